What follows belongs to an exercise in optimizing a design on an open flow for small area; a production flow would make more cautious choices.
RTL that was checked went through simulation tests only; none was proved equivalent to the original.
The runs stand in the order in which they began. Some may have run side by side, so a run need not build on the results above it, and the first need not be the original design.
Some runs may be left out. An edit can pass the tests and still lose a function that they never use.
No functional check of the RTL was part of runs 5 and 6.

==> flow/design.v <==
`timescale 1ns / 1ps
module vga(clk,
			  rst,
			  h_sync,
			  v_sync,
			  r_pixel,
			  c_pixel,
			  video_on);
	input  clk,rst;
	output h_sync,  
			 v_sync,  
			 video_on; 
	output [9:0] r_pixel, 
			 c_pixel; 
	wire		 h_sync,
				 v_sync,
				 video_on;
	reg [9:0] r_pixel,c_pixel;
	parameter H_PIXEL = 640;
	parameter HSYNC_START = 659;
	parameter HSYNC_END = 755;
	parameter H_MAX = 799;
	parameter V_PIXEL = 480;
	parameter VSYNC_START = 493;
	parameter VSYNC_END = 494;
	parameter V_MAX = 524;
	always @(posedge clk) begin
		if (rst) begin
			r_pixel 	<= 0;
			c_pixel  <= 0;
		end
		else begin
			if(c_pixel == H_MAX) begin
				c_pixel <= 10'b0;
			end
			else begin
				c_pixel <= c_pixel+1;
			end
			if(r_pixel >= V_MAX && c_pixel >= H_MAX) begin
				r_pixel <= 10'b0;
			end
			else if(c_pixel == H_MAX) begin
				r_pixel <= r_pixel +1;
			end
		end
	end
	assign h_sync   = ~((c_pixel >= HSYNC_START)&&(c_pixel <= HSYNC_END));
	assign v_sync   = ~((r_pixel >= VSYNC_START)&&(r_pixel <= VSYNC_END));
	assign video_on = ((c_pixel < H_PIXEL)&&(r_pixel < V_PIXEL));
endmodule
`timescale 1ns / 1ps
module LevelDebounce(clk,
							rst,
							button,
							debounce);
	input  	  clk,
				  rst,
				  button;
	output 	  debounce;
	parameter DEBOUNCE_COUNT = 20'd7;
	reg [19:0] cntr;
	reg 		  debounce;
	reg 		  button_1;
	reg 		  button_sync;
	always @(posedge clk)
	begin
		button_1 <= button;
		button_sync <= button_1;
	end
	always @(posedge clk)
	begin
		if(rst)
		begin
			cntr <= 0;
			debounce <= 0;
		end
		else if (button_sync)
		begin
			if(cntr + 20'd1 == DEBOUNCE_COUNT)
			begin
				cntr <= 0 ;
				debounce <= 1;
			end
			else
			begin
				cntr <= cntr + 20'd1;
			end
		end
		else
		begin
			cntr <= 0;
			debounce <= 0;
		end
	end
endmodule
`timescale 1ns / 1ps
module movement(clk,
					 rst,
					 game_over,
					 btn_right,
					 btn_left,
					 btn_up,
					 btn_down,
					 Head_X,
					 Head_Y,
					 post_ticket);
	input  clk,
			 rst,
			 game_over,
			 btn_right,
			 btn_left,
			 btn_up,
			 btn_down;
	output [7:0] Head_X,
			 Head_Y;
	output post_ticket;
	parameter snake_speed = 25'd511;
	parameter move_right  = 4'b0001,
				 move_left 	 = 4'b0010,
				 move_up 	 = 4'b0100,
				 move_down 	 = 4'b1000;
	reg 		  post_ticket; 
	reg [3:0]  move,Head_position; 
	reg [7:0]  Head_X,Head_Y; 
	reg [24:0] speed_cnt; 
	always @(posedge clk) begin
		if(rst) begin
			post_ticket <= 0;
			speed_cnt 	<= 0;
		end
		else if(speed_cnt == snake_speed ) begin
			speed_cnt 	<= 0;
			post_ticket <= 1;
		end
		else begin
			post_ticket <= 0;
			speed_cnt 	<= speed_cnt + 1;
		end
	end
	always @(posedge clk) begin
		if(rst) begin
			move <= 0;
		end
		else if(btn_left  == 1 && !game_over) begin
			move <= move_left;
		end
		else if(btn_right == 1 && !game_over) begin
			move <= move_right;
		end
		else if(btn_up    == 1 && !game_over) begin
			move <= move_up;
		end
		else if(btn_down  == 1 && !game_over) begin
			move <= move_down;
		end
	end
	always @(posedge clk) begin
		if(rst)begin
			Head_position <= move_right;
		end
		else if(post_ticket) begin
			if(move == move_left  && Head_position != move_left  && Head_position != move_right)begin
				Head_position <= move_left;
			end
			else if(move == move_right && Head_position != move_right && Head_position != move_left) begin
				Head_position <= move_right;
			end
			else if(move == move_up    && Head_position != move_up    && Head_position != move_down) begin
				Head_position <= move_up;
			end
			else if(move == move_down  && Head_position != move_down  && Head_position != move_up)   begin
				Head_position <= move_down;
			end
		end
	end
	always @(posedge clk) begin
		if(rst) begin
			Head_X <= 8'h40;
			Head_Y <= 8'h40;
		end
		else if(post_ticket) begin
			case(Head_position)
				move_left  : Head_X <= Head_X - 1;
				move_right : Head_X <= Head_X + 1;
				move_up 	  : Head_Y <= Head_Y - 1;
				move_down  : Head_Y <= Head_Y + 1;
				default    : ;
			endcase
		end
	end
endmodule
`timescale 1ns / 1ps
module food_gen(clk,
					 rst,
					 c_pixel,
					 r_pixel,
					 gen_food,
					 game_over,
					 food_X,
					 food_Y,
					 food_prnt,
					 bound_prnt );
	input [7:0] c_pixel,
					r_pixel;
	input 		clk,
					rst,
					gen_food,
					game_over;
	output 		food_prnt,
					bound_prnt;
	output [7:0]	food_X,
					food_Y;
	reg			food_prnt,
					bound_prnt;
	reg 	[7:0]	new_food_X,
					new_food_Y;
	reg 	[7:0] food_X,
					food_Y;
	always @(*)
	begin
		if(!game_over && !gen_food && c_pixel == food_X && r_pixel == food_Y) begin
			food_prnt = 1'b1;
		end
		else begin
			food_prnt = 1'b0;
		end
		if (c_pixel < 8'h10 || c_pixel >8'h90) begin
			 bound_prnt = 1'b1;
		end
		else if (r_pixel < 8'h0A || r_pixel >8'h6E) begin
			bound_prnt = 1'b1;
		end
		else begin
			bound_prnt = 1'b0;
		end
	end
	always @(posedge clk)
	begin
	  if (rst) begin
		new_food_X <= 8'h11;
		new_food_Y <= 8'hB;
	  end
	  else begin
		if(new_food_X >= 8'h89 )begin
			new_food_X <= 8'h11;
		end
		else begin
			new_food_X <= new_food_X + 1;
		end
		if(new_food_Y >= 8'h6d) begin
			new_food_Y <= 8'hB;
		end
		else begin
			new_food_Y <= new_food_Y + 1;
		end
	  end
	end
	always @(posedge clk)
	begin
	  if(rst) begin
			food_X <= 8'h50;
		   food_Y <= 8'h47;
	  end
	  else if(gen_food)begin
			food_X <= new_food_X;
		   food_Y <= new_food_Y;
	  end
	end
endmodule
`timescale 1ns / 1ps
module print_snake(clk,
						 rst,
						 post_ticket,
						 r_pixel,
						 c_pixel,
						 pos_X,
						 pos_Y,
						 food_X,
						 food_Y,
						 prnt,
						 make_food,
						 game_over);
	input 		 clk,
					 rst,
					 post_ticket;
	input [7:0]  r_pixel,
					 c_pixel,
					 pos_X,
					 pos_Y,
					 food_X,
					 food_Y;
	output 		 prnt;
	output 		 make_food,
					 game_over;
	reg [7:0]    snake_len;
	reg [15:0] 	 snake_body[0:100];
	reg 		 	 prnt,
					 make_food,
					 game_over;
	reg 			 go_keep,
					 hit;
	reg [7:0]    len_next;
	integer k;
	always @(*) begin
		prnt = 1'b0;
		for (k = 1; k <= 100; k = k + 1) begin
			if ({c_pixel,r_pixel} == snake_body[k]) begin
				prnt = 1'b1;
			end
		end
	end
	always @(*) begin
		go_keep = (snake_len >= 8'd100) ? game_over : 1'b0;
		if(!go_keep && snake_body[0] == {food_X,food_Y}) begin
			len_next = (snake_len >= 8'd100) ? 8'd100 : snake_len + 8'd1;
		end
		else begin
			len_next = snake_len;
		end
		hit = 1'b0;
		for (k = 2; k <= 100; k = k + 1) begin
			if ((snake_body[0] == snake_body[k]) && (len_next >= k)) begin
				hit = 1'b1;
			end
		end
		if ( ( snake_body[0][15:8] == 8'h91 )|| ( snake_body[0][15:8] == 8'h10 )|| ( snake_body[0][7:0] == 8'h6F )||( snake_body[0][7:0] == 8'h0A ) ) begin
			hit = 1'b1;
		end
	end
	always @(posedge clk)
	begin
		if(rst)begin
			game_over <= 0;
			make_food <= 0;
			snake_len <= 8'd10;
			snake_body[0]  <= {8'h40,8'h40};
			for (k = 1; k <= 18; k = k + 1) begin
				snake_body[k] <= {8'h40 - k[7:0], 8'h40};
			end
			for (k = 19; k <= 100; k = k + 1) begin
				snake_body[k] <= 16'd0;
			end
		end
		else if(post_ticket) begin
			for (k = 1; k <= 100; k = k + 1) begin
				if(snake_len >= k) begin
					snake_body[k] <= snake_body[k-1];
				end
				else begin
					snake_body[k] <= 16'h0;
				end
			end
			if(!go_keep) begin
				snake_body[0] <= {pos_X,pos_Y};
			end
			else begin
				snake_body[0] <= 0;
			end
			make_food <= !go_keep && (snake_body[0] == {food_X,food_Y});
			snake_len <= len_next;
			game_over <= go_keep | hit;
		end
	end
endmodule
`timescale 1ns / 1ps
module set_color(clk,
					  rst,
					  video_on,
					  food_prnt,
					  bound_prnt,
					  prnt,
					  game_over,
					  vgaRed,
					  vgaGreen,
					  vgaBlue);
	input		 	 clk,
					 rst,
					 video_on;
	input  	    food_prnt,
					 game_over,
					 bound_prnt,
					 prnt;
	output [2:0] vgaRed;
	output [2:0] vgaGreen;
	output [1:0] vgaBlue;
	reg 			 flag;
	reg    [2:0] vgaRed,
					 vgaGreen;
	reg	 [1:0] vgaBlue;
	always @(posedge clk)
	begin
	    if(rst) begin
			flag 		<= 0;
			vgaRed   <= 3'h7;
			vgaGreen <= 3'h0;
			vgaBlue  <= 2'h0;
	    end
	    else if(video_on)begin
			 if(flag) begin
				 vgaRed   <= 3'h0;
				 vgaGreen <= 3'h0;
				 vgaBlue  <= 2'h0;
			 end
			 else if(game_over)begin
				 flag <= 1;
			 end
			 else if(bound_prnt == 1'b1) begin
				 vgaRed   <= 3'h0;
				 vgaGreen <= 3'h0;
				 vgaBlue  <= 2'h3;
			 end
			 else if(prnt == 1'b1 )begin
				 vgaRed   <= 3'h7;
				 vgaGreen <= 3'h0;
				 vgaBlue  <= 2'h0;
			 end
			 else if(food_prnt == 1'b1)begin
				 vgaRed   <= 3'h0;
				 vgaGreen <= 3'h7;
				 vgaBlue  <= 2'h0;
			 end
			 else begin
				 vgaRed   <= 3'h0;
				 vgaGreen <= 3'h0;
				 vgaBlue  <= 2'h0;
			 end
		end
		else begin
			vgaRed   <= 3'h0;
			vgaGreen <= 3'h0;
			vgaBlue  <= 2'h0;
		end
	end
endmodule
`timescale 1ns / 1ps
module snake_game(clk,
						rst,
						btn_right,
						btn_left,
						btn_up,
						btn_down,
						h_sync,
						v_sync,
						vgaRed,
						vgaGreen,
						vgaBlue);
	input 		 clk,
					 rst,
					 btn_right,
					 btn_left,
					 btn_up,
					 btn_down;
	output 		 h_sync,
					 v_sync;
	output [2:0] vgaRed,
					 vgaGreen;
	output [1:0] vgaBlue;
	wire 		  	 post_ticket,
					 btn_right_db,
					 btn_left_db,
					 btn_up_db,
					 btn_down_db,
					 prnt,
					 video_on,
					 game_over,
					 gen_food,
					 food_prnt,
					 bound_prnt;
	wire 	 [9:0] r_pixel,c_pixel;
	wire 	 [7:0] food_X,
					 food_Y,
					 Head_loc_X,
					 Head_loc_Y;
	 vga	 SV( .clk(clk),
				  .rst(rst),
				  .h_sync(h_sync),
				  .v_sync(v_sync),
				  .r_pixel(r_pixel),
				  .c_pixel(c_pixel),
				  .video_on(video_on));
	 movement SM(.clk(clk),
					 .rst(rst),
					 .game_over(game_over),
					 .btn_right(btn_right_db),
					 .btn_left(btn_left_db),
					 .btn_up(btn_up_db),
					 .btn_down(btn_down_db),
					 .Head_X(Head_loc_X),
					 .Head_Y(Head_loc_Y),
				 	 .post_ticket(post_ticket));
	 print_snake PS(.clk(clk),
						 .rst(rst),
						 .post_ticket(post_ticket),
						 .r_pixel(r_pixel[9:2]),
						 .c_pixel(c_pixel[9:2]),
						 .pos_X(Head_loc_X),
						 .pos_Y(Head_loc_Y),
						 .food_X(food_X),
						 .food_Y(food_Y),
						 .prnt(prnt),
						 .make_food(gen_food),
						 .game_over(game_over));
	 food_gen FG(.clk(clk),
					 .rst(rst),
					 .c_pixel(c_pixel[9:2]),
					 .r_pixel(r_pixel[9:2]),
					 .gen_food(gen_food),
					 .game_over(game_over),
					 .food_X(food_X),
					 .food_Y(food_Y),
					 .food_prnt(food_prnt),
					 .bound_prnt(bound_prnt) );
	 set_color SC(.clk(clk),
					  .rst(rst),
					  .video_on(video_on),
					  .food_prnt(food_prnt),
					  .bound_prnt(bound_prnt),
					  .prnt(prnt),
					  .game_over(game_over),
					  .vgaRed(vgaRed),
					  .vgaGreen(vgaGreen),
					  .vgaBlue(vgaBlue));
	 LevelDebounce BTN_Right(.clk(clk),
									 .rst(rst),
									 .button(btn_right),
									 .debounce(btn_right_db));
	 LevelDebounce BTN_Left( .clk(clk),
									 .rst(rst),
									 .button(btn_left),
									 .debounce(btn_left_db));
	 LevelDebounce BTN_Up(	 .clk(clk),
									 .rst(rst),
									 .button(btn_up),
									 .debounce(btn_up_db));
	 LevelDebounce BTN_Down( .clk(clk),
									 .rst(rst),
									 .button(btn_down),
									 .debounce(btn_down_db));
endmodule
==> flow/run.sh <==
#!/bin/bash
# synth_recipe.tcl (not shown) runs the flow's synth.tcl, then flattens the netlist and writes it again
# the make line also repeats each setting of config.mk as NAME=value (left out here)
make -C /OpenROAD-flow-scripts/flow DESIGN_CONFIG=/design/flow/config.mk WORK_HOME=/design/flow/orfs CLKGATE_MAP_FILE= SYNTH_SCRIPT=/design/flow/synth_recipe.tcl finish
==> flow/config.mk <==
export PLATFORM = sky130hd
export DESIGN_NAME = snake_game
export DESIGN_NICKNAME = snake_game
export VERILOG_FILES = /design/flow/design.v
export SDC_FILE = /design/flow/constraint.sdc
export NUM_CORES = 4
export LEC_CHECK = 0
export CAP_MARGIN = 20
export CORE_MARGIN = 2
export CORE_UTILIZATION = 40
export SLEW_MARGIN = 20
==> flow/constraint.sdc <==
create_clock -name core_clock -period 8.0 [get_ports {clk}]
set_input_delay 1.6000 -clock core_clock [delete_from_list [all_inputs] [get_ports {clk}]]
set_output_delay 1.6000 -clock core_clock [all_outputs]
set_load 0.01 [all_outputs]
==> results of run 1 <==
[final timing paths]
check                                   startpoint                         end  slack, ns
setup / recovery        SV.r_pixel[8]$_SDFFE_PP0P_                      v_sync       2.85
hold / removal             BTN_Up.button_1$_DFF_P_  BTN_Up.button_sync$_DFF_P_       0.33
setup reg to reg  PS.snake_body[0][6]$_SDFFE_PP1P_   PS.game_over$_SDFFE_PP0P_       3.09
hold reg to reg            BTN_Up.button_1$_DFF_P_  BTN_Up.button_sync$_DFF_P_       0.33
[area by class of cell]
cell class              count  share of cell area (%)
multi-input cells        8904                    55.1
inverters                  39                   0.138
diodes                      7                  0.0157
clock inverters            76                   0.798
clock buffers             288                    5.19
repair buffers            256                    2.16
flip-flops and latches   1824                    32.8
well taps                3366                    3.77
[cell usage in the layout, fill, tap and decap left out, types with 14 or more instances in the layout]
master,n
a21oi_2,14
a31oi_1,18
nand3_1,219
xor2_1,1885
ha_1,37
and3_1,40
nor3_1,45
xnor2_1,1473
nor2_1,1740
buf_12,35
a21oi_1,269
nor4_1,541
buf_4,203
clkbuf_16,201
nor4_2,31
or3_1,14
clkinv_2,37
clkbuf_1,43
clkdlybuf4s50_1,14
clkbuf_8,44
mux2i_1,14
nand4_1,508
nand2_1,237
a22oi_1,1387
o21ai_0,67
dfxtp_4,33
dfxtp_1,1791
nor2b_1,16
nand2b_1,18
inv_1,38
nor2_2,24
a221o_1,89
[routing by layer]
layer  vias to the layer above  GRT usage [%]  part of all wire (%)  wire [um]
met5                         -              0                 0.057        232
met4                        36           16.8                   6.3      25900
met3                      1373           6.78                    10      42100
met2                      5253           46.0                    43     177000
met1                     44337           39.8                    40     166000
li1                      39998              -                     -          -
[kinds of logic (layout without fill, tap and decap cells)]
kind of cell | count (synthesis) | in the layout | synth area share [%]
buffers and inverters | 1003 | 659 | 4.11
AO/OA/AOI/OAI | 1984 | 1984 | 14.0
adder cells (fa/ha/maj) | 39 | 39 | 0.494
multiplexers | 16 | 16 | 0.174
AND/OR/NAND/NOR | 3506 | 3506 | 16.5
flip-flops | 1824 | 1824 | 35.8
XOR/XNOR | 3358 | 3358 | 28.9
other | 1 | 8 | 0.00368
[per-stage QoR]
step | utilization [%] | setup slack, ns | hold WS, ns
2_1_floorplan | - | 4.59 | 0.310
3_3_place_gp | 41.3 | 3.09 | 0.312
3_5_place_dp | 41.3 | 3.20 | 0.316
4_1_cts | 43.9 | 2.82 | 0.336
5_1_grt | 44.0 | 2.70 | 0.351
6_report | 44.0 | 2.85 | 0.334
[registers in the layout, indices dropped and copies added (netlist names), 4 cells and up]
| name | count |
|---|---|
| BTN_Right.cntr | 20 |
| SM.speed_cnt | 25 |
| FG.new_food_X | 8 |
| PS.snake_len | 8 |
| SM.Head_Y | 8 |
| BTN_Left.cntr | 20 |
| BTN_Down.cntr | 20 |
| FG.new_food_Y | 8 |
| BTN_Up.cntr | 20 |
| FG.food_Y | 8 |
| SM.Head_X | 8 |
| SV.r_pixel | 10 |
| PS.snake_body | 1616 |
| SV.c_pixel | 10 |
| SM.move | 4 |
| SM.Head_position | 4 |
| FG.food_X | 8 |
[critical path, cell delays in order (launching register included)]
cell	delay [ns]
dfxtp_4	0.80
buf_12	0.58
nand2_1	0.18
nor2_1	0.23
nand3_1	0.23
clkdlybuf4s50_1	0.54
==> results.yml, run 1 <==
route:
  remaining_drc_errors: 0
  first_iter_violations: 12027
  postRouteAntennaNets: 0
  detail_route.vias_per_cell: 6.17
  avgRoutedWirePerCell_um: 27.8
  num_vias: 90997
  drt_pre_antenna_iters: 7
  totalWireLength_mm: 410
synthesis:
  avgSynthCellArea_sq_um: 8.68
  synth_edf_count: 0
  seq_area_frac_synth_pct: 35.8
  postSynth.asyncResetShare_pct: 0
  synthTopCellsByCount: "xor2_1, dfxtp_1, nor2_1"
  syn_inst: 11731
  synthMostInstantiatedCell: "xor2_1"
  synth_cell_types: 85
  yosysWarnings: 7
  yosys.area.top_type_share_pct: 35.8
  synthTopCellsByArea: "dfxtp_1, xor2_1, xnor2_1"
  synth_area_leader_cell: "dfxtp_1"
  synth-seq-cells: 1824
  syn-cell-area_sq_um: 102000
  synth_nets: 11776
  ys.flop_type: "dfxtp_1"
placed_design:
  placed_cells: 14385
  portBuffers: 15
  hpwl_mm: 265
  placed_cell_area_sq_um: 105000
  place_congestion: 0.969
clock_network:
  clockBufferDepth: 3
  cts_setup_buffers: 0
  ctsHoldBuffers: 0
  cts_tree: "done"
  cts_root_buf: "clkbuf_16"
  cts.sinks: 1824
  cts_inserted_buffers: 200
  clk_pin_slew_ns: 0.06
  clkLatencyLatePin_ns: 0.91
  h-tree-depth: 4
  cts_resized: 0
worst_setup_path:
  cp.arrival_ns: 3.55
  worstPathMaxFanout: 58
  start_kind: "register"
  cp.required_ns: 6.40
  setup.worst_path.end_class: "output port"
  r2r_cells: 11
  critPathKind: "register to output port"
job:
  cap_violations: 0
sta:
  rsz0062_at_grt: "no"
  hold_viol: 0
  tns_ns: 0
  finalCritPeriodShare_pct: 64.3
  fmax_ghz: 0.194
  layout_min_cycle_time_ns: 5.15
  relSlewSlack_pct: 14.5
  drv_slew: 0
  skew_ns: 0.0527
  worst_slew_pin_slew_ns: 1.27
  finalSetupViolCount: 0
min_path:
  hold_class: "register to register"
  holdPathStages: 0
layout:
  num-nets-final: 11270
  multi_input_area_sq_um: 61500
  register_area_sq_um: 36600
  drive_above_1_share_pct: 6.21
  final_cell_area_sq_um: 112000
  synthToLayoutAreaGrowth_pct: 9.54
  fin_cells: 14760
  fill_cells: 24662
global_route:
  overflow: 0
  grt_pass1_vias: 86366
  track_usage_pct: 30.4
  grt_start_max_net_pins: 206
  antenna_found_initial: 22
  grt_pass1_wl_mm: 597
floorplan:
  die_area_sq_um: 259000
  start_util_pct: 40.2
  io_pins: 16
  die_x_um: 509
  fp.dieH_um: 509
  core_area_sq_um: 254000
  core.rowCount: 185
outcome:
  status: "complete, no violations"
Power of run 1 is not shown: the default activity estimate is doubtful for this run.
==> run 2, diff against run 1 <==
--- a/flow/design.v
+++ b/flow/design.v
@@ -58,6 +58,5 @@
 				  button;
 	output 	  debounce;
-	parameter DEBOUNCE_COUNT = 20'd7;
-	reg [19:0] cntr;
+	reg [2:0]  cntr;
 	reg 		  debounce;
 	reg 		  button_1;
@@ -77,5 +76,5 @@
 		else if (button_sync)
 		begin
-			if(cntr + 20'd1 == DEBOUNCE_COUNT)
+			if(cntr == 3'd6)
 			begin
 				cntr <= 0 ;
@@ -84,5 +83,5 @@
 			else
 			begin
-				cntr <= cntr + 20'd1;
+				cntr <= cntr + 3'd1;
 			end
 		end
@@ -95,100 +94,4 @@
 endmodule
 `timescale 1ns / 1ps
-module movement(clk,
-					 rst,
-					 game_over,
-					 btn_right,
-					 btn_left,
-					 btn_up,
-					 btn_down,
-					 Head_X,
-					 Head_Y,
-					 post_ticket);
-	input  clk,
-			 rst,
-			 game_over,
-			 btn_right,
-			 btn_left,
-			 btn_up,
-			 btn_down;
-	output [7:0] Head_X,
-			 Head_Y;
-	output post_ticket;
-	parameter snake_speed = 25'd511;
-	parameter move_right  = 4'b0001,
-				 move_left 	 = 4'b0010,
-				 move_up 	 = 4'b0100,
-				 move_down 	 = 4'b1000;
-	reg 		  post_ticket; 
-	reg [3:0]  move,Head_position; 
-	reg [7:0]  Head_X,Head_Y; 
-	reg [24:0] speed_cnt; 
-	always @(posedge clk) begin
-		if(rst) begin
-			post_ticket <= 0;
-			speed_cnt 	<= 0;
-		end
-		else if(speed_cnt == snake_speed ) begin
-			speed_cnt 	<= 0;
-			post_ticket <= 1;
-		end
-		else begin
-			post_ticket <= 0;
-			speed_cnt 	<= speed_cnt + 1;
-		end
-	end
-	always @(posedge clk) begin
-		if(rst) begin
-			move <= 0;
-		end
-		else if(btn_left  == 1 && !game_over) begin
-			move <= move_left;
-		end
-		else if(btn_right == 1 && !game_over) begin
-			move <= move_right;
-		end
-		else if(btn_up    == 1 && !game_over) begin
-			move <= move_up;
-		end
-		else if(btn_down  == 1 && !game_over) begin
-			move <= move_down;
-		end
-	end
-	always @(posedge clk) begin
-		if(rst)begin
-			Head_position <= move_right;
-		end
-		else if(post_ticket) begin
-			if(move == move_left  && Head_position != move_left  && Head_position != move_right)begin
-				Head_position <= move_left;
-			end
-			else if(move == move_right && Head_position != move_right && Head_position != move_left) begin
-				Head_position <= move_right;
-			end
-			else if(move == move_up    && Head_position != move_up    && Head_position != move_down) begin
-				Head_position <= move_up;
-			end
-			else if(move == move_down  && Head_position != move_down  && Head_position != move_up)   begin
-				Head_position <= move_down;
-			end
-		end
-	end
-	always @(posedge clk) begin
-		if(rst) begin
-			Head_X <= 8'h40;
-			Head_Y <= 8'h40;
-		end
-		else if(post_ticket) begin
-			case(Head_position)
-				move_left  : Head_X <= Head_X - 1;
-				move_right : Head_X <= Head_X + 1;
-				move_up 	  : Head_Y <= Head_Y - 1;
-				move_down  : Head_Y <= Head_Y + 1;
-				default    : ;
-			endcase
-		end
-	end
-endmodule
-`timescale 1ns / 1ps
 module food_gen(clk,
 					 rst,
@@ -271,9 +174,10 @@
 module print_snake(clk,
 						 rst,
-						 post_ticket,
+						 btn_right,
+						 btn_left,
+						 btn_up,
+						 btn_down,
 						 r_pixel,
 						 c_pixel,
-						 pos_X,
-						 pos_Y,
 						 food_X,
 						 food_Y,
@@ -283,83 +187,190 @@
 	input 		 clk,
 					 rst,
-					 post_ticket;
-	input [7:0]  r_pixel,
-					 c_pixel,
-					 pos_X,
-					 pos_Y,
-					 food_X,
+					 btn_right,
+					 btn_left,
+					 btn_up,
+					 btn_down;
+	input [9:0]  r_pixel,
+					 c_pixel;
+	input [7:0]  food_X,
 					 food_Y;
 	output 		 prnt;
-	output 		 make_food,
+	output reg	 make_food,
 					 game_over;
-	reg [7:0]    snake_len;
-	reg [15:0] 	 snake_body[0:100];
-	reg 		 	 prnt,
-					 make_food,
-					 game_over;
-	reg 			 go_keep,
-					 hit;
-	reg [7:0]    len_next;
-	integer k;
-	always @(*) begin
-		prnt = 1'b0;
-		for (k = 1; k <= 100; k = k + 1) begin
-			if ({c_pixel,r_pixel} == snake_body[k]) begin
-				prnt = 1'b1;
-			end
+	localparam [1:0] DR = 2'd0, DL = 2'd1, DU = 2'd2, DD = 2'd3;
+	integer i;
+	reg [8:0] spd;
+	reg       post_ticket;
+	always @(posedge clk) begin
+		if (rst) begin
+			spd <= 0;
+			post_ticket <= 0;
+		end
+		else begin
+			spd <= spd + 9'd1;
+			post_ticket <= (spd == 9'd511);
 		end
 	end
+	reg       mv_v;
+	reg [1:0] mv_d;
+	always @(posedge clk) begin
+		if (rst)
+			mv_v <= 0;
+		else if (!game_over) begin
+			if (btn_left)       begin mv_v <= 1; mv_d <= DL; end
+			else if (btn_right) begin mv_v <= 1; mv_d <= DR; end
+			else if (btn_up)    begin mv_v <= 1; mv_d <= DU; end
+			else if (btn_down)  begin mv_v <= 1; mv_d <= DD; end
+		end
+	end
+	reg [1:0]  HP;       
+	reg [1:0]  LD;       
+	reg [6:0]  z;        
+	reg [15:0] body0;    
+	reg [6:0]  len;      
+	reg [6:0]  E;        
+	reg        hit_r, dup_r;
+	reg [15:0] tail;     
+	wire [7:0] b0x = body0[15:8];
+	wire [7:0] b0y = body0[7:0];
+	wire       zf  = |z;
+	reg [7:0] hx, hy;
 	always @(*) begin
-		go_keep = (snake_len >= 8'd100) ? game_over : 1'b0;
-		if(!go_keep && snake_body[0] == {food_X,food_Y}) begin
-			len_next = (snake_len >= 8'd100) ? 8'd100 : snake_len + 8'd1;
+		hx = b0x;
+		hy = b0y;
+		if (zf)
+			case (LD)
+				DR: hx = b0x + 8'd1;
+				DL: hx = b0x - 8'd1;
+				DU: hy = b0y - 8'd1;
+				DD: hy = b0y + 8'd1;
+			endcase
+	end
+	wire go_keep = (len == 7'd100) & game_over;
+	wire eat     = !go_keep && (body0 == {food_X, food_Y});
+	wire wall    = (b0x == 8'h91) || (b0x == 8'h10) || (b0y == 8'h6F) || (b0y == 8'h0A);
+	always @(posedge clk) begin
+		if (rst) begin
+			game_over <= 0;
+			make_food <= 0;
+			len       <= 7'd10;
+			E         <= 7'd10;
+			body0     <= 16'h4040;
+			HP        <= DR;
+			LD        <= DR;
+			z         <= 0;
+		end
+		else if (post_ticket) begin
+			make_food <= eat;
+			len       <= (eat && len != 7'd100) ? len + 7'd1 : len;
+			E         <= len;
+			game_over <= go_keep | hit_r | wall;
+			body0     <= go_keep ? 16'h0 : {hx, hy};
+			LD        <= HP;
+			if (mv_v && (mv_d[1] != HP[1]))
+				HP <= mv_d;
+			if (z != 7'd127)
+				z <= z + 7'd1;
+		end
+	end
+	reg [1:0] ring [0:99];
+	reg [6:0] c100;
+	reg       pending, fill, dirty;
+	reg [1:0] ins_dir;
+	wire       c99     = (c100 == 7'd99);
+	wire       ins_now = c99 && (pending || post_ticket);
+	wire       start   = ins_now || (c100 == 7'd0);
+	wire [1:0] cur_dir = ins_now ? (pending ? ins_dir : LD) : (fill ? DR : ring[0]);
+	always @(posedge clk) begin
+		for (i = 0; i < 99; i = i + 1)
+			ring[i] <= ring[i+1];
+		ring[99] <= cur_dir;
+	end
+	always @(posedge clk) begin
+		if (rst) begin
+			c100    <= 0;
+			pending <= 0;
+			fill    <= 1;
+			dirty   <= 0;
 		end
 		else begin
-			len_next = snake_len;
-		end
-		hit = 1'b0;
-		for (k = 2; k <= 100; k = k + 1) begin
-			if ((snake_body[0] == snake_body[k]) && (len_next >= k)) begin
-				hit = 1'b1;
-			end
-		end
-		if ( ( snake_body[0][15:8] == 8'h91 )|| ( snake_body[0][15:8] == 8'h10 )|| ( snake_body[0][7:0] == 8'h6F )||( snake_body[0][7:0] == 8'h0A ) ) begin
-			hit = 1'b1;
+			c100    <= ins_now ? 7'd1 : (c99 ? 7'd0 : c100 + 7'd1);
+			if (c99)
+				fill <= 0;
+			pending <= post_ticket ? !ins_now : (ins_now ? 1'b0 : pending);
+			dirty   <= start ? (post_ticket && !ins_now) : (dirty | post_ticket);
 		end
 	end
 	always @(posedge clk)
-	begin
-		if(rst)begin
-			game_over <= 0;
-			make_food <= 0;
-			snake_len <= 8'd10;
-			snake_body[0]  <= {8'h40,8'h40};
-			for (k = 1; k <= 18; k = k + 1) begin
-				snake_body[k] <= {8'h40 - k[7:0], 8'h40};
-			end
-			for (k = 19; k <= 100; k = k + 1) begin
-				snake_body[k] <= 16'd0;
-			end
+		if (post_ticket)
+			ins_dir <= LD;
+	reg [15:0] wpos;
+	wire [6:0] zk     = (dirty && !start) ? z - 7'd1 : z;
+	wire [6:0] kcur   = ins_now ? 7'd1 : c100 + 7'd1;
+	wire       nostep = (kcur == zk) || (ins_now && !pending);
+	wire [15:0] base  = start ? body0 : wpos;
+	reg  [15:0] wnext;
+	always @(*) begin
+		wnext = base;
+		if (!nostep)
+			case (cur_dir)
+				DR: wnext[15:8] = base[15:8] - 8'd1;
+				DL: wnext[15:8] = base[15:8] + 8'd1;
+				DU: wnext[7:0]  = base[7:0]  + 8'd1;
+				DD: wnext[7:0]  = base[7:0]  - 8'd1;
+			endcase
+	end
+	always @(posedge clk)
+		wpos <= wnext;
+	wire [6:0] wk  = (c100 == 7'd0) ? 7'd100 : c100;
+	wire       eq0 = (wpos == body0);
+	wire       eqt = (wpos == tail);
+	reg        hacc, dacc;
+	always @(posedge clk) begin
+		if (wk == 7'd1) begin
+			hacc <= 0;
+			dacc <= eqt;
 		end
-		else if(post_ticket) begin
-			for (k = 1; k <= 100; k = k + 1) begin
-				if(snake_len >= k) begin
-					snake_body[k] <= snake_body[k-1];
-				end
-				else begin
-					snake_body[k] <= 16'h0;
-				end
-			end
-			if(!go_keep) begin
-				snake_body[0] <= {pos_X,pos_Y};
-			end
-			else begin
-				snake_body[0] <= 0;
-			end
-			make_food <= !go_keep && (snake_body[0] == {food_X,food_Y});
-			snake_len <= len_next;
-			game_over <= go_keep | hit;
+		else begin
+			hacc <= hacc | eq0;
+			dacc <= dacc | eqt;
+		end
+		if (wk == E) begin
+			hit_r <= hacc | eq0;
+			dup_r <= dacc | eq0;
+			tail  <= wpos;
+		end
+	end
+	wire       lastline = (r_pixel[1:0] == 2'b11);
+	wire       clr_all  = lastline && (c_pixel == 10'd579);
+	wire [7:0] rowB     = r_pixel[9:2] + {7'd0, lastline && (c_pixel >= 10'd580)};
+	reg  breq, bact, bext;
+	wire bstart = start && breq;
+	wire [6:0] limit = post_ticket ? len - 7'd1 : (dirty ? E - 7'd1 : E);
+	wire       wset = ((bact && (wk <= limit)) || bext) && (wpos[7:0] == rowB);
+	wire       tadd = post_ticket && (b0y == rowB);
+	wire       sen  = wset | tadd;
+	wire [7:0] sx   = wset ? wpos[15:8] : b0x;
+	wire       trem = post_ticket && (len == E) && !dup_r && (tail[7:0] == rowB);
+	always @(posedge clk) begin
+		if (rst) begin
+			breq <= 0;
+			bact <= 0;
+			bext <= 0;
+		end
+		else begin
+			if (clr_all)
+				breq <= 1;
+			else if (bstart)
+				breq <= 0;
+			bact <= bstart ? 1'b1 : (start ? 1'b0 : bact);
+			bext <= start && bact && (dirty || (post_ticket && ins_now));
 		end
 	end
+	reg [144:16] bm;
+	always @(posedge clk)
+		for (i = 16; i <= 144; i = i + 1)
+			bm[i] <= !clr_all && ((bm[i] && !(trem && tail[15:8] == i)) || (sen && sx == i));
+	assign prnt = bm[c_pixel[9:2]];
 endmodule
 `timescale 1ns / 1ps
@@ -456,6 +467,5 @@
 					 vgaGreen;
 	output [1:0] vgaBlue;
-	wire 		  	 post_ticket,
-					 btn_right_db,
+	wire 		  	 btn_right_db,
 					 btn_left_db,
 					 btn_up_db,
@@ -469,7 +479,5 @@
 	wire 	 [9:0] r_pixel,c_pixel;
 	wire 	 [7:0] food_X,
-					 food_Y,
-					 Head_loc_X,
-					 Head_loc_Y;
+					 food_Y;
 	 vga	 SV( .clk(clk),
 				  .rst(rst),
@@ -479,21 +487,12 @@
 				  .c_pixel(c_pixel),
 				  .video_on(video_on));
-	 movement SM(.clk(clk),
-					 .rst(rst),
-					 .game_over(game_over),
-					 .btn_right(btn_right_db),
-					 .btn_left(btn_left_db),
-					 .btn_up(btn_up_db),
-					 .btn_down(btn_down_db),
-					 .Head_X(Head_loc_X),
-					 .Head_Y(Head_loc_Y),
-				 	 .post_ticket(post_ticket));
 	 print_snake PS(.clk(clk),
 						 .rst(rst),
-						 .post_ticket(post_ticket),
-						 .r_pixel(r_pixel[9:2]),
-						 .c_pixel(c_pixel[9:2]),
-						 .pos_X(Head_loc_X),
-						 .pos_Y(Head_loc_Y),
+						 .btn_right(btn_right_db),
+						 .btn_left(btn_left_db),
+						 .btn_up(btn_up_db),
+						 .btn_down(btn_down_db),
+						 .r_pixel(r_pixel),
+						 .c_pixel(c_pixel),
 						 .food_X(food_X),
 						 .food_Y(food_Y),
==> run 2 against run 1 <==
Compared with the run above: non-clock buffer count shrank 226; sequential cell count shrank 1308; register-to-register slack worse by 0.71 ns; die area decreased by 79%; sequential share of layout area rose by 12 points; cell count fell by 81%; area after synthesis down 79%; synthesized cell count is 82% lower; critical path depth increased by 12; wire length fell by 88%; count of clock-buffer cells in the layout down 213.
==> results.yml, run 2 <==
route:
  detail_route.vias_per_cell: 5.54
  drt_pre_antenna_iters: 9
  num_vias: 15329
  first_iter_violations: 1068
  avgRoutedWirePerCell_um: 18.4
  postRouteAntennaNets: 0
  totalWireLength_mm: 50.9
  remaining_drc_errors: 0
placed_design:
  placed_cells: 2671
  place_congestion: 0.827
  portBuffers: 15
  dp_slack_ns: 2.49
  hpwl_mm: 33.7
floorplan:
  die_x_um: 235
  core_area_sq_um: 52800
  fp.dieH_um: 235
  io_pins: 16
  start_util_pct: 40.6
  die_area_sq_um: 55400
  core.rowCount: 84
global_route:
  grt_start_max_net_pins: 106
  grt_pass1_wl_mm: 82.8
  met3_usage_pct: 2.99
  gr-usage-met2_pct: 29.3
  top_usage_layer: "met2"
  antenna_found_initial: 1
  overflow: 0
  track_usage_pct: 18.3
  grt_pass1_vias: 14861
  use_met1_pct: 25.4
clock_network:
  cts_inserted_buffers: 53
  cts_resized: 0
  clk_pin_slew_ns: 0.06
  cts_root_buf: "clkbuf_16"
  h-tree-depth: 2
  ctsHoldBuffers: 0
  clkLatencyLatePin_ns: 0.62
  cts.sinks: 516
  cts_setup_buffers: 0
  cts_tree: "done"
  clockBufferDepth: 3
synthesis:
  syn_inst: 2103
  synth-seq-cells: 516
  avgSynthCellArea_sq_um: 10.2
  synthMostInstantiatedCell: "dfxtp_1"
  ys.flop_type: "dfxtp_1"
  seq_area_frac_synth_pct: 49.3
  synth_area_leader_cell: "dfxtp_1"
  synthTopCellsByCount: "dfxtp_1, nand2_1, nor2_1"
  syn-cell-area_sq_um: 21400
  synth_nets: 2181
  yosysWarnings: 6
  synth_edf_count: 22
  postSynth.asyncResetShare_pct: 0
  synth_cell_types: 70
  yosys.area.top_type_share_pct: 46.2
  synthTopCellsByArea: "dfxtp_1, mux4_2, xor2_1"
sta:
  rsz0062_at_grt: "no"
  hold_viol: 0
  tns_ns: 0
  worst_slew_pin_slew_ns: 1.11
  finalSetupViolCount: 0
  relSlewSlack_pct: 25.7
  skew_ns: 0.0415
  layout_min_cycle_time_ns: 5.62
  worst_slack_ns: 2.38
  finalCritPeriodShare_pct: 70.2
  fmax_ghz: 0.178
  drv_slew: 0
layout:
  fill_cells: 4976
  drive_above_1_share_pct: 8.38
  largest_reg_flops: 200
  num-nets-final: 2116
  fin_cells: 2765
  top_regs: "PS.ring x200, PS.bm x129"
  antenna_cells_inserted: 0
  mostFrequentLayoutCells: "dfxtp_1, nand2_1, nor2_1"
  regMostFlops: "PS.ring"
  synthToLayoutAreaGrowth_pct: 10.9
  final_common_cell: "dfxtp_1"
min_path:
  hold_class: "register to register"
worst_setup_path:
  r2r_slack_ns: 2.38
  worstPathMaxFanout: 39
  cp_slowest_cell: "nor4_1"
  crit_chain: "buf_4 -> nor4_1 -> nor2b_1 -> o311a_1 -> ha_1 -> ha_1 -> nand3_2 -> xor2_1 -> xnor2_1 -> nor4_1 -> nand4_1 -> a21oi_2 -> buf_4 -> mux2i_2 -> buf_4 -> nand2b_1 -> o21ai_0"
  cp.required_ns: 8.44
  max_stage_delay_ns: 0.78
  cp.arrival_ns: 6.06
  start_kind: "register"
  critPathKind: "register to register"
  critPathMostFrequentCell: "buf_4"
  setup.worst_path.end_class: "register"
job:
  cap_violations: 0
outcome:
  status: "complete, no violations"
[run 2: changes by cell type after synthesis, sizes merged, moves of 204 or more]
cell    change
xor2     -1780
buf       -325
a21oi     -204
xnor2    -1386
a22oi    -1385
nand4     -487
dfxtp    -1330
nor4      -550
clkbuf    -489
nor2     -1611
[run 2: cells by family after synthesis]
logic type / synth area share, %
mux: 7.13
compound gates: 13.5
fa+ha+maj: 4.35
flops: 49.3
simple gates: 13.3
other cells: 0.0175
buf+inv: 3.73
xor+xnor: 8.69
[run 2: critical path: cells and delay by family (launching register included)]
kind	cells	cell delay (ns)
xor gates and xnor gates	2	0.35
AOI/OAI and AO/OA	3	0.91
DFF	1	0.29
adders and majority gates	2	0.49
buffers and inverters	3	1.04
muxes	1	0.49
and+or+nand+nor	6	1.85
[run 2: layout make-up]
| type | count | area [sq um] | area share (%) |
|---|---|---|---|
| Clock inverter | 19 | 249 | 1.05 |
| Inverter | 45 | 169 | 0.711 |
| Timing Repair Buffer | 30 | 258 | 1.09 |
| Multi-Input combinational cell | 1392 | 10100 | 42.6 |
| Clock buffer | 75 | 1550 | 6.53 |
| Sequential cell | 516 | 10600 | 44.4 |
| Tap cell | 688 | 861 | 3.62 |
[run 2: stage by stage]
stage	hold WS, ns	utilization [%]	instance area [sq um]
2_1_floorplan	0.310	-	21400
3_3_place_gp	0.310	41.6	21900
3_5_place_dp	0.312	41.6	21900
4_1_cts	0.312	45.0	23700
5_1_grt	0.320	45.0	23700
6_report	0.318	45.0	23700
[run 2: worst paths after layout]
| kind | start | endpoint | depth (start not counted) |
|---|---|---|---|
| worst min register to register | PS.ring[86][0]$_DFF_P_ | PS.ring[85][0]$_DFF_P_ | 0 |
| worst max register to register | SV.c_pixel[3]$_SDFF_PP0_ | PS.bm[80]$_DFF_P_ | 17 |
| worst max-delay path | SV.c_pixel[3]$_SDFF_PP0_ | PS.bm[80]$_DFF_P_ | 17 |
| worst min-delay path | PS.ring[86][0]$_DFF_P_ | PS.ring[85][0]$_DFF_P_ | 0 |
[run 2: metal layers]
| layer | part of all wire (%) | up-vias |
|---|---|---|
| li1 | - | 7343 |
| met5 | 0.022 | - |
| met3 | 6.4 | 77 |
| met4 | 2.0 | 2 |
| met1 | 46 | 7429 |
| met2 | 46 | 478 |
Power of run 2 is not shown: the default activity estimate is doubtful for this run.
==> run 3, diff against run 2 <==
--- a/flow/config.mk
+++ b/flow/config.mk
@@ -8,4 +8,6 @@
 export CAP_MARGIN = 20
 export CORE_MARGIN = 2
-export CORE_UTILIZATION = 40
+export CORE_UTILIZATION = 60
+export CTS_BUF_LIST = sky130_fd_sc_hd__clkbuf_8
+export CTS_CLUSTER_SIZE = 20
 export SLEW_MARGIN = 20
==> run 3 against run 2 <==
Compared with the run above: still clean on timing, DRC and antenna; register-to-register slack better by 0.43 ns; sequential cell count unchanged; utilization rose by 21 points; wire length down 2.3%; non-clock buffer count is 1 higher; critical path depth shrank 2; die area down 33%; clock skew down 0.0018 ns; synthesized cell count unchanged; area after synthesis is the same; final area down 1.5%; critical path type unchanged; critical endpoint is now PS.bm[122]$_DFF_P_; highest routed layer is now met4.
==> results.yml, run 3 <==
job:
  cap_violations: 0
floorplan:
  start_util_pct: 60.5
  core.rowCount: 69
  fp.dieH_um: 193
  io_pins: 16
  die_area_sq_um: 37200
  die_x_um: 193
  core_area_sq_um: 35400
route:
  remaining_drc_errors: 0
  first_iter_violations: 1158
  detail_route.vias_per_cell: 5.94
  route.met3.wl_mm: 2.63
  met1Wirelength_mm: 22.9
  postRouteAntennaNets: 0
  totalWireLength_mm: 49.8
  num_vias: 15401
  avgRoutedWirePerCell_um: 19.2
  drt_pre_antenna_iters: 5
  wl_met2_mm: 23.1
  topRoutingLayerUsed: "met4"
min_path:
  hold_class: "register to register"
  holdPathStages: 0
  worstHoldStart: "PS.ring[76][1]$_DFF_P_"
  hold-path-endpoint: "PS.ring[75][1]$_DFF_P_"
clock_network:
  ctsHoldBuffers: 0
  cts_root_buf: "clkbuf_8"
  clkLatencyLatePin_ns: 0.67
  cts.sinks: 516
  cts_tree: "done"
  cts_resized: 0
  clk_pin_slew_ns: 0.06
  cts_inserted_buffers: 80
  h-tree-depth: 3
  cts_setup_buffers: 0
  clockBufferDepth: 3
sta:
  worst_slew_pin_slew_ns: 0.971
  skew_ns: 0.0397
  layout_min_cycle_time_ns: 5.19
  fmax_ghz: 0.193
  hold_viol: 0
  finalCritPeriodShare_pct: 64.8
  finalSetupViolCount: 0
  drv_slew: 0
  worst_slack_ns: 2.81
  relSlewSlack_pct: 34.8
  rsz0062_at_grt: "no"
  tns_ns: 0
outcome:
  status: "complete, no violations"
placed_design:
  place_congestion: 0.847
  dp_slack_ns: 2.95
  hpwl_mm: 32.7
  portBuffers: 15
layout:
  num-nets-final: 2144
  register_area_sq_um: 10600
  regMostFlops: "PS.ring"
  synthToLayoutAreaGrowth_pct: 9.19
  drive_above_1_share_pct: 9.76
  top_regs: "PS.ring x200, PS.bm x129"
  final_common_cell: "dfxtp_1"
  fill_cells: 2916
  antenna_cells_inserted: 0
  multi_input_area_sq_um: 10100
  mostFrequentLayoutCells: "dfxtp_1, nand2_1, nor2_1"
  largest_reg_flops: 200
synthesis:
  yosysWarnings: 6
  synthMostInstantiatedCell: "dfxtp_1"
  syn_inst: 2103
  synth_edf_count: 22
  synth_area_leader_cell: "dfxtp_1"
  synth_cell_types: 70
  postSynth.asyncResetShare_pct: 0
  ys.flop_type: "dfxtp_1"
  seq_area_frac_synth_pct: 49.3
  syn-cell-area_sq_um: 21400
  yosys.area.top_type_share_pct: 46.2
  synthTopCellsByArea: "dfxtp_1, mux4_2, xor2_1"
  synth_nets: 2181
  synth-seq-cells: 516
  avgSynthCellArea_sq_um: 10.2
  synthTopCellsByCount: "dfxtp_1, nand2_1, nor2_1"
worst_setup_path:
  worstPathMaxFanout: 31
  r2r_slack_ns: 2.81
  setup.worst_path.end_class: "register"
  r2r_end: "PS.bm[122]$_DFF_P_"
  start_kind: "register"
  cp.arrival_ns: 5.69
  crit-reg2reg-launch: "SV.c_pixel[4]$_SDFF_PP0_"
  r2r_cells: 15
  critPathKind: "register to register"
  cp.required_ns: 8.51
global_route:
  overflow: 0
  grt_pass1_wl_mm: 79.8
  grt_pass1_vias: 14871
  antenna_found_initial: 0
  grt_start_max_net_pins: 116
  track_usage_pct: 27.1
==> run 3: cell types whose count changed in the layout (fill, tap and decap cells not counted), sizes merged <==
cell / before / now
inv: 49 / 81
clkbuf: 75 / 103
clkinv: 9 / 6
clkinvlp: 3 / 1
buf: 16 / 17
bufinv: 3 / 2
==> run 3: layer usage <==
metal / vias up / track usage (%)
met3: 92 / 4.71
met5: - / 0
li1: 7416 / -
met2: 458 / 44.5
met4: 0 / 8.86
met1: 7435 / 36.6
==> run 3: cell type report <==
cell class	count	share of cell area (%)
Clock buffer	103	6.06
Tap cell	461	2.47
Multi-Input combinational cell	1392	43.2
Inverter	45	0.722
Timing Repair Buffer	31	1.15
Clock inverter	45	1.26
Sequential cell	516	45.1
==> run 3: cell families after synthesis <==
kind of cell    count (synthesis)  synth area share (%)
other cells                     1                0.0175
compound gates                432                  13.5
buf+inv                       195                  3.73
flops                         516                  49.3
simple gates                  587                  13.3
xor+xnor                      200                  8.69
fa+ha+maj                      72                  4.35
mux                           100                  7.13
==> run 3: how the worst max path moves through the flow <==
stage,startpoint,to,cells after the start
finish,SV.c_pixel[4]$_SDFF_PP0_,PS.bm[122]$_DFF_P_,15
global route,SV.c_pixel[4]$_SDFF_PP0_,PS.bm[40]$_DFF_P_,15
CTS,SV.c_pixel[4]$_SDFF_PP0_,PS.bm[122]$_DFF_P_,15
detailed placement,SV.c_pixel[4]$_SDFF_PP0_,PS.bm[122]$_DFF_P_,15
global placement,SV.c_pixel[3]$_SDFF_PP0_,PS.bm[78]$_DFF_P_,16
floorplan,SV.c_pixel[3]$_SDFF_PP0_,PS.bm[32]$_DFF_P_,18
==> run 3: critical path, cell delays in order, from the launching register on <==
cell	delay [ns]
dfxtp_1	0.58
nor4_1	0.88
nor2b_1	0.11
o311a_1	0.34
ha_1	0.24
ha_1	0.25
nand3_2	0.12
xor2_1	0.26
xnor2_1	0.09
nor4_1	0.33
nand4_1	0.17
a21oi_2	0.13
buf_4	0.40
nor4b_1	0.16
a21oi_4	0.79
o31ai_1	0.17
==> run 3: metrics by stage <==
stage	cells	util [%]	cell area [sq um]	hold WS, ns
floorplan	2103	-	21400	0.310
global placement	2445	61.2	21700	0.311
detailed placement	2445	61.2	21700	0.312
CTS	2593	66.0	23400	0.319
global route	2593	66.1	23400	0.323
finish	2593	66.1	23400	0.314
Power of run 3 is not shown: the default activity estimate is doubtful for this run.
==> run 4, diff against run 3 <==
--- a/flow/config.mk
+++ b/flow/config.mk
@@ -9,5 +9,5 @@
 export CORE_MARGIN = 2
 export CORE_UTILIZATION = 60
-export CTS_BUF_LIST = sky130_fd_sc_hd__clkbuf_8
-export CTS_CLUSTER_SIZE = 20
+export CTS_BUF_LIST = sky130_fd_sc_hd__clkbuf_4
+export CTS_CLUSTER_SIZE = 30
 export SLEW_MARGIN = 20
==> run 4 against run 3 <==
Compared with the run above: via count up 2.6%; die area unchanged; largest cell class unchanged; critical path depth unchanged.
==> results.yml, run 4 <==
placed_design:
  hpwl_mm: 32.7
  portBuffers: 15
  place_congestion: 0.847
floorplan:
  core_area_sq_um: 35400
  io_pins: 16
  core.rowCount: 69
  start_util_pct: 60.5
  die_x_um: 193
  fp.dieH_um: 193
  die_area_sq_um: 37200
clock_network:
  clkLatencyLatePin_ns: 0.86
  h-tree-depth: 4
  cts.sinks: 516
  cts_inserted_buffers: 133
  cts_resized: 0
  clockBufferDepth: 3
  cts_setup_buffers: 0
  ctsHoldBuffers: 0
  clk_pin_slew_ns: 0.06
  cts_root_buf: "clkbuf_4"
  cts_tree: "done"
sta:
  relSlewSlack_pct: 34.9
  skew_ns: 0.0751
  finalSetupViolCount: 0
  tns_ns: 0
  worst_slew_pin_slew_ns: 0.974
  fmax_ghz: 0.193
  drv_slew: 0
  finalCritPeriodShare_pct: 64.7
  rsz0062_at_grt: "no"
  holdWs_ns: 0.296
  hold_viol: 0
  layout_min_cycle_time_ns: 5.18
synthesis:
  postSynth.asyncResetShare_pct: 0
  syn_inst: 2103
  avgSynthCellArea_sq_um: 10.2
  synth_area_leader_cell: "dfxtp_1"
  synth-seq-cells: 516
  yosysWarnings: 6
  syn-cell-area_sq_um: 21400
  yosys.area.top_type_share_pct: 46.2
  seq_area_frac_synth_pct: 49.3
  synth_edf_count: 22
  ys.flop_type: "dfxtp_1"
  synthTopCellsByArea: "dfxtp_1, mux4_2, xor2_1"
  synthTopCellsByCount: "dfxtp_1, nand2_1, nor2_1"
  synth_nets: 2181
  synth_cell_types: 70
  synthMostInstantiatedCell: "dfxtp_1"
route:
  remaining_drc_errors: 0
  postRouteAntennaNets: 0
  drt_pre_antenna_iters: 7
  num_vias: 15797
  detail_route.vias_per_cell: 5.91
  avgRoutedWirePerCell_um: 18.8
  totalWireLength_mm: 50.3
  first_iter_violations: 1130
global_route:
  grt_start_max_net_pins: 116
  grt_pass1_wl_mm: 80.7
  antenna_found_initial: 2
  overflow: 0
  track_usage_pct: 27.5
  grt_pass1_vias: 15420
job:
  cap_violations: 0
outcome:
  status: "complete, no violations"
worst_setup_path:
  worstPathMaxFanout: 31
  path_delay_family: "simple AND/OR/NAND/NOR gates"
  path_buf_inv: 1
  critPathKind: "register to register"
  max_stage_delay_ns: 0.88
  setup.worst_path.end_class: "register"
  cp.arrival_ns: 5.82
  crit_chain: "nor4_1 -> nor2b_1 -> o311a_1 -> ha_1 -> ha_1 -> nand3_2 -> xor2_1 -> xnor2_1 -> nor4_1 -> nand4_1 -> a21oi_2 -> buf_4 -> nor4b_1 -> a21oi_4 -> o31ai_1"
  cp.required_ns: 8.65
  start_kind: "register"
  cp_slowest_cell: "nor4_1"
layout:
  num-nets-final: 2197
  final_common_cell: "dfxtp_1"
  mostFrequentLayoutCells: "dfxtp_1, clkbuf_4, nand2_1"
  top_regs: "PS.ring x200, PS.bm x129"
  largest_reg_flops: 200
  fill_cells: 2988
  drive_above_1_share_pct: 13.2
  multi_input_area_sq_um: 10100
  register_area_sq_um: 10600
  synthToLayoutAreaGrowth_pct: 9.03
  regMostFlops: "PS.ring"
min_path:
  hold_class: "register to register"
-- run 4: cell types whose count changed in the layout (fill, tap and decap cells not counted), sizes merged --
cell,before,now
clkbuf,103,182
clkinv,6,34
inv,81,54
diode,0,2
bufinv,2,3
clkinvlp,1,0
-- run 4: final timing paths --
kind | to | start | cells after the start | slack [ns]
setup / recovery | PS.bm[114]$_DFF_P_ | SV.c_pixel[4]$_SDFF_PP0_ | 15 | 2.82
hold / removal | PS.ring[4][1]$_DFF_P_ | PS.ring[5][1]$_DFF_P_ | 0 | 0.30
setup reg to reg | PS.bm[114]$_DFF_P_ | SV.c_pixel[4]$_SDFF_PP0_ | 15 | 2.82
hold reg to reg | PS.ring[4][1]$_DFF_P_ | PS.ring[5][1]$_DFF_P_ | 0 | 0.30
-- run 4: cell families (layout without fill, tap and decap cells) --
family / Yosys count / after routing / share of synthesized area, %
compound gates: 432 / 432 / 13.5
flops: 516 / 516 / 49.3
other cells: 1 / 3 / 0.0175
buf+inv: 195 / 304 / 3.73
xor+xnor: 200 / 200 / 8.69
mux: 100 / 100 / 7.13
simple gates: 587 / 587 / 13.3
fa+ha+maj: 72 / 72 / 4.35
-- run 4: area by class of cell --
cell class,count,area share [%]
well taps,461,2.47
flip-flops and latches,516,45.2
diodes,2,0.0214
repair buffers,31,1.15
inverters,45,0.723
clock inverters,46,1.32
clock buffers,182,5.85
multi-input cells,1392,43.3
-- run 4: per-layer routing --
layer	share of wire [%]	vias up	track usage [%]	wire, um
li1	-	7600	-	-
met1	45	7577	35.9	22500
met2	47	525	45.1	23700
met3	5.9	95	5.78	2990
met4	2.3	0	10.0	1170
met5	0	-	0	0
-- run 4: through the flow --
step / area, sq um / util, % / instances / setup WS [ns]
after floorplan: 21400 / - / 2103 / 3.78
after global placement: 21700 / 61.2 / 2445 / 3.13
after detailed placement: 21700 / 61.2 / 2445 / 2.95
after CTS: 23300 / 65.9 / 2673 / 2.93
after global routing: 23300 / 66.0 / 2675 / 2.49
final: 23300 / 66.0 / 2675 / 2.82
Power of run 4 is not shown: the default activity estimate is doubtful for this run.
==> run 5, diff against run 4 <==
--- a/flow/design.v
+++ b/flow/design.v
@@ -59,5 +59,5 @@
 	output 	  debounce;
 	reg [2:0]  cntr;
-	reg 		  debounce;
+	wire 		  debounce = (cntr == 3'd7);
 	reg 		  button_1;
 	reg 		  button_sync;
@@ -69,26 +69,8 @@
 	always @(posedge clk)
 	begin
-		if(rst)
-		begin
+		if (rst || !button_sync)
 			cntr <= 0;
-			debounce <= 0;
-		end
-		else if (button_sync)
-		begin
-			if(cntr == 3'd6)
-			begin
-				cntr <= 0 ;
-				debounce <= 1;
-			end
-			else
-			begin
-				cntr <= cntr + 3'd1;
-			end
-		end
-		else
-		begin
-			cntr <= 0;
-			debounce <= 0;
-		end
+		else if (cntr != 3'd7)
+			cntr <= cntr + 3'd1;
 	end
 endmodule
@@ -226,13 +208,13 @@
 	reg [1:0]  HP;       
 	reg [1:0]  LD;       
-	reg [6:0]  z;        
+	reg        zf;       
 	reg [15:0] body0;    
 	reg [6:0]  len;      
-	reg [6:0]  E;        
+	reg        grew;     
+	wire [6:0] E = len - {6'd0, grew};   
 	reg        hit_r, dup_r;
 	reg [15:0] tail;     
 	wire [7:0] b0x = body0[15:8];
 	wire [7:0] b0y = body0[7:0];
-	wire       zf  = |z;
 	reg [7:0] hx, hy;
 	always @(*) begin
@@ -255,14 +237,14 @@
 			make_food <= 0;
 			len       <= 7'd10;
-			E         <= 7'd10;
+			grew      <= 0;
 			body0     <= 16'h4040;
 			HP        <= DR;
 			LD        <= DR;
-			z         <= 0;
+			zf        <= 0;
 		end
 		else if (post_ticket) begin
 			make_food <= eat;
 			len       <= (eat && len != 7'd100) ? len + 7'd1 : len;
-			E         <= len;
+			grew      <= eat && len != 7'd100;
 			game_over <= go_keep | hit_r | wall;
 			body0     <= go_keep ? 16'h0 : {hx, hy};
@@ -270,6 +252,5 @@
 			if (mv_v && (mv_d[1] != HP[1]))
 				HP <= mv_d;
-			if (z != 7'd127)
-				z <= z + 7'd1;
+			zf        <= 1;
 		end
 	end
@@ -281,5 +262,6 @@
 	wire       ins_now = c99 && (pending || post_ticket);
 	wire       start   = ins_now || (c100 == 7'd0);
-	wire [1:0] cur_dir = ins_now ? (pending ? ins_dir : LD) : (fill ? DR : ring[0]);
+	wire [1:0] new_dir = zf ? LD : DL;    
+	wire [1:0] cur_dir = ins_now ? (pending ? ins_dir : new_dir) : (fill ? DR : ring[0]);
 	always @(posedge clk) begin
 		for (i = 0; i < 99; i = i + 1)
@@ -304,9 +286,11 @@
 	always @(posedge clk)
 		if (post_ticket)
-			ins_dir <= LD;
+			ins_dir <= new_dir;
 	reg [15:0] wpos;
-	wire [6:0] zk     = (dirty && !start) ? z - 7'd1 : z;
-	wire [6:0] kcur   = ins_now ? 7'd1 : c100 + 7'd1;
-	wire       nostep = (kcur == zk) || (ins_now && !pending);
+	reg [1:0]  wprev;    
+	wire [1:0] prev   = start ? LD : wprev;
+	wire       nostep = (cur_dir == DL && prev == DR) || (ins_now && !pending);
+	always @(posedge clk)
+		wprev <= cur_dir;
 	wire [15:0] base  = start ? body0 : wpos;
 	reg  [15:0] wnext;
@@ -342,10 +326,9 @@
 		end
 	end
-	wire       lastline = (r_pixel[1:0] == 2'b11);
-	wire       clr_all  = lastline && (c_pixel == 10'd579);
-	wire [7:0] rowB     = r_pixel[9:2] + {7'd0, lastline && (c_pixel >= 10'd580)};
+	wire       clr_all = (c_pixel == 10'd579);
+	wire [7:0] rowB    = r_pixel[9:2] + {7'd0, (r_pixel[1:0] == 2'b11) && (c_pixel >= 10'd580)};
 	reg  breq, bact, bext;
 	wire bstart = start && breq;
-	wire [6:0] limit = post_ticket ? len - 7'd1 : (dirty ? E - 7'd1 : E);
+	wire [6:0] limit = dirty ? E - 7'd1 : E;
 	wire       wset = ((bact && (wk <= limit)) || bext) && (wpos[7:0] == rowB);
 	wire       tadd = post_ticket && (b0y == rowB);
@@ -368,9 +351,48 @@
 		end
 	end
-	reg [144:16] bm;
+	reg [15:0] dlo;
+	reg [9:1]  dhi;
+	always @(*) begin
+		dlo = 16'd0;
+		dlo[sx[3:0]] = 1'b1;
+		dhi = 9'd0;
+		for (i = 1; i <= 9; i = i + 1)
+			dhi[i] = sen && (sx[7:4] == i);
+	end
+	wire [144:16] bmn;
+	genvar g;
+	generate
+		for (g = 16; g <= 144; g = g + 1) begin : map
+			rowmap_bit mb(.clk(clk), .clr(clr_all), .h(dhi[g/16]), .l(dlo[g%16]), .qn(bmn[g]));
+		end
+	endgenerate
+	reg       m1v, m2v, tk1;
+	reg [7:0] m1x, m2x;
+	always @(posedge clk) begin
+		if (rst || clr_all) begin
+			m1v <= 0;
+			m2v <= 0;
+			tk1 <= 0;
+		end
+		else if (post_ticket) begin
+			tk1 <= 1;
+			if (!tk1) begin
+				m1v <= trem;
+				m1x <= tail[15:8];
+			end
+			else begin
+				m2v <= trem;
+				m2x <= tail[15:8];
+			end
+		end
+	end
+	wire [7:0] cx = c_pixel[9:2];
+	assign prnt = !bmn[cx] && !(m1v && m1x == cx) && !(m2v && m2x == cx);
+endmodule
+module rowmap_bit(clk, clr, h, l, qn);
+	input clk, clr, h, l;
+	output reg qn;
 	always @(posedge clk)
-		for (i = 16; i <= 144; i = i + 1)
-			bm[i] <= !clr_all && ((bm[i] && !(trem && tail[15:8] == i)) || (sen && sx == i));
-	assign prnt = bm[c_pixel[9:2]];
+		qn <= clr | (qn & ~(h & l));
 endmodule
 `timescale 1ns / 1ps
--- a/flow/config.mk
+++ b/flow/config.mk
@@ -9,5 +9,5 @@
 export CORE_MARGIN = 2
 export CORE_UTILIZATION = 60
-export CTS_BUF_LIST = sky130_fd_sc_hd__clkbuf_4
+export CTS_CLUSTER_DIAMETER = 60
 export CTS_CLUSTER_SIZE = 30
 export SLEW_MARGIN = 20
==> run 5 against run 4 <==
Compared with the run above: sequential share of layout area increased by 3.1 points; largest cell class unchanged; register-to-register slack got worse by 1.6 ns; count of clock-buffer cells in the layout decreased by 145; critical path type unchanged; cell count decreased by 7.4%; final area decreased by 4.4%; worst setup slack got worse by 1.6 ns; hold slack improved by 0.029 ns; die area decreased by 2.1%; synthesized cell count decreased by 1.8%; non-clock buffer count decreased by 2; first-iteration DRC count increased by 9.6%; clock skew decreased by 0.048 ns.
==> results.yml, run 5 <==
synthesis:
  synth-seq-cells: 519
  yosysWarnings: 7
  synth_edf_count: 38
  synthTopCellsByCount: "dfxtp_1, nor2_1, a21oi_1"
  postSynth.asyncResetShare_pct: 0
  synthMostInstantiatedCell: "dfxtp_1"
  syn_inst: 2065
  ys.flop_type: "dfxtp_1"
  yosys.area.top_type_share_pct: 46.0
  synth_cell_types: 89
  seq_area_frac_synth_pct: 51.4
  synth_area_leader_cell: "dfxtp_1"
  synthTopCellsByArea: "dfxtp_1, edfxtp_1, nor2_1"
  synth_nets: 2144
  syn-cell-area_sq_um: 20900
  avgSynthCellArea_sq_um: 10.1
route:
  remaining_drc_errors: 0
  num_vias: 14445
  drt_pre_antenna_iters: 5
  postRouteAntennaNets: 0
  detail_route.vias_per_cell: 5.83
  avgRoutedWirePerCell_um: 18.9
  first_iter_violations: 1238
  totalWireLength_mm: 46.7
clock_network:
  h-tree-depth: 1
  clkLatencyLatePin_ns: 0.60
  clk_pin_slew_ns: 0.10
  cts.sinks: 519
  ctsHoldBuffers: 0
  clockBufferDepth: 3
  cts_resized: 0
  cts_setup_buffers: 0
  cts_inserted_buffers: 31
  cts_root_buf: "clkbuf_16"
  cts_tree: "done"
worst_setup_path:
  critPathKind: "register to register"
  max_stage_delay_ns: 0.75
  cp.arrival_ns: 7.20
  setup.worst_path.end_class: "register"
  start_kind: "register"
  path_delay_family: "simple AND/OR/NAND/NOR gates"
  worstPathMaxFanout: 24
  path_buf_inv: 0
  cp.required_ns: 8.43
  critPathMostFrequentCell: "ha_1"
  crit_chain: "or2_2 -> nor3_1 -> nor2b_1 -> o311a_1 -> ha_1 -> ha_1 -> nand3b_1 -> a21oi_1 -> nor4_1 -> or2_0 -> nor2_1 -> mux2i_1 -> ha_1 -> nand2_1 -> a2bb2oi_1 -> o21ai_2 -> nor2b_1 -> a21oi_1"
  cp_slowest_cell: "or2_0"
outcome:
  status: "complete, no violations"
job:
  cap_violations: 0
layout:
  antenna_cells_inserted: 0
  largest_reg_flops: 198
  num-nets-final: 2079
  final_util_pct: 64.8
  fill_cells: 2817
  final_common_cell: "dfxtp_1"
  top_regs: "PS.ring x198, PS.map.mb.qn x129"
  drive_above_1_share_pct: 8.36
  regMostFlops: "PS.ring"
  mostFrequentLayoutCells: "dfxtp_1, nor2_1, a21oi_1"
  synthToLayoutAreaGrowth_pct: 6.54
global_route:
  overflow: 0
  grt_pass1_vias: 13603
  top_usage_layer: "met2"
  use_met1_pct: 38.2
  grt_start_max_net_pins: 66
  track_usage_pct: 25.9
  met3_usage_pct: 3.39
  gr-usage-met2_pct: 39.7
  grt_pass1_wl_mm: 74.4
  antenna_found_initial: 1
floorplan:
  core_area_sq_um: 34500
  fp.dieH_um: 191
  die_x_um: 191
  io_pins: 16
  core.rowCount: 68
  die_area_sq_um: 36400
  start_util_pct: 60.8
placed_design:
  portBuffers: 15
  place_congestion: 0.920
  hpwl_mm: 32.3
sta:
  fmax_ghz: 0.148
  finalCritPeriodShare_pct: 84.6
  worst_slew_pin_slew_ns: 1.13
  layout_min_cycle_time_ns: 6.77
  finalSetupViolCount: 0
  relSlewSlack_pct: 23.4
  skew_ns: 0.0269
  rsz0062_at_grt: "no"
  holdWs_ns: 0.325
  hold_viol: 0
  drv_slew: 0
  tns_ns: 0
min_path:
  hold_class: "register to register"
## run 5: worst register-to-register path: cells and delay by family (launching register included)
family	cells	cell delay, ns
AO/OA/AOI/OAI	5	1.44
adder cells (fa/ha/maj)	3	0.93
flip-flops	1	0.60
multiplexers	1	0.22
AND/OR/NAND/NOR	9	3.43
## run 5: area by class of cell
cell class | count | area, sq um | area share (%)
sequential | 519 | 10800 | 48.3
multi-input combinational | 1374 | 9440 | 42.3
clock buffer | 37 | 838 | 3.76
tap | 455 | 569 | 2.55
clock inverter | 17 | 273 | 1.22
timing repair buffer | 29 | 250 | 1.12
inverter | 45 | 169 | 0.757
## run 5: logic make-up (layout without fill, tap and decap cells)
kind of cell    Yosys count  count (layout)  synth area share [%]
xor+xnor                200             200                  8.43
flops                   519             519                  51.4
fa+ha+maj                73              73                  4.50
mux                      90              90                  6.02
simple gates            686             686                  16.5
other cells               1               1                0.0179
compound gates          324             324                  9.48
buf+inv                 172             128                  3.61
## run 5: metal layers
| metal | part of all wire (%) | vias to the layer above |
|---|---|---|
| met1 | 48 | 6977 |
| met5 | 0 | - |
| met4 | 2.8 | 0 |
| li1 | - | 7007 |
| met3 | 5.3 | 89 |
| met2 | 44 | 372 |
## run 5: final timing paths
kind / slack [ns] / from / end / depth (start not counted)
max: 1.23 / SV.c_pixel[4]$_SDFF_PP0_ / PS.map[108].mb.qn$_DFF_P_ / 18
min: 0.33 / PS.ring[13][1]$_DFF_P_ / PS.ring[12][1]$_DFF_P_ / 0
max reg2reg: 1.23 / SV.c_pixel[4]$_SDFF_PP0_ / PS.map[108].mb.qn$_DFF_P_ / 18
min reg2reg: 0.33 / PS.ring[13][1]$_DFF_P_ / PS.ring[12][1]$_DFF_P_ / 0
## run 5: stage by stage
step,worst slack [ns],std cells,cell area [sq um]
floorplan,2.88,2065,20900
global placement,1.52,2422,21200
detailed placement,1.35,2422,21200
CTS,1.32,2476,22300
global route,0.832,2476,22300
finish,1.23,2476,22300
Power of run 5 is not shown: the default activity estimate is doubtful for this run.
==> run 6, diff against run 5 <==
--- a/flow/config.mk
+++ b/flow/config.mk
@@ -9,5 +9,5 @@
 export CORE_MARGIN = 2
 export CORE_UTILIZATION = 60
-export CTS_CLUSTER_DIAMETER = 60
-export CTS_CLUSTER_SIZE = 30
+export CTS_CLUSTER_DIAMETER = 100
+export CTS_CLUSTER_SIZE = 25
 export SLEW_MARGIN = 20
==> run 6 against run 5 <==
Compared with the run above: fmax barely moved; final area fell by 2.0%; register-to-register slack barely moved; hold slack got worse by 0.0013 ns; global-route usage fell by 0.21 points; critical path depth did not move; critical path type unchanged.
==> results.yml, run 6 <==
synthesis:
  avgSynthCellArea_sq_um: 10.1
  synthTopCellsByCount: "dfxtp_1, nor2_1, a21oi_1"
  synth-seq-cells: 519
  yosysWarnings: 7
  postSynth.asyncResetShare_pct: 0
  synth_nets: 2144
  synth_area_leader_cell: "dfxtp_1"
  syn-cell-area_sq_um: 20900
  synthMostInstantiatedCell: "dfxtp_1"
  syn_inst: 2065
  synth_edf_count: 38
  synth_cell_types: 89
  ys.flop_type: "dfxtp_1"
  yosys.area.top_type_share_pct: 46.0
  seq_area_frac_synth_pct: 51.4
  synthTopCellsByArea: "dfxtp_1, edfxtp_1, nor2_1"
route:
  first_iter_violations: 1158
  detail_route.vias_per_cell: 5.82
  avgRoutedWirePerCell_um: 18.9
  postRouteAntennaNets: 0
  drt_pre_antenna_iters: 5
  totalWireLength_mm: 46.4
  num_vias: 14302
  remaining_drc_errors: 0
sta:
  layout_min_cycle_time_ns: 6.76
  tns_ns: 0
  drv_slew: 0
  rsz0062_at_grt: "no"
  fmax_ghz: 0.148
  hold_viol: 0
  skew_ns: 0.0261
  relSlewSlack_pct: 22.7
  worst_slew_pin_slew_ns: 1.14
  finalSetupViolCount: 0
  finalCritPeriodShare_pct: 84.5
global_route:
  track_usage_pct: 25.7
  grt_pass1_vias: 13502
  overflow: 0
  grt_start_max_net_pins: 66
  antenna_found_initial: 1
  grt_pass1_wl_mm: 73.9
worst_setup_path:
  setup.worst_path.end_class: "register"
  r2r_cells: 18
  crit_start: "SV.c_pixel[4]$_SDFF_PP0_"
  max_stage_delay_ns: 0.75
  r2r_slack_ns: 1.24
  path_buf_inv: 0
  worstPathMaxFanout: 24
  r2r_end: "PS.map[108].mb.qn$_DFF_P_"
  cp.required_ns: 8.42
  start_kind: "register"
  crit-reg2reg-launch: "SV.c_pixel[4]$_SDFF_PP0_"
  critPathMostFrequentCell: "ha_1"
  cp.arrival_ns: 7.18
  cp_slowest_cell: "o21ai_2"
  crit_chain: "or2_2 -> nor3_1 -> nor2b_1 -> o311a_1 -> ha_1 -> ha_1 -> nand3b_1 -> a21oi_1 -> nor4_1 -> or2_0 -> nor2_1 -> mux2i_1 -> ha_1 -> nand2_1 -> a2bb2oi_1 -> o21ai_2 -> nor2b_1 -> a21oi_1"
  critPathKind: "register to register"
  path_delay_family: "simple AND/OR/NAND/NOR gates"
clock_network:
  clkLatencyLatePin_ns: 0.58
  cts.sinks: 519
  clk_pin_slew_ns: 0.10
  ctsHoldBuffers: 0
  cts_resized: 0
  clockBufferDepth: 3
  h-tree-depth: 1
  cts_tree: "done"
  cts_root_buf: "clkbuf_16"
  cts_setup_buffers: 0
  cts_inserted_buffers: 24
layout:
  num-nets-final: 2072
  final_common_cell: "dfxtp_1"
  fill_cells: 2872
  synthToLayoutAreaGrowth_pct: 4.38
  drive_above_1_share_pct: 7.20
  antenna_cells_inserted: 0
  largest_reg_flops: 198
  regMostFlops: "PS.ring"
  mostFrequentLayoutCells: "dfxtp_1, nor2_1, a21oi_1"
  top_regs: "PS.ring x198, PS.map.mb.qn x129"
floorplan:
  start_util_pct: 60.8
  core.rowCount: 68
  fp.dieH_um: 191
  core_area_sq_um: 34500
  die_x_um: 191
  io_pins: 16
  die_area_sq_um: 36400
min_path:
  worstHoldStart: "PS.ring[9][1]$_DFF_P_"
  holdPathStages: 0
  hold-path-endpoint: "PS.ring[8][1]$_DFF_P_"
  hold_class: "register to register"
placed_design:
  hpwl_mm: 32.3
  place_congestion: 0.920
  portBuffers: 15
outcome:
  status: "complete, no violations"
job:
  cap_violations: 0
==> run 6: changes by cell type in the layout (fill, tap and decap cells not counted), moves of 2 or more <==
cell	before	now
clkbuf_1	2	7
clkinv_2	0	2
clkbuf_16	31	24
clkbuf_8	4	0
clkinv_8	3	0
inv_6	4	0
inv_16	2	0
inv_8	3	0
==> run 6: final cells by class <==
type / instances / area [sq um] / share of cell area, %
flip-flops and latches: 519 / 10800 / 49.3
repair buffers: 29 / 250 / 1.14
well taps: 455 / 569 / 2.60
inverters: 45 / 169 / 0.773
clock inverters: 3 / 40.0 / 0.183
clock buffers: 31 / 627 / 2.87
multi-input cells: 1374 / 9440 / 43.2
==> run 6: per-layer routing <==
layer	global-route usage [%]	vias up	part of all wire (%)	wire, um
met1	37.9	6917	48	22300
met4	7.90	2	3.0	1390
met5	0	-	0.015	7
met2	39.4	313	44	20400
met3	3.04	83	4.7	2170
li1	-	6987	-	-
==> run 6: per-stage QoR <==
step           setup WS (ns)  cell area [sq um]  cells  util (%)  hold WS [ns]
2_1_floorplan           2.88              20900   2065         -         0.310
3_3_place_gp            1.52              21200   2422      61.5         0.309
3_5_place_dp            1.35              21200   2422      61.5         0.312
4_1_cts                 1.33              21900   2456      63.4         0.329
5_1_grt                0.844              21900   2456      63.4         0.329
6_report                1.24              21900   2456      63.4         0.324
==> run 6: worst max path at each step <==
stage / to / slack [ns] / depth (start not counted)
global route: PS.map[108].mb.qn$_DFF_P_ / 0.84 / 18
global placement: PS.map[108].mb.qn$_DFF_P_ / 1.52 / 18
floorplan: PS.map[83].mb.qn$_DFF_P_ / 2.88 / 22
CTS: PS.map[60].mb.qn$_DFF_P_ / 1.33 / 18
finish: PS.map[108].mb.qn$_DFF_P_ / 1.24 / 18
detailed placement: PS.map[108].mb.qn$_DFF_P_ / 1.35 / 18
==> run 6: kinds of logic (layout without fill, tap and decap cells) <==
family | count (synthesis) | after routing | synth area share [%]
AOI/OAI and AO/OA | 324 | 324 | 9.48
xor gates and xnor gates | 200 | 200 | 8.43
adders and majority gates | 73 | 73 | 4.50
buffers and inverters | 172 | 108 | 3.61
DFF | 519 | 519 | 51.4
muxes | 90 | 90 | 6.02
other | 1 | 1 | 0.0179
and+or+nand+nor | 686 | 686 | 16.5
Power of run 6 is not shown: the default activity estimate is doubtful for this run.
==> run 7, diff against run 6 <==
--- a/flow/design.v
+++ b/flow/design.v
@@ -360,9 +360,9 @@
 			dhi[i] = sen && (sx[7:4] == i);
 	end
-	wire [144:16] bmn;
+	wire [144:16] bm;
 	genvar g;
 	generate
 		for (g = 16; g <= 144; g = g + 1) begin : map
-			rowmap_bit mb(.clk(clk), .clr(clr_all), .h(dhi[g/16]), .l(dlo[g%16]), .qn(bmn[g]));
+			rowmap_bit mb(.clk(clk), .clr(clr_all), .h(dhi[g/16]), .l(dlo[g%16]), .q(bm[g]));
 		end
 	endgenerate
@@ -388,11 +388,40 @@
 	end
 	wire [7:0] cx = c_pixel[9:2];
-	assign prnt = !bmn[cx] && !(m1v && m1x == cx) && !(m2v && m2x == cx);
+	wire bsel;
+	rowmap_read rr(.bm(bm), .cx(cx), .q(bsel));
+	assign prnt = bsel && !(m1v && m1x == cx) && !(m2v && m2x == cx);
 endmodule
-module rowmap_bit(clk, clr, h, l, qn);
+module rowmap_bit(clk, clr, h, l, q);
 	input clk, clr, h, l;
-	output reg qn;
+	output reg q;
 	always @(posedge clk)
-		qn <= clr | (qn & ~(h & l));
+		q <= ~clr & (q | (h & l));
+endmodule
+module rowmap_read(bm, cx, q);
+	input [144:16] bm;
+	input [7:0] cx;
+	output q;
+	wire [15:0] lo;
+	wire [9:1]  hi;
+	wire [9:1]  g;
+	genvar j;
+	generate
+		for (j = 0; j < 16; j = j + 1) begin : dl
+			assign lo[j] = (cx[3:0] == j);
+		end
+		for (j = 1; j <= 9; j = j + 1) begin : dh
+			assign hi[j] = (cx[7:4] == j);
+		end
+		for (j = 1; j <= 8; j = j + 1) begin : gr
+			rm_group16 gg(.b(bm[16*j+15:16*j]), .lo(lo), .y(g[j]));
+		end
+	endgenerate
+	assign g[9] = bm[144];
+	assign q = |(g & hi);
+endmodule
+module rm_group16(b, lo, y);
+	input [15:0] b, lo;
+	output y;
+	assign y = |(b & lo);
 endmodule
 `timescale 1ns / 1ps
--- a/flow/config.mk
+++ b/flow/config.mk
@@ -12,2 +12,4 @@
 export CTS_CLUSTER_SIZE = 25
 export SLEW_MARGIN = 20
+export SYNTH_HIERARCHICAL = 1
+export SYNTH_MINIMUM_KEEP_SIZE = 0
==> run 7 against run 6 <==
Compared with the run above: die area down 3.5%; non-clock buffer count grew 12; clock skew fell by 0.00051 ns; wire length down 7.8%; still clean on timing, DRC and antenna; area after synthesis down 3.5%; first-iteration DRC count shrank 5.5%; sequential share of layout area rose by 0.95 points; count of clock-buffer cells in the layout shrank 3.
==> results.yml, run 7 <==
sta:
  skew_ns: 0.0256
  holdWs_ns: 0.326
  fmax_ghz: 0.156
  finalCritPeriodShare_pct: 80.0
  layout_min_cycle_time_ns: 6.40
  relSlewSlack_pct: 28.3
  finalSetupViolCount: 0
  drv_slew: 0
  tns_ns: 0
  hold_viol: 0
  rsz0062_at_grt: "no"
  worst_slew_pin_slew_ns: 1.08
layout:
  largest_reg_flops: 200
  num-nets-final: 1996
  multi_input_area_sq_um: 9010
  final_cell_area_sq_um: 21400
  top_regs: "PS.ring x200, PS.map.mb.q x129"
  synthToLayoutAreaGrowth_pct: 6.13
  mostFrequentLayoutCells: "dfxtp_1, nor2_1, a21oi_1"
  antenna_cells_inserted: 0
  regMostFlops: "PS.ring"
  drive_above_1_share_pct: 7.17
  fill_cells: 2803
  final_common_cell: "dfxtp_1"
  register_area_sq_um: 10800
floorplan:
  die_x_um: 188
  start_util_pct: 60.6
  die_area_sq_um: 35200
  core_area_sq_um: 33400
  fp.dieH_um: 188
  core.rowCount: 67
  io_pins: 16
synthesis:
  synth_edf_count: 38
  syn-cell-area_sq_um: 20200
  yosysWarnings: 13
  synthTopCellsByCount: "dfxtp_1, nor2_1, a21oi_1"
  postSynth.asyncResetShare_pct: 0
  avgSynthCellArea_sq_um: 10.5
  ys.flop_type: "dfxtp_1"
  syn_inst: 1928
  seq_area_frac_synth_pct: 53.3
  synth_area_leader_cell: "dfxtp_1"
  yosys.area.top_type_share_pct: 47.7
  synth_cell_types: 86
  synthTopCellsByArea: "dfxtp_1, edfxtp_1, nor2_1"
  synth-seq-cells: 519
  synthMostInstantiatedCell: "dfxtp_1"
  synth_nets: 2004
placed_design:
  portBuffers: 15
  place_congestion: 0.843
  placed_cell_area_sq_um: 20800
  hpwl_mm: 29.1
worst_setup_path:
  crit_chain: "or4_1 -> a211oi_1 -> nor2_1 -> ha_1 -> ha_1 -> xnor2_2 -> xnor2_1 -> nor3_1 -> nand4_1 -> or3_1 -> nor2_1 -> mux2i_1 -> ha_1 -> nand2_1 -> nor2_1 -> a211oi_1 -> a21oi_1 -> nor3_1 -> a21oi_1 -> nor2_1"
  max_stage_delay_ns: 0.90
  cp.arrival_ns: 6.92
  critPathMostFrequentCell: "nor2_1"
  start_kind: "register"
  setup.worst_path.end_class: "register"
  worstPathMaxFanout: 20
  cp_slowest_cell: "nor3_1"
  cp.required_ns: 8.52
  critPathKind: "register to register"
  path_delay_family: "simple AND/OR/NAND/NOR gates"
  path_buf_inv: 0
global_route:
  grt_pass1_vias: 13067
  track_usage_pct: 24.2
  use_met1_pct: 35.4
  gr-usage-met2_pct: 38.9
  top_usage_layer: "met2"
  antenna_found_initial: 0
  met3_usage_pct: 2.34
  grt_pass1_wl_mm: 69.8
  overflow: 0
  grt_start_max_net_pins: 81
clock_network:
  cts.sinks: 519
  ctsHoldBuffers: 0
  cts_root_buf: "clkbuf_16"
  clockBufferDepth: 3
  clk_pin_slew_ns: 0.10
  cts_inserted_buffers: 24
  cts_tree: "done"
  h-tree-depth: 1
  cts_setup_buffers: 0
  clkLatencyLatePin_ns: 0.59
  cts_resized: 0
route:
  remaining_drc_errors: 0
  drt_pre_antenna_iters: 5
  num_vias: 13759
  postRouteAntennaNets: 0
  detail_route.vias_per_cell: 5.80
  first_iter_violations: 1094
  avgRoutedWirePerCell_um: 18.0
  totalWireLength_mm: 42.7
job:
  cap_violations: 0
min_path:
  hold_class: "register to register"
outcome:
  status: "complete, no violations"
-- run 7: changes by cell type in the layout (fill, tap and decap cells not counted), sizes merged, moves of 12 or more --
cell / before / now
mux4: 26 / 0
nor2: 295 / 265
nand2b: 17 / 29
nand2: 87 / 63
a22o: 1 / 33
nand3: 56 / 41
a31oi: 23 / 10
buf: 15 / 27
inv: 44 / 28
a221oi: 4 / 32
-- run 7: final cells by class --
class	count	area share [%]
tap	448	2.61
clock inverter	2	0.181
multi-input combinational	1306	42.0
clock buffer	28	2.87
inverter	28	0.490
timing repair buffer	41	1.59
sequential	519	50.2
-- run 7: cell families (layout without fill, tap and decap cells) --
group	count (synthesis)	after routing	synth area share (%)
simple gates	610	610	14.9
flops	519	519	53.3
compound gates	359	359	12.4
xor+xnor	201	201	9.16
buf+inv	103	99	2.38
fa+ha+maj	70	70	4.48
mux	65	65	3.36
other cells	1	1	0.0186
-- run 7: worst register-to-register path, cell delays in order (launching register included) --
cell and delay [ns]:
dfxtp_1 0.55, or4_1 0.66, a211oi_1 0.27, nor2_1 0.09
ha_1 0.23, ha_1 0.26, xnor2_2 0.28, xnor2_1 0.10
nor3_1 0.22, nand4_1 0.15, or3_1 0.44, nor2_1 0.69
mux2i_1 0.17, ha_1 0.37, nand2_1 0.18, nor2_1 0.06
a211oi_1 0.26, a21oi_1 0.19, nor3_1 0.90, a21oi_1 0.15
nor2_1 0.13
-- run 7: layer usage --
metal / vias to the layer above / wire [um]
met5: - / 0
met4: 0 / 956
met3: 60 / 1880
met2: 329 / 19500
met1: 6628 / 20400
li1: 6742 / -
-- run 7: stage by stage --
step / setup slack (ns) / instances / util (%)
3_3_place_gp: 1.83 / 2342 / 62.2
5_1_grt: 1.06 / 2372 / 64.3
4_1_cts: 1.51 / 2372 / 64.2
2_1_floorplan: 2.78 / 1928 / -
6_report: 1.60 / 2372 / 64.3
3_5_place_dp: 1.58 / 2342 / 62.2
-- run 7: path summary, 6_finish.rpt --
path	start	to	slack (ns)	cells after the start
max	SV.c_pixel[2]$_SDFF_PP0_	PS.map[30].mb.q$_DFF_P_	1.60	20
max reg2reg	SV.c_pixel[2]$_SDFF_PP0_	PS.map[30].mb.q$_DFF_P_	1.60	20
min reg2reg	PS.ring[96][0]$_DFF_P_	PS.ring[95][0]$_DFF_P_	0.33	0
min	PS.ring[96][0]$_DFF_P_	PS.ring[95][0]$_DFF_P_	0.33	0
-- run 7: Yosys stat by module, one instance, submodules excluded, excerpt --
| module | cells inside | flops+latches | area [sq um] |
|---|---|---|---|
| food_gen | 157 | 32 | 1510 |
| rm_group16 | 9 | 0 | 101 |
| set_color | 20 | 4 | 203 |
| LevelDebounce | 15 | 5 | 184 |
| vga | 124 | 20 | 1080 |
| print_snake | 1074 | 314 | 11900 |
| rowmap_bit | 3 | 1 | 28.8 |
| rowmap_read | 34 | 0 | 210 |
Power of run 7 is not shown: the default activity estimate is doubtful for this run.
==> run 8, diff against run 7 <==
--- a/flow/design.v
+++ b/flow/design.v
@@ -6,4 +6,5 @@
 			  r_pixel,
 			  c_pixel,
+			  r_next,
 			  video_on);
 	input  clk,rst;
@@ -12,9 +13,11 @@
 			 video_on; 
 	output [9:0] r_pixel, 
-			 c_pixel; 
+			 c_pixel, 
+			 r_next; 
 	wire		 h_sync,
 				 v_sync,
 				 video_on;
 	reg [9:0] r_pixel,c_pixel;
+	assign r_next = r_pixel + 10'd1;
 	parameter H_PIXEL = 640;
 	parameter HSYNC_START = 659;
@@ -41,5 +44,5 @@
 			end
 			else if(c_pixel == H_MAX) begin
-				r_pixel <= r_pixel +1;
+				r_pixel <= r_next;
 			end
 		end
@@ -161,4 +164,5 @@
 						 btn_down,
 						 r_pixel,
+						 r_next,
 						 c_pixel,
 						 food_X,
@@ -174,4 +178,5 @@
 					 btn_down;
 	input [9:0]  r_pixel,
+					 r_next,
 					 c_pixel;
 	input [7:0]  food_X,
@@ -230,5 +235,5 @@
 	end
 	wire go_keep = (len == 7'd100) & game_over;
-	wire eat     = !go_keep && (body0 == {food_X, food_Y});
+	wire eat     = (body0 == {food_X, food_Y});
 	wire wall    = (b0x == 8'h91) || (b0x == 8'h10) || (b0y == 8'h6F) || (b0y == 8'h0A);
 	always @(posedge clk) begin
@@ -248,5 +253,5 @@
 			grew      <= eat && len != 7'd100;
 			game_over <= go_keep | hit_r | wall;
-			body0     <= go_keep ? 16'h0 : {hx, hy};
+			body0     <= {hx, hy};    
 			LD        <= HP;
 			if (mv_v && (mv_d[1] != HP[1]))
@@ -327,5 +332,5 @@
 	end
 	wire       clr_all = (c_pixel == 10'd579);
-	wire [7:0] rowB    = r_pixel[9:2] + {7'd0, (r_pixel[1:0] == 2'b11) && (c_pixel >= 10'd580)};
+	wire [7:0] rowB    = (c_pixel >= 10'd580) ? r_next[9:2] : r_pixel[9:2];
 	reg  breq, bact, bext;
 	wire bstart = start && breq;
@@ -528,5 +533,5 @@
 					 food_prnt,
 					 bound_prnt;
-	wire 	 [9:0] r_pixel,c_pixel;
+	wire 	 [9:0] r_pixel,c_pixel,r_next;
 	wire 	 [7:0] food_X,
 					 food_Y;
@@ -537,4 +542,5 @@
 				  .r_pixel(r_pixel),
 				  .c_pixel(c_pixel),
+				  .r_next(r_next),
 				  .video_on(video_on));
 	 print_snake PS(.clk(clk),
@@ -545,4 +551,5 @@
 						 .btn_down(btn_down_db),
 						 .r_pixel(r_pixel),
+						 .r_next(r_next),
 						 .c_pixel(c_pixel),
 						 .food_X(food_X),
==> run 8 against run 7 <==
Compared with the run above: still clean; count of clock-buffer cells in the layout grew 1; utilization grew 0.84 points; cell count shrank 0.97%; sequential cell count is the same; final area shrank 0.95%; first-iteration DRC count shrank 11%; worst setup slack gained 0.66 ns; critical path type unchanged.
==> results.yml, run 8 <==
floorplan:
  core_area_sq_um: 32600
  die_area_sq_um: 34700
  fp.dieH_um: 186
  io_pins: 16
  core.rowCount: 66
  start_util_pct: 61.1
  die_x_um: 186
worst_setup_path:
  critPathKind: "register to register"
  crit-reg2reg-launch: "PS.len[0]$_SDFFE_PP0P_"
  crit_chain: "inv_1 -> ha_1 -> nand2_1 -> xor2_1 -> nand4_1 -> a211oi_1 -> xnor2_1 -> ha_1 -> nand3_1 -> nor2_1 -> a21oi_1 -> a21boi_0 -> o211ai_1 -> buf_4 -> mux2i_1 -> ha_1 -> mux4_1 -> nor3_1 -> a21oi_1 -> nor2_1"
  setup.worst_path.end_class: "register"
  path_delay_family: "simple AND/OR/NAND/NOR gates"
  cp_slowest_cell: "nor3_1"
  cp.required_ns: 8.50
  critPathMostFrequentCell: "ha_1"
  cp.arrival_ns: 6.24
  r2r_end: "PS.map[86].mb.q$_DFF_P_"
  path_buf_inv: 2
  r2r_slack_ns: 2.26
  worstPathMaxFanout: 20
  start_kind: "register"
  max_stage_delay_ns: 0.91
  r2r_cells: 20
min_path:
  hold-path-endpoint: "PS.ring[2][0]$_DFF_P_"
  worstHoldStart: "PS.ring[3][0]$_DFF_P_"
  hold_class: "register to register"
  holdPathStages: 0
synthesis:
  avgSynthCellArea_sq_um: 10.4
  postSynth.asyncResetShare_pct: 0
  synth_nets: 1984
  syn_inst: 1909
  syn-cell-area_sq_um: 19900
  ys.flop_type: "dfxtp_1"
  synthTopCellsByCount: "dfxtp_1, nor2_1, a21oi_1"
  yosys.area.top_type_share_pct: 48.3
  synth_edf_count: 38
  synth_area_leader_cell: "dfxtp_1"
  seq_area_frac_synth_pct: 54.0
  synthMostInstantiatedCell: "dfxtp_1"
  yosysWarnings: 13
  synth_cell_types: 76
  synthTopCellsByArea: "dfxtp_1, edfxtp_1, xor2_1"
  synth-seq-cells: 519
clock_network:
  clkLatencyLatePin_ns: 0.58
  clk_pin_slew_ns: 0.10
  clockBufferDepth: 3
  cts.sinks: 519
  cts_setup_buffers: 0
  cts_tree: "done"
  h-tree-depth: 1
  cts_inserted_buffers: 24
  cts_root_buf: "clkbuf_16"
  ctsHoldBuffers: 0
  cts_resized: 0
sta:
  drv_slew: 0
  skew_ns: 0.0171
  relSlewSlack_pct: 23.1
  fmax_ghz: 0.174
  worst_slew_pin_slew_ns: 1.14
  rsz0062_at_grt: "no"
  tns_ns: 0
  finalCritPeriodShare_pct: 71.7
  layout_min_cycle_time_ns: 5.74
  hold_viol: 0
  finalSetupViolCount: 0
  holdWs_ns: 0.322
placed_design:
  portBuffers: 15
  placed_cell_area_sq_um: 20600
  place_congestion: 0.880
  hpwl_mm: 28.5
route:
  first_iter_violations: 975
  avgRoutedWirePerCell_um: 18.1
  drt_pre_antenna_iters: 5
  totalWireLength_mm: 42.5
  remaining_drc_errors: 0
  num_vias: 13437
  postRouteAntennaNets: 0
  detail_route.vias_per_cell: 5.72
global_route:
  track_usage_pct: 24.2
  grt_pass1_wl_mm: 69.0
  grt_start_max_net_pins: 108
  overflow: 0
  antenna_found_initial: 0
  grt_pass1_vias: 12886
layout:
  mostFrequentLayoutCells: "dfxtp_1, nor2_1, a21oi_1"
  synthToLayoutAreaGrowth_pct: 6.50
  antenna_cells_inserted: 0
  regMostFlops: "PS.ring"
  final_cell_area_sq_um: 21200
  top_regs: "PS.ring x200, PS.map.mb.q x129"
  num-nets-final: 1977
  drive_above_1_share_pct: 7.03
  final_common_cell: "dfxtp_1"
  largest_reg_flops: 200
job:
  cap_violations: 0
outcome:
  status: "complete, no violations"
==> run 8: changes by cell type after synthesis, sizes merged, moves of 6 or more <==
cell	before	now
a21oi	190	182
xnor3	6	0
nand4	31	25
nand2	63	78
mux2	22	13
nor3	55	47
o21ai	22	34
a31oi	10	3
mux2i	43	64
==> run 8: cells by family after synthesis <==
kind of cell | synth area share, %
buf+inv | 2.20
mux | 4.21
flops | 54.0
other cells | 0.0188
fa+ha+maj | 4.48
simple gates | 14.1
xor+xnor | 8.83
compound gates | 12.2
==> run 8: worst max path at each step <==
stage | from | slack (ns) | end | depth (start not counted)
2_1_floorplan | SV.c_pixel[3]$_SDFF_PP0_ | 0.63 | PS.m1x[0]$_DFFE_PP_ | 4
5_1_grt | PS.len[0]$_SDFFE_PP0P_ | 1.79 | PS.map[120].mb.q$_DFF_P_ | 20
3_3_place_gp | PS.len[0]$_SDFFE_PP0P_ | 2.34 | PS.map[61].mb.q$_DFF_P_ | 20
6_report | PS.len[0]$_SDFFE_PP0P_ | 2.26 | PS.map[86].mb.q$_DFF_P_ | 20
3_5_place_dp | PS.len[0]$_SDFFE_PP0P_ | 2.38 | PS.map[86].mb.q$_DFF_P_ | 20
4_1_cts | PS.len[0]$_SDFFE_PP0P_ | 2.33 | PS.map[86].mb.q$_DFF_P_ | 20
==> run 8: Yosys stat by module, one instance, submodules excluded, a selection <==
module         copies in the design  cell area [sq um]  flops+latches
food_gen                          1               1510             32
print_snake                       1              11600            314
LevelDebounce                     4                184              5
rm_group16                        8                101              0
rowmap_bit                      129               28.8              1
vga                               1               1150             20
==> run 8: per-layer routing <==
layer  global-route usage (%)  wire length (um)  part of all wire [%]  vias up
met2                     38.3             18700                    44      337
met1                     35.7             20600                    49     6423
met3                     2.33              1940                   4.6       76
li1                         -                 -                     -     6601
met4                     6.65              1180                   2.8        0
met5                        0                 0                     0        -
==> run 8: final cells by class <==
| type | instances | area, sq um |
|---|---|---|
| timing repair buffer | 36 | 303 |
| inverter | 31 | 116 |
| tap | 442 | 553 |
| multi-input combinational | 1290 | 8840 |
| clock buffer | 29 | 619 |
| fill | 2656 | 11400 |
| clock inverter | 2 | 36.3 |
| sequential | 519 | 10800 |
==> run 8: metrics by stage <==
| stage | instances | worst slack [ns] | util [%] |
|---|---|---|---|
| 3_5_place_dp | 2318 | 2.38 | 63.1 |
| 2_1_floorplan | 1909 | 0.634 | - |
| 4_1_cts | 2349 | 2.33 | 65.1 |
| 5_1_grt | 2349 | 1.79 | 65.1 |
| 3_3_place_gp | 2318 | 2.34 | 63.0 |
| 6_report | 2349 | 2.26 | 65.1 |
Power of run 8 is not shown: the default activity estimate is doubtful for this run.
==> run 9, diff against run 8 <==
--- a/flow/design.v
+++ b/flow/design.v
@@ -389,4 +389,6 @@
 				m2v <= trem;
 				m2x <= tail[15:8];
+				if (tadd && m1x == b0x)
+					m1v <= 0;
 			end
 		end
==> run 9 against run 8 <==
Compared with the run above: area after synthesis grew 0.98%; critical path depth grew 3; cell count grew 0.85%; sequential share of layout area shrank 0.35 points; global-route usage shrank 0.37 points; fmax shrank 12%; count of clock-buffer cells in the layout grew 2; sequential cell count is the same; non-clock buffer count shrank 1; utilization shrank 0.86 points; first-iteration DRC count shrank 6.9%.
==> results.yml, run 9 <==
worst_setup_path:
  r2r_cells: 23
  setup.worst_path.end_class: "register"
  critPathKind: "register to register"
  r2r_slack_ns: 1.48
  worstPathMaxFanout: 14
  start_kind: "register"
  cp.arrival_ns: 7.03
  cp.required_ns: 8.51
  r2r_end: "PS.map[142].mb.q$_DFF_P_"
  crit-reg2reg-launch: "PS.len[0]$_SDFFE_PP0P_"
floorplan:
  fp.dieH_um: 187
  core_area_sq_um: 33300
  core.rowCount: 67
  io_pins: 16
  die_x_um: 187
  die_area_sq_um: 35100
  start_util_pct: 60.5
clock_network:
  h-tree-depth: 1
  cts_inserted_buffers: 24
  clkLatencyLatePin_ns: 0.58
  cts.sinks: 519
  ctsHoldBuffers: 0
  cts_setup_buffers: 0
  cts_tree: "done"
  clk_pin_slew_ns: 0.10
  clockBufferDepth: 3
  cts_root_buf: "clkbuf_16"
  cts_resized: 0
synthesis:
  postSynth.asyncResetShare_pct: 0
  synth_nets: 1993
  seq_area_frac_synth_pct: 53.5
  synthTopCellsByCount: "dfxtp_1, nor2_1, a21oi_1"
  yosys.area.top_type_share_pct: 47.8
  synth-seq-cells: 519
  syn-cell-area_sq_um: 20100
  ys.flop_type: "dfxtp_1"
  avgSynthCellArea_sq_um: 10.5
  synthMostInstantiatedCell: "dfxtp_1"
  synthTopCellsByArea: "dfxtp_1, edfxtp_1, xor2_1"
  yosysWarnings: 13
  synth_area_leader_cell: "dfxtp_1"
  syn_inst: 1918
  synth_cell_types: 81
  synth_edf_count: 38
layout:
  antenna_cells_inserted: 0
  drive_above_1_share_pct: 7.08
  regMostFlops: "PS.ring"
  top_regs: "PS.ring x200, PS.map.mb.q x129"
  final_common_cell: "dfxtp_1"
  mostFrequentLayoutCells: "dfxtp_1, nor2_1, a21oi_1"
  num-nets-final: 1988
  synthToLayoutAreaGrowth_pct: 6.19
  fin_cells: 2369
  largest_reg_flops: 200
sta:
  layout_min_cycle_time_ns: 6.52
  worst_slew_pin_slew_ns: 1.10
  finalSetupViolCount: 0
  finalCritPeriodShare_pct: 81.5
  relSlewSlack_pct: 25.9
  worst_slack_ns: 1.48
  tns_ns: 0
  fmax_ghz: 0.153
  holdWs_ns: 0.324
  rsz0062_at_grt: "no"
  hold_viol: 0
  drv_slew: 0
  skew_ns: 0.0146
route:
  avgRoutedWirePerCell_um: 17.7
  detail_route.vias_per_cell: 5.74
  postRouteAntennaNets: 0
  first_iter_violations: 908
  totalWireLength_mm: 42.0
  num_vias: 13595
  remaining_drc_errors: 0
  drt_pre_antenna_iters: 5
global_route:
  grt_start_max_net_pins: 82
  gr-usage-met2_pct: 38.0
  track_usage_pct: 23.9
  grt_pass1_vias: 12879
  met3_usage_pct: 2.14
  overflow: 0
  antenna_found_initial: 0
  top_usage_layer: "met2"
  use_met1_pct: 34.9
  grt_pass1_wl_mm: 68.4
min_path:
  worstHoldStart: "PS.ring[92][0]$_DFF_P_"
  holdPathStages: 0
  hold-path-endpoint: "PS.ring[91][0]$_DFF_P_"
  hold_class: "register to register"
placed_design:
  dp_slack_ns: 1.67
  placed_cells: 2334
  portBuffers: 15
  hpwl_mm: 28.4
  place_congestion: 0.882
outcome:
  status: "complete, no violations"
job:
  cap_violations: 0
[run 9: worst max-delay path by stage]
| stage | startpoint | slack (ns) | end |
|---|---|---|---|
| 6_report | PS.len[0]$_SDFFE_PP0P_ | 1.48 | PS.map[142].mb.q$_DFF_P_ |
| 5_1_grt | PS.len[0]$_SDFFE_PP0P_ | 0.92 | PS.map[78].mb.q$_DFF_P_ |
| 4_1_cts | PS.len[0]$_SDFFE_PP0P_ | 1.64 | PS.map[94].mb.q$_DFF_P_ |
| 3_5_place_dp | PS.len[0]$_SDFFE_PP0P_ | 1.67 | PS.map[94].mb.q$_DFF_P_ |
| 3_3_place_gp | PS.len[0]$_SDFFE_PP0P_ | 2.04 | PS.map[46].mb.q$_DFF_P_ |
| 2_1_floorplan | SV.c_pixel[3]$_SDFF_PP0_ | 0.45 | PS.m1x[0]$_DFFE_PP_ |
[run 9: cells by family after synthesis]
logic type | after synthesis | share of synthesized area (%)
AOI/OAI and AO/OA | 350 | 12.3
DFF | 519 | 53.5
and+or+nand+nor | 603 | 14.7
muxes | 68 | 3.50
other | 1 | 0.0186
adders and majority gates | 69 | 4.44
buffers and inverters | 94 | 2.22
xor gates and xnor gates | 214 | 9.31
[run 9: worst max-delay path: stages, from the launching register on]
cell	delay (ns)
dfxtp_1	0.46
inv_1	0.12
ha_1	0.22
nor2b_1	0.15
xnor2_1	0.45
nand4_1	0.21
a211oi_1	0.33
xnor2_1	0.17
ha_1	0.28
nand4_1	0.13
a21oi_1	0.05
nor4b_1	0.30
o31a_1	0.36
and3_4	0.39
mux2_4	0.38
inv_4	0.12
ha_1	0.43
inv_1	0.21
nor3_1	0.28
o21ai_0	0.11
mux2_2	0.30
nor3_1	0.69
a21oi_1	0.15
nor2_1	0.13
[run 9: area by class of cell]
class                           count  area, sq um
Clock buffer                       31          627
Clock inverter                      3         40.0
Fill cell                        2749        11900
Inverter                           28          108
Multi-Input combinational cell   1305         8990
Sequential cell                   519        10800
Tap cell                          448          561
Timing Repair Buffer               35          293
[run 9: layer usage]
metal,up-vias,routed length [um]
met3,57,1960
met1,6510,20300
li1,6684,-
met5,-,0
met2,344,18600
met4,0,1090
[run 9: modules after synthesis, one instance, submodules excluded, a selection]
module         flip-flops and latches  cells inside  cell area [sq um]  copies in the design
print_snake                       314          1052              11800                     1
food_gen                           32           157               1510                     1
vga                                20           136               1150                     1
rowmap_read                         0            34                210                     1
set_color                           4            20                203                     1
LevelDebounce                       5            15                184                     4
rm_group16                          0             9                101                     8
rowmap_bit                          1             3               28.8                   129
[run 9: per-stage QoR]
stage                     utilization (%)  area (sq um)
after CTS                            64.2         21400
final                                64.3         21400
after global routing                 64.3         21400
after detailed placement             62.2         20700
after global placement               62.2         20700
after floorplan                         -         20100
Power of run 9 is not shown: the default activity estimate is doubtful for this run.
==> run 10, diff against run 9 <==
--- a/flow/design.v
+++ b/flow/design.v
@@ -331,43 +331,35 @@
 		end
 	end
-	wire       clr_all = (c_pixel == 10'd579);
-	wire [7:0] rowB    = (c_pixel >= 10'd580) ? r_next[9:2] : r_pixel[9:2];
-	reg  breq, bact, bext;
-	wire bstart = start && breq;
+	wire [9:0] c       = c_pixel;
+	wire       clr_all = (c == 10'd579);
+	wire       clrA    = clr_all || (c == 10'd127) || (c == 10'd383);
+	wire       clrB    = (c == 10'd255) || (c == 10'd511);
+	wire       blank   = (c >= 10'd580);
+	wire [7:0] rowB    = blank ? r_next[9:2] : r_pixel[9:2];
+	wire [2:0] tgt     = blank ? 3'd0 : {1'b0, c[8:7]} + 3'd1;
+	wire       tgt_ok  = blank || !c[9];
 	wire [6:0] limit = dirty ? E - 7'd1 : E;
-	wire       wset = ((bact && (wk <= limit)) || bext) && (wpos[7:0] == rowB);
-	wire       tadd = post_ticket && (b0y == rowB);
-	wire       sen  = wset | tadd;
-	wire [7:0] sx   = wset ? wpos[15:8] : b0x;
-	wire       trem = post_ticket && (len == E) && !dup_r && (tail[7:0] == rowB);
-	always @(posedge clk) begin
-		if (rst) begin
-			breq <= 0;
-			bact <= 0;
-			bext <= 0;
-		end
-		else begin
-			if (clr_all)
-				breq <= 1;
-			else if (bstart)
-				breq <= 0;
-			bact <= bstart ? 1'b1 : (start ? 1'b0 : bact);
-			bext <= start && bact && (dirty || (post_ticket && ins_now));
-		end
-	end
-	reg [15:0] dlo;
-	reg [9:1]  dhi;
-	always @(*) begin
-		dlo = 16'd0;
-		dlo[sx[3:0]] = 1'b1;
-		dhi = 9'd0;
-		for (i = 1; i <= 9; i = i + 1)
-			dhi[i] = sen && (sx[7:4] == i);
-	end
-	wire [144:16] bm;
+	wire       wset  = (wk <= limit) && (wpos[7:0] == rowB) && tgt_ok && (wpos[15:13] == tgt);
+	wire       trow  = post_ticket && (b0y == rowB);
+	wire       tadd  = trow && ((tgt_ok && b0x[7:5] == tgt) || (!blank && b0x[7:5] == c[9:7]));
+	wire       trem  = post_ticket && (len == E) && !dup_r && (tail[7:0] == rowB);
+	wire [15:0] lo1, lo2;
+	wire [3:0]  hi1, hi2;
 	genvar g;
 	generate
-		for (g = 16; g <= 144; g = g + 1) begin : map
-			rowmap_bit mb(.clk(clk), .clr(clr_all), .h(dhi[g/16]), .l(dlo[g%16]), .q(bm[g]));
+		for (g = 0; g < 16; g = g + 1) begin : dl
+			assign lo1[g] = (wpos[11:8] == g);
+			assign lo2[g] = (b0x[3:0] == g);
+		end
+		for (g = 0; g < 4; g = g + 1) begin : dh
+			assign hi1[g] = wset && (wpos[13:12] == g);
+			assign hi2[g] = tadd && (b0x[5:4] == g);
+		end
+	endgenerate
+	wire [63:0] bm;
+	generate
+		for (g = 0; g < 64; g = g + 1) begin : map
+			rowmap_bit mb(.clk(clk), .clr(g < 32 ? clrA : clrB),
+							  .h1(hi1[g/16]), .l1(lo1[g%16]), .h2(hi2[g/16]), .l2(lo2[g%16]), .q(bm[g]));
 		end
 	endgenerate
@@ -389,5 +381,5 @@
 				m2v <= trem;
 				m2x <= tail[15:8];
-				if (tadd && m1x == b0x)
+				if (trow && m1x == b0x)
 					m1v <= 0;
 			end
@@ -396,20 +388,19 @@
 	wire [7:0] cx = c_pixel[9:2];
 	wire bsel;
-	rowmap_read rr(.bm(bm), .cx(cx), .q(bsel));
+	rowmap_read rr(.bm(bm), .cx(cx[5:0]), .q(bsel));
 	assign prnt = bsel && !(m1v && m1x == cx) && !(m2v && m2x == cx);
 endmodule
-module rowmap_bit(clk, clr, h, l, q);
-	input clk, clr, h, l;
+module rowmap_bit(clk, clr, h1, l1, h2, l2, q);
+	input clk, clr, h1, l1, h2, l2;
 	output reg q;
 	always @(posedge clk)
-		q <= ~clr & (q | (h & l));
+		q <= ~clr & (q | (h1 & l1) | (h2 & l2));
 endmodule
 module rowmap_read(bm, cx, q);
-	input [144:16] bm;
-	input [7:0] cx;
+	input [63:0] bm;
+	input [5:0] cx;
 	output q;
 	wire [15:0] lo;
-	wire [9:1]  hi;
-	wire [9:1]  g;
+	wire [3:0]  g;
 	genvar j;
 	generate
@@ -417,13 +408,9 @@
 			assign lo[j] = (cx[3:0] == j);
 		end
-		for (j = 1; j <= 9; j = j + 1) begin : dh
-			assign hi[j] = (cx[7:4] == j);
-		end
-		for (j = 1; j <= 8; j = j + 1) begin : gr
+		for (j = 0; j < 4; j = j + 1) begin : gr
 			rm_group16 gg(.b(bm[16*j+15:16*j]), .lo(lo), .y(g[j]));
 		end
 	endgenerate
-	assign g[9] = bm[144];
-	assign q = |(g & hi);
+	assign q = g[cx[5:4]];
 endmodule
 module rm_group16(b, lo, y);
==> run 10 against run 9 <==
Compared with the run above: non-clock buffer count is 1 lower; area after synthesis is 8.2% lower; global-route usage is essentially flat; count of clock-buffer cells in the layout shrank 4; critical path type unchanged.
==> results.yml, run 10 <==
synthesis:
  synth_area_leader_cell: "dfxtp_1"
  syn_inst: 1689
  synthTopCellsByArea: "dfxtp_1, a221oi_2, edfxtp_1"
  synthMostInstantiatedCell: "dfxtp_1"
  ys.flop_type: "dfxtp_1"
  synth_nets: 1764
  avgSynthCellArea_sq_um: 10.9
  synth_cell_types: 84
  seq_area_frac_synth_pct: 50.9
  synthTopCellsByCount: "dfxtp_1, nor2_1, xor2_1"
  synth_edf_count: 38
  syn-cell-area_sq_um: 18500
  yosysWarnings: 13
  yosys.area.top_type_share_pct: 44.7
  postSynth.asyncResetShare_pct: 0
  synth-seq-cells: 451
layout:
  mostFrequentLayoutCells: "dfxtp_1, nor2_1, xor2_1"
  fill_cells: 2529
  regMostFlops: "PS.ring"
  top_regs: "PS.ring x200, PS.map.mb.q x64"
  multi_input_area_sq_um: 8660
  drive_above_1_share_pct: 10.8
  final_util_pct: 64.4
  register_area_sq_um: 9410
  final_cell_area_sq_um: 19600
  num-nets-final: 1751
  largest_reg_flops: 200
  final_common_cell: "dfxtp_1"
  antenna_cells_inserted: 0
  synthToLayoutAreaGrowth_pct: 6.03
worst_setup_path:
  worstPathMaxFanout: 30
  crit_chain: "buf_4 -> o41a_1 -> o31ai_2 -> buf_4 -> mux2i_1 -> xnor2_1 -> nor4_1 -> nand4_1 -> nor3_2 -> buf_4 -> a221oi_2 -> nor2_1"
  path_buf_inv: 3
  path_delay_family: "simple AND/OR/NAND/NOR gates"
  cp_slowest_cell: "nor3_2"
  setup.worst_path.end_class: "register"
  start_kind: "register"
  max_stage_delay_ns: 0.78
  r2r_slack_ns: 3.64
  critPathMostFrequentCell: "buf_4"
  cp.required_ns: 8.49
  cp.arrival_ns: 4.85
  critPathKind: "register to register"
global_route:
  grt_pass1_wl_mm: 63.7
  grt_start_max_net_pins: 53
  grt_pass1_vias: 11977
  track_usage_pct: 23.8
  antenna_found_initial: 0
  overflow: 0
route:
  postRouteAntennaNets: 0
  totalWireLength_mm: 39.1
  num_vias: 12267
  avgRoutedWirePerCell_um: 18.8
  remaining_drc_errors: 0
  first_iter_violations: 773
  drt_pre_antenna_iters: 5
  detail_route.vias_per_cell: 5.90
sta:
  relSlewSlack_pct: 27.5
  rsz0062_at_grt: "no"
  finalCritPeriodShare_pct: 54.5
  worst_slew_pin_slew_ns: 1.08
  fmax_ghz: 0.229
  skew_ns: 0.0200
  drv_slew: 0
  hold_viol: 0
  layout_min_cycle_time_ns: 4.36
  tns_ns: 0
  finalSetupViolCount: 0
clock_network:
  cts_setup_buffers: 0
  clockBufferDepth: 3
  h-tree-depth: 1
  cts_root_buf: "clkbuf_16"
  clkLatencyLatePin_ns: 0.56
  cts.sinks: 451
  cts_inserted_buffers: 22
  cts_resized: 0
  cts_tree: "done"
  ctsHoldBuffers: 0
  clk_pin_slew_ns: 0.10
min_path:
  hold_class: "register to register"
floorplan:
  start_util_pct: 60.7
  io_pins: 16
  die_x_um: 180
  core.rowCount: 64
  fp.dieH_um: 180
  die_area_sq_um: 32200
  core_area_sq_um: 30400
outcome:
  status: "complete, no violations"
placed_design:
  hpwl_mm: 26.4
  portBuffers: 15
  place_congestion: 0.857
  placed_cell_area_sq_um: 19000
job:
  cap_violations: 0
-- run 10: cell types whose count changed in the layout (fill, tap and decap cells not counted), sizes merged, moves of 15 or more --
cell    previous run  this run
a21oi            175        49
a221oi            32        80
a22o              32        16
dfxtp            481       413
nand2             83        68
nor2             250       194
-- run 10: through the flow --
stage	instances	hold WS [ns]	setup WS, ns
floorplan	1689	0.310	3.25
global placement	2048	0.310	3.75
detailed placement	2048	0.312	3.57
CTS	2078	0.328	3.54
global route	2078	0.335	3.38
finish	2078	0.325	3.64
-- run 10: final cells by class --
cell class	count	share of cell area [%]
clock buffers	27	2.90
inverters	35	0.670
multi-input cells	1132	44.2
clock inverters	3	0.223
well taps	396	2.53
flip-flops and latches	451	48.0
repair buffers	34	1.47
-- run 10: cells by family (layout without fill, tap and decap cells) --
group                    count (synthesis)  in the layout  share of synthesized area (%)
multiplexers                            57             57                           3.25
buffers and inverters                  106             99                           2.62
flip-flops                             451            451                           50.9
other                                    1              1                         0.0203
AO/OA/AOI/OAI                          251            251                           12.9
AND/OR/NAND/NOR                        546            546                           15.6
adder cells (fa/ha/maj)                 69             69                           4.83
XOR/XNOR                               208            208                           9.86
-- run 10: path summary, 6_finish.rpt --
kind,from,to,cells past startpoint
setup / recovery,SV.c_pixel[3]$_SDFF_PP0_,PS.map[0].mb.q$_DFF_P_,12
hold / removal,PS.ring[68][0]$_DFF_P_,PS.ring[67][0]$_DFF_P_,0
setup reg to reg,SV.c_pixel[3]$_SDFF_PP0_,PS.map[0].mb.q$_DFF_P_,12
hold reg to reg,PS.ring[68][0]$_DFF_P_,PS.ring[67][0]$_DFF_P_,0
-- run 10: routing by layer --
layer	global-route usage, %	wire length [um]	vias to the layer above
li1	-	-	6001
met1	33.4	18900	5990
met2	40.2	18000	226
met3	2.21	1310	50
met4	5.50	916	0
met5	0	0	-
-- run 10: modules after synthesis, one instance, submodules excluded, excerpt --
module         flip-flops and latches  times used  area, sq um  cells inside
LevelDebounce                       5           4          184            15
food_gen                           32           1         1510           157
rowmap_bit                          1          64         38.8             3
rm_group16                          0           4          101             9
set_color                           4           1          203            20
vga                                20           1         1140           133
rowmap_read                         0           1          299            21
print_snake                       311           1        11700          1070
Power of run 10 is not shown: the default activity estimate is doubtful for this run.
==> run 11, diff against run 10 <==
--- a/flow/design.v
+++ b/flow/design.v
@@ -339,9 +339,11 @@
 	wire [2:0] tgt     = blank ? 3'd0 : {1'b0, c[8:7]} + 3'd1;
 	wire       tgt_ok  = blank || !c[9];
-	wire [6:0] limit = dirty ? E - 7'd1 : E;
-	wire       wset  = (wk <= limit) && (wpos[7:0] == rowB) && tgt_ok && (wpos[15:13] == tgt);
+	reg        okf;
+	always @(posedge clk)
+		okf <= start ? 1'b1 : ((wk == E) ? 1'b0 : okf);
+	wire       wset  = okf && !(dirty && wk == E) && (wpos[7:0] == rowB) && tgt_ok && (wpos[15:13] == tgt);
 	wire       trow  = post_ticket && (b0y == rowB);
 	wire       tadd  = trow && ((tgt_ok && b0x[7:5] == tgt) || (!blank && b0x[7:5] == c[9:7]));
-	wire       trem  = post_ticket && (len == E) && !dup_r && (tail[7:0] == rowB);
+	wire       trem  = post_ticket && !grew && !dup_r && (tail[7:0] == rowB);
 	wire [15:0] lo1, lo2;
 	wire [3:0]  hi1, hi2;
@@ -394,6 +396,14 @@
 	input clk, clr, h1, l1, h2, l2;
 	output reg q;
+	wire n1, n2;
+	rm_nand2 x1(.a(h1), .b(l1), .y(n1));
+	rm_nand2 x2(.a(h2), .b(l2), .y(n2));
 	always @(posedge clk)
-		q <= ~clr & (q | (h1 & l1) | (h2 & l2));
+		q <= ~clr & (q | ~n1 | ~n2);
+endmodule
+module rm_nand2(a, b, y);
+	input a, b;
+	output y;
+	assign y = ~(a & b);
 endmodule
 module rowmap_read(bm, cx, q);
@@ -417,5 +427,17 @@
 	input [15:0] b, lo;
 	output y;
-	assign y = |(b & lo);
+	wire [5:0] t;
+	rm_aoi222 a0(.a(b[0]), .b(lo[0]), .c(b[1]), .d(lo[1]), .e(b[2]), .f(lo[2]), .y(t[0]));
+	rm_aoi222 a1(.a(b[3]), .b(lo[3]), .c(b[4]), .d(lo[4]), .e(b[5]), .f(lo[5]), .y(t[1]));
+	rm_aoi222 a2(.a(b[6]), .b(lo[6]), .c(b[7]), .d(lo[7]), .e(b[8]), .f(lo[8]), .y(t[2]));
+	rm_aoi222 a3(.a(b[9]), .b(lo[9]), .c(b[10]), .d(lo[10]), .e(b[11]), .f(lo[11]), .y(t[3]));
+	rm_aoi222 a4(.a(b[12]), .b(lo[12]), .c(b[13]), .d(lo[13]), .e(b[14]), .f(lo[14]), .y(t[4]));
+	assign t[5] = ~(b[15] & lo[15]);
+	assign y = ~&t;
+endmodule
+module rm_aoi222(a, b, c, d, e, f, y);
+	input a, b, c, d, e, f;
+	output y;
+	assign y = ~((a & b) | (c & d) | (e & f));
 endmodule
 `timescale 1ns / 1ps
==> run 11 against run 10 <==
Compared with the run above: still clean; via count rose by 2.7%; area after synthesis is 2.2% lower; hold slack lost 0.0016 ns; clock skew increased by 0.0022 ns; final area is 2.1% lower; register-to-register slack worse by 0.10 ns; critical endpoint is now PS.map[13].mb.q$_DFF_P_.
==> results.yml, run 11 <==
outcome:
  status: "complete, no violations"
synthesis:
  synth_edf_count: 38
  yosys.area.top_type_share_pct: 45.8
  syn-cell-area_sq_um: 18100
  yosysWarnings: 13
  ys.flop_type: "dfxtp_1"
  synth_area_leader_cell: "dfxtp_1"
  synth_cell_types: 93
  synthMostInstantiatedCell: "dfxtp_1"
  postSynth.asyncResetShare_pct: 0
  avgSynthCellArea_sq_um: 10.0
  synthTopCellsByArea: "dfxtp_1, edfxtp_1, xor2_1"
  synth-seq-cells: 452
  syn_inst: 1802
  seq_area_frac_synth_pct: 52.1
  synth_nets: 1862
  synthTopCellsByCount: "dfxtp_1, nand2_1, nor2_1"
sta:
  layout_min_cycle_time_ns: 4.46
  finalCritPeriodShare_pct: 55.8
  tns_ns: 0
  relSlewSlack_pct: 34.0
  skew_ns: 0.0222
  rsz0062_at_grt: "no"
  drv_slew: 0
  finalSetupViolCount: 0
  fmax_ghz: 0.224
  worst_slack_ns: 3.54
  worst_slew_pin_slew_ns: 0.986
  hold_viol: 0
worst_setup_path:
  setup.worst_path.end_class: "register"
  cp.arrival_ns: 4.95
  start_kind: "register"
  critPathKind: "register to register"
  worstPathMaxFanout: 16
  cp.required_ns: 8.49
global_route:
  grt_pass1_vias: 11914
  grt_pass1_wl_mm: 63.5
  overflow: 0
  antenna_found_initial: 1
  grt_start_max_net_pins: 43
  track_usage_pct: 25.1
route:
  postRouteAntennaNets: 0
  totalWireLength_mm: 39.2
  drt_pre_antenna_iters: 6
  num_vias: 12604
  avgRoutedWirePerCell_um: 17.9
  first_iter_violations: 940
  detail_route.vias_per_cell: 5.76
  remaining_drc_errors: 0
min_path:
  hold_class: "register to register"
layout:
  num-nets-final: 1851
  final_common_cell: "dfxtp_1"
  regMostFlops: "PS.ring"
  synthToLayoutAreaGrowth_pct: 6.11
  largest_reg_flops: 200
  fill_cells: 2428
  mostFrequentLayoutCells: "dfxtp_1, nand2_1, nor2_1"
  drive_above_1_share_pct: 5.50
  antenna_cells_inserted: 0
  top_regs: "PS.ring x200, PS.map.mb.q x64"
floorplan:
  start_util_pct: 61.0
  die_x_um: 178
  core_area_sq_um: 29600
  fp.dieH_um: 178
  core.rowCount: 63
  die_area_sq_um: 31500
  io_pins: 16
job:
  cap_violations: 0
clock_network:
  ctsHoldBuffers: 0
  cts_inserted_buffers: 22
  cts_root_buf: "clkbuf_16"
  cts_setup_buffers: 0
  h-tree-depth: 1
  clk_pin_slew_ns: 0.10
  cts_tree: "done"
  clkLatencyLatePin_ns: 0.57
  cts.sinks: 452
  cts_resized: 0
  clockBufferDepth: 3
placed_design:
  place_congestion: 0.901
  hpwl_mm: 26.6
  dp_slack_ns: 3.70
  portBuffers: 15
run 11: cell types whose count changed after synthesis, moves of 7 or more:
cell      before  now
clkbuf_1      43   36
a31oi_1        5   71
ha_1          65   52
nand3_1       44   53
a222oi_1       0   20
a221oi_2      80    0
nand2_1       68  201
inv_1         35  104
mux2_2        14    7
a22o_1        16    0
nor2_1       193  133
run 11: modules after synthesis (local to each module, per instance), a selection:
module	flops+latches	cell area (sq um)	times used
rowmap_bit	1	30.0	64
rowmap_read	0	299	1
vga	20	1130	1
rm_nand2	0	3.75	128
food_gen	32	1510	1
rm_group16	0	16.3	4
rm_aoi222	0	10.0	20
print_snake	312	11500	1
set_color	4	203	1
LevelDebounce	5	184	4
run 11: per-stage QoR:
step / area, sq um / cells / util, % / hold slack [ns]
2_1_floorplan: 18100 / 1802 / - / 0.310
3_3_place_gp: 18500 / 2157 / 62.5 / 0.310
3_5_place_dp: 18500 / 2157 / 62.5 / 0.312
4_1_cts: 19200 / 2190 / 64.7 / 0.321
5_1_grt: 19200 / 2190 / 64.7 / 0.325
6_report: 19200 / 2190 / 64.7 / 0.324
run 11: final cells by class:
class                   instances  area (sq um)  area share (%)
inverters                     106           398            2.07
multi-input cells            1174          7930            41.3
clock buffers                  30           591            3.08
flip-flops and latches        452          9430            49.1
clock inverters                 3          57.6           0.300
well taps                     390           488            2.54
repair buffers                 35           295            1.54
run 11: per-layer routing:
metal	vias to the layer above	global-route usage (%)	share of wire, %
li1	6182	-	-
met1	6023	35.7	46
met2	332	40.1	46
met3	67	3.06	5.4
met4	0	7.48	2.7
met5	-	0	0
run 11: cell families (layout without fill, tap and decap cells):
kind of cell             count (synthesis)  in the layout  share of synthesized area, %
AND/OR/NAND/NOR                        612            612                          17.2
flip-flops                             452            452                          52.1
AO/OA/AOI/OAI                          248            248                          9.56
XOR/XNOR                               204            204                          9.88
buffers and inverters                  176            174                          4.12
multiplexers                            55             55                          3.25
adder cells (fa/ha/maj)                 54             54                          3.82
other                                    1              1                        0.0207
run 11: path summary, 6_finish.rpt:
path                                  end  slack, ns                startpoint  depth (start not counted)
setup / recovery  PS.map[13].mb.q$_DFF_P_       3.54  SV.c_pixel[6]$_SDFF_PP0_                         10
hold / removal      PS.ring[7][1]$_DFF_P_       0.32     PS.ring[8][1]$_DFF_P_                          0
setup reg to reg  PS.map[13].mb.q$_DFF_P_       3.54  SV.c_pixel[6]$_SDFF_PP0_                         10
hold reg to reg     PS.ring[7][1]$_DFF_P_       0.32     PS.ring[8][1]$_DFF_P_                          0
run 11: worst max-delay path: stages, from the launching register on:
cell,delay [ns]
dfxtp_1,0.74
o41ai_2,0.20
a21boi_2,0.67
mux2i_1,0.51
xnor2_1,0.13
nor4_1,0.31
nand4_1,0.16
a2111oi_2,0.43
nor3b_2,0.89
nand2_1,0.12
a31oi_1,0.23
Power of run 11 is not shown: the default activity estimate is doubtful for this run.
==> run 12, diff against run 11 <==
--- a/flow/design.v
+++ b/flow/design.v
@@ -266,5 +266,5 @@
 	wire       c99     = (c100 == 7'd99);
 	wire       ins_now = c99 && (pending || post_ticket);
-	wire       start   = ins_now || (c100 == 7'd0);
+	wire       start   = ins_now || (c100 == 7'd100);
 	wire [1:0] new_dir = zf ? LD : DL;    
 	wire [1:0] cur_dir = ins_now ? (pending ? ins_dir : new_dir) : (fill ? DR : ring[0]);
@@ -276,5 +276,5 @@
 	always @(posedge clk) begin
 		if (rst) begin
-			c100    <= 0;
+			c100    <= 7'd100;
 			pending <= 0;
 			fill    <= 1;
@@ -282,5 +282,5 @@
 		end
 		else begin
-			c100    <= ins_now ? 7'd1 : (c99 ? 7'd0 : c100 + 7'd1);
+			c100    <= (ins_now || c100 == 7'd100) ? 7'd1 : c100 + 7'd1;
 			if (c99)
 				fill <= 0;
@@ -312,5 +312,5 @@
 	always @(posedge clk)
 		wpos <= wnext;
-	wire [6:0] wk  = (c100 == 7'd0) ? 7'd100 : c100;
+	wire [6:0] wk  = c100;
 	wire       eq0 = (wpos == body0);
 	wire       eqt = (wpos == tail);
--- a/flow/config.mk
+++ b/flow/config.mk
@@ -10,5 +10,5 @@
 export CORE_UTILIZATION = 60
 export CTS_CLUSTER_DIAMETER = 100
-export CTS_CLUSTER_SIZE = 25
+export CTS_CLUSTER_SIZE = 30
 export SLEW_MARGIN = 20
 export SYNTH_HIERARCHICAL = 1
==> run 12 against run 11 <==
Compared with the run above: utilization is 0.37 points lower; non-clock buffer count is 1 higher; synthesized cell count is 0.94% lower; largest cell class unchanged; highest routed layer unchanged.
==> results.yml, run 12 <==
clock_network:
  cts_tree: "done"
  h-tree-depth: 1
  cts_inserted_buffers: 19
  clk_pin_slew_ns: 0.11
  cts.sinks: 452
  cts_resized: 0
  clkLatencyLatePin_ns: 0.56
  cts_setup_buffers: 0
  ctsHoldBuffers: 0
  cts_root_buf: "clkbuf_16"
  clockBufferDepth: 3
layout:
  synthToLayoutAreaGrowth_pct: 5.94
  regMostFlops: "PS.ring"
  largest_reg_flops: 200
  antenna_cells_inserted: 0
  mostFrequentLayoutCells: "dfxtp_1, nand2_1, nor2_1"
  top_regs: "PS.ring x200, PS.map.mb.q x64"
  fill_cells: 2471
  drive_above_1_share_pct: 5.05
  num-nets-final: 1833
  final_common_cell: "dfxtp_1"
synthesis:
  synth_edf_count: 38
  postSynth.asyncResetShare_pct: 0
  synth_cell_types: 89
  yosysWarnings: 13
  syn_inst: 1785
  synth_nets: 1845
  synthMuxAreaShare_pct: 2.97
  seq_area_frac_synth_pct: 52.6
  synthTopCellsByArea: "dfxtp_1, edfxtp_1, xor2_1"
  synth_compound_gate_area_share_pct: 9.47
  synth_fa_ha_area_share_pct: 3.86
  avgSynthCellArea_sq_um: 10.0
  synthMostInstantiatedCell: "dfxtp_1"
  ys.flop_type: "dfxtp_1"
  synth_xor_area_share_pct: 10.0
  syn-cell-area_sq_um: 17900
  synth_area_leader_cell: "dfxtp_1"
  yosys.area_share.simple_pct: 17.1
  synthTopCellsByCount: "dfxtp_1, nand2_1, nor2_1"
  synth_top_family_by_area: "simple AND/OR/NAND/NOR gates"
  yosys.area.top_type_share_pct: 46.3
  synth-seq-cells: 452
job:
  cap_violations: 0
global_route:
  track_usage_pct: 24.9
  grt_pass1_vias: 11619
  overflow: 0
  antenna_found_initial: 0
  grt_start_max_net_pins: 69
  grt_pass1_wl_mm: 62.5
min_path:
  holdPathStages: 0
  worstHoldStart: "PS.ring[66][0]$_DFF_P_"
  hold-path-endpoint: "PS.ring[65][0]$_DFF_P_"
  hold_class: "register to register"
worst_setup_path:
  worstPathMaxFanout: 7
  crit_chain: "inv_1 -> ha_1 -> a2111oi_0 -> or3b_2 -> clkdlybuf4s50_1"
  setup.worst_path.end_class: "output port"
  start_kind: "register"
  max_stage_delay_ns: 0.51
  r2r_cells: 11
  r2r_slack_ns: 3.86
  cp_slowest_cell: "dfxtp_1"
  crit-reg2reg-launch: "PS.post_ticket$_SDFF_PP0_"
  r2r_end: "PS.wpos[6]$_DFF_P_"
  critPathKind: "register to output port"
  cp.required_ns: 6.40
  cp.arrival_ns: 2.75
route:
  drt_pre_antenna_iters: 8
  detail_route.vias_per_cell: 5.75
  remaining_drc_errors: 0
  avgRoutedWirePerCell_um: 17.9
  postRouteAntennaNets: 0
  first_iter_violations: 1238
  num_vias: 12488
  totalWireLength_mm: 39.0
sta:
  fmax_ghz: 0.230
  hold_viol: 0
  worst_slew_pin_slew_ns: 0.944
  layout_min_cycle_time_ns: 4.35
  rsz0062_at_grt: "no"
  finalSetupViolCount: 0
  relSlewSlack_pct: 36.8
  drv_slew: 0
  skew_ns: 0.0230
  worst_slack_ns: 3.65
  tns_ns: 0
  finalCritPeriodShare_pct: 54.4
floorplan:
  fp.dieH_um: 177
  start_util_pct: 60.8
  core.rowCount: 63
  io_pins: 16
  die_x_um: 177
  core_area_sq_um: 29500
  die_area_sq_um: 31200
placed_design:
  portBuffers: 15
  place_congestion: 0.896
  dp_slack_ns: 3.76
  hpwl_mm: 26.5
outcome:
  status: "complete, no violations"
run 12: changes by cell type in the layout (fill, tap and decap cells not counted), sizes merged, moves of 6 or more:
cell   change
inv        -8
xnor2     -10
xor2      +11
nor3      +10
nand2     +10
or4        -6
nand3     -12
run 12: how the worst max path moves through the flow:
stage / slack (ns) / to / from
floorplan: 4.06 / PS.map[0].mb.q$_DFF_P_ / SV.c_pixel[3]$_SDFF_PP0_
CTS: 3.64 / v_sync / SV.r_pixel[0]$_SDFFE_PP0P_
global placement: 3.85 / PS.map[35].mb.q$_DFF_P_ / SV.c_pixel[4]$_SDFF_PP0_
detailed placement: 3.76 / PS.map[0].mb.q$_DFF_P_ / SV.c_pixel[4]$_SDFF_PP0_
finish: 3.65 / v_sync / SV.r_pixel[0]$_SDFFE_PP0P_
global route: 3.51 / PS.wpos[6]$_DFF_P_ / PS.post_ticket$_SDFF_PP0_
run 12: kinds of logic after synthesis:
family | count (synthesis)
simple gates | 612
flops | 452
compound gates | 243
xor+xnor | 205
buf+inv | 167
fa+ha+maj | 54
mux | 51
other cells | 1
run 12: cell type report:
cell class | instances | area [sq um] | share of cell area (%)
clock buffer | 26 | 513 | 2.70
inverter | 98 | 374 | 1.97
tap | 390 | 488 | 2.57
clock inverter | 3 | 43.8 | 0.231
multi-input combinational | 1166 | 7820 | 41.2
sequential | 452 | 9430 | 49.7
timing repair buffer | 36 | 307 | 1.62
run 12: critical path, delay by kind of cell (launching register included):
family                   cells  cell delay [ns]
AND/OR/NAND/NOR              1             0.49
buffers and inverters        2             0.62
flip-flops                   1             0.51
AO/OA/AOI/OAI                1             0.36
adder cells (fa/ha/maj)      1             0.22
run 12: Yosys stat by module (local to each module, per instance), a selection:
module,times used,flip-flops and latches,area [sq um],cells inside
LevelDebounce,4,5,184,15
food_gen,1,32,1510,157
print_snake,1,312,11400,1038
rm_aoi222,20,0,10.0,1
rm_group16,4,0,16.3,3
rm_nand2,128,0,3.75,1
rowmap_bit,64,1,30.0,3
rowmap_read,1,0,299,21
set_color,1,4,203,20
vga,1,20,1150,137
run 12: routing by layer:
metal	wire length, um	global-route usage, %	up-vias
li1	-	-	6111
met1	18500	36.1	5969
met2	17300	38.8	341
met3	2270	3.91	67
met4	873	6.65	0
met5	0	0	-
run 12: per-stage QoR:
stage,hold WS (ns),cells,cell area (sq um),utilization (%)
after global routing,0.324,2171,19000,64.4
after detailed placement,0.312,2142,18400,62.4
after CTS,0.321,2171,19000,64.3
final,0.321,2171,19000,64.4
after floorplan,0.310,1785,17900,-
after global placement,0.310,2141,18400,62.4
Power of run 12 is not shown: the default activity estimate is doubtful for this run.
==> run 13, diff against run 12 <==
--- a/flow/config.mk
+++ b/flow/config.mk
@@ -10,5 +10,5 @@
 export CORE_UTILIZATION = 60
 export CTS_CLUSTER_DIAMETER = 100
-export CTS_CLUSTER_SIZE = 30
+export CTS_CLUSTER_SIZE = 25
 export SLEW_MARGIN = 20
 export SYNTH_HIERARCHICAL = 1
==> run 13 against run 12 <==
Compared with the run above: sequential share of layout area fell by 0.21 points; utilization rose by 0.27 points; non-clock buffer count did not move; fmax fell by 0.23%; synthesized cell count did not move; largest cell class unchanged; highest routed layer unchanged.
==> results.yml, run 13 <==
layout:
  final_common_cell: "dfxtp_1"
  regMostFlops: "PS.ring"
  mostFrequentLayoutCells: "dfxtp_1, nand2_1, nor2_1"
  synthToLayoutAreaGrowth_pct: 6.39
  antenna_cells_inserted: 0
  drive_above_1_share_pct: 5.05
  largest_reg_flops: 200
  top_regs: "PS.ring x200, PS.map.mb.q x64"
  num-nets-final: 1836
global_route:
  grt_start_max_net_pins: 69
  antenna_found_initial: 0
  grt_pass1_wl_mm: 62.6
  track_usage_pct: 24.9
  grt_pass1_vias: 11629
  overflow: 0
floorplan:
  die_area_sq_um: 31200
  start_util_pct: 60.8
  io_pins: 16
  core_area_sq_um: 29500
  core.rowCount: 63
  die_x_um: 177
  fp.dieH_um: 177
synthesis:
  ys.flop_type: "dfxtp_1"
  syn_inst: 1785
  synthTopCellsByArea: "dfxtp_1, edfxtp_1, xor2_1"
  synth_cell_types: 89
  synth_nets: 1845
  syn-cell-area_sq_um: 17900
  postSynth.asyncResetShare_pct: 0
  synth-seq-cells: 452
  seq_area_frac_synth_pct: 52.6
  synth_edf_count: 38
  synth_area_leader_cell: "dfxtp_1"
  yosysWarnings: 13
  yosys.area.top_type_share_pct: 46.3
  synthTopCellsByCount: "dfxtp_1, nand2_1, nor2_1"
  avgSynthCellArea_sq_um: 10.0
  synthMostInstantiatedCell: "dfxtp_1"
worst_setup_path:
  worstPathMaxFanout: 7
  max_stage_delay_ns: 0.51
  cp.required_ns: 6.40
  cp.arrival_ns: 2.76
  setup.worst_path.end_class: "output port"
  crit_chain: "inv_1 -> ha_1 -> a2111oi_0 -> or3b_2 -> clkdlybuf4s50_1"
  critPathKind: "register to output port"
  cp_slowest_cell: "dfxtp_1"
  start_kind: "register"
sta:
  rsz0062_at_grt: "no"
  finalCritPeriodShare_pct: 54.5
  layout_min_cycle_time_ns: 4.36
  fmax_ghz: 0.229
  relSlewSlack_pct: 37.6
  hold_viol: 0
  skew_ns: 0.0200
  worst_slew_pin_slew_ns: 0.933
  tns_ns: 0
  drv_slew: 0
  finalSetupViolCount: 0
clock_network:
  h-tree-depth: 1
  cts_inserted_buffers: 22
  cts_root_buf: "clkbuf_16"
  clk_pin_slew_ns: 0.10
  cts_setup_buffers: 0
  cts_resized: 0
  cts_tree: "done"
  ctsHoldBuffers: 0
  cts.sinks: 452
  clockBufferDepth: 3
  clkLatencyLatePin_ns: 0.57
min_path:
  hold_class: "register to register"
route:
  totalWireLength_mm: 39.0
  drt_pre_antenna_iters: 8
  detail_route.vias_per_cell: 5.72
  num_vias: 12440
  remaining_drc_errors: 0
  avgRoutedWirePerCell_um: 17.9
  first_iter_violations: 1202
  postRouteAntennaNets: 0
placed_design:
  hpwl_mm: 26.5
  place_congestion: 0.896
  portBuffers: 15
outcome:
  status: "complete, no violations"
job:
  cap_violations: 0
==> run 13: cell count changes in the layout (fill, tap and decap cells not counted), sizes merged <==
cell    change
clkbuf      +3
inv         -1
==> run 13: logic make-up (layout without fill, tap and decap cells) <==
| group | count (synthesis) | count (layout) | synth area share [%] |
|---|---|---|---|
| simple gates | 612 | 612 | 17.1 |
| xor+xnor | 205 | 205 | 10.0 |
| flops | 452 | 452 | 52.6 |
| buf+inv | 167 | 165 | 3.93 |
| mux | 51 | 51 | 2.97 |
| compound gates | 243 | 243 | 9.47 |
| other cells | 1 | 1 | 0.0209 |
| fa+ha+maj | 54 | 54 | 3.86 |
==> run 13: worst paths after layout <==
path	from	endpoint	slack (ns)	cells past startpoint
max	SV.r_pixel[0]$_SDFFE_PP0P_	v_sync	3.64	5
min	PS.ring[89][1]$_DFF_P_	PS.ring[88][1]$_DFF_P_	0.31	0
max reg2reg	PS.post_ticket$_SDFF_PP0_	PS.wpos[6]$_DFF_P_	3.86	11
min reg2reg	PS.ring[89][1]$_DFF_P_	PS.ring[88][1]$_DFF_P_	0.31	0
==> run 13: cell type report <==
type / count / area (sq um)
sequential: 452 / 9430
fill: 2460 / 10400
clock inverter: 2 / 60.1
multi-input combinational: 1166 / 7820
clock buffer: 29 / 577
tap: 390 / 488
timing repair buffer: 36 / 307
inverter: 98 / 374
==> run 13: through the flow <==
| stage | utilization (%) | worst slack, ns | cells | hold WS (ns) | instance area [sq um] |
|---|---|---|---|---|---|
| 2_1_floorplan | - | 4.06 | 1785 | 0.310 | 17900 |
| 6_report | 64.6 | 3.64 | 2173 | 0.311 | 19100 |
| 3_3_place_gp | 62.4 | 3.85 | 2141 | 0.310 | 18400 |
| 3_5_place_dp | 62.4 | 3.76 | 2142 | 0.312 | 18400 |
| 4_1_cts | 64.6 | 3.63 | 2173 | 0.313 | 19000 |
| 5_1_grt | 64.6 | 3.50 | 2173 | 0.311 | 19100 |
==> run 13: worst max-delay path: cells and delay by family (launching register included) <==
family	cells	cell delay, ns
buf+inv	2	0.63
flops	1	0.51
simple gates	1	0.49
fa+ha+maj	1	0.23
compound gates	1	0.36
==> run 13: routing by layer <==
metal | GRT usage, % | part of all wire, % | vias to the layer above
met5 | 0 | 0 | -
met4 | 7.33 | 2.3 | 0
met3 | 4.10 | 6.0 | 61
met2 | 38.8 | 44 | 338
met1 | 35.8 | 48 | 5920
li1 | - | - | 6121
==> run 13: Yosys stat by module, one instance, submodules excluded, excerpt <==
| module | flops+latches | copies in the design | cell area, sq um | cells |
|---|---|---|---|---|
| rm_aoi222 | 0 | 20 | 10.0 | 1 |
| rowmap_bit | 1 | 64 | 30.0 | 3 |
| vga | 20 | 1 | 1150 | 137 |
| print_snake | 312 | 1 | 11400 | 1038 |
| LevelDebounce | 5 | 4 | 184 | 15 |
| food_gen | 32 | 1 | 1510 | 157 |
| rowmap_read | 0 | 1 | 299 | 21 |
| rm_nand2 | 0 | 128 | 3.75 | 1 |
| set_color | 4 | 1 | 203 | 20 |
| rm_group16 | 0 | 4 | 16.3 | 3 |
Power of run 13 is not shown: the default activity estimate is doubtful for this run.
==> run 14, diff against run 13 <==
--- a/flow/config.mk
+++ b/flow/config.mk
@@ -9,6 +9,7 @@
 export CORE_MARGIN = 2
 export CORE_UTILIZATION = 60
-export CTS_CLUSTER_DIAMETER = 100
-export CTS_CLUSTER_SIZE = 25
+export CTS_BUF_LIST = sky130_fd_sc_hd__clkbuf_8
+export CTS_CLUSTER_DIAMETER = 60
+export CTS_CLUSTER_SIZE = 15
 export SLEW_MARGIN = 20
 export SYNTH_HIERARCHICAL = 1
==> run 14 against run 13 <==
Compared with the run above: register-to-register slack barely moved; final area grew 0.72%; critical path depth is the same; clock skew is 0.0011 ns higher; worst setup slack lost 0.025 ns; area after synthesis unchanged; fmax is 0.57% lower; count of clock-buffer cells in the layout up 12; largest cell class unchanged.
==> results.yml, run 14 <==
synthesis:
  syn_inst: 1785
  syn-cell-area_sq_um: 17900
  ys.flop_type: "dfxtp_1"
  synthMuxAreaShare_pct: 2.97
  synth_top_family_by_area: "simple AND/OR/NAND/NOR gates"
  seq_area_frac_synth_pct: 52.6
  synth_area_leader_cell: "dfxtp_1"
  postSynth.asyncResetShare_pct: 0
  synth_nets: 1845
  synth_fa_ha_area_share_pct: 3.86
  synth_xor_area_share_pct: 10.0
  synthMostInstantiatedCell: "dfxtp_1"
  yosys.area_share.simple_pct: 17.1
  synthTopCellsByCount: "dfxtp_1, nand2_1, nor2_1"
  synth_edf_count: 38
  synth_cell_types: 89
  synthTopCellsByArea: "dfxtp_1, edfxtp_1, xor2_1"
  yosys.area.top_type_share_pct: 46.3
  yosysWarnings: 13
  synth-seq-cells: 452
  avgSynthCellArea_sq_um: 10.0
  synth_compound_gate_area_share_pct: 9.47
layout:
  synthToLayoutAreaGrowth_pct: 7.16
  antenna_cells_inserted: 0
  largest_reg_flops: 200
  mostFrequentLayoutCells: "dfxtp_1, nand2_1, nor2_1"
  final_cell_area_sq_um: 19200
  num-nets-final: 1855
  top_regs: "PS.ring x200, PS.map.mb.q x64"
  drive_above_1_share_pct: 6.94
  regMostFlops: "PS.ring"
  final_common_cell: "dfxtp_1"
clock_network:
  cts.sinks: 452
  clockBufferDepth: 3
  clk_pin_slew_ns: 0.10
  cts_resized: 0
  cts_root_buf: "clkbuf_8"
  cts_tree: "done"
  h-tree-depth: 2
  ctsHoldBuffers: 0
  clkLatencyLatePin_ns: 0.60
  cts_inserted_buffers: 41
  cts_setup_buffers: 0
worst_setup_path:
  setup.worst_path.end_class: "output port"
  max_stage_delay_ns: 0.50
  endpoint: "v_sync"
  cp_slowest_cell: "dfxtp_1"
  path_buf_inv: 2
  worstPathMaxFanout: 7
  critPathKind: "register to output port"
  crit_start: "SV.r_pixel[0]$_SDFFE_PP0P_"
  crit_chain: "inv_1 -> ha_1 -> a2111oi_0 -> or3b_2 -> clkdlybuf4s50_1"
  r2r_end: "PS.wpos[6]$_DFF_P_"
  cp.required_ns: 6.40
  start_kind: "register"
  r2r_cells: 11
  path_delay_family: "buffers and inverters"
  cp.arrival_ns: 2.79
  crit_cells: 5
  r2r_slack_ns: 3.86
  crit-reg2reg-launch: "PS.post_ticket$_SDFF_PP0_"
sta:
  hold_viol: 0
  skew_ns: 0.0212
  fmax_ghz: 0.228
  finalCritPeriodShare_pct: 54.8
  finalSetupViolCount: 0
  worst_slew_pin_slew_ns: 0.936
  worst_slack_ns: 3.61
  tns_ns: 0
  rsz0062_at_grt: "no"
  relSlewSlack_pct: 37.4
  drv_slew: 0
  layout_min_cycle_time_ns: 4.39
global_route:
  track_usage_pct: 25.1
  grt_pass1_wl_mm: 62.7
  overflow: 0
  grt_pass1_vias: 11790
  antenna_found_initial: 0
  grt_start_max_net_pins: 69
route:
  totalWireLength_mm: 39.2
  drt_pre_antenna_iters: 9
  num_vias: 12625
  first_iter_violations: 1139
  detail_route.vias_per_cell: 5.73
  avgRoutedWirePerCell_um: 17.8
  remaining_drc_errors: 0
  postRouteAntennaNets: 0
placed_design:
  hpwl_mm: 26.5
  dp_slack_ns: 3.76
  portBuffers: 15
  placed_cell_area_sq_um: 18400
  place_congestion: 0.896
floorplan:
  die_x_um: 177
  die_area_sq_um: 31200
  io_pins: 16
  core_area_sq_um: 29500
  fp.dieH_um: 177
  start_util_pct: 60.8
  core.rowCount: 63
outcome:
  status: "complete, no violations"
min_path:
  holdPathStages: 0
  hold_class: "register to register"
  worstHoldStart: "PS.ring[81][0]$_DFF_P_"
job:
  cap_violations: 0
==> run 14: cell counts after synthesis <==
No cell type changed its count.
==> run 14: modules after synthesis (local to each module, per instance), excerpt <==
| module | flops+latches | times used | area (sq um) |
|---|---|---|---|
| rowmap_read | 0 | 1 | 299 |
| rm_group16 | 0 | 4 | 16.3 |
| food_gen | 32 | 1 | 1510 |
| print_snake | 312 | 1 | 11400 |
| LevelDebounce | 5 | 4 | 184 |
| rm_nand2 | 0 | 128 | 3.75 |
| set_color | 4 | 1 | 203 |
| vga | 20 | 1 | 1150 |
| rm_aoi222 | 0 | 20 | 10.0 |
| rowmap_bit | 1 | 64 | 30.0 |
==> run 14: cell type report <==
type                       count  area, sq um
fill                        2467        10300
multi-input combinational   1166         7820
clock buffer                  41          564
clock inverter                22          210
inverter                      98          374
timing repair buffer          36          307
sequential                   452         9430
tap                          390          488
==> run 14: kinds of logic (layout without fill, tap and decap cells) <==
group | count (synthesis) | after routing
DFF | 452 | 452
muxes | 51 | 51
other | 1 | 1
AOI/OAI and AO/OA | 243 | 243
buffers and inverters | 167 | 197
xor gates and xnor gates | 205 | 205
and+or+nand+nor | 612 | 612
adders and majority gates | 54 | 54
==> run 14: through the flow <==
| stage | hold WS [ns] | utilization (%) | std cells |
|---|---|---|---|
| 4_1_cts | 0.324 | 65.1 | 2205 |
| 3_5_place_dp | 0.312 | 62.4 | 2142 |
| 5_1_grt | 0.333 | 65.1 | 2205 |
| 2_1_floorplan | 0.310 | - | 1785 |
| 6_report | 0.325 | 65.1 | 2205 |
| 3_3_place_gp | 0.310 | 62.4 | 2141 |
==> run 14: how the worst min path moves through the flow <==
stage                                              end  slack (ns)
after global placement          PS.ring[74][1]$_DFF_P_        0.31
final                           PS.ring[80][0]$_DFF_P_        0.32
after detailed placement        PS.ring[59][0]$_DFF_P_        0.31
after CTS                       PS.ring[80][0]$_DFF_P_        0.32
after global routing            PS.ring[80][0]$_DFF_P_        0.33
after floorplan           BTN_Down.button_sync$_DFF_P_        0.31
==> run 14: metal layers <==
layer	share of wire [%]	track usage (%)	up-vias
met5	0	0	-
met4	2.8	8.71	0
met3	6.3	4.88	85
met2	43	38.1	377
met1	48	35.7	5989
li1	-	-	6174
Power of run 14 is not shown: the default activity estimate is doubtful for this run.
==> run 15, diff against run 14 <==
--- a/flow/config.mk
+++ b/flow/config.mk
@@ -9,7 +9,6 @@
 export CORE_MARGIN = 2
 export CORE_UTILIZATION = 60
-export CTS_BUF_LIST = sky130_fd_sc_hd__clkbuf_8
-export CTS_CLUSTER_DIAMETER = 60
-export CTS_CLUSTER_SIZE = 15
+export CTS_CLUSTER_DIAMETER = 100
+export CTS_CLUSTER_SIZE = 28
 export SLEW_MARGIN = 20
 export SYNTH_HIERARCHICAL = 1
==> run 15 against run 14 <==
Compared with the run above: sequential share of layout area is 0.50 points higher; count of clock-buffer cells in the layout is 15 lower; hold slack worse by 0.016 ns; non-clock buffer count stayed put.
==> results.yml, run 15 <==
clock_network:
  h-tree-depth: 1
  ctsHoldBuffers: 0
  clk_pin_slew_ns: 0.11
  cts_root_buf: "clkbuf_16"
  cts.sinks: 452
  cts_tree: "done"
  cts_setup_buffers: 0
  clockBufferDepth: 3
  clkLatencyLatePin_ns: 0.55
  cts_inserted_buffers: 20
  cts_resized: 0
global_route:
  grt_pass1_wl_mm: 62.3
  grt_pass1_vias: 11594
  track_usage_pct: 24.8
  grt_start_max_net_pins: 69
  antenna_found_initial: 0
  overflow: 0
worst_setup_path:
  start_kind: "register"
  cp.required_ns: 6.40
  worstPathMaxFanout: 7
  cp.arrival_ns: 2.75
  crit-reg2reg-launch: "SV.c_pixel[4]$_SDFF_PP0_"
  r2r_slack_ns: 3.81
  r2r_cells: 11
  setup.worst_path.end_class: "output port"
  critPathKind: "register to output port"
  crit_start: "SV.r_pixel[0]$_SDFFE_PP0P_"
  endpoint: "v_sync"
  r2r_end: "PS.map[24].mb.q$_DFF_P_"
synthesis:
  synth_cell_types: 89
  yosys.area.top_type_share_pct: 46.3
  syn_inst: 1785
  syn-cell-area_sq_um: 17900
  synth-seq-cells: 452
  postSynth.asyncResetShare_pct: 0
  synth_nets: 1845
  yosysWarnings: 13
  synthTopCellsByArea: "dfxtp_1, edfxtp_1, xor2_1"
  ys.flop_type: "dfxtp_1"
  synth_edf_count: 38
  synth_area_leader_cell: "dfxtp_1"
  synthTopCellsByCount: "dfxtp_1, nand2_1, nor2_1"
  synthMostInstantiatedCell: "dfxtp_1"
  seq_area_frac_synth_pct: 52.6
  avgSynthCellArea_sq_um: 10.0
route:
  num_vias: 12435
  drt_pre_antenna_iters: 6
  first_iter_violations: 1123
  avgRoutedWirePerCell_um: 17.9
  remaining_drc_errors: 0
  totalWireLength_mm: 38.9
  detail_route.vias_per_cell: 5.73
  postRouteAntennaNets: 0
placed_design:
  hpwl_mm: 26.5
  placed_cells: 2142
  portBuffers: 15
  placed_cell_area_sq_um: 18400
  place_congestion: 0.896
sta:
  hold_viol: 0
  layout_min_cycle_time_ns: 4.35
  worst_slew_pin_slew_ns: 0.945
  relSlewSlack_pct: 36.8
  skew_ns: 0.0250
  rsz0062_at_grt: "no"
  tns_ns: 0
  drv_slew: 0
  fmax_ghz: 0.230
  finalCritPeriodShare_pct: 54.4
  finalSetupViolCount: 0
layout:
  synthToLayoutAreaGrowth_pct: 6.07
  drive_above_1_share_pct: 5.00
  final_common_cell: "dfxtp_1"
  top_regs: "PS.ring x200, PS.map.mb.q x64"
  fin_cells: 2170
  largest_reg_flops: 200
  regMostFlops: "PS.ring"
  final_util_pct: 64.4
  antenna_cells_inserted: 0
  mostFrequentLayoutCells: "dfxtp_1, nand2_1, nor2_1"
  final_cell_area_sq_um: 19000
  fill_cells: 2474
  num-nets-final: 1834
floorplan:
  die_area_sq_um: 31200
  io_pins: 16
  fp.dieH_um: 177
  core.rowCount: 63
  core_area_sq_um: 29500
  start_util_pct: 60.8
  die_x_um: 177
job:
  cap_violations: 0
outcome:
  status: "complete, no violations"
min_path:
  hold_class: "register to register"
-- run 15: cell counts after synthesis --
Identical to the previous run, type by type.
-- run 15: per-stage QoR --
| stage | worst slack [ns] | hold slack (ns) |
|---|---|---|
| finish | 3.65 | 0.309 |
| global placement | 3.85 | 0.310 |
| floorplan | 4.06 | 0.310 |
| CTS | 3.63 | 0.314 |
| global route | 3.51 | 0.311 |
| detailed placement | 3.76 | 0.312 |
-- run 15: routing by layer --
layer / vias to the layer above / track usage [%] / part of all wire, %
met2: 351 / 37.9 / 43
li1: 6118 / - / -
met1: 5896 / 36.1 / 48
met4: 0 / 7.82 / 2.6
met5: - / 0 / 0
met3: 70 / 4.06 / 6.2
-- run 15: worst min-delay path by stage --
stage | startpoint | endpoint | cells past startpoint
after floorplan | BTN_Down.button_1$_DFF_P_ | BTN_Down.button_sync$_DFF_P_ | 0
after global placement | PS.ring[75][1]$_DFF_P_ | PS.ring[74][1]$_DFF_P_ | 0
after detailed placement | PS.ring[60][0]$_DFF_P_ | PS.ring[59][0]$_DFF_P_ | 0
after CTS | PS.ring[84][0]$_DFF_P_ | PS.ring[83][0]$_DFF_P_ | 0
after global routing | PS.ring[84][0]$_DFF_P_ | PS.ring[83][0]$_DFF_P_ | 0
final | PS.ring[84][0]$_DFF_P_ | PS.ring[83][0]$_DFF_P_ | 0
-- run 15: per-module statistics from Yosys, one instance, submodules excluded, a selection --
module         cell area (sq um)  times used
LevelDebounce                184           4
food_gen                    1510           1
print_snake                11400           1
rm_aoi222                   10.0          20
rm_group16                  16.3           4
rm_nand2                    3.75         128
rowmap_bit                  30.0          64
rowmap_read                  299           1
set_color                    203           1
vga                         1150           1
-- run 15: critical path: stages (launching register included) --
cell and delay, ns:
dfxtp_1 0.51, inv_1 0.13, ha_1 0.23, a2111oi_0 0.36
or3b_2 0.49, clkdlybuf4s50_1 0.49
-- run 15: cell families (layout without fill, tap and decap cells) --
kind of cell / Yosys count / after routing / share of synthesized area (%)
other cells: 1 / 1 / 0.0209
simple gates: 612 / 612 / 17.1
xor+xnor: 205 / 205 / 10.0
fa+ha+maj: 54 / 54 / 3.86
compound gates: 243 / 243 / 9.47
flops: 452 / 452 / 52.6
buf+inv: 167 / 162 / 3.93
mux: 51 / 51 / 2.97
-- run 15: area by class of cell --
cell class	instances	area (sq um)	area share [%]
repair buffers	36	307	1.61
inverters	98	374	1.97
well taps	390	488	2.57
clock buffers	26	533	2.81
flip-flops and latches	452	9430	49.6
multi-input cells	1166	7820	41.2
clock inverters	2	46.3	0.244
Power of run 15 is not shown: the default activity estimate is doubtful for this run.
==> run 16, diff against run 15 <==
--- a/flow/config.mk
+++ b/flow/config.mk
@@ -10,5 +10,6 @@
 export CORE_UTILIZATION = 60
 export CTS_CLUSTER_DIAMETER = 100
-export CTS_CLUSTER_SIZE = 28
+export CTS_CLUSTER_SIZE = 25
+export PLACE_DENSITY = 0.75
 export SLEW_MARGIN = 20
 export SYNTH_HIERARCHICAL = 1
==> run 16 against run 15 <==
Compared with the run above: still clean on timing, DRC and antenna; global-route usage decreased by 0.29 points; die area is the same; cell count is 0.14% higher; via count increased by 1.9%; synthesized cell count unchanged; final area is 0.24% higher; wire length fell by 2.3%; critical endpoint is now PS.wpos[6]$_DFF_P_; largest cell class unchanged.
==> results.yml, run 16 <==
layout:
  fill_cells: 2356
  final_util_pct: 64.6
  num-nets-final: 1835
  drive_above_1_share_pct: 4.99
  regMostFlops: "PS.ring"
  antenna_cells_inserted: 0
  synthToLayoutAreaGrowth_pct: 6.33
  mostFrequentLayoutCells: "dfxtp_1, nand2_1, nor2_1"
  largest_reg_flops: 200
  final_common_cell: "dfxtp_1"
  top_regs: "PS.ring x200, PS.map.mb.q x64"
clock_network:
  cts_setup_buffers: 0
  clkLatencyLatePin_ns: 0.57
  cts.sinks: 452
  cts_resized: 0
  clockBufferDepth: 3
  ctsHoldBuffers: 0
  cts_tree: "done"
  h-tree-depth: 1
  cts_inserted_buffers: 22
  cts_root_buf: "clkbuf_16"
  clk_pin_slew_ns: 0.10
sta:
  fmax_ghz: 0.214
  rsz0062_at_grt: "no"
  relSlewSlack_pct: 41.4
  finalSetupViolCount: 0
  hold_viol: 0
  skew_ns: 0.0182
  tns_ns: 0
  drv_slew: 0
  holdWs_ns: 0.309
  layout_min_cycle_time_ns: 4.67
  finalCritPeriodShare_pct: 58.4
  worst_slew_pin_slew_ns: 0.879
synthesis:
  synthTopCellsByArea: "dfxtp_1, edfxtp_1, xor2_1"
  yosysWarnings: 13
  yosys.area.top_type_share_pct: 46.3
  synth_area_leader_cell: "dfxtp_1"
  synth_nets: 1845
  avgSynthCellArea_sq_um: 10.0
  synth-seq-cells: 452
  synthTopCellsByCount: "dfxtp_1, nand2_1, nor2_1"
  synth_edf_count: 38
  synth_cell_types: 89
  synthMostInstantiatedCell: "dfxtp_1"
  ys.flop_type: "dfxtp_1"
  postSynth.asyncResetShare_pct: 0
  syn_inst: 1785
  syn-cell-area_sq_um: 17900
  seq_area_frac_synth_pct: 52.6
route:
  num_vias: 12670
  totalWireLength_mm: 38.0
  remaining_drc_errors: 0
  postRouteAntennaNets: 0
  avgRoutedWirePerCell_um: 17.5
  first_iter_violations: 1185
  detail_route.vias_per_cell: 5.83
  drt_pre_antenna_iters: 8
global_route:
  track_usage_pct: 24.5
  grt_pass1_vias: 12191
  grt_pass1_wl_mm: 62.5
  overflow: 0
  antenna_found_initial: 0
  grt_start_max_net_pins: 59
min_path:
  hold_class: "register to register"
placed_design:
  portBuffers: 15
  hpwl_mm: 25.9
  place_congestion: 0.904
floorplan:
  core.rowCount: 63
  die_area_sq_um: 31200
  die_x_um: 177
  start_util_pct: 60.8
  core_area_sq_um: 29500
  io_pins: 16
  fp.dieH_um: 177
worst_setup_path:
  cp.arrival_ns: 5.13
  setup.worst_path.end_class: "register"
  max_stage_delay_ns: 0.90
  critPathKind: "register to register"
  start_kind: "register"
  worstPathMaxFanout: 20
  crit_chain: "nand3_1 -> o32a_1 -> o221a_4 -> nor2_1 -> xor2_1 -> ha_1 -> o311a_1 -> a221oi_1 -> xnor2_1 -> mux2_2"
  cp.required_ns: 8.46
  cp_slowest_cell: "dfxtp_1"
job:
  cap_violations: 0
outcome:
  status: "complete, no violations"
-- run 16: cell counts after synthesis --
No cell type changed its count.
-- run 16: cells by family after synthesis --
logic type	synth area share [%]
simple gates	17.1
xor+xnor	10.0
flops	52.6
mux	2.97
buf+inv	3.93
fa+ha+maj	3.86
other cells	0.0209
compound gates	9.47
-- run 16: final cells by class --
class / count / area (sq um) / area share (%)
Clock buffer: 30 / 581 / 3.05
Clock inverter: 2 / 60.1 / 0.315
Inverter: 98 / 374 / 1.96
Multi-Input combinational cell: 1166 / 7810 / 41.0
Sequential cell: 452 / 9430 / 49.5
Tap cell: 390 / 488 / 2.56
Timing Repair Buffer: 35 / 299 / 1.57
-- run 16: critical path: cells and delay by family (launching register included) --
kind,cells,cell delay [ns]
AOI/OAI and AO/OA,4,1.52
xor gates and xnor gates,2,0.26
adders and majority gates,1,0.28
DFF,1,0.90
muxes,1,0.27
and+or+nand+nor,2,1.33
-- run 16: Yosys stat by module, one instance, submodules excluded, a selection --
| module | times used | cell area (sq um) | cells inside | flip-flops and latches |
|---|---|---|---|---|
| vga | 1 | 1150 | 137 | 20 |
| rm_group16 | 4 | 16.3 | 3 | 0 |
| set_color | 1 | 203 | 20 | 4 |
| rm_aoi222 | 20 | 10.0 | 1 | 0 |
| LevelDebounce | 4 | 184 | 15 | 5 |
| rm_nand2 | 128 | 3.75 | 1 | 0 |
| food_gen | 1 | 1510 | 157 | 32 |
| rowmap_bit | 64 | 30.0 | 3 | 1 |
| print_snake | 1 | 11400 | 1038 | 312 |
| rowmap_read | 1 | 299 | 21 | 0 |
-- run 16: path summary, 6_finish.rpt --
path / to / depth (start not counted) / start / slack (ns)
min: PS.ring[74][0]$_DFF_P_ / 0 / PS.ring[75][0]$_DFF_P_ / 0.31
max reg2reg: PS.wpos[6]$_DFF_P_ / 10 / PS.post_ticket$_SDFF_PP0_ / 3.33
min reg2reg: PS.ring[74][0]$_DFF_P_ / 0 / PS.ring[75][0]$_DFF_P_ / 0.31
max: PS.wpos[6]$_DFF_P_ / 10 / PS.post_ticket$_SDFF_PP0_ / 3.33
-- run 16: stage by stage --
stage	cells	instance area, sq um	worst slack [ns]
after floorplan	1785	17900	4.06
after global placement	2140	18400	3.32
after detailed placement	2141	18400	3.11
after CTS	2173	19000	3.08
after global routing	2173	19000	3.02
final	2173	19000	3.33
-- run 16: layer usage --
metal / track usage, % / wire, um
met5: 0 / 0
met2: 39.9 / 17500
met4: 8.40 / 1220
met3: 3.48 / 2380
met1: 33.7 / 16900
Power of run 16 is not shown: the default activity estimate is doubtful for this run.
==> run 17, diff against run 16 <==
--- a/flow/config.mk
+++ b/flow/config.mk
@@ -8,8 +8,7 @@
 export CAP_MARGIN = 20
 export CORE_MARGIN = 2
-export CORE_UTILIZATION = 60
+export CORE_UTILIZATION = 72
 export CTS_CLUSTER_DIAMETER = 100
 export CTS_CLUSTER_SIZE = 25
-export PLACE_DENSITY = 0.75
 export SLEW_MARGIN = 20
 export SYNTH_HIERARCHICAL = 1
==> run 17 against run 16 <==
Compared with the run above: wire length rose by 7.1%; register-to-register slack worse by 0.16 ns; largest cell class unchanged; area after synthesis unchanged; worst setup slack got worse by 0.16 ns; sequential share of layout area rose by 0.26 points; critical endpoint unchanged; highest routed layer unchanged; still clean on timing, DRC and antenna; sequential cell count unchanged; die area shrank 16%; count of clock-buffer cells in the layout up 1.
==> results.yml, run 17 <==
sta:
  rsz0062_at_grt: "no"
  tns_ns: 0
  worst_slew_pin_slew_ns: 1.14
  finalSetupViolCount: 0
  skew_ns: 0.0212
  fmax_ghz: 0.207
  finalCritPeriodShare_pct: 60.4
  layout_min_cycle_time_ns: 4.83
  hold_viol: 0
  drv_slew: 0
  relSlewSlack_pct: 23.2
layout:
  antenna_cells_inserted: 0
  num-nets-final: 1834
  mostFrequentLayoutCells: "dfxtp_1, nand2_1, nor2_1"
  fill_cells: 1654
  final_common_cell: "dfxtp_1"
  top_regs: "PS.ring x200, PS.map.mb.q x64"
  synthToLayoutAreaGrowth_pct: 5.78
  drive_above_1_share_pct: 4.94
  regMostFlops: "PS.ring"
  largest_reg_flops: 200
worst_setup_path:
  setup.worst_path.end_class: "register"
  cp.arrival_ns: 5.29
  critPathKind: "register to register"
  worstPathMaxFanout: 20
  cp.required_ns: 8.45
  start_kind: "register"
route:
  totalWireLength_mm: 40.7
  drt_pre_antenna_iters: 9
  topRoutingLayerUsed: "met4"
  first_iter_violations: 1530
  avgRoutedWirePerCell_um: 19.3
  wl_met2_mm: 18.9
  detail_route.vias_per_cell: 6.21
  remaining_drc_errors: 0
  route.met3.wl_mm: 3.09
  postRouteAntennaNets: 0
  num_vias: 13084
  met1Wirelength_mm: 17.5
clock_network:
  clockBufferDepth: 3
  cts_tree: "done"
  cts_setup_buffers: 0
  cts_resized: 0
  h-tree-depth: 1
  clk_pin_slew_ns: 0.10
  clkLatencyLatePin_ns: 0.55
  cts_inserted_buffers: 22
  ctsHoldBuffers: 0
  cts_root_buf: "clkbuf_16"
  cts.sinks: 452
floorplan:
  die_area_sq_um: 26200
  start_util_pct: 73.4
  core.rowCount: 57
  io_pins: 16
  core_area_sq_um: 24400
  die_x_um: 162
  fp.dieH_um: 162
min_path:
  hold_class: "register to register"
global_route:
  antenna_found_initial: 0
  grt_pass1_vias: 12632
  track_usage_pct: 30.9
  overflow: 0
  grt_start_max_net_pins: 46
  grt_pass1_wl_mm: 65.6
synthesis:
  yosys.area.top_type_share_pct: 46.3
  avgSynthCellArea_sq_um: 10.0
  yosysWarnings: 13
  synth-seq-cells: 452
  synthMostInstantiatedCell: "dfxtp_1"
  synthTopCellsByArea: "dfxtp_1, edfxtp_1, xor2_1"
  ys.flop_type: "dfxtp_1"
  synth_area_leader_cell: "dfxtp_1"
  syn_inst: 1785
  syn-cell-area_sq_um: 17900
  synthTopCellsByCount: "dfxtp_1, nand2_1, nor2_1"
  synth_cell_types: 89
  synth_nets: 1845
  seq_area_frac_synth_pct: 52.6
  synth_edf_count: 38
  postSynth.asyncResetShare_pct: 0
placed_design:
  portBuffers: 15
  hpwl_mm: 26.9
  place_congestion: 0.948
job:
  cap_violations: 0
outcome:
  status: "complete, no violations"
==> run 17: cells by family after synthesis <==
| group | count (synthesis) | share of synthesized area, % |
|---|---|---|
| other | 1 | 0.0209 |
| DFF | 452 | 52.6 |
| xor gates and xnor gates | 205 | 10.0 |
| AOI/OAI and AO/OA | 243 | 9.47 |
| buffers and inverters | 167 | 3.93 |
| and+or+nand+nor | 612 | 17.1 |
| adders and majority gates | 54 | 3.86 |
| muxes | 51 | 2.97 |
==> run 17: routing by layer <==
metal  track usage [%]  vias up
met5                 0        -
met4              10.5        0
met3              4.16      118
met2              51.2      577
met1              42.3     6264
li1                  -     6125
==> run 17: area by class of cell <==
class / instances / area [sq um] / area share [%]
Multi-Input combinational cell: 1166 / 7820 / 41.3
Clock inverter: 2 / 46.3 / 0.244
Tap cell: 324 / 405 / 2.14
Timing Repair Buffer: 34 / 288 / 1.52
Sequential cell: 452 / 9430 / 49.8
Clock buffer: 31 / 584 / 3.08
Inverter: 98 / 374 / 1.97
==> run 17: per-stage QoR <==
step                cell area [sq um]  utilization (%)  setup WS (ns)  hold WS [ns]  instances
finish                          18900             77.7           3.17         0.310       2107
detailed placement              18300             75.0           3.24         0.312       2074
global placement                18300             75.0           3.39         0.310       2074
global route                    18900             77.7           2.84         0.313       2107
CTS                             18900             77.6           3.24         0.314       2107
floorplan                       17900                -           4.06         0.310       1785
==> run 17: worst paths after layout <==
kind / startpoint / end / slack [ns] / cells after the start
worst min register to register: PS.ring[86][0]$_DFF_P_ / PS.ring[85][0]$_DFF_P_ / 0.31 / 0
worst max register to register: PS.post_ticket$_SDFF_PP0_ / PS.wpos[6]$_DFF_P_ / 3.17 / 10
worst min-delay path: PS.ring[86][0]$_DFF_P_ / PS.ring[85][0]$_DFF_P_ / 0.31 / 0
worst max-delay path: PS.post_ticket$_SDFF_PP0_ / PS.wpos[6]$_DFF_P_ / 3.17 / 10
==> run 17: modules after synthesis, one instance, submodules excluded, a selection <==
| module | cell area, sq um | flops+latches | copies in the design |
|---|---|---|---|
| vga | 1150 | 20 | 1 |
| rm_aoi222 | 10.0 | 0 | 20 |
| food_gen | 1510 | 32 | 1 |
| LevelDebounce | 184 | 5 | 4 |
| set_color | 203 | 4 | 1 |
| rowmap_bit | 30.0 | 1 | 64 |
| print_snake | 11400 | 312 | 1 |
| rm_group16 | 16.3 | 0 | 4 |
| rm_nand2 | 3.75 | 0 | 128 |
| rowmap_read | 299 | 0 | 1 |
==> run 17: critical path, cell delays in order, from the launching register on <==
cell,delay [ns]
dfxtp_1,0.94
nand3_1,0.68
o32a_1,0.53
o221a_4,0.27
nor2_1,0.67
xor2_1,0.19
ha_1,0.29
o311a_1,0.38
a221oi_1,0.41
xnor2_1,0.12
mux2_2,0.26
Power of run 17 is not shown: the default activity estimate is doubtful for this run.
==> run 18, diff against run 17 <==
--- a/flow/design.v
+++ b/flow/design.v
@@ -343,7 +343,8 @@
 		okf <= start ? 1'b1 : ((wk == E) ? 1'b0 : okf);
 	wire       wset  = okf && !(dirty && wk == E) && (wpos[7:0] == rowB) && tgt_ok && (wpos[15:13] == tgt);
-	wire       trow  = post_ticket && (b0y == rowB);
-	wire       tadd  = trow && ((tgt_ok && b0x[7:5] == tgt) || (!blank && b0x[7:5] == c[9:7]));
-	wire       trem  = post_ticket && !grew && !dup_r && (tail[7:0] == rowB);
+	wire       tadd  = post_ticket && (b0y == rowB) &&
+						  ((tgt_ok && b0x[7:5] == tgt) || (!blank && b0x[7:5] == c[9:7]));
+	wire       trem  = post_ticket && !grew && !dup_r && (tail[7:0] == rowB) &&
+						  ((tgt_ok && tail[15:13] == tgt) || (!blank && tail[15:13] == c[9:7]));
 	wire [15:0] lo1, lo2;
 	wire [3:0]  hi1, hi2;
@@ -366,24 +367,12 @@
 		end
 	endgenerate
-	reg       m1v, m2v, tk1;
-	reg [7:0] m1x, m2x;
+	reg       m1v;
+	reg [7:0] m1x;
 	always @(posedge clk) begin
-		if (rst || clr_all) begin
+		if (rst || clr_all)
 			m1v <= 0;
-			m2v <= 0;
-			tk1 <= 0;
-		end
 		else if (post_ticket) begin
-			tk1 <= 1;
-			if (!tk1) begin
-				m1v <= trem;
-				m1x <= tail[15:8];
-			end
-			else begin
-				m2v <= trem;
-				m2x <= tail[15:8];
-				if (trow && m1x == b0x)
-					m1v <= 0;
-			end
+			m1v <= trem;
+			m1x <= tail[15:8];
 		end
 	end
@@ -391,5 +380,5 @@
 	wire bsel;
 	rowmap_read rr(.bm(bm), .cx(cx[5:0]), .q(bsel));
-	assign prnt = bsel && !(m1v && m1x == cx) && !(m2v && m2x == cx);
+	assign prnt = bsel && !(m1v && m1x == cx);
 endmodule
 module rowmap_bit(clk, clr, h1, l1, h2, l2, q);
--- a/flow/config.mk
+++ b/flow/config.mk
@@ -8,5 +8,5 @@
 export CAP_MARGIN = 20
 export CORE_MARGIN = 2
-export CORE_UTILIZATION = 72
+export CORE_UTILIZATION = 60
 export CTS_CLUSTER_DIAMETER = 100
 export CTS_CLUSTER_SIZE = 25
==> run 18 against run 17 <==
Compared with the run above: cell count grew 1.9%; area after synthesis shrank 0.89%; via count fell by 5.6%; wire length fell by 5.1%; utilization shrank 13 points; clock skew rose by 0.028 ns; synthesized cell count is 0.22% lower; final area fell by 1.5%; hold slack lost 0.013 ns; fmax rose by 2.8%; global-route usage fell by 6.0 points; count of clock-buffer cells in the layout decreased by 3.
==> results.yml, run 18 <==
sta:
  holdWs_ns: 0.297
  skew_ns: 0.0496
  worst_slack_ns: 3.30
  finalSetupViolCount: 0
  fmax_ghz: 0.213
  worst_slew_pin_slew_ns: 1.05
  rsz0062_at_grt: "no"
  layout_min_cycle_time_ns: 4.70
  hold_viol: 0
  tns_ns: 0
  drv_slew: 0
  relSlewSlack_pct: 30.2
  finalCritPeriodShare_pct: 58.8
placed_design:
  place_congestion: 0.907
  dp_slack_ns: 3.06
  placed_cell_area_sq_um: 18100
  hpwl_mm: 26.2
  portBuffers: 15
worst_setup_path:
  r2r_end: "PS.map[12].mb.q$_DFF_P_"
  path_buf_inv: 1
  path_delay_family: "compound AO/OA/AOI/OAI gates"
  crit_start: "SV.c_pixel[2]$_SDFF_PP0_"
  crit_cells: 11
  crit_chain: "buf_4 -> o41a_1 -> o31ai_4 -> mux2i_1 -> xor2_1 -> nand4_1 -> or4_1 -> a2111oi_0 -> nor2b_2 -> nand2_1 -> a31oi_1"
  max_stage_delay_ns: 0.68
  endpoint: "PS.map[12].mb.q$_DFF_P_"
  worstPathMaxFanout: 29
  setup.worst_path.end_class: "register"
  crit-reg2reg-launch: "SV.c_pixel[2]$_SDFF_PP0_"
  critPathKind: "register to register"
  cp.arrival_ns: 5.18
  start_kind: "register"
  r2r_slack_ns: 3.30
  cp.required_ns: 8.47
  r2r_cells: 11
  cp_slowest_cell: "nor2b_2"
route:
  detail_route.vias_per_cell: 5.75
  remaining_drc_errors: 0
  postRouteAntennaNets: 0
  avgRoutedWirePerCell_um: 18.0
  num_vias: 12346
  drt_pre_antenna_iters: 7
  totalWireLength_mm: 38.7
  first_iter_violations: 986
synthesis:
  synth_area_leader_cell: "dfxtp_1"
  seq_area_frac_synth_pct: 51.5
  postSynth.asyncResetShare_pct: 0
  synth_nets: 1841
  syn-cell-area_sq_um: 17800
  yosys.area.top_type_share_pct: 46.5
  avgSynthCellArea_sq_um: 9.97
  ys.flop_type: "dfxtp_1"
  synth_cell_types: 91
  synth-seq-cells: 442
  syn_inst: 1781
  yosysWarnings: 13
  synthTopCellsByCount: "dfxtp_1, nand2_1, nor2_1"
  synthTopCellsByArea: "dfxtp_1, xor2_1, edfxtp_1"
  synthMostInstantiatedCell: "dfxtp_1"
  synth_edf_count: 30
layout:
  num-nets-final: 1818
  fill_cells: 2409
  top_regs: "PS.ring x200, PS.map.mb.q x64"
  largest_reg_flops: 200
  mostFrequentLayoutCells: "dfxtp_1, nand2_1, nor2_1"
  regMostFlops: "PS.ring"
  final_common_cell: "dfxtp_1"
  synthToLayoutAreaGrowth_pct: 5.15
  antenna_cells_inserted: 0
  drive_above_1_share_pct: 4.76
  final_cell_area_sq_um: 18700
floorplan:
  die_area_sq_um: 31000
  core.rowCount: 62
  fp.dieH_um: 176
  io_pins: 16
  core_area_sq_um: 28900
  die_x_um: 176
  start_util_pct: 61.4
clock_network:
  clkLatencyLatePin_ns: 0.55
  cts_tree: "done"
  cts_setup_buffers: 0
  h-tree-depth: 1
  clk_pin_slew_ns: 0.11
  cts_root_buf: "clkbuf_16"
  cts.sinks: 442
  clockBufferDepth: 3
  cts_resized: 0
  cts_inserted_buffers: 21
  ctsHoldBuffers: 0
global_route:
  grt_pass1_wl_mm: 62.4
  use_met1_pct: 35.8
  grt_pass1_vias: 11702
  track_usage_pct: 24.9
  grt_start_max_net_pins: 43
  met3_usage_pct: 2.73
  overflow: 0
  top_usage_layer: "met2"
  antenna_found_initial: 0
  gr-usage-met2_pct: 40.3
min_path:
  hold_class: "register to register"
outcome:
  status: "complete, no violations"
job:
  cap_violations: 0
-- run 18: cell count changes in the layout (fill, tap and decap cells not counted), sizes merged, moves of 6 or more --
cell / change
xor2: -7
xnor2: -7
or3: -6
edfxtp: -8
o21ai: +7
nor3: -20
-- run 18: per-module statistics from Yosys, one instance, submodules excluded, excerpt --
module | cells inside | area, sq um | times used | flip-flops and latches
print_snake | 1037 | 11200 | 1 | 302
rowmap_bit | 3 | 30.0 | 64 | 1
rowmap_read | 21 | 299 | 1 | 0
food_gen | 157 | 1510 | 1 | 32
rm_group16 | 3 | 16.3 | 4 | 0
rm_aoi222 | 1 | 10.0 | 20 | 0
LevelDebounce | 15 | 184 | 4 | 5
set_color | 20 | 203 | 1 | 4
vga | 134 | 1130 | 1 | 20
rm_nand2 | 1 | 3.75 | 128 | 0
-- run 18: logic make-up (layout without fill, tap and decap cells) --
| group | Yosys count | after routing | synth area share, % |
|---|---|---|---|
| flip-flops | 442 | 442 | 51.5 |
| adder cells (fa/ha/maj) | 54 | 54 | 3.89 |
| multiplexers | 47 | 47 | 2.81 |
| AO/OA/AOI/OAI | 261 | 261 | 10.2 |
| buffers and inverters | 171 | 154 | 4.37 |
| other | 1 | 1 | 0.0211 |
| AND/OR/NAND/NOR | 614 | 614 | 17.7 |
| XOR/XNOR | 191 | 191 | 9.42 |
-- run 18: worst min path at each step --
stage                                         start  depth (start not counted)                           end  slack, ns
after floorplan           BTN_Down.button_1$_DFF_P_                          0  BTN_Down.button_sync$_DFF_P_       0.31
after global placement      BTN_Up.button_1$_DFF_P_                          0    BTN_Up.button_sync$_DFF_P_       0.31
after detailed placement     PS.ring[67][1]$_DFF_P_                          0        PS.ring[66][1]$_DFF_P_       0.31
after CTS                    PS.ring[49][0]$_DFF_P_                          0        PS.ring[48][0]$_DFF_P_       0.31
after global routing         PS.ring[49][0]$_DFF_P_                          0        PS.ring[48][0]$_DFF_P_       0.32
final                        PS.ring[49][0]$_DFF_P_                          0        PS.ring[48][0]$_DFF_P_       0.30
-- run 18: final cells by class --
class / instances / area (sq um) / area share, %
clock buffer: 28 / 562 / 3.01
timing repair buffer: 30 / 258 / 1.38
clock inverter: 1 / 8.76 / 0.0469
multi-input combinational: 1168 / 7850 / 42.1
inverter: 95 / 357 / 1.91
sequential: 442 / 9150 / 49.0
tap: 384 / 480 / 2.57
-- run 18: per-stage QoR --
| step | utilization (%) | std cells |
|---|---|---|
| finish | 64.5 | 2148 |
| floorplan | - | 1781 |
| global route | 64.5 | 2148 |
| global placement | 62.5 | 2119 |
| detailed placement | 62.5 | 2119 |
| CTS | 64.5 | 2148 |
-- run 18: per-layer routing --
metal	vias up	routed length (um)
li1	6093	-
met1	5897	18300
met2	303	17700
met3	53	1980
met4	0	700
met5	-	0
Power of run 18 is not shown: the default activity estimate is doubtful for this run.
==> run 19, diff against run 18 <==
--- a/flow/config.mk
+++ b/flow/config.mk
@@ -9,6 +9,6 @@
 export CORE_MARGIN = 2
 export CORE_UTILIZATION = 60
-export CTS_CLUSTER_DIAMETER = 100
-export CTS_CLUSTER_SIZE = 25
+export CTS_CLUSTER_DIAMETER = 60
+export CTS_CLUSTER_SIZE = 30
 export SLEW_MARGIN = 20
 export SYNTH_HIERARCHICAL = 1
==> run 19 against run 18 <==
Compared with the run above: still clean; wire length is 0.41% higher; sequential cell count stayed put; first-iteration DRC count is 7.4% higher; register-to-register slack hardly changed; cell count is 1.6% higher; synthesized cell count stayed put; non-clock buffer count stayed put; fmax is 0.32% higher; final area is 4.4% higher; critical path type unchanged.
==> results.yml, run 19 <==
sta:
  layout_min_cycle_time_ns: 4.69
  skew_ns: 0.0309
  rsz0062_at_grt: "no"
  finalSetupViolCount: 0
  relSlewSlack_pct: 31.1
  finalCritPeriodShare_pct: 58.6
  tns_ns: 0
  worst_slew_pin_slew_ns: 1.03
  drv_slew: 0
  fmax_ghz: 0.213
  hold_viol: 0
global_route:
  antenna_found_initial: 0
  track_usage_pct: 25.2
  grt_pass1_vias: 11898
  overflow: 0
  top_usage_layer: "met2"
  grt_start_max_net_pins: 43
  use_met1_pct: 35.6
  gr-usage-met2_pct: 40.6
  met3_usage_pct: 3.68
  grt_pass1_wl_mm: 63.0
clock_network:
  cts_root_buf: "clkbuf_16"
  cts_setup_buffers: 0
  cts_inserted_buffers: 35
  clkLatencyLatePin_ns: 0.55
  cts_tree: "done"
  clk_pin_slew_ns: 0.10
  h-tree-depth: 2
  clockBufferDepth: 3
  cts.sinks: 442
  cts_resized: 0
  ctsHoldBuffers: 0
placed_design:
  place_congestion: 0.907
  hpwl_mm: 26.2
  portBuffers: 15
worst_setup_path:
  path_delay_family: "compound AO/OA/AOI/OAI gates"
  start_kind: "register"
  critPathKind: "register to register"
  max_stage_delay_ns: 0.69
  worstPathMaxFanout: 29
  r2r_slack_ns: 3.31
  path_buf_inv: 1
  cp_slowest_cell: "nor2b_2"
  cp.required_ns: 8.45
  setup.worst_path.end_class: "register"
  crit_chain: "buf_4 -> o41a_1 -> o31ai_4 -> mux2i_1 -> xor2_1 -> nand4_1 -> or4_1 -> a2111oi_0 -> nor2b_2 -> nand2_1 -> a31oi_1"
  cp.arrival_ns: 5.13
layout:
  final_common_cell: "dfxtp_1"
  largest_reg_flops: 200
  mostFrequentLayoutCells: "dfxtp_1, nand2_1, nor2_1"
  multi_input_area_sq_um: 7850
  register_area_sq_um: 9150
  drive_above_1_share_pct: 6.89
  num-nets-final: 1832
  regMostFlops: "PS.ring"
  antenna_cells_inserted: 0
  synthToLayoutAreaGrowth_pct: 9.83
  fill_cells: 2293
  top_regs: "PS.ring x200, PS.map.mb.q x64"
route:
  first_iter_violations: 1059
  postRouteAntennaNets: 0
  drt_pre_antenna_iters: 8
  remaining_drc_errors: 0
  totalWireLength_mm: 38.8
  avgRoutedWirePerCell_um: 17.8
  num_vias: 12569
  detail_route.vias_per_cell: 5.76
synthesis:
  synth-seq-cells: 442
  synth_cell_types: 91
  seq_area_frac_synth_pct: 51.5
  syn_inst: 1781
  synth_fa_ha_area_share_pct: 3.89
  avgSynthCellArea_sq_um: 9.97
  synth_area_leader_cell: "dfxtp_1"
  postSynth.asyncResetShare_pct: 0
  syn-cell-area_sq_um: 17800
  synthMuxAreaShare_pct: 2.81
  synth_compound_gate_area_share_pct: 10.2
  synth_xor_area_share_pct: 9.42
  synthMostInstantiatedCell: "dfxtp_1"
  synthTopCellsByCount: "dfxtp_1, nand2_1, nor2_1"
  ys.flop_type: "dfxtp_1"
  synth_top_family_by_area: "simple AND/OR/NAND/NOR gates"
  synth_nets: 1841
  yosys.area.top_type_share_pct: 46.5
  yosysWarnings: 13
  synthTopCellsByArea: "dfxtp_1, xor2_1, edfxtp_1"
  yosys.area_share.simple_pct: 17.7
  synth_edf_count: 30
job:
  cap_violations: 0
floorplan:
  fp.dieH_um: 176
  core_area_sq_um: 28900
  start_util_pct: 61.4
  die_x_um: 176
  io_pins: 16
  die_area_sq_um: 31000
  core.rowCount: 62
outcome:
  status: "complete, no violations"
min_path:
  hold_class: "register to register"
run 19: cell counts after synthesis:
No cell type changed its count.
run 19: layout make-up:
cell class,instances,area share (%)
timing repair buffer,30,1.32
inverter,95,1.83
clock inverter,28,2.67
tap,384,2.46
multi-input combinational,1168,40.3
sequential,442,46.9
clock buffer,36,4.51
run 19: cells by family (layout without fill, tap and decap cells):
family / count (synthesis) / count (layout)
other: 1 / 1
AO/OA/AOI/OAI: 261 / 261
AND/OR/NAND/NOR: 614 / 614
XOR/XNOR: 191 / 191
multiplexers: 47 / 47
flip-flops: 442 / 442
buffers and inverters: 171 / 189
adder cells (fa/ha/maj): 54 / 54
run 19: final timing paths:
check,from,end,cells after the start
worst min register to register,PS.ring[39][1]$_DFF_P_,PS.ring[38][1]$_DFF_P_,0
worst min-delay path,PS.ring[39][1]$_DFF_P_,PS.ring[38][1]$_DFF_P_,0
worst max register to register,SV.c_pixel[2]$_SDFF_PP0_,PS.map[3].mb.q$_DFF_P_,11
worst max-delay path,SV.c_pixel[2]$_SDFF_PP0_,PS.map[3].mb.q$_DFF_P_,11
run 19: Yosys stat by module, one instance, submodules excluded, excerpt:
module,flops+latches,copies in the design,cells
food_gen,32,1,157
vga,20,1,134
rowmap_bit,1,64,3
set_color,4,1,20
LevelDebounce,5,4,15
rowmap_read,0,1,21
rm_aoi222,0,20,1
rm_nand2,0,128,1
print_snake,302,1,1037
rm_group16,0,4,3
run 19: per-layer routing:
metal | part of all wire [%] | vias to the layer above | wire length, um
met5 | 0 | - | 0
met4 | 2.4 | 0 | 920
met3 | 5.7 | 68 | 2210
met2 | 45 | 414 | 17700
met1 | 46 | 5935 | 18000
li1 | - | 6152 | -
run 19: worst reg2reg max path, delay by kind of cell, from the launching register on:
family / cells / cell delay [ns]
flip-flops: 1 / 0.30
AND/OR/NAND/NOR: 4 / 1.48
buffers and inverters: 1 / 0.23
multiplexers: 1 / 0.51
AO/OA/AOI/OAI: 4 / 1.92
XOR/XNOR: 1 / 0.19
run 19: through the flow:
step           utilization [%]  hold WS [ns]  instance area [sq um]  worst slack (ns)  instances
2_1_floorplan                -         0.310                  17800              3.95       1781
3_3_place_gp              62.5         0.310                  18100              3.22       2119
3_5_place_dp              62.5         0.312                  18100              3.06       2119
4_1_cts                   67.4         0.331                  19500              3.06       2183
5_1_grt                   67.4         0.332                  19500              3.03       2183
6_report                  67.4         0.325                  19500              3.31       2183
Power of run 19 is not shown: the default activity estimate is doubtful for this run.

## afterwards: timing with drivers on the ports
How much do the figures lean on ideal ports? The routed layouts below were timed once more, with nothing changed but the port constraints. Step 1, drivers: a clkbuf_16 drives clk and a buf_2 each remaining input, both assumed. Step 2 times the ports against the registers' clock, not the clock port: input delays grow and output delays shrink by t, the midpoint of the rising clock arrivals with the driver on. Slacks: ideal / step 1 / step 2; pairs: ideal / step 1.
run	t, ns	slack for setup (ns)	worst setup path after step 2	latest minus earliest clock arrival (ns)	slew at the worst register clock pin (ns)
run 1	0.975	2.855 / 2.761 / 3.089	register to register	0.056 / 0.056	0.07 / 0.07
run 2	0.660	2.385 / 2.385 / 2.385	register to register	0.042 / 0.042	0.06 / 0.06
run 3	0.703	2.815 / 2.815 / 2.815	register to register	0.040 / 0.039	0.07 / 0.07
run 4	0.871	2.824 / 2.824 / 2.824	register to register	0.075 / 0.075	0.07 / 0.07
run 5	0.638	1.235 / 1.235 / 1.235	register to register	0.030 / 0.030	0.10 / 0.10
run 6	0.628	1.240 / 1.240 / 1.240	register to register	0.026 / 0.026	0.10 / 0.10
run 7	0.633	1.602 / 1.602 / 1.602	register to register	0.026 / 0.025	0.11 / 0.11
run 8	0.623	2.264 / 2.264 / 2.264	register to register	0.020 / 0.020	0.11 / 0.11
run 9	0.619	1.484 / 1.484 / 1.484	register to register	0.016 / 0.016	0.10 / 0.10
run 10	0.605	3.640 / 3.640 / 3.640	register to register	0.025 / 0.025	0.10 / 0.10
run 11	0.611	3.537 / 3.537 / 3.537	register to register	0.024 / 0.024	0.10 / 0.10
run 12	0.591	3.649 / 3.598 / 3.862	register to register	0.031 / 0.031	0.12 / 0.12
run 13	0.605	3.639 / 3.589 / 3.858	register to register	0.029 / 0.029	0.11 / 0.11
run 14	0.637	3.615 / 3.565 / 3.856	register to register	0.022 / 0.021	0.10 / 0.10
run 15	0.595	3.648 / 3.595 / 3.813	register to register	0.035 / 0.035	0.12 / 0.12
run 16	0.599	3.331 / 3.331 / 3.331	register to register	0.037 / 0.036	0.11 / 0.11
run 17	0.595	3.166 / 3.166 / 3.166	register to register	0.035 / 0.034	0.11 / 0.11
run 18	0.579	3.298 / 3.298 / 3.298	register to register	0.052 / 0.051	0.11 / 0.11
run 19	0.587	3.313 / 3.313 / 3.313	register to register	0.035 / 0.035	0.10 / 0.10
After both steps every run listed still meets setup and hold.
